This design comes from an exercise in tuning for small area on the open sky130 flow, not from production work.
Where RTL was checked, it was by simulation tests only, not by an equivalence proof against the original.
Order is by start time. A run may have started before the one above it ended, and the first run may already hold edits.
The series may have gaps, and a smaller design here may also do less where the tests do not look.
The RTL of runs 7 and 8 was laid out without a check of its function.
In runs 15 to 18 the design's own scripts or RTL, not TritonCTS, make the clock network.
No driver is modelled on the clock port, so clock power and skew are understated where the tree is cut down; a real chip needs a root buffer or a tree.
Power figures rest on the tool's default switching activity, not on a simulated workload.

## flow/run.sh

```bash
#!/bin/bash
# synth_recipe.tcl (not shown) runs the flow's synth.tcl, then flattens the netlist and writes it again
# the make line also repeats each setting of config.mk as NAME=value (left out here)
make -C /OpenROAD-flow-scripts/flow DESIGN_CONFIG=/design/flow/config.mk WORK_HOME=/design/flow/orfs CLKGATE_MAP_FILE= SYNTH_SCRIPT=/design/flow/synth_recipe.tcl finish
```

## flow/config.mk

```make
export PLATFORM = sky130hd
export DESIGN_NAME = DigitalLock
export DESIGN_NICKNAME = DigitalLock
export VERILOG_FILES = /design/flow/design.v
export SDC_FILE = /design/flow/constraint.sdc
export NUM_CORES = 4
export LEC_CHECK = 0
export CAP_MARGIN = 20
export CORE_MARGIN = 2
export CORE_UTILIZATION = 40
export SLEW_MARGIN = 20
```

## flow/constraint.sdc

```tcl
create_clock -name core_clock -period 12.0 [get_ports {clock}]
set_input_delay 2.4000 -clock core_clock [delete_from_list [all_inputs] [get_ports {clock}]]
set_output_delay 2.4000 -clock core_clock [all_outputs]
set_load 0.01 [all_outputs]
```

## flow/design.v

```verilog
module HexTo7Seg ( 
	input		[3:0] hex, 
	output reg	[6:0] SevenSeg
);
always @(*) begin
	case(hex)
		4'h0: SevenSeg = ~7'b0000000;   
		4'h1: SevenSeg = ~7'b0000110;  
		4'h2: SevenSeg = ~7'b1011011;  
		4'h4: SevenSeg = ~7'b1001111;  
		4'h8: SevenSeg = ~7'b1100110;  
		4'h3: SevenSeg = ~7'b1111001;  
		4'h5: SevenSeg = ~7'b1010000;  
		4'h6: SevenSeg = ~7'b0111111;  
		4'h7: SevenSeg = ~7'b0111110;  
		4'h9: SevenSeg = ~7'b1010100;  
		4'hA: SevenSeg = ~7'b0111000;  
		4'hB: SevenSeg = ~7'b0111001;  
		4'hC: SevenSeg = ~7'b1011110;  
		4'hD: SevenSeg = ~7'b1101101;  
		4'hE: SevenSeg = ~7'b1111000;  
		default: SevenSeg = 7'b0000000;
	endcase
end
endmodule
module PasswordTo7Seg #(
	parameter NUM_DISPLAYS = 6
)(
	input [(4*NUM_DISPLAYS)-1:0] password,
	output [(7*NUM_DISPLAYS)-1:0] seven_seg
);
genvar i;
generate 
	for (i = 0; i < NUM_DISPLAYS; i = i + 1) begin : SevenSeg_loop
		HexTo7Seg display (
			.hex		( password[(i*4)+:4] ),
			.SevenSeg	( seven_seg[(i*7)+:7] )
		);
	end 
endgenerate
endmodule
module KeyPressFilter (
	input clock,
	input [3:0] key,
	output [3:0] posedge_key
); 
reg delay;
always @(posedge clock) begin
	delay <= |key;
end
assign posedge_key = key & ~{(4){delay}};
endmodule
module DigitalLockFSM #(
	parameter PASSWORD_LENGTH = 4,
	parameter NUM_DISPLAYS = 6,
	parameter MAX_IDLE = 500000000
)(
	input clock, reset,
	input [3:0] key,
	output reg lock_flag, error_flag, enter_pwd_flag, create_pwd_flag,
	output reg [(4*NUM_DISPLAYS)-1:0] display_digits
); 
reg [(4*PASSWORD_LENGTH)-1:0] password, temp_password;
localparam RESET_PASSWORD = {((4*PASSWORD_LENGTH)-1){1'b0}};
integer key_presses;
integer idle_counter;
integer num_pwd_entered;
reg [2:0] state, prev_state, sub_state;
localparam	UNLOCKED 			= 3'd0,
			LOCKED 			= 3'd1,
			CREATE_PASSWORD 	= 3'd2,
			ENTER_PASSWORD		= 3'd3,
			ERROR 			= 3'd4,
			ENTER_DIGIT		= 3'd5,
			CHECK			= 3'd6,
			RETURN_PASSWORD		= 3'd7;
always @(*) begin
	if (reset) begin
		display_digits <= {4'h5, 4'h3, 4'hD, 4'h3, 4'hE};
	end else begin
		case (state) 
			ERROR: display_digits <= {4'h3, 4'h5, 4'h5, 4'h6, 4'h5};
			UNLOCKED: display_digits <= {4'h7, 4'h9, 4'hA, 4'h6, 4'hB, 4'hC};
			LOCKED: display_digits <= {4'hA, 4'h6, 4'hB, 4'hB, 4'h3, 4'hC};
			default: display_digits <= temp_password >> 4*(PASSWORD_LENGTH - key_presses);
		endcase
	end
end
always @(*) begin
	lock_flag = (prev_state == LOCKED);
	error_flag = 1'b0;
	enter_pwd_flag = 1'b0;
	create_pwd_flag = 1'b0;
	case (state)
		UNLOCKED: begin 
			lock_flag = 1'b0;
		end
		LOCKED: begin 
			lock_flag = 1'b1;
		end
		CREATE_PASSWORD: begin 
			create_pwd_flag = 1'b1;
			lock_flag = 1'b0;
		end
		ENTER_PASSWORD: begin
			enter_pwd_flag = 1'b1;
			lock_flag = 1'b1;	
		end
		ERROR: begin
			error_flag = 1'b1;
		end
	endcase
end
always @(posedge clock or posedge reset) begin
	if (reset) begin
		state		<= UNLOCKED;
		sub_state	<= ENTER_DIGIT;
		prev_state	<= UNLOCKED;
		password	<= RESET_PASSWORD;
		temp_password	<= RESET_PASSWORD;
		key_presses	<= 0;
		idle_counter	<= 0;
		num_pwd_entered	<= 0;
	end else if (idle_counter == MAX_IDLE) begin
		state		<= ERROR;
		idle_counter	<= 0;
	end else begin
		case (state)
			UNLOCKED: begin 
				if (|key) begin 
					state	<= CREATE_PASSWORD;
				end else begin
					state	<= UNLOCKED;
				end
			end
			CREATE_PASSWORD: begin 
				prev_state	<= UNLOCKED;
				InputPassword();
				if (sub_state == RETURN_PASSWORD) begin
					if (num_pwd_entered == 0) begin
						password <= temp_password;
						num_pwd_entered	<= num_pwd_entered + 1;
					end else begin
						num_pwd_entered	<= 0;
						if (temp_password == password) begin
							state		<= LOCKED;
						end else begin
							state		<= ERROR;
							password	<= RESET_PASSWORD;
						end
					end 
					temp_password	<= RESET_PASSWORD;
				end
			end
			LOCKED: begin
				if (|key) begin 
					state	<= ENTER_PASSWORD;
				end else begin
					state	<= LOCKED;
				end
			end
			ENTER_PASSWORD: begin
				prev_state <= LOCKED;
				InputPassword();
				if (sub_state == RETURN_PASSWORD) begin
					if (password == temp_password) begin
						state		<= UNLOCKED;
						password	<= RESET_PASSWORD;
						temp_password	<= RESET_PASSWORD;
					end else begin
						state 		<= ERROR;
						temp_password	<= RESET_PASSWORD;
					end
				end
			end
			ERROR: begin
				if (|key) begin
					state		<= prev_state;
					key_presses	<= 0;
				end else begin
					state 		<= ERROR;
				end
			end
			default: begin
				state	<= ERROR;
			end
		endcase
	end
end
task InputPassword();
	case(sub_state)
		ENTER_DIGIT: begin
			if (|key) begin
				temp_password[(4*PASSWORD_LENGTH)-1 - (4*key_presses) -: 4] <= key;
				key_presses	<= key_presses + 1;
				sub_state 	<= CHECK;
				idle_counter 	<= 0;
			end else begin
				sub_state 	<= ENTER_DIGIT;
				idle_counter 	<= idle_counter+1;
			end
		end
		CHECK: begin
			if (key_presses >= PASSWORD_LENGTH) begin
				sub_state 	<= RETURN_PASSWORD;
				key_presses 	<= 0;
			end else begin
				sub_state 	<= ENTER_DIGIT;
			end
		end
		RETURN_PASSWORD: begin
			sub_state	<= ENTER_DIGIT;
		end
		default: begin
			sub_state 	<= ENTER_DIGIT;
		end
	endcase
endtask
endmodule
module DigitalLock #(
	parameter PASSWORD_LENGTH = 5,
	parameter NUM_DISPLAYS = 6,
	parameter MAX_IDLE = 1000
)(
	input clock, 
	input reset,
	input [3:0] key,
	output LED_locked, 
	output LED_error, 
	output LED_ep, 
	output LED_cp, 
	output LED_unlocked, 
	output LED_reset,
	output [(7*NUM_DISPLAYS)-1:0] seven_seg
); 
wire [3:0] filtered_key;
wire [(4*NUM_DISPLAYS)-1:0] display_digits;
KeyPressFilter Filter (
	.clock			( clock ),
	.key			( ~key ),
	.posedge_key		( filtered_key )
);
DigitalLockFSM #(
	.PASSWORD_LENGTH	( PASSWORD_LENGTH ),
	.NUM_DISPLAYS		( NUM_DISPLAYS ),
	.MAX_IDLE		( MAX_IDLE )
) FSM (
	.clock			( clock ),
	.reset			( reset ),
	.key			( filtered_key ),
	.lock_flag		( LED_locked ),
	.error_flag		( LED_error ),
	.enter_pwd_flag		( LED_ep ),
	.create_pwd_flag	( LED_cp ),
	.display_digits		( display_digits )
);
PasswordTo7Seg #(
	.NUM_DISPLAYS		( NUM_DISPLAYS )
) SevenSegments (
	.password		( display_digits ),
	.seven_seg		( seven_seg )
);
assign LED_unlocked = ~LED_locked;
assign LED_reset = reset;
endmodule
```

==> flow_summary.toml, run 1 <==
[synthesis]
ys_top_cells_by_area = "dfrtp_1, ha_1, nor2_1"
synth_fa_ha_area_share_pct = 6.10
synth_compound_area_share_pct = 20.2
synth_area_per_cell_um2 = 7.88
synth-main-ff-cell = "dfrtp_1"
synth_mux_area_share_pct = 3.89
ys_warn_count = 3
synth_commonest_cells = "nor2_1, dfrtp_1, nand2_1"
ys_seq_area_share_pct = 29.1
synth_area_um2 = 12300
yosys.area.top_type_share_pct = 28.8
ys_async_sr_fraction_pct = 99.3
ys_ff_latch = 143
synth-xor-area-share_pct = 7.42
synth.largest_area_cell = "dfrtp_1"
syn_inst = 1557
synth_top_family_by_area = "simple AND/OR/NAND/NOR gates"
synth_edf_count = 0
ys_types = 82
yosysMostFrequentCell = "nor2_1"
synthSimpleGateAreaFrac_pct = 27.9

[detailed_routing]
num_vias = 11600
first_pass_iters = 5
wl_per_cell_um = 17.7
drt_wl_total_um = 34600
via_per_inst = 5.90
first_iter_violations = 900
route.detailed.drc = 0
antenna_left = 0

[global_routing]
top_usage_layer = "met2"
grt_pass1_vias = 10500
gr-usage-met1_pct = 30.2
antenna_found_initial = 0
grt_use_met3_pct = 2.93
grt_max_degree = 89
grt_pass1_wl_um = 56100
grtUsageTotal_pct = 21.8
overflow = 0
met2_usage_pct = 35.6

[critical_path]
arrival_ns = 6.49
critPathLaunchType = "register"
crit_path_max_fanout = 15
worstSetupEndpointType = "output port"
critPathRequiredTime_ns = 9.60
path_class = "reg -> out"

[min_path]
hold_path_class = "reg -> reg"

[sta]
drv_slew = 0
period_share_pct = 74.1
fin_worst_skew_ns = 0.0161
setup_viol = 0
period_minus_slack_ns = 8.89
fmax_mhz = 113
setup_slack_ns = 3.11
worst_pin_slew_ns = 0.979
finalHoldViolations = 0
slew_headroom_pct = 34.3
rsz0062_at_grt = "no"
tns_ns = 0

[place]
dp_slack_ns = 3.72
io_buffers = 53
hpwlAfterDp_um = 25200
gp_routability_congestion = 0.881
place_area_um2 = 13100

[clock_tree]
h-tree-depth = 4
ctsRootBufferMaster = "clkbuf_16"
post_cts_buffers = 0
cts_tree = "done"
clockBufferDepth = 2
holdBufCountCts = 0
numCtsBuffers = 17
cts-resized-gates = 0
clock_latency_ns = 0.44
numClockSinks = 143
clkTransAtPathRegs_ns = 0.07

[status]
outcome = "no timing/DRC/antenna violations"

[cells_and_area]
nFillCells = 3042
nNetsFinal = 1614
syn_to_final_growth_pct = 11.5
diodes = 0
final_cell_area_um2 = 13700
drive_above_1_share_pct = 6.53

[floorplan]
die_x_um = 179
io_pins = 54
die_h_um = 179
rows = 64
core_um2 = 30400
start_util_pct = 40.3
die_area_um2 = 32100

[power]
vdd_drop_max_mv = 0.212
leakagePower_nw = 5.78
power_density_nw_per_um2 = 184

[run]
maxCapViolCount = 0
-- sequential cells by signal, indices dropped and copies added (netlist names) --
| signal | cells |
|---|---|
| FSM.temp_password | 20 |
| FSM.key_presses | 32 |
| FSM.idle_counter | 32 |
| FSM.num_pwd_entered | 32 |
| FSM.password | 20 |
| FSM.state | 3 |
| FSM.sub_state | 2 |
| FSM.prev_state | 1 |
| Filter.delay | 1 |
-- where the power goes --
part	switching (W)	internal, W	total [W]	leakage [nW]
sequential	0.0000639	0.000539	0.000603	1.71
clock	0.000237	0.000294	0.000531	0.270
combinational	0.000822	0.000565	0.00139	3.79
-- cell type report --
cell class              instances  area, um^2  share of cell area [%]
inverters                      71         272                    1.98
clock buffers                  18         429                    3.14
clock inverters                14         155                    1.13
multi-input cells            1242        8070                    59.0
flip-flops and latches        143        3570                    26.1
well taps                     396         495                    3.62
repair buffers                 74         688                    5.03
-- metrics by stage --
| step | total power, W | hold slack [ns] | utilization, % | std cells |
|---|---|---|---|---|
| 2_1_floorplan | 0.00155 | 0.464 | - | 1557 |
| 3_3_place_gp | 0.00196 | 0.496 | 43.0 | 1925 |
| 3_5_place_dp | 0.00198 | 0.510 | 43.0 | 1925 |
| 4_1_cts | 0.00252 | 0.521 | 45.0 | 1957 |
| 5_1_grt | 0.00270 | 0.555 | 45.0 | 1958 |
| 6_report | 0.00252 | 0.516 | 45.0 | 1958 |
-- final timing paths --
| path | start | endpoint | slack, ns | cells past startpoint |
|---|---|---|---|---|
| setup / recovery | FSM.key_presses[10]$_DFFE_PP0P_ | seven_seg[7] | 3.11 | 14 |
| hold / removal | FSM.idle_counter[7]$_DFFE_PP0P_ | FSM.idle_counter[7]$_DFFE_PP0P_ | 0.52 | 1 |
| setup reg to reg | FSM.key_presses[1]$_DFFE_PP0P_ | FSM.temp_password[10]$_DFFE_PP0P_ | 5.65 | 14 |
| hold reg to reg | FSM.idle_counter[7]$_DFFE_PP0P_ | FSM.idle_counter[7]$_DFFE_PP0P_ | 0.52 | 1 |
| max in group asynchronous | reset | FSM.num_pwd_entered[15]$_DFFE_PP0P_ | 7.93 | 3 |
| min in group asynchronous | reset | FSM.password[4]$_DFFE_PP0P_ | 2.84 | 2 |
-- critical path, stage by stage (launching register included) --
cell,delay (ns)
dfrtp_1,0.56
or4_1,0.72
or3_1,0.42
a2111o_1,0.37
a2111oi_0,0.55
o2111a_1,0.30
nand4_1,0.55
nand2b_1,0.44
a211oi_1,0.29
nand2b_1,0.22
inv_1,0.10
ha_1,0.22
or2_2,0.29
mux4_2,0.45
clkdlybuf4s50_1,0.56
-- placed cells by master, fill, tap and decap left out, drive strengths merged, types with 9 or more instances in the layout --
master,netlist,layout
nor2,174,174
dfrtp,141,141
nand2,114,114
o21ai,93,93
nand3,83,83
inv,69,75
a21oi,72,72
ha,59,59
nor3,57,57
clkdlybuf4s50,0,53
xnor2,52,52
xor2,52,52
nor4,45,45
nand4,30,30
a31oi,26,26
and3,25,25
o211ai,24,24
or3,23,23
mux2i,23,23
and2,22,22
buf,16,21
nand2b,20,20
a211oi,20,20
clkbuf,85,18
nor2b,15,15
mux2,14,14
o31ai,14,14
or4,13,13
o21a,13,13
a221o,13,13
or2,12,12
nor4b,9,9
-- metal layers --
| layer | vias up | part of all wire, % | routed length, um |
|---|---|---|---|
| met4 | 0 | 1.5 | 520 |
| met5 | - | 0 | 0 |
| met3 | 35 | 4.5 | 1550 |
| met1 | 5535 | 47 | 16200 |
| met2 | 333 | 47 | 16300 |
| li1 | 5653 | - | - |
-- cells by family after synthesis --
| logic type | after synthesis |
|---|---|
| and+or+nand+nor | 668 |
| AOI/OAI and AO/OA | 369 |
| buffers and inverters | 172 |
| DFF | 143 |
| xor gates and xnor gates | 104 |
| adders and majority gates | 60 |
| muxes | 41 |
==> run 2, diff against run 1 <==
==> flow/design.v (replaced) <==
module HexTo7Seg ( 
	input		[3:0] hex, 
	output reg	[6:0] SevenSeg
);
always @(*) begin
	case(hex)
		4'h0: SevenSeg = ~7'b0000000;   
		4'h1: SevenSeg = ~7'b0000110;  
		4'h2: SevenSeg = ~7'b1011011;  
		4'h4: SevenSeg = ~7'b1001111;  
		4'h8: SevenSeg = ~7'b1100110;  
		4'h3: SevenSeg = ~7'b1111001;  
		4'h5: SevenSeg = ~7'b1010000;  
		4'h6: SevenSeg = ~7'b0111111;  
		4'h7: SevenSeg = ~7'b0111110;  
		4'h9: SevenSeg = ~7'b1010100;  
		4'hA: SevenSeg = ~7'b0111000;  
		4'hB: SevenSeg = ~7'b0111001;  
		4'hC: SevenSeg = ~7'b1011110;  
		4'hD: SevenSeg = ~7'b1101101;  
		4'hE: SevenSeg = ~7'b1111000;  
		default: SevenSeg = 7'b0000000;
	endcase
end
endmodule
module PasswordTo7Seg #(
	parameter NUM_DISPLAYS = 6
)(
	input [(4*NUM_DISPLAYS)-1:0] password,
	output [(7*NUM_DISPLAYS)-1:0] seven_seg
);
genvar i;
generate 
	for (i = 0; i < NUM_DISPLAYS; i = i + 1) begin : SevenSeg_loop
		HexTo7Seg display (
			.hex		( password[(i*4)+:4] ),
			.SevenSeg	( seven_seg[(i*7)+:7] )
		);
	end 
endgenerate
endmodule
module DigitalLock #(
	parameter PASSWORD_LENGTH = 5,
	parameter NUM_DISPLAYS = 6,
	parameter MAX_IDLE = 1000
)(
	input clock,
	input reset,
	input [3:0] key,
	output LED_locked,
	output LED_error,
	output LED_ep,
	output LED_cp,
	output LED_unlocked,
	output LED_reset,
	output [(7*NUM_DISPLAYS)-1:0] seven_seg
);
localparam [1:0] PH_DIGIT = 2'd0, PH_CHECK = 2'd1, PH_RET_OK = 2'd2, PH_RET_BAD = 2'd3;
function [9:0] lfsr_next(input [9:0] s);
	lfsr_next = {s[8:0], ~(s[9] ^ s[6])};
endfunction
function [9:0] lfsr_after(input integer n);
	integer j;
	reg [9:0] s;
	begin
		s = 10'd0;
		for (j = 0; j < n; j = j + 1) s = lfsr_next(s);
		lfsr_after = s;
	end
endfunction
localparam [9:0] IDLE_END = lfsr_after(MAX_IDLE);
wire [3:0] pressed = ~key;
reg dly;
reg S, E, Er, f;
reg [1:0] ph;
reg [19:0] temp, password;
reg [9:0] cnt;
wire ev   = ~dly & (|pressed);
wire tmo  = E & (cnt == IDLE_END);
wire full = |temp[19:16];
wire done = E & (ph == PH_CHECK) & full;
always @(posedge clock) dly <= |pressed;
always @(posedge clock) begin
	if (E & (ph == PH_DIGIT) & ~ev & ~tmo)
		cnt <= lfsr_next(cnt);
	else
		cnt <= 10'd0;
end
always @(posedge clock) begin
	if (~E | done)
		temp <= 20'd0;
	else if ((ph == PH_DIGIT) & ev)
		temp <= {temp[15:0], pressed};
end
always @(posedge clock) begin
	if (done & ~S & ~f)
		password <= temp;
end
always @(posedge clock) begin
	if (~E)
		ph <= PH_DIGIT;
	else case (ph)
		PH_DIGIT: if (ev) ph <= PH_CHECK;
		PH_CHECK: if (full) ph <= ((temp == password) | (~S & ~f)) ? PH_RET_OK : PH_RET_BAD;
		          else ph <= PH_DIGIT;
		default:  ph <= PH_DIGIT;
	endcase
end
always @(posedge clock or posedge reset) begin
	if (reset) begin
		S  <= 1'b0;
		E  <= 1'b0;
		Er <= 1'b0;
		f  <= 1'b0;
	end else if (tmo) begin
		E  <= 1'b0;
		Er <= 1'b1;
	end else if (Er) begin
		if (ev) Er <= 1'b0;
	end else if (~E) begin
		if (ev) E <= 1'b1;
	end else begin
		if (done & ~S) f <= ~f;
		if (ph == PH_RET_BAD) begin
			E  <= 1'b0;
			Er <= 1'b1;
		end else if ((ph == PH_RET_OK) & ~f) begin
			E <= 1'b0;
			S <= ~S;
		end
	end
end
assign LED_locked   = S;
assign LED_unlocked = ~S;
assign LED_error    = Er;
assign LED_ep       = E & S;
assign LED_cp       = E & ~S;
assign LED_reset    = reset;
reg [23:0] digits;
always @(*) begin
	if (reset)
		digits = {4'h0, 4'h5, 4'h3, 4'hD, 4'h3, 4'hE};       
	else if (Er)
		digits = {4'h0, 4'h3, 4'h5, 4'h5, 4'h6, 4'h5};       
	else if (E)
		digits = {4'h0, temp};
	else if (S)
		digits = {4'hA, 4'h6, 4'hB, 4'hB, 4'h3, 4'hC};       
	else
		digits = {4'h7, 4'h9, 4'hA, 4'h6, 4'hB, 4'hC};       
end
PasswordTo7Seg #(.NUM_DISPLAYS(NUM_DISPLAYS)) SevenSegments (
	.password  ( digits ),
	.seven_seg ( seven_seg )
);
endmodule
==> flow_summary.toml, run 2 <==
[status]
outcome = "no timing/DRC/antenna violations"

[floorplan]
die_h_um = 106
die_area_um2 = 11200
core_um2 = 10200
die_x_um = 106
io_pins = 54
start_util_pct = 40.7
rows = 37

[detailed_routing]
drt_wl_total_um = 9170
wl_per_cell_um = 14.4
first_pass_iters = 4
via_per_inst = 5.16
route.detailed.drc = 0
antenna_left = 0
num_vias = 3289
first_iter_violations = 176

[sta]
drv_slew = 0
setup_viol = 0
fmax_mhz = 118
period_share_pct = 70.3
slew_headroom_pct = 35.6
fin_worst_skew_ns = 0.00749
period_minus_slack_ns = 8.44
rsz0062_at_grt = "no"
tns_ns = 0
finalHoldViolations = 0
worst_pin_slew_ns = 0.962

[power]
leakagePower_nw = 2.00
vdd_drop_max_mv = 0.0984
power_density_nw_per_um2 = 132

[clock_tree]
cts-resized-gates = 0
numClockSinks = 57
clkTransAtPathRegs_ns = 0.05
clockBufferDepth = 2
h-tree-depth = 3
holdBufCountCts = 0
ctsRootBufferMaster = "clkbuf_8"
clock_latency_ns = 0.33
cts_tree = "done"
numCtsBuffers = 9
post_cts_buffers = 0

[cells_and_area]
syn_to_final_growth_pct = 19.4
nNetsFinal = 547
largestRegisters = "password x20, temp x20, cnt x10"
layout_commonest_cell = "nand2_1"
mostFrequentLayoutCells = "nand2_1, clkdlybuf4s50_1, ha_1"
diodes = 0
final-instance-count-excl-fill = 637
drive_above_1_share_pct = 8.78
finalCoreUtilization_pct = 48.6

[synthesis]
ys_ff_latch = 57
syn_inst = 448
ys_async_sr_fraction_pct = 7.02
synth_area_per_cell_um2 = 9.25
ys_seq_area_share_pct = 32.9
yosysMostFrequentCell = "nand2_1"
synth.largest_area_cell = "dfxtp_1"
synth_area_um2 = 4140
ys_types = 63
synth_edf_count = 20
synth_commonest_cells = "nand2_1, ha_1, dfxtp_1"
synth-main-ff-cell = "dfxtp_1"
ys_warn_count = 2
ys_top_cells_by_area = "dfxtp_1, edfxtp_1, ha_1"
yosys.area.top_type_share_pct = 15.9

[run]
maxCapViolCount = 0

[place]
hpwlAfterDp_um = 6800
dp.cells = 621
io_buffers = 53
gp_routability_congestion = 0.874

[critical_path]
arrival_ns = 6.04
reg2reg_depth = 3
crit_path_max_fanout = 15
critPathLaunchType = "input pin"
path_cells = "clkdlybuf4s50_1 > or2_1 > a211oi_1 > inv_1 > ha_1 > nand2_1 > mux2_2 > a32oi_1 > clkdlybuf4s50_1"
slowest_delay_ns = 0.77
crit_path_top_delay_cell = "clkdlybuf4s50_1"
path_class = "in -> out"
crit_top_cell = "clkdlybuf4s50_1"
critPathRequiredTime_ns = 9.60
r2r_slack_ns = 9.98
worstSetupEndpointType = "output port"

[global_routing]
gr-usage-met1_pct = 23.4
grt_max_degree = 26
antenna_found_initial = 0
grtUsageTotal_pct = 16.8
top_usage_layer = "met2"
met2_usage_pct = 26.7
overflow = 0
grt_pass1_wl_um = 15300
grt_pass1_vias = 3088
grt_use_met3_pct = 3.53

[min_path]
hold_path_class = "reg -> reg"
hold_depth = 1
[run 2: final timing paths]
kind                                        start                      to
worst max-delay path                        reset           seven_seg[22]
min in group asynchronous                   reset           f$_DFFE_PP0P_
max in group asynchronous                   reset           S$_DFFE_PP0P_
worst min register to register  cnt[2]$_SDFF_PN0_       cnt[3]$_SDFF_PN0_
worst max register to register      E$_DFFE_PP0P_  password[14]$_DFFE_PP_
worst min-delay path            cnt[2]$_SDFF_PN0_       cnt[3]$_SDFF_PN0_
[run 2: cell families after synthesis]
kind of cell / synth area share, %
AND/OR/NAND/NOR: 18.1
AO/OA/AOI/OAI: 12.9
flip-flops: 32.9
buffers and inverters: 5.56
adder cells (fa/ha/maj): 13.6
multiplexers: 11.3
XOR/XNOR: 5.71
[run 2: per-stage QoR]
step | setup slack, ns | power, W | area, um^2 | hold slack [ns]
4_1_cts | 3.58 | 0.000661 | 4950 | 0.456
2_1_floorplan | 5.32 | 0.000405 | 4140 | 0.406
5_1_grt | 3.31 | 0.000696 | 4950 | 0.478
6_report | 3.56 | 0.000653 | 4950 | 0.451
3_5_place_dp | 3.60 | 0.000512 | 4780 | 0.440
3_3_place_gp | 3.73 | 0.000507 | 4780 | 0.434
[run 2: critical path: cells and delay by family]
family	cells	cell delay, ns
adder cells (fa/ha/maj)	1	0.40
AND/OR/NAND/NOR	2	0.62
AO/OA/AOI/OAI	2	0.83
multiplexers	1	0.26
buffers and inverters	3	1.52
[run 2: routing by layer]
layer / vias up / wire length, um
met5: - / 0
met4: 0 / 70
met3: 8 / 323
met2: 65 / 4290
met1: 1553 / 4490
li1: 1663 / -
[run 2: report_power, final]
group	leakage, nW	total [W]	internal [W]	switching (W)
clock network	0.0817	0.000147	0.0000806	0.0000667
registers	0.502	0.000236	0.000219	0.0000176
logic	1.41	0.000269	0.000140	0.000130
total	2.00	0.000653	0.000439	0.000214
[run 2: final cells by class]
type	instances	area (um^2)
fill	993	5240
sequential	57	1360
multi-input combinational	338	2570
clock buffer	15	156
timing repair buffer	57	561
tap	136	170
inverter	33	124
clock inverter	1	5.00
==> run 3, diff against run 2 <==
==> flow/flow/run.sh (new file) <==
#!/bin/bash
# Own flow: the standard layout (standard.sh) with three changes passed to ORFS's make:
#  - ADDER_MAP_FILE empty: no half/full-adder extraction in synthesis (the design has no
#    adders; extraction only turned decoder gates into half-adder cells);
#  - port buffers are buf_1 cells;
#  - clock tree of small clock buffers without dummy loads.
# Registers and synthesis are otherwise the standard ones.
set -euo pipefail
cd "$(dirname "$0")/.."
bash standard.sh \
  ADDER_MAP_FILE= \
  "BUFFER_PORTS_ARGS=-buffer_cell sky130_fd_sc_hd__buf_1" \
  finish > run_make.log 2>&1
==> flow/standard.sh (new file) <==
#!/bin/bash
# synth_recipe.tcl (not shown) runs the flow's synth.tcl, then flattens the netlist and writes it again
# the make line also repeats each setting of config.mk as NAME=value (left out here)
make -C /OpenROAD-flow-scripts/flow DESIGN_CONFIG=/design/flow/config.mk WORK_HOME=/design/flow/orfs CLKGATE_MAP_FILE= SYNTH_SCRIPT=/design/flow/synth_recipe.tcl "${@:-finish}"
--- a/flow/config.mk
+++ b/flow/config.mk
@@ -7,2 +7,3 @@
 export LEC_CHECK = 0
+export ABC_AREA = 1
 export CAP_MARGIN = 20
removed: flow/run.sh
==> flow_summary.toml, run 3 <==
[status]
outcome = "no timing/DRC/antenna violations"

[cells_and_area]
multi_input_area_um2 = 1720
largestRegisters = "password x20, temp x20, cnt x10"
final-instance-count-excl-fill = 653
syn_to_final_growth_pct = 12.0
nFillCells = 857
layout_commonest_cell = "nand2_1"
drive_above_1_share_pct = 9.67
nNetsFinal = 549
regArea_um2 = 1360
diodes = 0
mostFrequentLayoutCells = "nand2_1, inv_1, nor2_1"

[global_routing]
grt_pass1_vias = 2979
grt_pass1_wl_um = 13700
grt_use_met3_pct = 5.61
top_usage_layer = "met2"
antenna_found_initial = 0
grt_max_degree = 25
gr-usage-met1_pct = 23.3
met2_usage_pct = 28.5
grtUsageTotal_pct = 17.7
overflow = 0

[synthesis]
synth_edf_count = 20
yosys.area.top_type_share_pct = 19.0
synth.largest_area_cell = "dfxtp_1"
ys_ff_latch = 57
ys_warn_count = 2
ys_async_sr_fraction_pct = 7.02
synth_area_um2 = 3470
ys_types = 43
ys_seq_area_share_pct = 39.2
synth_commonest_cells = "nand2_1, inv_1, nor2_1"
synth-main-ff-cell = "dfxtp_1"
ys_top_cells_by_area = "dfxtp_1, edfxtp_1, nand2_1"
syn_inst = 493
yosysMostFrequentCell = "nand2_1"
synth_area_per_cell_um2 = 7.04

[critical_path]
critPathRequiredTime_ns = 9.60
worstSetupEndpointType = "output port"
slowest_delay_ns = 0.40
crit_path_max_fanout = 13
crit_path_top_delay_cell = "nor2_4"
crit_start = "reset"
r2r_slack_ns = 10.22
critPathLaunchType = "input pin"
path_class = "in -> out"
path_cells = "buf_1 > nor2_4 > nand2_4 > a21oi_2 > inv_2 > nand2_1 > nand2_1 > o21ai_1 > nand3_1 > o21ai_1 > buf_1"
arrival_ns = 4.02
worstReg2RegStart = "temp[16]$_SDFFE_PP0P_"

[sta]
drv_slew = 0
rsz0062_at_grt = "no"
finalHoldViolations = 0
fin_worst_skew_ns = 0.00916
tns_ns = 0
fmax_mhz = 156
worst_pin_slew_ns = 0.773
period_share_pct = 53.5
period_minus_slack_ns = 6.42
slew_headroom_pct = 48.3
setup_slack_ns = 5.58
fin_hold_ws_ns = 0.439
setup_viol = 0

[clock_tree]
post_cts_buffers = 0
clock_latency_ns = 0.33
cts_tree = "done"
h-tree-depth = 3
clkTransAtPathRegs_ns = 0.07
cts-resized-gates = 0
numClockSinks = 57
numCtsBuffers = 9
holdBufCountCts = 0
clockBufferDepth = 2
ctsRootBufferMaster = "clkbuf_8"

[floorplan]
io_pins = 54
die_h_um = 97.1
die_area_um2 = 9430
start_util_pct = 41.8
rows = 33
die_x_um = 97.1
core_um2 = 8300

[power]
vdd_drop_max_mv = 0.159
leakagePower_nw = 1.65
power_density_nw_per_um2 = 168

[detailed_routing]
first_iter_violations = 181
route.detailed.drc = 0
drt_wl_total_um = 8240
wl_per_cell_um = 12.6
via_per_inst = 5.05
first_pass_iters = 4
antenna_left = 0
num_vias = 3299

[min_path]
hold_path_class = "reg -> reg"
hp-start = "cnt[4]$_SDFF_PN0_"

[place]
io_buffers = 51
dp.cells = 637
hpwlAfterDp_um = 6120
dp_slack_ns = 5.58
gp_routability_congestion = 0.846

[run]
maxCapViolCount = 0
[run 3: report_power, final]
group | total [W] | internal [W] | switching, W
clock network | 0.000150 | 0.0000791 | 0.0000714
registers | 0.000224 | 0.000212 | 0.0000124
logic | 0.000277 | 0.0000814 | 0.000196
[run 3: worst max-delay path, delay by kind of cell]
| family | cells | cell delay, ns |
|---|---|---|
| compound gates | 3 | 0.37 |
| buf+inv | 3 | 0.48 |
| simple gates | 5 | 0.77 |
[run 3: metrics by stage]
step	util [%]	instance area, um^2	total power, W
after floorplan	-	3470	0.000431
after global placement	44.8	3720	0.000503
after global routing	46.8	3880	0.000705
after CTS	46.8	3880	0.000657
final	46.8	3880	0.000652
after detailed placement	44.8	3720	0.000506
[run 3: cells by family (layout without fill, tap and decap cells)]
logic type / after synthesis / after routing / share of synthesized area (%)
AOI/OAI and AO/OA: 89 / 89 / 17.4
xor gates and xnor gates: 5 / 5 / 1.26
buffers and inverters: 95 / 149 / 11.5
DFF: 57 / 57 / 39.2
other: 1 / 2 / 0.108
and+or+nand+nor: 246 / 246 / 30.5
[run 3: layout make-up]
type                    count  area share, %
clock inverters             4          0.515
multi-input cells         342           44.2
flip-flops and latches     57           35.0
inverters                  79           7.63
well taps                 105           3.38
clock buffers              12           3.74
repair buffers             54           5.51
[run 3: path summary, 6_finish.rpt]
| path | endpoint | cells past startpoint |
|---|---|---|
| worst max-delay path | seven_seg[15] | 11 |
| worst min-delay path | cnt[5]$_SDFF_PN0_ | 2 |
| worst max register to register | temp[4]$_SDFFE_PP0P_ | 5 |
| worst min register to register | cnt[5]$_SDFF_PN0_ | 2 |
| max in group asynchronous | Er$_DFF_PP0_ | 2 |
| min in group asynchronous | E$_DFFE_PP0P_ | 2 |
[run 3: metal layers]
| layer | share of wire, % | up-vias |
|---|---|---|
| li1 | - | 1704 |
| met1 | 49 | 1532 |
| met2 | 47 | 57 |
| met3 | 3.8 | 6 |
| met4 | 0.72 | 0 |
| met5 | 0 | - |
==> run 4, diff against run 3 <==
==> flow/flow/run.sh (replaced) <==
#!/bin/bash
# Own flow: the standard layout (standard.sh) with these changes passed to ORFS's make:
#  - ADDER_MAP_FILE empty: no half/full-adder extraction in synthesis (the design has no
#    adders; extraction only turned decoder gates into half-adder cells);
#  - an area-oriented ABC script (flow/abc_area.script) in a copy of ORFS's scripts folder;
#  - port buffers are buf_1 cells;
#  - a clock tree of small clock buffers without dummy loads.
# Everything else, registers included, is the standard flow.
set -euo pipefail
cd "$(dirname "$0")/.."
rm -rf scripts_own
cp -r "$FLOW_HOME/scripts" scripts_own
cp flow/abc_area.script scripts_own/abc_area.script
bash standard.sh \
  SCRIPTS_DIR="$PWD/scripts_own" \
  ADDER_MAP_FILE= \
  "BUFFER_PORTS_ARGS=-buffer_cell sky130_fd_sc_hd__buf_1" \
  "CTS_ARGS=-sink_clustering_enable -repair_clock_nets -dont_use_dummy_load -root_buf sky130_fd_sc_hd__clkbuf_4 -buf_list sky130_fd_sc_hd__clkbuf_4 -sink_clustering_size 30" \
  finish > run_make.log 2>&1
==> flow/flow/abc_area.script (new file) <==
strash
dch
amap
strash
dch
amap
topo
==> flow_summary.toml, run 4 <==
[place]
gp_routability_congestion = 0.813
dp_slack_ns = 5.02
dp.cells = 514
hpwlAfterDp_um = 5320
io_buffers = 51

[detailed_routing]
first_iter_violations = 218
drt_wl_total_um = 7050
wl_per_cell_um = 13.5
via_per_inst = 5.28
num_vias = 2761
antenna_left = 0
first_pass_iters = 4
route.detailed.drc = 0

[synthesis]
synth-main-ff-cell = "dfxtp_1"
synth-xor-area-share_pct = 0.299
synth_mux_area_share_pct = 0
synth_edf_count = 20
ys_ff_latch = 57
ys_seq_area_share_pct = 46.4
synth.largest_area_cell = "dfxtp_1"
synth_commonest_cells = "nor2_1, clkinv_1, dfxtp_1"
synthSimpleGateAreaFrac_pct = 20.5
ys_types = 35
synth_area_um2 = 2930
synth_area_per_cell_um2 = 7.97
ys_warn_count = 2
yosysMostFrequentCell = "nor2_1"
ys_top_cells_by_area = "dfxtp_1, edfxtp_1, nor2_1"
synth_compound_area_share_pct = 24.8
synth_fa_ha_area_share_pct = 0
ys_async_sr_fraction_pct = 7.02
yosys.area.top_type_share_pct = 22.5
syn_inst = 368
synth_top_family_by_area = "compound AO/OA/AOI/OAI gates"

[critical_path]
critPathRequiredTime_ns = 9.60
path_class = "in -> out"
worstSetupEndpointType = "output port"
timing.rr.end = "password[14]$_DFFE_PP_"
worstReg2RegStart = "E$_DFFE_PP0P_"
reg2reg_depth = 5
slowest_delay_ns = 0.32
crit_path_top_delay_cell = "o21ai_0"
r2r_slack_ns = 9.30
path_delay_family = "buffers and inverters"
crit_start = "reset"
critPathLaunchType = "input pin"
crit_cells = 10
arrival_ns = 4.57
critPathBufInv = 5
path_cells = "buf_1 > clkinv_1 > o21ai_0 > clkinv_1 > o21ai_0 > clkinv_1 > nor3_1 > nor2_1 > o21ai_0 > buf_1"
crit_end = "seven_seg[1]"
crit_path_max_fanout = 8

[sta]
fin_hold_ws_ns = 0.405
fmax_mhz = 144
setup_slack_ns = 5.03
rsz0062_at_grt = "no"
drv_slew = 0
worst_pin_slew_ns = 1.05
setup_viol = 0
finalHoldViolations = 0
tns_ns = 0
slew_headroom_pct = 29.7
period_minus_slack_ns = 6.97
fin_worst_skew_ns = 0.0383
period_share_pct = 58.1

[clock_tree]
cts-resized-gates = 0
ctsRootBufferMaster = "clkbuf_4"
h-tree-depth = 3
clockBufferDepth = 2
clkTransAtPathRegs_ns = 0.09
post_cts_buffers = 0
clock_latency_ns = 0.40
holdBufCountCts = 0
numCtsBuffers = 9
cts_tree = "done"
numClockSinks = 57

[cells_and_area]
syn_to_final_growth_pct = 12.5
drive_above_1_share_pct = 2.59
final-instance-count-excl-fill = 523
nFillCells = 750
multi_input_area_um2 = 1350
finalCoreUtilization_pct = 45.9
nNetsFinal = 432
largestRegisters = "password x20, temp x20, cnt x10"
regArea_um2 = 1360
diodes = 0
mostFrequentLayoutCells = "nor2_1, clkinv_1, buf_1"
layout_commonest_cell = "nor2_1"

[floorplan]
die_x_um = 89.6
die_h_um = 89.6
start_util_pct = 40.9
core_um2 = 7180
rows = 31
die_area_um2 = 8030
io_pins = 54

[power]
vdd_drop_max_mv = 0.0677
leakagePower_nw = 1.11
power_density_nw_per_um2 = 164

[global_routing]
grt_pass1_vias = 2378
overflow = 0
antenna_found_initial = 0
grt_pass1_wl_um = 11200
grtUsageTotal_pct = 18.6
grt_max_degree = 22

[status]
outcome = "no timing/DRC/antenna violations"

[min_path]
hp-start = "cnt[8]$_SDFF_PN0_"
hold_path_class = "reg -> reg"

[run]
maxCapViolCount = 0
## run 4: cell count changes in the layout (fill, tap and decap cells not counted), sizes merged, moves of 5 or more
cell / before / now
a211oi: 19 / 8
a221oi: 0 / 18
clkinv: 4 / 52
inv: 79 / 0
nand2: 138 / 23
nand3: 24 / 0
nor2: 63 / 85
nor3: 5 / 12
o211ai: 5 / 0
o21ai: 35 / 29
o22ai: 2 / 13
## run 4: worst min-delay path: cells and delay by family (launching register included)
family,cells,cell delay (ns)
flops,1,0.30
buf+inv,1,0.05
simple gates,1,0.04
## run 4: worst min path at each step
stage,endpoint,cells after the start
after floorplan,cnt[3]$_SDFF_PN0_,2
after global placement,cnt[9]$_SDFF_PN0_,2
after detailed placement,cnt[3]$_SDFF_PN0_,2
after CTS,cnt[9]$_SDFF_PN0_,2
after global routing,cnt[9]$_SDFF_PN0_,2
final,cnt[9]$_SDFF_PN0_,2
## run 4: final cells by class
type                            instances  area share, %
Inverter                               52           5.92
Multi-Input combinational cell        254           40.9
Sequential cell                        57           41.3
Tap cell                               99           3.76
Clock buffer                            9           2.05
Timing Repair Buffer                   52           6.03
## run 4: cell families (layout without fill, tap and decap cells)
logic type,after synthesis,after routing
buffers and inverters,58,113
AO/OA/AOI/OAI,110,110
AND/OR/NAND/NOR,141,141
other,1,2
XOR/XNOR,1,1
flip-flops,57,57
## run 4: power breakdown
group	internal, W	leakage, nW	switching, W
Combinational	0.0000713	0.571	0.000149
Sequential	0.000214	0.497	0.0000143
Clock	0.0000347	0.0414	0.0000579
## run 4: per-layer routing
layer / global-route usage, % / part of all wire (%) / up-vias
li1: - / - / 1438
met1: 25.0 / 48 / 1249
met2: 29.3 / 47 / 65
met3: 4.11 / 4.4 / 9
met4: 7.06 / 1.4 / 0
met5: 0 / 0 / -
## run 4: through the flow
| stage | instance area, um^2 | power, W |
|---|---|---|
| 2_1_floorplan | 2940 | 0.000387 |
| 3_3_place_gp | 3230 | 0.000452 |
| 3_5_place_dp | 3230 | 0.000454 |
| 4_1_cts | 3300 | 0.000547 |
| 5_1_grt | 3300 | 0.000588 |
| 6_report | 3300 | 0.000541 |
==> run 5, diff against run 4 <==
--- a/flow/flow/run.sh
+++ b/flow/flow/run.sh
@@ -7,3 +7,4 @@
 #  - a clock tree of small clock buffers without dummy loads.
-# Everything else, registers included, is the standard flow.
+# Everything else, registers included, is the standard flow. make's full output goes to
+# run_make.log here, and ORFS keeps each step's log under orfs/logs/.
 set -euo pipefail
@@ -17,3 +18,3 @@
   "BUFFER_PORTS_ARGS=-buffer_cell sky130_fd_sc_hd__buf_1" \
-  "CTS_ARGS=-sink_clustering_enable -repair_clock_nets -dont_use_dummy_load -root_buf sky130_fd_sc_hd__clkbuf_4 -buf_list sky130_fd_sc_hd__clkbuf_4 -sink_clustering_size 30" \
+  "CTS_ARGS=-sink_clustering_enable -repair_clock_nets -dont_use_dummy_load -root_buf sky130_fd_sc_hd__clkbuf_4 -buf_list sky130_fd_sc_hd__clkbuf_4 -sink_clustering_size 20 -sink_clustering_max_diameter 100" \
   finish > run_make.log 2>&1
==> flow_summary.toml, run 5 <==
[cells_and_area]
nFillCells = 750
layout_commonest_cell = "nor2_1"
nNetsFinal = 432
mostFrequentLayoutCells = "nor2_1, clkinv_1, buf_1"
largestRegisters = "password x20, temp x20, cnt x10"
drive_above_1_share_pct = 2.59
final-instance-count-excl-fill = 523
diodes = 0
syn_to_final_growth_pct = 12.5

[synthesis]
ys_top_cells_by_area = "dfxtp_1, edfxtp_1, nor2_1"
yosysMostFrequentCell = "nor2_1"
ys_warn_count = 2
synth.largest_area_cell = "dfxtp_1"
syn_inst = 368
synth_commonest_cells = "nor2_1, clkinv_1, dfxtp_1"
synth-main-ff-cell = "dfxtp_1"
synth_edf_count = 20
synth_area_um2 = 2930
ys_types = 35
ys_async_sr_fraction_pct = 7.02
yosys.area.top_type_share_pct = 22.5
ys_ff_latch = 57
ys_seq_area_share_pct = 46.4
synth_area_per_cell_um2 = 7.97

[critical_path]
worstSetupEndpointType = "output port"
path_cells = "buf_1 > clkinv_1 > o21ai_0 > clkinv_1 > o21ai_0 > clkinv_1 > nor3_1 > nor2_1 > o21ai_0 > buf_1"
crit_path_max_fanout = 8
path_class = "in -> out"
crit_start = "reset"
worstReg2RegStart = "E$_DFFE_PP0P_"
crit_path_top_delay_cell = "o21ai_0"
critPathLaunchType = "input pin"
critPathRequiredTime_ns = 9.60
arrival_ns = 4.57
slowest_delay_ns = 0.32

[power]
power_density_nw_per_um2 = 164
pwr-share-clk_pct = 17.1
comb_power_share_pct = 40.7
p_seq_share_pct = 42.2
leakagePower_nw = 1.11
cellInternalPower_w = 0.000320
switchingPower_w = 0.000221
vdd_drop_max_mv = 0.0677
swShare_pct = 40.9

[clock_tree]
numCtsBuffers = 9
post_cts_buffers = 0
numClockSinks = 57
cts_tree = "done"
cts-resized-gates = 0
h-tree-depth = 3
clock_latency_ns = 0.40
clockBufferDepth = 2
holdBufCountCts = 0
ctsRootBufferMaster = "clkbuf_4"
clkTransAtPathRegs_ns = 0.09

[place]
io_buffers = 51
gp_routability_congestion = 0.813
dp.cells = 514
hpwlAfterDp_um = 5320

[floorplan]
io_pins = 54
die_x_um = 89.6
start_util_pct = 40.9
die_h_um = 89.6
die_area_um2 = 8030
core_um2 = 7180
rows = 31

[sta]
worst_pin_slew_ns = 1.05
period_minus_slack_ns = 6.97
setup_viol = 0
tns_ns = 0
slew_headroom_pct = 29.7
rsz0062_at_grt = "no"
drv_slew = 0
fmax_mhz = 144
fin_worst_skew_ns = 0.0383
finalHoldViolations = 0
period_share_pct = 58.1

[min_path]
hp-start = "cnt[8]$_SDFF_PN0_"
hold_path_class = "reg -> reg"

[detailed_routing]
first_iter_violations = 218
via_per_inst = 5.28
num_vias = 2761
drt_wl_total_um = 7050
antenna_left = 0
route.detailed.drc = 0
first_pass_iters = 4
wl_per_cell_um = 13.5

[global_routing]
grt_pass1_vias = 2378
antenna_found_initial = 0
grt_pass1_wl_um = 11200
grt_max_degree = 22
overflow = 0
grtUsageTotal_pct = 18.6

[status]
outcome = "no timing/DRC/antenna violations"

[run]
maxCapViolCount = 0
==> run 5: cell counts in the layout (fill, tap and decap cells not counted) <==
Identical to the previous run, type by type.
==> run 5: layout make-up <==
class / count / area, um^2 / area share (%)
multi-input combinational: 254 / 1350 / 40.9
tap: 99 / 124 / 3.76
sequential: 57 / 1360 / 41.3
clock buffer: 9 / 67.6 / 2.05
inverter: 52 / 195 / 5.92
timing repair buffer: 52 / 199 / 6.03
==> run 5: critical path: cells and delay by family <==
family,cells,cell delay (ns)
buffers and inverters,5,1.19
AND/OR/NAND/NOR,2,0.38
AO/OA/AOI/OAI,3,0.58
==> run 5: power by group through the flow <==
stage               Combinational [W]   Clock, W  Sequential (W)
CTS                          0.000222  0.0000967        0.000228
global placement             0.000220          0        0.000232
detailed placement           0.000222          0        0.000232
floorplan                    0.000159          0        0.000228
global route                 0.000252   0.000105        0.000231
finish                       0.000220  0.0000926        0.000228
==> run 5: final timing paths <==
kind	endpoint	slack, ns	depth (start not counted)
worst max register to register	password[14]$_DFFE_PP_	9.30	5
min in group asynchronous	f$_DFFE_PP0P_	2.04	2
worst min-delay path	cnt[9]$_SDFF_PN0_	0.41	2
worst min register to register	cnt[9]$_SDFF_PN0_	0.41	2
max in group asynchronous	Er$_DFF_PP0_	9.81	2
worst max-delay path	seven_seg[1]	5.03	10
==> run 5: cell families (layout without fill, tap and decap cells) <==
logic type	after synthesis	after routing	share of synthesized area, %
other	1	2	0.128
AND/OR/NAND/NOR	141	141	20.5
flip-flops	57	57	46.4
AO/OA/AOI/OAI	110	110	24.8
XOR/XNOR	1	1	0.299
buffers and inverters	58	113	7.81
==> run 5: per-layer routing <==
layer / track usage (%) / part of all wire (%) / vias up
met5: 0 / 0 / -
met4: 7.06 / 1.4 / 0
met3: 4.11 / 4.4 / 9
met2: 29.3 / 47 / 65
met1: 25.0 / 48 / 1249
li1: - / - / 1438
==> run 5: metrics by stage <==
step	setup WS, ns	instance area [um^2]	power [W]	util, %	hold WS, ns
global route	4.61	3300	0.000588	45.9	0.425
detailed placement	5.02	3230	0.000454	45.0	0.411
finish	5.03	3300	0.000541	45.9	0.405
CTS	4.99	3300	0.000547	45.9	0.410
floorplan	5.83	2940	0.000387	-	0.400
global placement	5.14	3230	0.000452	45.0	0.408
==> run 6, diff against run 5 <==
--- a/flow/flow/run.sh
+++ b/flow/flow/run.sh
@@ -18,3 +18,3 @@
   "BUFFER_PORTS_ARGS=-buffer_cell sky130_fd_sc_hd__buf_1" \
-  "CTS_ARGS=-sink_clustering_enable -repair_clock_nets -dont_use_dummy_load -root_buf sky130_fd_sc_hd__clkbuf_4 -buf_list sky130_fd_sc_hd__clkbuf_4 -sink_clustering_size 20 -sink_clustering_max_diameter 100" \
+  "CTS_ARGS=-sink_clustering_enable -repair_clock_nets -dont_use_dummy_load -root_buf sky130_fd_sc_hd__clkbuf_8 -buf_list sky130_fd_sc_hd__clkbuf_4 -sink_clustering_size 15 -sink_clustering_max_diameter 150" \
   finish > run_make.log 2>&1
==> flow_summary.toml, run 6 <==
[status]
outcome = "no timing/DRC/antenna violations"

[power]
cellInternalPower_w = 0.000352
leakagePower_nw = 1.13
comb_power_share_pct = 38.1
vdd_drop_max_mv = 0.0757
switchingPower_w = 0.000228
pwr-share-clk_pct = 22.5
swShare_pct = 39.3
finalPower_w = 0.000580
power_density_nw_per_um2 = 173
p_seq_share_pct = 39.4

[detailed_routing]
first_pass_iters = 4
route.detailed.drc = 0
drt_wl_total_um = 7140
antenna_left = 0
met3WireLength_um = 311
wl_per_cell_um = 13.6
met2_length_um = 3270
wl_met1_um = 3460
first_iter_violations = 206
topRoutingLayerUsed = "met4"
via_per_inst = 5.28
num_vias = 2764

[place]
place_area_um2 = 3230
io_buffers = 51
dp_slack_ns = 5.02
hpwlAfterDp_um = 5320
gp_routability_congestion = 0.813

[sta]
slew_headroom_pct = 30.6
worst_pin_slew_ns = 1.03
period_minus_slack_ns = 6.97
finalHoldViolations = 0
fmax_mhz = 143
period_share_pct = 58.1
rsz0062_at_grt = "no"
fin_worst_skew_ns = 0.0272
setup_viol = 0
drv_slew = 0
tns_ns = 0
setup_slack_ns = 5.03
fin_hold_ws_ns = 0.410

[floorplan]
die_h_um = 89.6
io_pins = 54
die_x_um = 89.6
start_util_pct = 40.9
rows = 31
core_um2 = 7180
die_area_um2 = 8030

[critical_path]
path_delay_family = "buffers and inverters"
arrival_ns = 4.57
reg2reg_depth = 5
path_class = "in -> out"
timing.rr.end = "password[14]$_DFFE_PP_"
r2r_slack_ns = 9.29
critPathRequiredTime_ns = 9.60
crit_path_max_fanout = 8
critPathLaunchType = "input pin"
worstReg2RegStart = "E$_DFFE_PP0P_"
slowest_delay_ns = 0.32
critPathBufInv = 5
worstSetupEndpointType = "output port"
path_cells = "buf_1 > clkinv_1 > o21ai_0 > clkinv_1 > o21ai_0 > clkinv_1 > nor3_1 > nor2_1 > o21ai_0 > buf_1"
crit_path_top_delay_cell = "o21ai_0"

[clock_tree]
post_cts_buffers = 0
cts-resized-gates = 0
numClockSinks = 57
ctsRootBufferMaster = "clkbuf_8"
h-tree-depth = 3
numCtsBuffers = 9
clock_latency_ns = 0.34
holdBufCountCts = 0
clockBufferDepth = 2
cts_tree = "done"
clkTransAtPathRegs_ns = 0.06

[synthesis]
synth_edf_count = 20
synth_commonest_cells = "nor2_1, clkinv_1, dfxtp_1"
ys_warn_count = 2
yosys.area.top_type_share_pct = 22.5
ys_types = 35
ys_top_cells_by_area = "dfxtp_1, edfxtp_1, nor2_1"
ys_ff_latch = 57
synth_area_per_cell_um2 = 7.97
synth.largest_area_cell = "dfxtp_1"
syn_inst = 368
ys_async_sr_fraction_pct = 7.02
ys_seq_area_share_pct = 46.4
synth-main-ff-cell = "dfxtp_1"
yosysMostFrequentCell = "nor2_1"
synth_area_um2 = 2930

[cells_and_area]
nNetsFinal = 432
multi_input_area_um2 = 1350
regArea_um2 = 1360
diodes = 0
layout_commonest_cell = "nor2_1"
largestRegisters = "password x20, temp x20, cnt x10"
syn_to_final_growth_pct = 14.4
drive_above_1_share_pct = 2.59
nFillCells = 738
mostFrequentLayoutCells = "nor2_1, clkinv_1, buf_1"
final_cell_area_um2 = 3350

[min_path]
hold_depth = 2
hold_path_class = "reg -> reg"
hp-start = "cnt[8]$_SDFF_PN0_"
min_to = "cnt[9]$_SDFF_PN0_"

[global_routing]
grtUsageTotal_pct = 18.7
grt_pass1_vias = 2382
overflow = 0
grt_max_degree = 22
antenna_found_initial = 0
grt_pass1_wl_um = 11300

[run]
maxCapViolCount = 0
-- run 6: cell counts after synthesis --
Identical to the previous run, type by type.
-- run 6: power groups by stage --
stage          combinational, W  sequential, W  clock (W)
2_1_floorplan          0.000159       0.000228          0
3_3_place_gp           0.000220       0.000232          0
5_1_grt                0.000252       0.000231   0.000143
6_report               0.000221       0.000229   0.000130
4_1_cts                0.000222       0.000229   0.000133
3_5_place_dp           0.000222       0.000232          0
-- run 6: cells by family after synthesis --
kind of cell | after synthesis | share of synthesized area [%]
DFF | 57 | 46.4
AOI/OAI and AO/OA | 110 | 24.8
xor gates and xnor gates | 1 | 0.299
buffers and inverters | 58 | 7.81
and+or+nand+nor | 141 | 20.5
other | 1 | 0.128
-- run 6: stage by stage --
step / instances / util [%]
2_1_floorplan: 369 / -
3_3_place_gp: 514 / 45.0
3_5_place_dp: 514 / 45.0
4_1_cts: 523 / 46.7
5_1_grt: 523 / 46.7
6_report: 523 / 46.7
-- run 6: layout make-up --
| cell class | count | share of cell area, % |
|---|---|---|
| sequential | 57 | 40.6 |
| multi-input combinational | 254 | 40.3 |
| timing repair buffer | 52 | 5.93 |
| inverter | 52 | 5.82 |
| clock buffer | 9 | 3.69 |
| tap | 99 | 3.69 |
-- run 6: worst max path at each step --
stage,depth (start not counted),start,endpoint
6_report,10,reset,seven_seg[1]
5_1_grt,10,reset,seven_seg[1]
4_1_cts,10,reset,seven_seg[1]
3_5_place_dp,10,reset,seven_seg[1]
3_3_place_gp,10,reset,seven_seg[1]
2_1_floorplan,9,reset,seven_seg[8]
-- run 6: per-layer routing --
| layer | vias to the layer above | track usage (%) |
|---|---|---|
| met5 | - | 0 |
| met1 | 1248 | 25.1 |
| li1 | 1438 | - |
| met3 | 8 | 4.11 |
| met2 | 70 | 29.3 |
| met4 | 0 | 7.87 |
-- run 6: worst register-to-register path: stages, from the launching register on --
cell and delay [ns]:
dfrtp_1 0.56, clkinv_1 0.52, nor2_1 0.29, clkinv_1 0.13, nor3_2 0.57, buf_4 0.34
==> run 7, diff against run 6 <==
--- a/flow/design.v
+++ b/flow/design.v
@@ -57,3 +57,2 @@
 );
-localparam [1:0] PH_DIGIT = 2'd0, PH_CHECK = 2'd1, PH_RET_OK = 2'd2, PH_RET_BAD = 2'd3;
 function [9:0] lfsr_next(input [9:0] s);
@@ -71,2 +70,20 @@
 localparam [9:0] IDLE_END = lfsr_after(MAX_IDLE);
+function [3:0] enc_key(input [3:0] v);
+	enc_key =
+		({4{v == 4'd1}} & 4'd2) |
+		({4{v == 4'd2}} & 4'd14) |
+		({4{v == 4'd3}} & 4'd7) |
+		({4{v == 4'd4}} & 4'd10) |
+		({4{v == 4'd5}} & 4'd1) |
+		({4{v == 4'd6}} & 4'd6) |
+		({4{v == 4'd7}} & 4'd13) |
+		({4{v == 4'd8}} & 4'd3) |
+		({4{v == 4'd9}} & 4'd9) |
+		({4{v == 4'd10}} & 4'd12) |
+		({4{v == 4'd11}} & 4'd4) |
+		({4{v == 4'd12}} & 4'd8) |
+		({4{v == 4'd13}} & 4'd11) |
+		({4{v == 4'd14}} & 4'd5) |
+		({4{v == 4'd15}} & 4'd15);
+endfunction
 wire [3:0] pressed = ~key;
@@ -74,12 +91,14 @@
 reg S, E, Er, f;
-reg [1:0] ph;
+reg C;
 reg [19:0] temp, password;
 reg [9:0] cnt;
-wire ev   = ~dly & (|pressed);
-wire tmo  = E & (cnt == IDLE_END);
-wire full = |temp[19:16];
-wire done = E & (ph == PH_CHECK) & full;
+wire ev     = ~dly & (|pressed);
+wire tmo    = E & (cnt == IDLE_END);
+wire full   = |temp[19:16];
+wire empty0 = ~|temp[3:0];
+wire done   = E & C & full;
+wire match  = (temp == password);
 always @(posedge clock) dly <= |pressed;
 always @(posedge clock) begin
-	if (E & (ph == PH_DIGIT) & ~ev & ~tmo)
+	if (E & ~C & ~ev & ~tmo)
 		cnt <= lfsr_next(cnt);
@@ -91,4 +110,4 @@
 		temp <= 20'd0;
-	else if ((ph == PH_DIGIT) & ev)
-		temp <= {temp[15:0], pressed};
+	else if (~C & ev)
+		temp <= {temp[15:0], enc_key(pressed)};
 end
@@ -100,9 +119,7 @@
 	if (~E)
-		ph <= PH_DIGIT;
-	else case (ph)
-		PH_DIGIT: if (ev) ph <= PH_CHECK;
-		PH_CHECK: if (full) ph <= ((temp == password) | (~S & ~f)) ? PH_RET_OK : PH_RET_BAD;
-		          else ph <= PH_DIGIT;
-		default:  ph <= PH_DIGIT;
-	endcase
+		C <= 1'b0;
+	else if (C)
+		C <= full;
+	else
+		C <= ev;
 end
@@ -117,14 +134,18 @@
 		Er <= 1'b1;
-	end else if (Er) begin
-		if (ev) Er <= 1'b0;
 	end else if (~E) begin
-		if (ev) E <= 1'b1;
-	end else begin
-		if (done & ~S) f <= ~f;
-		if (ph == PH_RET_BAD) begin
-			E  <= 1'b0;
-			Er <= 1'b1;
-		end else if ((ph == PH_RET_OK) & ~f) begin
-			E <= 1'b0;
-			S <= ~S;
+		if (ev) begin
+			if (Er) Er <= 1'b0;
+			else    E  <= 1'b1;
+		end
+	end else if (C) begin
+		if (full) begin
+			if (~S) f <= ~f;
+			Er <= ~match & (S | f);
+		end else if (empty0) begin
+			if (Er)
+				E <= 1'b0;
+			else if (~f) begin
+				E <= 1'b0;
+				S <= ~S;
+			end
 		end
@@ -134,3 +155,3 @@
 assign LED_unlocked = ~S;
-assign LED_error    = Er;
+assign LED_error    = Er & ~E;
 assign LED_ep       = E & S;
@@ -138,19 +159,88 @@
 assign LED_reset    = reset;
-reg [23:0] digits;
-always @(*) begin
-	if (reset)
-		digits = {4'h0, 4'h5, 4'h3, 4'hD, 4'h3, 4'hE};       
-	else if (Er)
-		digits = {4'h0, 4'h3, 4'h5, 4'h5, 4'h6, 4'h5};       
-	else if (E)
-		digits = {4'h0, temp};
-	else if (S)
-		digits = {4'hA, 4'h6, 4'hB, 4'hB, 4'h3, 4'hC};       
-	else
-		digits = {4'h7, 4'h9, 4'hA, 4'h6, 4'hB, 4'hC};       
-end
-PasswordTo7Seg #(.NUM_DISPLAYS(NUM_DISPLAYS)) SevenSegments (
-	.password  ( digits ),
-	.seven_seg ( seven_seg )
-);
+wire [6:0] g0 =
+	({7{temp[3:0] == 4'd0}} & 7'b1111111) |
+	({7{temp[3:0] == 4'd1}} & 7'b0101111) |
+	({7{temp[3:0] == 4'd2}} & 7'b1111001) |
+	({7{temp[3:0] == 4'd3}} & 7'b0011001) |
+	({7{temp[3:0] == 4'd4}} & 7'b1000110) |
+	({7{temp[3:0] == 4'd5}} & 7'b0000111) |
+	({7{temp[3:0] == 4'd6}} & 7'b1000000) |
+	({7{temp[3:0] == 4'd7}} & 7'b0000110) |
+	({7{temp[3:0] == 4'd8}} & 7'b0100001) |
+	({7{temp[3:0] == 4'd9}} & 7'b0101011) |
+	({7{temp[3:0] == 4'd10}} & 7'b0110000) |
+	({7{temp[3:0] == 4'd11}} & 7'b0010010) |
+	({7{temp[3:0] == 4'd12}} & 7'b1000111) |
+	({7{temp[3:0] == 4'd13}} & 7'b1000001) |
+	({7{temp[3:0] == 4'd14}} & 7'b0100100);
+assign seven_seg[6:0] = E ? g0 : Er ? 7'b0101111 : S ? 7'b0100001 : reset ? 7'b0000111 : 7'b0100001;
+wire [6:0] g1 =
+	({7{temp[7:4] == 4'd0}} & 7'b1111111) |
+	({7{temp[7:4] == 4'd1}} & 7'b0101111) |
+	({7{temp[7:4] == 4'd2}} & 7'b1111001) |
+	({7{temp[7:4] == 4'd3}} & 7'b0011001) |
+	({7{temp[7:4] == 4'd4}} & 7'b1000110) |
+	({7{temp[7:4] == 4'd5}} & 7'b0000111) |
+	({7{temp[7:4] == 4'd6}} & 7'b1000000) |
+	({7{temp[7:4] == 4'd7}} & 7'b0000110) |
+	({7{temp[7:4] == 4'd8}} & 7'b0100001) |
+	({7{temp[7:4] == 4'd9}} & 7'b0101011) |
+	({7{temp[7:4] == 4'd10}} & 7'b0110000) |
+	({7{temp[7:4] == 4'd11}} & 7'b0010010) |
+	({7{temp[7:4] == 4'd12}} & 7'b1000111) |
+	({7{temp[7:4] == 4'd13}} & 7'b1000001) |
+	({7{temp[7:4] == 4'd14}} & 7'b0100100);
+assign seven_seg[13:7] = E ? g1 : Er ? 7'b1000000 : S ? 7'b0000110 : reset ? 7'b0000110 : 7'b1000110;
+wire [6:0] g2 =
+	({7{temp[11:8] == 4'd0}} & 7'b1111111) |
+	({7{temp[11:8] == 4'd1}} & 7'b0101111) |
+	({7{temp[11:8] == 4'd2}} & 7'b1111001) |
+	({7{temp[11:8] == 4'd3}} & 7'b0011001) |
+	({7{temp[11:8] == 4'd4}} & 7'b1000110) |
+	({7{temp[11:8] == 4'd5}} & 7'b0000111) |
+	({7{temp[11:8] == 4'd6}} & 7'b1000000) |
+	({7{temp[11:8] == 4'd7}} & 7'b0000110) |
+	({7{temp[11:8] == 4'd8}} & 7'b0100001) |
+	({7{temp[11:8] == 4'd9}} & 7'b0101011) |
+	({7{temp[11:8] == 4'd10}} & 7'b0110000) |
+	({7{temp[11:8] == 4'd11}} & 7'b0010010) |
+	({7{temp[11:8] == 4'd12}} & 7'b1000111) |
+	({7{temp[11:8] == 4'd13}} & 7'b1000001) |
+	({7{temp[11:8] == 4'd14}} & 7'b0100100);
+assign seven_seg[20:14] = E ? g2 : Er ? 7'b0101111 : S ? 7'b1000110 : reset ? 7'b0010010 : 7'b1000000;
+wire [6:0] g3 =
+	({7{temp[15:12] == 4'd0}} & 7'b1111111) |
+	({7{temp[15:12] == 4'd1}} & 7'b0101111) |
+	({7{temp[15:12] == 4'd2}} & 7'b1111001) |
+	({7{temp[15:12] == 4'd3}} & 7'b0011001) |
+	({7{temp[15:12] == 4'd4}} & 7'b1000110) |
+	({7{temp[15:12] == 4'd5}} & 7'b0000111) |
+	({7{temp[15:12] == 4'd6}} & 7'b1000000) |
+	({7{temp[15:12] == 4'd7}} & 7'b0000110) |
+	({7{temp[15:12] == 4'd8}} & 7'b0100001) |
+	({7{temp[15:12] == 4'd9}} & 7'b0101011) |
+	({7{temp[15:12] == 4'd10}} & 7'b0110000) |
+	({7{temp[15:12] == 4'd11}} & 7'b0010010) |
+	({7{temp[15:12] == 4'd12}} & 7'b1000111) |
+	({7{temp[15:12] == 4'd13}} & 7'b1000001) |
+	({7{temp[15:12] == 4'd14}} & 7'b0100100);
+assign seven_seg[27:21] = E ? g3 : Er ? 7'b0101111 : S ? 7'b1000110 : reset ? 7'b0000110 : 7'b1000111;
+wire [6:0] g4 =
+	({7{temp[19:16] == 4'd0}} & 7'b1111111) |
+	({7{temp[19:16] == 4'd1}} & 7'b0101111) |
+	({7{temp[19:16] == 4'd2}} & 7'b1111001) |
+	({7{temp[19:16] == 4'd3}} & 7'b0011001) |
+	({7{temp[19:16] == 4'd4}} & 7'b1000110) |
+	({7{temp[19:16] == 4'd5}} & 7'b0000111) |
+	({7{temp[19:16] == 4'd6}} & 7'b1000000) |
+	({7{temp[19:16] == 4'd7}} & 7'b0000110) |
+	({7{temp[19:16] == 4'd8}} & 7'b0100001) |
+	({7{temp[19:16] == 4'd9}} & 7'b0101011) |
+	({7{temp[19:16] == 4'd10}} & 7'b0110000) |
+	({7{temp[19:16] == 4'd11}} & 7'b0010010) |
+	({7{temp[19:16] == 4'd12}} & 7'b1000111) |
+	({7{temp[19:16] == 4'd13}} & 7'b1000001) |
+	({7{temp[19:16] == 4'd14}} & 7'b0100100);
+assign seven_seg[34:28] = E ? g4 : Er ? 7'b0000110 : S ? 7'b1000000 : reset ? 7'b0101111 : 7'b0101011;
+assign seven_seg[41:35] = E ? 7'b1111111 : Er ? 7'b1111111 : S ? 7'b1000111 : reset ? 7'b1111111 : 7'b1000001;
 endmodule
--- a/flow/flow/run.sh
+++ b/flow/flow/run.sh
@@ -18,3 +18,3 @@
   "BUFFER_PORTS_ARGS=-buffer_cell sky130_fd_sc_hd__buf_1" \
-  "CTS_ARGS=-sink_clustering_enable -repair_clock_nets -dont_use_dummy_load -root_buf sky130_fd_sc_hd__clkbuf_8 -buf_list sky130_fd_sc_hd__clkbuf_4 -sink_clustering_size 15 -sink_clustering_max_diameter 150" \
+  "CTS_ARGS=-sink_clustering_enable -repair_clock_nets -dont_use_dummy_load -root_buf sky130_fd_sc_hd__clkbuf_4 -buf_list \"sky130_fd_sc_hd__clkbuf_4 sky130_fd_sc_hd__clkbuf_8\" -sink_clustering_size 15 -sink_clustering_max_diameter 100" \
   finish > run_make.log 2>&1
==> flow_summary.toml, run 7 <==
[synthesis]
synth_area_um2 = 2740
ys_ff_latch = 56
synth_area_per_cell_um2 = 8.24
ys_types = 28
synth_edf_count = 20
syn_inst = 333
synth-main-ff-cell = "dfxtp_1"
ys_top_cells_by_area = "dfxtp_1, edfxtp_1, nor2_1"
synth.largest_area_cell = "dfxtp_1"
yosys.area.top_type_share_pct = 23.3
ys_async_sr_fraction_pct = 7.14
ys_warn_count = 1
synth_commonest_cells = "nor2_1, clkinv_1, o21ai_0"
ys_seq_area_share_pct = 48.9
yosysMostFrequentCell = "nor2_1"

[floorplan]
io_pins = 54
die_x_um = 86.8
rows = 30
die_h_um = 86.8
start_util_pct = 40.8

[place]
io_buffers = 51
place_area_um2 = 3010
dp.cells = 461
gp_routability_congestion = 0.871
dp_slack_ns = 5.55
hpwlAfterDp_um = 5360

[status]
lastStage = "clock tree synthesis (4_1_cts)"
stop_error = "[ERROR STA-0564] clock_tree_synthesis positional arguments not supported."
outcome = "stopped before the end"
run 7: power groups by stage:
stage | combinational (W) | clock (W) | sequential, W
floorplan | 0.000205 | 0 | 0.000260
global placement | 0.000302 | 0 | 0.000273
detailed placement | 0.000303 | 0 | 0.000273
run 7: kinds of logic after synthesis:
family          Yosys count  synth area share (%)
flops                    56                  48.9
other cells               1                 0.137
compound gates          110                  25.1
simple gates            118                  18.5
buf+inv                  48                  7.39
run 7: worst min-delay path by stage:
stage	cells past startpoint	end	slack [ns]	startpoint
after detailed placement	2	cnt[4]$_SDFF_PN0_	0.42	cnt[3]$_SDFF_PN0_
after floorplan	2	cnt[5]$_SDFF_PN0_	0.40	cnt[4]$_SDFF_PN0_
after global placement	2	cnt[1]$_SDFF_PN0_	0.41	cnt[0]$_SDFF_PN0_
run 7: through the flow:
step / util [%] / hold slack [ns] / power [W]
2_1_floorplan: - / 0.403 / 0.000465
3_3_place_gp: 44.8 / 0.409 / 0.000574
3_5_place_dp: 44.8 / 0.415 / 0.000576
==> run 8, diff against run 7 <==
--- a/flow/flow/run.sh
+++ b/flow/flow/run.sh
@@ -18,3 +18,3 @@
   "BUFFER_PORTS_ARGS=-buffer_cell sky130_fd_sc_hd__buf_1" \
-  "CTS_ARGS=-sink_clustering_enable -repair_clock_nets -dont_use_dummy_load -root_buf sky130_fd_sc_hd__clkbuf_4 -buf_list \"sky130_fd_sc_hd__clkbuf_4 sky130_fd_sc_hd__clkbuf_8\" -sink_clustering_size 15 -sink_clustering_max_diameter 100" \
+  "CTS_ARGS=-sink_clustering_enable -repair_clock_nets -dont_use_dummy_load -root_buf sky130_fd_sc_hd__clkbuf_8 -buf_list sky130_fd_sc_hd__clkbuf_8" \
   finish > run_make.log 2>&1
==> flow_summary.toml, run 8 <==
[cells_and_area]
drive_above_1_share_pct = 1.81
final_cell_area_um2 = 3080
diodes = 0
layout_commonest_cell = "nor2_1"
finalCoreUtilization_pct = 45.8
largestRegisters = "password x20, temp x20, cnt x10"
syn_to_final_growth_pct = 12.2
mostFrequentLayoutCells = "nor2_1, buf_1, clkinv_1"
nNetsFinal = 394

[sta]
period_share_pct = 53.8
drv_slew = 0
fmax_mhz = 155
period_minus_slack_ns = 6.45
rsz0062_at_grt = "no"
finalHoldViolations = 0
fin_hold_ws_ns = 0.427
fin_worst_skew_ns = 0.0109
tns_ns = 0
worst_pin_slew_ns = 0.754
slew_headroom_pct = 49.8
setup_viol = 0

[critical_path]
crit_path_top_delay_cell = "o21ai_0"
path_cells = "buf_1 > clkinv_1 > o21ai_0 > clkinv_1 > a31oi_1 > buf_1"
crit_path_max_fanout = 8
worstSetupEndpointType = "output port"
critPathLaunchType = "input pin"
arrival_ns = 4.05
slowest_delay_ns = 0.59
critPathRequiredTime_ns = 9.60
path_class = "in -> out"

[synthesis]
yosysMostFrequentCell = "nor2_1"
ys_seq_area_share_pct = 48.9
ys_top_cells_by_area = "dfxtp_1, edfxtp_1, nor2_1"
synth-main-ff-cell = "dfxtp_1"
synth.largest_area_cell = "dfxtp_1"
ys_async_sr_fraction_pct = 7.14
synth_edf_count = 20
synth_commonest_cells = "nor2_1, clkinv_1, o21ai_0"
ys_types = 28
ys_warn_count = 1
synth_area_per_cell_um2 = 8.24
ys_ff_latch = 56
syn_inst = 333
synth_area_um2 = 2740
yosys.area.top_type_share_pct = 23.3

[floorplan]
die_x_um = 86.8
rows = 30
die_h_um = 86.8
die_area_um2 = 7540
start_util_pct = 40.8
core_um2 = 6720
io_pins = 54

[detailed_routing]
first_pass_iters = 4
route.detailed.drc = 0
via_per_inst = 5.62
wl_per_cell_um = 15.7
first_iter_violations = 128
num_vias = 2621
drt_wl_total_um = 7330
antenna_left = 0

[global_routing]
grt_max_degree = 23
antenna_found_initial = 0
grt_pass1_vias = 2214
grt_pass1_wl_um = 11500
grtUsageTotal_pct = 19.7
overflow = 0

[clock_tree]
cts_tree = "done"
numCtsBuffers = 5
cts-resized-gates = 0
holdBufCountCts = 0
clockBufferDepth = 2
numClockSinks = 56
h-tree-depth = 2
ctsRootBufferMaster = "clkbuf_8"
post_cts_buffers = 0
clkTransAtPathRegs_ns = 0.09
clock_latency_ns = 0.30

[place]
hpwlAfterDp_um = 5360
gp_routability_congestion = 0.871
io_buffers = 51
place_area_um2 = 3010

[status]
outcome = "no timing/DRC/antenna violations"

[min_path]
hold_path_class = "reg -> reg"

[power]
vdd_drop_max_mv = 0.0939
leakagePower_nw = 1.04
power_density_nw_per_um2 = 216

[run]
maxCapViolCount = 0
-- run 8: layer usage --
layer  up-vias  global-route usage, %  wire (um)
li1       1316                      -          -
met1      1213                   28.7       3570
met2        81                   30.3       3260
met3        11                   3.43        396
met4         0                   5.11        100
met5         -                      0          0
-- run 8: final timing paths --
| path | startpoint | endpoint | slack (ns) | cells after the start |
|---|---|---|---|---|
| max | reset | seven_seg[2] | 5.55 | 6 |
| max reg2reg | E$_DFF_PP0_ | temp[17]$_SDFFE_PP0P_ | 9.11 | 4 |
| min | cnt[8]$_SDFF_PN0_ | cnt[9]$_SDFF_PN0_ | 0.43 | 2 |
| min in group asynchronous | reset | S$_DFFE_PP0P_ | 1.99 | 2 |
| max in group asynchronous | reset | f$_DFFE_PP0P_ | 9.83 | 2 |
| min reg2reg | cnt[8]$_SDFF_PN0_ | cnt[9]$_SDFF_PN0_ | 0.43 | 2 |
-- run 8: where the power goes --
part	internal, W	switching (W)
combinational	0.0000978	0.000205
sequential	0.000227	0.0000431
clock	0.0000379	0.0000556
-- run 8: cells by family (layout without fill, tap and decap cells) --
kind of cell    Yosys count  count (layout)  share of synthesized area, %
simple gates            118             118                          18.5
compound gates          110             110                          25.1
flops                    56              56                          48.9
buf+inv                  48             100                          7.39
other cells               1               2                         0.137
-- run 8: stage by stage --
stage | total power [W] | setup slack [ns] | std cells
global route | 0.000719 | 5.26 | 466
CTS | 0.000670 | 5.55 | 466
finish | 0.000666 | 5.55 | 466
floorplan | 0.000465 | 5.98 | 334
detailed placement | 0.000576 | 5.55 | 461
global placement | 0.000574 | 5.62 | 461
-- run 8: layout make-up --
type	instances	area (um^2)
Inverter	42	158
Tap cell	80	100
Timing Repair Buffer	53	206
Clock buffer	5	68.8
Multi-Input combinational cell	230	1200
Fill cell	665	3640
Sequential cell	56	1340
-- run 8: critical path, delay by kind of cell --
family / cells / cell delay [ns]
buffers and inverters: 4 / 0.85
AOI/OAI and AO/OA: 2 / 0.80
==> run 9, diff against run 8 <==
--- a/flow/design.v
+++ b/flow/design.v
@@ -72,8 +72,8 @@
 	enc_key =
-		({4{v == 4'd1}} & 4'd2) |
+		({4{v == 4'd1}} & 4'd8) |
 		({4{v == 4'd2}} & 4'd14) |
-		({4{v == 4'd3}} & 4'd7) |
+		({4{v == 4'd3}} & 4'd6) |
 		({4{v == 4'd4}} & 4'd10) |
 		({4{v == 4'd5}} & 4'd1) |
-		({4{v == 4'd6}} & 4'd6) |
+		({4{v == 4'd6}} & 4'd12) |
 		({4{v == 4'd7}} & 4'd13) |
@@ -81,7 +81,7 @@
 		({4{v == 4'd9}} & 4'd9) |
-		({4{v == 4'd10}} & 4'd12) |
+		({4{v == 4'd10}} & 4'd5) |
 		({4{v == 4'd11}} & 4'd4) |
-		({4{v == 4'd12}} & 4'd8) |
+		({4{v == 4'd12}} & 4'd2) |
 		({4{v == 4'd13}} & 4'd11) |
-		({4{v == 4'd14}} & 4'd5) |
+		({4{v == 4'd14}} & 4'd7) |
 		({4{v == 4'd15}} & 4'd15);
@@ -162,9 +162,9 @@
 	({7{temp[3:0] == 4'd1}} & 7'b0101111) |
-	({7{temp[3:0] == 4'd2}} & 7'b1111001) |
+	({7{temp[3:0] == 4'd2}} & 7'b0100001) |
 	({7{temp[3:0] == 4'd3}} & 7'b0011001) |
 	({7{temp[3:0] == 4'd4}} & 7'b1000110) |
-	({7{temp[3:0] == 4'd5}} & 7'b0000111) |
-	({7{temp[3:0] == 4'd6}} & 7'b1000000) |
-	({7{temp[3:0] == 4'd7}} & 7'b0000110) |
-	({7{temp[3:0] == 4'd8}} & 7'b0100001) |
+	({7{temp[3:0] == 4'd5}} & 7'b1000111) |
+	({7{temp[3:0] == 4'd6}} & 7'b0000110) |
+	({7{temp[3:0] == 4'd7}} & 7'b0000111) |
+	({7{temp[3:0] == 4'd8}} & 7'b1111001) |
 	({7{temp[3:0] == 4'd9}} & 7'b0101011) |
@@ -172,3 +172,3 @@
 	({7{temp[3:0] == 4'd11}} & 7'b0010010) |
-	({7{temp[3:0] == 4'd12}} & 7'b1000111) |
+	({7{temp[3:0] == 4'd12}} & 7'b1000000) |
 	({7{temp[3:0] == 4'd13}} & 7'b1000001) |
@@ -179,9 +179,9 @@
 	({7{temp[7:4] == 4'd1}} & 7'b0101111) |
-	({7{temp[7:4] == 4'd2}} & 7'b1111001) |
+	({7{temp[7:4] == 4'd2}} & 7'b0100001) |
 	({7{temp[7:4] == 4'd3}} & 7'b0011001) |
 	({7{temp[7:4] == 4'd4}} & 7'b1000110) |
-	({7{temp[7:4] == 4'd5}} & 7'b0000111) |
-	({7{temp[7:4] == 4'd6}} & 7'b1000000) |
-	({7{temp[7:4] == 4'd7}} & 7'b0000110) |
-	({7{temp[7:4] == 4'd8}} & 7'b0100001) |
+	({7{temp[7:4] == 4'd5}} & 7'b1000111) |
+	({7{temp[7:4] == 4'd6}} & 7'b0000110) |
+	({7{temp[7:4] == 4'd7}} & 7'b0000111) |
+	({7{temp[7:4] == 4'd8}} & 7'b1111001) |
 	({7{temp[7:4] == 4'd9}} & 7'b0101011) |
@@ -189,3 +189,3 @@
 	({7{temp[7:4] == 4'd11}} & 7'b0010010) |
-	({7{temp[7:4] == 4'd12}} & 7'b1000111) |
+	({7{temp[7:4] == 4'd12}} & 7'b1000000) |
 	({7{temp[7:4] == 4'd13}} & 7'b1000001) |
@@ -196,9 +196,9 @@
 	({7{temp[11:8] == 4'd1}} & 7'b0101111) |
-	({7{temp[11:8] == 4'd2}} & 7'b1111001) |
+	({7{temp[11:8] == 4'd2}} & 7'b0100001) |
 	({7{temp[11:8] == 4'd3}} & 7'b0011001) |
 	({7{temp[11:8] == 4'd4}} & 7'b1000110) |
-	({7{temp[11:8] == 4'd5}} & 7'b0000111) |
-	({7{temp[11:8] == 4'd6}} & 7'b1000000) |
-	({7{temp[11:8] == 4'd7}} & 7'b0000110) |
-	({7{temp[11:8] == 4'd8}} & 7'b0100001) |
+	({7{temp[11:8] == 4'd5}} & 7'b1000111) |
+	({7{temp[11:8] == 4'd6}} & 7'b0000110) |
+	({7{temp[11:8] == 4'd7}} & 7'b0000111) |
+	({7{temp[11:8] == 4'd8}} & 7'b1111001) |
 	({7{temp[11:8] == 4'd9}} & 7'b0101011) |
@@ -206,3 +206,3 @@
 	({7{temp[11:8] == 4'd11}} & 7'b0010010) |
-	({7{temp[11:8] == 4'd12}} & 7'b1000111) |
+	({7{temp[11:8] == 4'd12}} & 7'b1000000) |
 	({7{temp[11:8] == 4'd13}} & 7'b1000001) |
@@ -213,9 +213,9 @@
 	({7{temp[15:12] == 4'd1}} & 7'b0101111) |
-	({7{temp[15:12] == 4'd2}} & 7'b1111001) |
+	({7{temp[15:12] == 4'd2}} & 7'b0100001) |
 	({7{temp[15:12] == 4'd3}} & 7'b0011001) |
 	({7{temp[15:12] == 4'd4}} & 7'b1000110) |
-	({7{temp[15:12] == 4'd5}} & 7'b0000111) |
-	({7{temp[15:12] == 4'd6}} & 7'b1000000) |
-	({7{temp[15:12] == 4'd7}} & 7'b0000110) |
-	({7{temp[15:12] == 4'd8}} & 7'b0100001) |
+	({7{temp[15:12] == 4'd5}} & 7'b1000111) |
+	({7{temp[15:12] == 4'd6}} & 7'b0000110) |
+	({7{temp[15:12] == 4'd7}} & 7'b0000111) |
+	({7{temp[15:12] == 4'd8}} & 7'b1111001) |
 	({7{temp[15:12] == 4'd9}} & 7'b0101011) |
@@ -223,3 +223,3 @@
 	({7{temp[15:12] == 4'd11}} & 7'b0010010) |
-	({7{temp[15:12] == 4'd12}} & 7'b1000111) |
+	({7{temp[15:12] == 4'd12}} & 7'b1000000) |
 	({7{temp[15:12] == 4'd13}} & 7'b1000001) |
@@ -230,9 +230,9 @@
 	({7{temp[19:16] == 4'd1}} & 7'b0101111) |
-	({7{temp[19:16] == 4'd2}} & 7'b1111001) |
+	({7{temp[19:16] == 4'd2}} & 7'b0100001) |
 	({7{temp[19:16] == 4'd3}} & 7'b0011001) |
 	({7{temp[19:16] == 4'd4}} & 7'b1000110) |
-	({7{temp[19:16] == 4'd5}} & 7'b0000111) |
-	({7{temp[19:16] == 4'd6}} & 7'b1000000) |
-	({7{temp[19:16] == 4'd7}} & 7'b0000110) |
-	({7{temp[19:16] == 4'd8}} & 7'b0100001) |
+	({7{temp[19:16] == 4'd5}} & 7'b1000111) |
+	({7{temp[19:16] == 4'd6}} & 7'b0000110) |
+	({7{temp[19:16] == 4'd7}} & 7'b0000111) |
+	({7{temp[19:16] == 4'd8}} & 7'b1111001) |
 	({7{temp[19:16] == 4'd9}} & 7'b0101011) |
@@ -240,3 +240,3 @@
 	({7{temp[19:16] == 4'd11}} & 7'b0010010) |
-	({7{temp[19:16] == 4'd12}} & 7'b1000111) |
+	({7{temp[19:16] == 4'd12}} & 7'b1000000) |
 	({7{temp[19:16] == 4'd13}} & 7'b1000001) |
--- a/flow/config.mk
+++ b/flow/config.mk
@@ -8,5 +8,6 @@
 export ABC_AREA = 1
-export CAP_MARGIN = 20
+export CAP_MARGIN = 0
 export CORE_MARGIN = 2
 export CORE_UTILIZATION = 40
-export SLEW_MARGIN = 20
+export GPL_TIMING_DRIVEN = 0
+export SLEW_MARGIN = 0
==> flow_summary.toml, run 9 <==
[detailed_routing]
first_iter_violations = 168
first_pass_iters = 7
wl_per_cell_um = 15.6
antenna_left = 0
route.detailed.drc = 0
drt_wl_total_um = 7130
via_per_inst = 5.49
num_vias = 2503

[place]
io_buffers = 51
hpwlAfterDp_um = 5260
dp_slack_ns = 5.34
gp_routability_congestion = 0.869

[floorplan]
io_pins = 54
rows = 29
core_um2 = 6420
die_area_um2 = 7360
die_h_um = 85.8
start_util_pct = 41.7
die_x_um = 85.8

[global_routing]
grt_pass1_wl_um = 11400
antenna_found_initial = 0
grt_max_degree = 24
overflow = 0
grt_pass1_vias = 2218
grtUsageTotal_pct = 19.9

[run]
maxCapViolCount = 0

[sta]
worst_pin_slew_ns = 0.779
period_minus_slack_ns = 6.66
drv_slew = 0
finalHoldViolations = 0
fmax_mhz = 150
setup_viol = 0
period_share_pct = 55.5
slew_headroom_pct = 48.0
fin_hold_ws_ns = 0.436
fin_worst_skew_ns = 0.0173
rsz0062_at_grt = "no"
setup_slack_ns = 5.34
tns_ns = 0

[synthesis]
ys_top_cells_by_area = "dfxtp_1, edfxtp_1, nor2_1"
ys_warn_count = 1
synth_top_family_by_area = "compound AO/OA/AOI/OAI gates"
synth_mux_area_share_pct = 0
ys_seq_area_share_pct = 50.1
synth_area_um2 = 2680
synth.largest_area_cell = "dfxtp_1"
yosys.area.top_type_share_pct = 23.9
synth-main-ff-cell = "dfxtp_1"
ys_ff_latch = 56
ys_async_sr_fraction_pct = 7.14
synth_commonest_cells = "nor2_1, clkinv_1, nand2_1"
synth_area_per_cell_um2 = 8.34
synth_compound_area_share_pct = 23.8
ys_types = 30
yosysMostFrequentCell = "nor2_1"
synth_fa_ha_area_share_pct = 0
synth_edf_count = 20
synth-xor-area-share_pct = 0
syn_inst = 321
synthSimpleGateAreaFrac_pct = 18.4

[critical_path]
critPathRequiredTime_ns = 9.60
reg2reg_depth = 5
path_cells = "buf_1 > clkinv_1 > o21ai_0 > clkinv_1 > a31oi_1 > buf_1"
critPathBufInv = 4
crit_path_max_fanout = 7
worstReg2RegStart = "E$_DFF_PP0_"
timing.rr.end = "password[7]$_DFFE_PP_"
critPathLaunchType = "input pin"
slowest_delay_ns = 0.68
path_class = "in -> out"
crit_path_top_delay_cell = "o21ai_0"
worstSetupEndpointType = "output port"
r2r_slack_ns = 8.59
path_delay_family = "buffers and inverters"
arrival_ns = 4.26

[power]
finalPower_w = 0.000666
power_density_nw_per_um2 = 218
leakagePower_nw = 1.06
vdd_drop_max_mv = 0.0941

[min_path]
hold_depth = 2
hp-start = "cnt[4]$_SDFF_PN0_"
hold_path_class = "reg -> reg"
min_to = "cnt[5]$_SDFF_PN0_"

[cells_and_area]
largestRegisters = "password x20, temp x20, cnt x10"
nNetsFinal = 387
drive_above_1_share_pct = 3.43
diodes = 0
finalCoreUtilization_pct = 47.6
mostFrequentLayoutCells = "nor2_1, buf_1, clkinv_1"
layout_commonest_cell = "nor2_1"
syn_to_final_growth_pct = 14.1

[clock_tree]
numCtsBuffers = 5
numClockSinks = 56
clock_latency_ns = 0.31
holdBufCountCts = 0
cts_tree = "done"
clockBufferDepth = 2
clkTransAtPathRegs_ns = 0.10
h-tree-depth = 2
cts-resized-gates = 0
post_cts_buffers = 0
ctsRootBufferMaster = "clkbuf_8"

[status]
outcome = "no timing/DRC/antenna violations"
run 9: cell count changes in the layout (fill, tap and decap cells not counted), sizes merged, moves of 4 or more:
cell   delta
a21oi     -9
buf       +5
nand2    +14
nor2      -8
nor3      -4
run 9: cell families (layout without fill, tap and decap cells):
logic type             Yosys count  count (layout)
flip-flops                      56              56
other                            1               2
buffers and inverters           48             105
AND/OR/NAND/NOR                117             117
AO/OA/AOI/OAI                   99              99
run 9: final cells by class:
cell class / count / area, um^2
sequential: 56 / 1340
buffer: 6 / 45.0
tap: 77 / 96.3
clock buffer: 5 / 68.8
inverter: 42 / 158
multi-input combinational: 218 / 1140
timing repair buffer: 52 / 206
fill: 666 / 3370
run 9: report_power, final:
part           internal [W]  leakage [nW]   total, W  switching, W
Clock             0.0000379        0.0359  0.0000934     0.0000556
Combinational      0.000102         0.532   0.000307      0.000204
Sequential         0.000227         0.495   0.000266     0.0000393
run 9: how the worst max path moves through the flow:
stage | startpoint | to | slack (ns) | depth (start not counted)
after floorplan | reset | seven_seg[1] | 5.96 | 4
after global placement | reset | seven_seg[2] | 5.40 | 6
after detailed placement | reset | seven_seg[30] | 5.34 | 6
after CTS | reset | seven_seg[30] | 5.35 | 6
after global routing | reset | seven_seg[2] | 5.17 | 6
final | reset | seven_seg[2] | 5.34 | 6
run 9: worst register-to-register path, cell delays in order (launching register included):
cell and delay, ns:
dfrtp_1 0.84, clkinv_1 0.81, nor3_1 0.56, nand2_1 0.15, nor2_2 0.52, buf_8 0.24
run 9: stage by stage:
step                      area (um^2)  instances
after floorplan                  2680        322
after global placement           2970        450
after detailed placement         2990        451
after CTS                        3060        456
after global routing             3060        456
final                            3060        456
run 9: metal layers:
metal	part of all wire [%]	routed length [um]	GRT usage, %
met1	48	3400	27.6
met5	0	0	0
met3	4.3	305	4.62
met4	1.5	105	6.49
met2	47	3320	30.8
==> run 10, diff against run 9 <==
--- a/flow/config.mk
+++ b/flow/config.mk
@@ -8,6 +8,5 @@
 export ABC_AREA = 1
-export CAP_MARGIN = 0
+export CAP_MARGIN = 20
 export CORE_MARGIN = 2
 export CORE_UTILIZATION = 40
-export GPL_TIMING_DRIVEN = 0
-export SLEW_MARGIN = 0
+export SLEW_MARGIN = 20
==> flow_summary.toml, run 10 <==
[status]
outcome = "no timing/DRC/antenna violations"

[floorplan]
rows = 29
die_h_um = 85.8
die_area_um2 = 7360
core_um2 = 6420
start_util_pct = 41.7
io_pins = 54
die_x_um = 85.8

[critical_path]
arrival_ns = 4.15
crit_start = "reset"
reg2reg_depth = 4
crit_path_top_delay_cell = "o21ai_0"
crit_path_max_fanout = 7
path_class = "in -> out"
worstReg2RegStart = "E$_DFF_PP0_"
path_cells = "buf_1 > clkinv_1 > o21ai_0 > clkinv_1 > a31oi_1 > buf_1"
slowest_delay_ns = 0.59
critPathLaunchType = "input pin"
critPathRequiredTime_ns = 9.60
worstSetupEndpointType = "output port"

[clock_tree]
numCtsBuffers = 5
ctsRootBufferMaster = "clkbuf_8"
h-tree-depth = 2
clkTransAtPathRegs_ns = 0.10
post_cts_buffers = 0
cts-resized-gates = 0
holdBufCountCts = 0
cts_tree = "done"
clockBufferDepth = 2
numClockSinks = 56
clock_latency_ns = 0.31

[synthesis]
ys_ff_latch = 56
synth-main-ff-cell = "dfxtp_1"
synth_commonest_cells = "nor2_1, clkinv_1, nand2_1"
yosysMostFrequentCell = "nor2_1"
synth_edf_count = 20
ys_warn_count = 1
synth_area_um2 = 2680
ys_async_sr_fraction_pct = 7.14
ys_seq_area_share_pct = 50.1
synth_area_per_cell_um2 = 8.34
yosys.area.top_type_share_pct = 23.9
synth.largest_area_cell = "dfxtp_1"
syn_inst = 321
ys_types = 30
ys_top_cells_by_area = "dfxtp_1, edfxtp_1, nor2_1"

[detailed_routing]
antenna_left = 0
via_per_inst = 5.75
route.detailed.drc = 0
first_iter_violations = 198
drt_wl_total_um = 7010
wl_per_cell_um = 15.6
num_vias = 2588
first_pass_iters = 17

[sta]
period_share_pct = 54.6
fin_worst_skew_ns = 0.0148
setup_viol = 0
drv_slew = 0
fin_hold_ws_ns = 0.423
worst_pin_slew_ns = 0.798
fmax_mhz = 153
rsz0062_at_grt = "no"
finalHoldViolations = 0
slew_headroom_pct = 46.8
period_minus_slack_ns = 6.55
tns_ns = 0

[cells_and_area]
mostFrequentLayoutCells = "nor2_1, buf_1, clkinv_1"
nNetsFinal = 381
diodes = 0
largestRegisters = "password x20, temp x20, cnt x10"
syn_to_final_growth_pct = 12.1
final_cell_area_um2 = 3000
finalCoreUtilization_pct = 46.7
drive_above_1_share_pct = 1.61
layout_commonest_cell = "nor2_1"

[power]
vdd_drop_max_mv = 0.106
swShare_pct = 45.1
cellInternalPower_w = 0.000362
switchingPower_w = 0.000297
p_seq_share_pct = 40.4
power_density_nw_per_um2 = 220
comb_power_share_pct = 45.5
leakagePower_nw = 1.03
pwr-share-clk_pct = 14.2

[place]
io_buffers = 51
hpwlAfterDp_um = 5150
gp_routability_congestion = 0.897
place_area_um2 = 2930

[global_routing]
antenna_found_initial = 0
met2_usage_pct = 32.6
grtUsageTotal_pct = 19.9
grt_max_degree = 24
top_usage_layer = "met2"
overflow = 0
grt_pass1_wl_um = 11400
grt_pass1_vias = 2247
gr-usage-met1_pct = 27.3
grt_use_met3_pct = 4.04

[min_path]
hold_depth = 2
hold_path_class = "reg -> reg"
hp-start = "cnt[0]$_SDFF_PN0_"

[run]
maxCapViolCount = 0
-- run 10: cell count changes in the layout (fill, tap and decap cells not counted) --
| cell | before | now |
|---|---|---|
| nor2_2 | 1 | 0 |
| buf_8 | 1 | 0 |
| buf_4 | 6 | 1 |
| nor2_1 | 52 | 53 |
-- run 10: layout make-up --
type	instances	area (um^2)
fillers	656	3420
flip-flops and latches	56	1340
multi-input cells	218	1140
repair buffers	52	199
inverters	42	158
well taps	77	96.3
clock buffers	5	68.8
-- run 10: logic make-up (layout without fill, tap and decap cells) --
kind of cell | after synthesis | in the layout | synth area share (%)
AOI/OAI and AO/OA | 99 | 99 | 23.8
and+or+nand+nor | 117 | 117 | 18.4
DFF | 56 | 56 | 50.1
other | 1 | 2 | 0.140
buffers and inverters | 48 | 99 | 7.57
-- run 10: metal layers --
metal | share of wire [%] | vias up
met5 | 0 | -
met4 | 0.60 | 0
met3 | 5.6 | 4
met2 | 47 | 73
met1 | 47 | 1242
li1 | - | 1269
-- run 10: worst paths after layout --
check                                        end  slack, ns
hold reg to reg                cnt[1]$_SDFF_PN0_       0.42
min in group asynchronous         Er$_DFFE_PP0P_       2.01
hold / removal                 cnt[1]$_SDFF_PN0_       0.42
setup / recovery                    seven_seg[2]       5.45
setup reg to reg           temp[13]$_SDFFE_PP0P_       8.80
max in group asynchronous          f$_DFFE_PP0P_       9.83
-- run 10: power by group through the flow --
stage	clock [W]	sequential, W	combinational (W)
floorplan	0	0.000258	0.000202
detailed placement	0	0.000270	0.000300
global route	0.000103	0.000272	0.000335
CTS	0.0000959	0.000265	0.000301
global placement	0	0.000269	0.000298
finish	0.0000935	0.000266	0.000299
-- run 10: critical path: cells and delay by family --
| family | cells | cell delay, ns |
|---|---|---|
| AOI/OAI and AO/OA | 2 | 0.82 |
| buffers and inverters | 4 | 0.94 |
-- run 10: through the flow --
stage / total power [W] / worst slack [ns] / std cells
after CTS: 0.000662 / 5.46 / 450
after detailed placement: 0.000569 / 5.48 / 445
after global routing: 0.000710 / 5.22 / 450
after floorplan: 0.000460 / 5.96 / 322
after global placement: 0.000567 / 5.55 / 445
final: 0.000659 / 5.45 / 450
==> run 11, diff against run 10 <==
--- a/flow/design.v
+++ b/flow/design.v
@@ -73,16 +73,16 @@
 		({4{v == 4'd1}} & 4'd8) |
-		({4{v == 4'd2}} & 4'd14) |
-		({4{v == 4'd3}} & 4'd6) |
-		({4{v == 4'd4}} & 4'd10) |
-		({4{v == 4'd5}} & 4'd1) |
+		({4{v == 4'd2}} & 4'd15) |
+		({4{v == 4'd3}} & 4'd7) |
+		({4{v == 4'd4}} & 4'd11) |
+		({4{v == 4'd5}} & 4'd2) |
 		({4{v == 4'd6}} & 4'd12) |
 		({4{v == 4'd7}} & 4'd13) |
-		({4{v == 4'd8}} & 4'd3) |
-		({4{v == 4'd9}} & 4'd9) |
+		({4{v == 4'd8}} & 4'd10) |
+		({4{v == 4'd9}} & 4'd1) |
 		({4{v == 4'd10}} & 4'd5) |
 		({4{v == 4'd11}} & 4'd4) |
-		({4{v == 4'd12}} & 4'd2) |
-		({4{v == 4'd13}} & 4'd11) |
-		({4{v == 4'd14}} & 4'd7) |
-		({4{v == 4'd15}} & 4'd15);
+		({4{v == 4'd12}} & 4'd9) |
+		({4{v == 4'd13}} & 4'd3) |
+		({4{v == 4'd14}} & 4'd6) |
+		({4{v == 4'd15}} & 4'd14);
 endfunction
@@ -161,16 +161,16 @@
 	({7{temp[3:0] == 4'd0}} & 7'b1111111) |
-	({7{temp[3:0] == 4'd1}} & 7'b0101111) |
-	({7{temp[3:0] == 4'd2}} & 7'b0100001) |
-	({7{temp[3:0] == 4'd3}} & 7'b0011001) |
+	({7{temp[3:0] == 4'd1}} & 7'b0101011) |
+	({7{temp[3:0] == 4'd2}} & 7'b0101111) |
+	({7{temp[3:0] == 4'd3}} & 7'b0010010) |
 	({7{temp[3:0] == 4'd4}} & 7'b1000110) |
 	({7{temp[3:0] == 4'd5}} & 7'b1000111) |
-	({7{temp[3:0] == 4'd6}} & 7'b0000110) |
-	({7{temp[3:0] == 4'd7}} & 7'b0000111) |
+	({7{temp[3:0] == 4'd6}} & 7'b0000111) |
+	({7{temp[3:0] == 4'd7}} & 7'b0000110) |
 	({7{temp[3:0] == 4'd8}} & 7'b1111001) |
-	({7{temp[3:0] == 4'd9}} & 7'b0101011) |
-	({7{temp[3:0] == 4'd10}} & 7'b0110000) |
-	({7{temp[3:0] == 4'd11}} & 7'b0010010) |
+	({7{temp[3:0] == 4'd9}} & 7'b0100001) |
+	({7{temp[3:0] == 4'd10}} & 7'b0011001) |
+	({7{temp[3:0] == 4'd11}} & 7'b0110000) |
 	({7{temp[3:0] == 4'd12}} & 7'b1000000) |
 	({7{temp[3:0] == 4'd13}} & 7'b1000001) |
-	({7{temp[3:0] == 4'd14}} & 7'b0100100);
+	({7{temp[3:0] == 4'd15}} & 7'b0100100);
 assign seven_seg[6:0] = E ? g0 : Er ? 7'b0101111 : S ? 7'b0100001 : reset ? 7'b0000111 : 7'b0100001;
@@ -178,16 +178,16 @@
 	({7{temp[7:4] == 4'd0}} & 7'b1111111) |
-	({7{temp[7:4] == 4'd1}} & 7'b0101111) |
-	({7{temp[7:4] == 4'd2}} & 7'b0100001) |
-	({7{temp[7:4] == 4'd3}} & 7'b0011001) |
+	({7{temp[7:4] == 4'd1}} & 7'b0101011) |
+	({7{temp[7:4] == 4'd2}} & 7'b0101111) |
+	({7{temp[7:4] == 4'd3}} & 7'b0010010) |
 	({7{temp[7:4] == 4'd4}} & 7'b1000110) |
 	({7{temp[7:4] == 4'd5}} & 7'b1000111) |
-	({7{temp[7:4] == 4'd6}} & 7'b0000110) |
-	({7{temp[7:4] == 4'd7}} & 7'b0000111) |
+	({7{temp[7:4] == 4'd6}} & 7'b0000111) |
+	({7{temp[7:4] == 4'd7}} & 7'b0000110) |
 	({7{temp[7:4] == 4'd8}} & 7'b1111001) |
-	({7{temp[7:4] == 4'd9}} & 7'b0101011) |
-	({7{temp[7:4] == 4'd10}} & 7'b0110000) |
-	({7{temp[7:4] == 4'd11}} & 7'b0010010) |
+	({7{temp[7:4] == 4'd9}} & 7'b0100001) |
+	({7{temp[7:4] == 4'd10}} & 7'b0011001) |
+	({7{temp[7:4] == 4'd11}} & 7'b0110000) |
 	({7{temp[7:4] == 4'd12}} & 7'b1000000) |
 	({7{temp[7:4] == 4'd13}} & 7'b1000001) |
-	({7{temp[7:4] == 4'd14}} & 7'b0100100);
+	({7{temp[7:4] == 4'd15}} & 7'b0100100);
 assign seven_seg[13:7] = E ? g1 : Er ? 7'b1000000 : S ? 7'b0000110 : reset ? 7'b0000110 : 7'b1000110;
@@ -195,16 +195,16 @@
 	({7{temp[11:8] == 4'd0}} & 7'b1111111) |
-	({7{temp[11:8] == 4'd1}} & 7'b0101111) |
-	({7{temp[11:8] == 4'd2}} & 7'b0100001) |
-	({7{temp[11:8] == 4'd3}} & 7'b0011001) |
+	({7{temp[11:8] == 4'd1}} & 7'b0101011) |
+	({7{temp[11:8] == 4'd2}} & 7'b0101111) |
+	({7{temp[11:8] == 4'd3}} & 7'b0010010) |
 	({7{temp[11:8] == 4'd4}} & 7'b1000110) |
 	({7{temp[11:8] == 4'd5}} & 7'b1000111) |
-	({7{temp[11:8] == 4'd6}} & 7'b0000110) |
-	({7{temp[11:8] == 4'd7}} & 7'b0000111) |
+	({7{temp[11:8] == 4'd6}} & 7'b0000111) |
+	({7{temp[11:8] == 4'd7}} & 7'b0000110) |
 	({7{temp[11:8] == 4'd8}} & 7'b1111001) |
-	({7{temp[11:8] == 4'd9}} & 7'b0101011) |
-	({7{temp[11:8] == 4'd10}} & 7'b0110000) |
-	({7{temp[11:8] == 4'd11}} & 7'b0010010) |
+	({7{temp[11:8] == 4'd9}} & 7'b0100001) |
+	({7{temp[11:8] == 4'd10}} & 7'b0011001) |
+	({7{temp[11:8] == 4'd11}} & 7'b0110000) |
 	({7{temp[11:8] == 4'd12}} & 7'b1000000) |
 	({7{temp[11:8] == 4'd13}} & 7'b1000001) |
-	({7{temp[11:8] == 4'd14}} & 7'b0100100);
+	({7{temp[11:8] == 4'd15}} & 7'b0100100);
 assign seven_seg[20:14] = E ? g2 : Er ? 7'b0101111 : S ? 7'b1000110 : reset ? 7'b0010010 : 7'b1000000;
@@ -212,16 +212,16 @@
 	({7{temp[15:12] == 4'd0}} & 7'b1111111) |
-	({7{temp[15:12] == 4'd1}} & 7'b0101111) |
-	({7{temp[15:12] == 4'd2}} & 7'b0100001) |
-	({7{temp[15:12] == 4'd3}} & 7'b0011001) |
+	({7{temp[15:12] == 4'd1}} & 7'b0101011) |
+	({7{temp[15:12] == 4'd2}} & 7'b0101111) |
+	({7{temp[15:12] == 4'd3}} & 7'b0010010) |
 	({7{temp[15:12] == 4'd4}} & 7'b1000110) |
 	({7{temp[15:12] == 4'd5}} & 7'b1000111) |
-	({7{temp[15:12] == 4'd6}} & 7'b0000110) |
-	({7{temp[15:12] == 4'd7}} & 7'b0000111) |
+	({7{temp[15:12] == 4'd6}} & 7'b0000111) |
+	({7{temp[15:12] == 4'd7}} & 7'b0000110) |
 	({7{temp[15:12] == 4'd8}} & 7'b1111001) |
-	({7{temp[15:12] == 4'd9}} & 7'b0101011) |
-	({7{temp[15:12] == 4'd10}} & 7'b0110000) |
-	({7{temp[15:12] == 4'd11}} & 7'b0010010) |
+	({7{temp[15:12] == 4'd9}} & 7'b0100001) |
+	({7{temp[15:12] == 4'd10}} & 7'b0011001) |
+	({7{temp[15:12] == 4'd11}} & 7'b0110000) |
 	({7{temp[15:12] == 4'd12}} & 7'b1000000) |
 	({7{temp[15:12] == 4'd13}} & 7'b1000001) |
-	({7{temp[15:12] == 4'd14}} & 7'b0100100);
+	({7{temp[15:12] == 4'd15}} & 7'b0100100);
 assign seven_seg[27:21] = E ? g3 : Er ? 7'b0101111 : S ? 7'b1000110 : reset ? 7'b0000110 : 7'b1000111;
@@ -229,16 +229,16 @@
 	({7{temp[19:16] == 4'd0}} & 7'b1111111) |
-	({7{temp[19:16] == 4'd1}} & 7'b0101111) |
-	({7{temp[19:16] == 4'd2}} & 7'b0100001) |
-	({7{temp[19:16] == 4'd3}} & 7'b0011001) |
+	({7{temp[19:16] == 4'd1}} & 7'b0101011) |
+	({7{temp[19:16] == 4'd2}} & 7'b0101111) |
+	({7{temp[19:16] == 4'd3}} & 7'b0010010) |
 	({7{temp[19:16] == 4'd4}} & 7'b1000110) |
 	({7{temp[19:16] == 4'd5}} & 7'b1000111) |
-	({7{temp[19:16] == 4'd6}} & 7'b0000110) |
-	({7{temp[19:16] == 4'd7}} & 7'b0000111) |
+	({7{temp[19:16] == 4'd6}} & 7'b0000111) |
+	({7{temp[19:16] == 4'd7}} & 7'b0000110) |
 	({7{temp[19:16] == 4'd8}} & 7'b1111001) |
-	({7{temp[19:16] == 4'd9}} & 7'b0101011) |
-	({7{temp[19:16] == 4'd10}} & 7'b0110000) |
-	({7{temp[19:16] == 4'd11}} & 7'b0010010) |
+	({7{temp[19:16] == 4'd9}} & 7'b0100001) |
+	({7{temp[19:16] == 4'd10}} & 7'b0011001) |
+	({7{temp[19:16] == 4'd11}} & 7'b0110000) |
 	({7{temp[19:16] == 4'd12}} & 7'b1000000) |
 	({7{temp[19:16] == 4'd13}} & 7'b1000001) |
-	({7{temp[19:16] == 4'd14}} & 7'b0100100);
+	({7{temp[19:16] == 4'd15}} & 7'b0100100);
 assign seven_seg[34:28] = E ? g4 : Er ? 7'b0000110 : S ? 7'b1000000 : reset ? 7'b0101111 : 7'b0101011;
--- a/flow/flow/run.sh
+++ b/flow/flow/run.sh
@@ -4,3 +4,4 @@
 #    adders; extraction only turned decoder gates into half-adder cells);
-#  - an area-oriented ABC script (flow/abc_area.script) in a copy of ORFS's scripts folder;
+#  - an area-oriented ABC script (flow/abc_area.script: AIG search with &deepsyn, fixed seed,
+#    no timeout, so the result is reproducible) in a copy of ORFS's scripts folder;
 #  - port buffers are buf_1 cells;
==> flow/flow/abc_area.script (replaced) <==
strash
dch
amap
strash
&get -n
&deepsyn -I 1 -J 100 -S 2
&put
dch
amap
topo
==> flow_summary.toml, run 11 <==
[status]
outcome = "no timing/DRC/antenna violations"

[sta]
setup_viol = 0
period_minus_slack_ns = 6.00
setup_slack_ns = 6.00
drv_slew = 0
worst_pin_slew_ns = 1.09
tns_ns = 0
finalHoldViolations = 0
fmax_mhz = 167
fin_worst_skew_ns = 0.0194
rsz0062_at_grt = "no"
period_share_pct = 50.0
slew_headroom_pct = 27.4

[place]
hpwlAfterDp_um = 5190
gp_routability_congestion = 0.868
place_area_um2 = 2850
dp_slack_ns = 6.01
io_buffers = 51

[global_routing]
antenna_found_initial = 0
overflow = 0
grtUsageTotal_pct = 19.0
grt_pass1_vias = 2101
grt_max_degree = 22
grt_pass1_wl_um = 10600

[floorplan]
die_area_um2 = 7160
start_util_pct = 41.2
io_pins = 54
die_x_um = 84.6
die_h_um = 84.6
core_um2 = 6310
rows = 29

[cells_and_area]
mostFrequentLayoutCells = "nor2_1, buf_1, clkinv_1"
drive_above_1_share_pct = 1.70
nNetsFinal = 360
final_cell_area_um2 = 2920
diodes = 0
finalCoreUtilization_pct = 46.3
layout_commonest_cell = "nor2_1"
syn_to_final_growth_pct = 12.4
largestRegisters = "password x20, temp x20, cnt x10"
nFillCells = 653

[detailed_routing]
first_iter_violations = 83
route.detailed.drc = 0
first_pass_iters = 5
num_vias = 2384
via_per_inst = 5.56
drt_wl_total_um = 6880
wl_per_cell_um = 16.0
antenna_left = 0

[min_path]
hold_path_class = "reg -> reg"

[clock_tree]
numClockSinks = 56
clockBufferDepth = 2
cts_tree = "done"
clock_latency_ns = 0.31
post_cts_buffers = 0
cts-resized-gates = 0
h-tree-depth = 2
numCtsBuffers = 5
clkTransAtPathRegs_ns = 0.10
holdBufCountCts = 0
ctsRootBufferMaster = "clkbuf_8"

[critical_path]
crit_path_top_delay_cell = "nor2_1"
path_class = "in -> out"
critPathBufInv = 3
crit_path_max_fanout = 5
worstSetupEndpointType = "output port"
path_delay_family = "simple AND/OR/NAND/NOR gates"
critPathLaunchType = "input pin"
crit_top_cell = "nor2_1"
r2r_slack_ns = 8.22
path_cells = "buf_1 > clkinv_1 > nor2_1 > nor2_1 > a21oi_1 > a31oi_1 > nor2_1 > buf_1"
slowest_delay_ns = 0.22
arrival_ns = 3.60
critPathRequiredTime_ns = 9.60

[run]
maxCapViolCount = 0

[synthesis]
synth_area_per_cell_um2 = 8.66
synth_commonest_cells = "nor2_1, clkinv_1, dfxtp_1"
ys_warn_count = 1
synth-main-ff-cell = "dfxtp_1"
ys_ff_latch = 56
syn_inst = 300
ys_seq_area_share_pct = 51.6
yosys.area.top_type_share_pct = 24.7
synth.largest_area_cell = "dfxtp_1"
ys_types = 39
ys_async_sr_fraction_pct = 7.14
synth_area_um2 = 2600
ys_top_cells_by_area = "dfxtp_1, edfxtp_1, nor2_1"
synth_edf_count = 20
yosysMostFrequentCell = "nor2_1"

[power]
vdd_drop_max_mv = 0.120
switchingPower_w = 0.000248
swShare_pct = 43.3
p_seq_share_pct = 39.8
cellInternalPower_w = 0.000325
power_density_nw_per_um2 = 196
comb_power_share_pct = 44.1
leakagePower_nw = 0.949
pwr-share-clk_pct = 16.1
==> run 11: worst reg2reg max path, delay by kind of cell, from the launching register on <==
| kind | cells | cell delay [ns] |
|---|---|---|
| buffers and inverters | 2 | 1.12 |
| AND/OR/NAND/NOR | 4 | 1.39 |
| AO/OA/AOI/OAI | 2 | 0.33 |
| flip-flops | 1 | 0.80 |
==> run 11: final cells by class <==
cell class / instances / area [um^2] / share of cell area [%]
Sequential cell: 56 / 1340 / 45.9
Timing Repair Buffer: 52 / 199 / 6.81
Inverter: 50 / 188 / 6.42
Multi-Input combinational cell: 189 / 1030 / 35.2
Clock buffer: 5 / 68.8 / 2.36
Tap cell: 77 / 96.3 / 3.30
==> run 11: power by group through the flow <==
stage	Clock, W	Combinational [W]	Sequential, W
global route	0.000102	0.000278	0.000230
detailed placement	0	0.000253	0.000232
finish	0.0000921	0.000253	0.000228
global placement	0	0.000253	0.000232
floorplan	0	0.000170	0.000227
CTS	0.0000948	0.000254	0.000227
==> run 11: kinds of logic after synthesis <==
group	after synthesis	synth area share (%)
buf+inv	56	8.96
simple gates	100	16.6
flops	56	51.6
compound gates	87	22.7
other cells	1	0.144
==> run 11: per-layer routing <==
metal | wire [um] | part of all wire, % | vias up | GRT usage [%]
met5 | 0 | 0 | - | 0
met4 | 55 | 0.80 | 0 | 5.05
met3 | 284 | 4.1 | 5 | 3.24
met2 | 3250 | 47 | 66 | 31.3
met1 | 3290 | 48 | 1139 | 26.0
li1 | - | - | 1174 | -
==> run 11: worst paths after layout <==
check                      cells past startpoint           endpoint               from
max in group asynchronous                      2      S$_DFFE_PP0P_              reset
setup reg to reg                               8     Er$_DFFE_PP0P_        E$_DFF_PP0_
min in group asynchronous                      2        E$_DFF_PP0_              reset
hold / removal                                 2  cnt[5]$_SDFF_PN0_  cnt[4]$_SDFF_PN0_
setup / recovery                               8       seven_seg[2]              reset
hold reg to reg                                2  cnt[5]$_SDFF_PN0_  cnt[4]$_SDFF_PN0_
==> run 11: through the flow <==
stage	hold WS (ns)	instances	power [W]
final	0.430	429	0.000572
after global routing	0.447	429	0.000610
after CTS	0.433	429	0.000576
after detailed placement	0.418	424	0.000484
after global placement	0.416	424	0.000485
after floorplan	0.403	301	0.000397
==> run 12, diff against run 11 <==
==> flow/flow/abc_area.script (replaced) <==
strash
dch
amap
strash
&get -n
&deepsyn -I 1 -J 100 -S 5
&put
dch
amap
topo
==> flow_summary.toml, run 12 <==
[cells_and_area]
largestRegisters = "password x20, temp x20, cnt x10"
multi_input_area_um2 = 1020
nFillCells = 663
diodes = 0
drive_above_1_share_pct = 1.71
final-instance-count-excl-fill = 428
syn_to_final_growth_pct = 12.5
mostFrequentLayoutCells = "nor2_1, buf_1, clkinv_1"
regArea_um2 = 1340
layout_commonest_cell = "nor2_1"
nNetsFinal = 359
final_cell_area_um2 = 2910

[sta]
worst_pin_slew_ns = 0.708
period_share_pct = 51.0
fin_worst_skew_ns = 0.0236
period_minus_slack_ns = 6.12
drv_slew = 0
fmax_mhz = 164
setup_viol = 0
slew_headroom_pct = 52.5
tns_ns = 0
finalHoldViolations = 0
rsz0062_at_grt = "no"

[clock_tree]
h-tree-depth = 2
cts_tree = "done"
clock_latency_ns = 0.31
holdBufCountCts = 0
numCtsBuffers = 5
numClockSinks = 56
post_cts_buffers = 0
ctsRootBufferMaster = "clkbuf_8"
clkTransAtPathRegs_ns = 0.09
clockBufferDepth = 2
cts-resized-gates = 0

[detailed_routing]
first_iter_violations = 172
first_pass_iters = 4
drt_wl_total_um = 6720
route.detailed.drc = 0
wl_per_cell_um = 15.7
antenna_left = 0
num_vias = 2393
via_per_inst = 5.59

[floorplan]
rows = 29
io_pins = 54
core_um2 = 6310
die_area_um2 = 7110
start_util_pct = 40.9
die_x_um = 84.4
die_h_um = 84.4

[synthesis]
synth.largest_area_cell = "dfxtp_1"
ys_ff_latch = 56
syn_inst = 299
ys_top_cells_by_area = "dfxtp_1, edfxtp_1, nor2_1"
synth-main-ff-cell = "dfxtp_1"
ys_types = 34
yosysMostFrequentCell = "nor2_1"
ys_async_sr_fraction_pct = 7.14
synth_area_per_cell_um2 = 8.64
ys_seq_area_share_pct = 51.9
ys_warn_count = 1
yosys.area.top_type_share_pct = 24.8
synth_edf_count = 20
synth_area_um2 = 2580
synth_commonest_cells = "nor2_1, clkinv_1, dfxtp_1"

[power]
finalPower_w = 0.000475
power_density_nw_per_um2 = 163
vdd_drop_max_mv = 0.0700
leakagePower_nw = 0.940

[place]
hpwlAfterDp_um = 5000
io_buffers = 51
dp.cells = 423
gp_routability_congestion = 0.870
place_area_um2 = 2840

[min_path]
hold_path_class = "reg -> reg"
hp-start = "cnt[0]$_SDFF_PN0_"
min_to = "cnt[1]$_SDFF_PN0_"
hold_depth = 2

[run]
maxCapViolCount = 0

[critical_path]
worstReg2RegStart = "E$_DFF_PP0_"
worstSetupEndpointType = "output port"
r2r_slack_ns = 8.83
reg2reg_depth = 5
crit_path_top_delay_cell = "nor2_1"
path_cells = "buf_1 > clkinv_1 > nor2_1 > nor2_1 > a21oi_1 > nor2_1 > nor2_1 > buf_1"
path_class = "in -> out"
crit_top_cell = "nor2_1"
critPathLaunchType = "input pin"
timing.rr.end = "password[16]$_DFFE_PP_"
crit_path_max_fanout = 5
critPathRequiredTime_ns = 9.60
arrival_ns = 3.72
slowest_delay_ns = 0.27

[global_routing]
antenna_found_initial = 0
grtUsageTotal_pct = 19.1
grt_pass1_wl_um = 10600
grt_pass1_vias = 2060
grt_max_degree = 23
overflow = 0

[status]
outcome = "no timing/DRC/antenna violations"
-- run 12: cell families after synthesis --
logic type / Yosys count / share of synthesized area, %
simple gates: 103 / 17.6
compound gates: 86 / 21.7
flops: 56 / 51.9
buf+inv: 53 / 8.58
other cells: 1 / 0.145
-- run 12: how the worst max path moves through the flow --
stage | slack, ns | endpoint | start | depth (start not counted)
2_1_floorplan | 6.31 | seven_seg[2] | reset | 6
3_3_place_gp | 5.98 | seven_seg[2] | reset | 8
6_report | 5.88 | seven_seg[2] | reset | 8
5_1_grt | 5.65 | seven_seg[2] | reset | 8
4_1_cts | 5.87 | seven_seg[2] | reset | 8
3_5_place_dp | 5.87 | seven_seg[2] | reset | 8
-- run 12: final cells by class --
type	instances	area share, %
Sequential cell	56	46.2
Multi-Input combinational cell	191	35.2
Timing Repair Buffer	52	6.85
Inverter	47	6.07
Tap cell	77	3.32
Clock buffer	5	2.37
-- run 12: routing by layer --
metal	track usage, %	routed length (um)
met1	26.7	3020
met2	30.3	3170
met3	2.85	377
met4	6.93	148
met5	0	0
-- run 12: through the flow --
stage	util [%]	setup slack (ns)	hold slack (ns)
floorplan	-	6.31	0.403
detailed placement	44.9	5.87	0.414
global route	46.0	5.65	0.456
CTS	46.0	5.87	0.428
finish	46.0	5.88	0.425
global placement	44.9	5.98	0.411
-- run 12: worst max-delay path, delay by kind of cell --
family	cells	cell delay, ns
compound gates	1	0.23
simple gates	4	0.59
buf+inv	3	0.50
-- run 12: report_power, final --
part	switching (W)	internal (W)	leakage, nW	total, W
clock	0.0000539	0.0000378	0.0359	0.0000918
sequential	0.00000772	0.000200	0.496	0.000207
combinational	0.000120	0.0000555	0.409	0.000176
==> run 13, diff against run 12 <==
--- a/flow/flow/run.sh
+++ b/flow/flow/run.sh
@@ -7,3 +7,3 @@
 #  - port buffers are buf_1 cells;
-#  - a clock tree of small clock buffers without dummy loads.
+#  - a clock tree of one clkbuf_16 (flow/cts_single.tcl, in place of TritonCTS).
 # Everything else, registers included, is the standard flow. make's full output goes to
@@ -15,2 +15,5 @@
 cp flow/abc_area.script scripts_own/abc_area.script
+grep -q 'log_cmd clock_tree_synthesis {\*}$cts_args' scripts_own/cts.tcl
+sed -i "s|log_cmd clock_tree_synthesis {\*}\$cts_args|source $PWD/flow/cts_single.tcl|" scripts_own/cts.tcl
+grep -q "cts_single.tcl" scripts_own/cts.tcl
 bash standard.sh \
@@ -19,3 +22,2 @@
   "BUFFER_PORTS_ARGS=-buffer_cell sky130_fd_sc_hd__buf_1" \
-  "CTS_ARGS=-sink_clustering_enable -repair_clock_nets -dont_use_dummy_load -root_buf sky130_fd_sc_hd__clkbuf_8 -buf_list sky130_fd_sc_hd__clkbuf_8" \
   finish > run_make.log 2>&1
==> flow/flow/cts_single.tcl (new file) <==
# Clock tree of one buffer: the clock port drives a single clkbuf_16, placed at the
# centre of the registers, which drives every register's clock pin.
set block [ord::get_db_block]
set dbu [$block getDbUnitsPerMicron]
set xs 0.0
set ys 0.0
set n 0
foreach inst [$block getInsts] {
  if {[[$inst getMaster] isSequential]} {
    set b [$inst getBBox]
    set xs [expr {$xs + [$b xCenter]}]
    set ys [expr {$ys + [$b yCenter]}]
    incr n
  }
}
set x [expr {$xs / $n / $dbu}]
set y [expr {$ys / $n / $dbu}]
log_cmd insert_buffer -buffer_cell sky130_fd_sc_hd__clkbuf_16 -net clock \
  -location [list $x $y] -buffer_name clkbuf_root -net_name clknet_root
[[$block findNet clknet_root] setSigType CLOCK]
set_propagated_clock [all_clocks]
==> flow_summary.toml, run 13 <==
[status]
outcome = "stopped before the end"
lastStage = "clock tree synthesis (4_1_cts)"
stop_error = "Error: cts.tcl, 36 Invalid method. Must be one of: configure cget -acquire -disown -delete xMin yMin xMax yMax isVia getTechVia getBlockVia getViaXY getViaBoxes getVia..."

[synthesis]
syn_inst = 299
ys_top_cells_by_area = "dfxtp_1, edfxtp_1, nor2_1"
yosysMostFrequentCell = "nor2_1"
synth_commonest_cells = "nor2_1, clkinv_1, dfxtp_1"
synth.largest_area_cell = "dfxtp_1"
ys_seq_area_share_pct = 51.9
ys_async_sr_fraction_pct = 7.14
ys_ff_latch = 56
yosys.area.top_type_share_pct = 24.8
synth_area_um2 = 2580
synth_edf_count = 20
synth_area_per_cell_um2 = 8.64
ys_warn_count = 1
ys_types = 34
synth-main-ff-cell = "dfxtp_1"

[place]
hpwlAfterDp_um = 5000
gp_routability_congestion = 0.870
dp.cells = 423
io_buffers = 51

[floorplan]
start_util_pct = 40.9
die_x_um = 84.4
rows = 29
io_pins = 54
die_h_um = 84.4
## run 13: cell counts after synthesis
Identical to the previous run, type by type.
## run 13: stage by stage
stage	setup slack (ns)	instance area (um^2)	hold slack, ns	total power, W
after floorplan	6.31	2590	0.403	0.000326
after global placement	5.98	2840	0.411	0.000386
after detailed placement	5.87	2840	0.414	0.000387
## run 13: cells by family after synthesis
group           Yosys count  share of synthesized area [%]
simple gates            103                           17.6
compound gates           86                           21.7
flops                    56                           51.9
buf+inv                  53                           8.58
other cells               1                          0.145
## run 13: worst max-delay path by stage
| stage | end | slack, ns | depth (start not counted) |
|---|---|---|---|
| after detailed placement | seven_seg[2] | 5.87 | 8 |
| after global placement | seven_seg[2] | 5.98 | 8 |
| after floorplan | seven_seg[2] | 6.31 | 6 |
## run 13: power by group through the flow
| stage | logic [W] | clock network [W] | registers (W) |
|---|---|---|---|
| floorplan | 0.000117 | 0 | 0.000210 |
| global placement | 0.000174 | 0 | 0.000212 |
| detailed placement | 0.000176 | 0 | 0.000212 |
==> run 14, diff against run 13 <==
--- a/flow/flow/cts_single.tcl
+++ b/flow/flow/cts_single.tcl
@@ -10,4 +10,4 @@
     set b [$inst getBBox]
-    set xs [expr {$xs + [$b xCenter]}]
-    set ys [expr {$ys + [$b yCenter]}]
+    set xs [expr {$xs + ([$b xMin] + [$b xMax]) / 2.0}]
+    set ys [expr {$ys + ([$b yMin] + [$b yMax]) / 2.0}]
     incr n
==> flow_summary.toml, run 14 <==
[synthesis]
yosysMostFrequentCell = "nor2_1"
ys_warn_count = 1
ys_types = 34
ys_seq_area_share_pct = 51.9
ys_ff_latch = 56
synth_commonest_cells = "nor2_1, clkinv_1, dfxtp_1"
synth_area_per_cell_um2 = 8.64
yosys.area.top_type_share_pct = 24.8
syn_inst = 299
synth-main-ff-cell = "dfxtp_1"
synth_area_um2 = 2580
synth_edf_count = 20
ys_top_cells_by_area = "dfxtp_1, edfxtp_1, nor2_1"
ys_async_sr_fraction_pct = 7.14
synth.largest_area_cell = "dfxtp_1"

[status]
outcome = "stopped before the end"
lastStage = "clock tree synthesis (4_1_cts)"
stop_error = "Error: cts.tcl, 36 invalid command name \"NULL\""

[place]
gp_routability_congestion = 0.870
dp.cells = 423
io_buffers = 51
dp_slack_ns = 5.87
hpwlAfterDp_um = 5000

[floorplan]
die_x_um = 84.4
io_pins = 54
rows = 29
start_util_pct = 40.9
die_h_um = 84.4
run 14: cell counts after synthesis:
Identical to the previous run, type by type.
run 14: through the flow:
stage	cell area (um^2)	total power, W
2_1_floorplan	2590	0.000326
3_5_place_dp	2840	0.000387
3_3_place_gp	2840	0.000386
run 14: worst max path at each step:
stage                    to  slack, ns  depth (start not counted)
3_5_place_dp   seven_seg[2]       5.87                          8
2_1_floorplan  seven_seg[2]       6.31                          6
3_3_place_gp   seven_seg[2]       5.98                          8
run 14: logic make-up after synthesis:
family | count (synthesis) | synth area share [%]
AND/OR/NAND/NOR | 103 | 17.6
AO/OA/AOI/OAI | 86 | 21.7
flip-flops | 56 | 51.9
buffers and inverters | 53 | 8.58
other | 1 | 0.145
run 14: power groups by stage:
stage / clock [W] / combinational (W) / sequential, W
after detailed placement: 0 / 0.000176 / 0.000212
after global placement: 0 / 0.000174 / 0.000212
after floorplan: 0 / 0.000117 / 0.000210
==> run 15, diff against run 14 <==
--- a/flow/flow/run.sh
+++ b/flow/flow/run.sh
@@ -7,3 +7,4 @@
 #  - port buffers are buf_1 cells;
-#  - a clock tree of one clkbuf_16 (flow/cts_single.tcl, in place of TritonCTS).
+#  - a clock tree of 2 clkbuf_16 buffers driven by the clock port, one per group of nearby
+#    registers (flow/cts_groups.tcl, in place of TritonCTS).
 # Everything else, registers included, is the standard flow. make's full output goes to
@@ -16,4 +17,4 @@
 grep -q 'log_cmd clock_tree_synthesis {\*}$cts_args' scripts_own/cts.tcl
-sed -i "s|log_cmd clock_tree_synthesis {\*}\$cts_args|source $PWD/flow/cts_single.tcl|" scripts_own/cts.tcl
-grep -q "cts_single.tcl" scripts_own/cts.tcl
+sed -i "s|log_cmd clock_tree_synthesis {\*}\$cts_args|source $PWD/flow/cts_groups.tcl|" scripts_own/cts.tcl
+grep -q "cts_groups.tcl" scripts_own/cts.tcl
 bash standard.sh \
==> flow/flow/cts_groups.tcl (new file) <==
# Clock tree of 2 clkbuf_16 buffers driven straight from the clock port, each driving the
# clock pins of one group of registers (groups by k-means on the placed positions), placed
# at its group's centre.
set K 2
set cell sky130_fd_sc_hd__clkbuf_16
set block [ord::get_db_block]
set dbu [$block getDbUnitsPerMicron]
set pins {}
foreach inst [$block getInsts] {
  if {[[$inst getMaster] isSequential]} {
    set b [$inst getBBox]
    foreach it [$inst getITerms] {
      if {[[$it getMTerm] getSigType] eq "CLOCK" || [[$it getMTerm] getName] eq "CLK"} {
        lappend pins [list [$inst getName] [[$it getMTerm] getName] \
          [expr {([$b xMin] + [$b xMax]) / 2.0 / $dbu}] [expr {([$b yMin] + [$b yMax]) / 2.0 / $dbu}]]
      }
    }
  }
}
set pins [lsort -real -index 2 $pins]
set n [llength $pins]
# start: K groups by x order, then k-means iterations
set cx {}; set cy {}
for {set k 0} {$k < $K} {incr k} {
  set p [lindex $pins [expr {int(($k + 0.5) * $n / $K)}]]
  lappend cx [lindex $p 2]; lappend cy [lindex $p 3]
}
for {set it 0} {$it < 20} {incr it} {
  set asg {}
  foreach p $pins {
    set best 0; set bd 1e30
    for {set k 0} {$k < $K} {incr k} {
      set d [expr {abs([lindex $p 2] - [lindex $cx $k]) + abs([lindex $p 3] - [lindex $cy $k])}]
      if {$d < $bd} { set bd $d; set best $k }
    }
    lappend asg $best
  }
  set sx [lrepeat $K 0.0]; set sy [lrepeat $K 0.0]; set sn [lrepeat $K 0]
  foreach p $pins a $asg {
    lset sx $a [expr {[lindex $sx $a] + [lindex $p 2]}]
    lset sy $a [expr {[lindex $sy $a] + [lindex $p 3]}]
    lset sn $a [expr {[lindex $sn $a] + 1}]
  }
  for {set k 0} {$k < $K} {incr k} {
    if {[lindex $sn $k] > 0} {
      lset cx $k [expr {[lindex $sx $k] / [lindex $sn $k]}]
      lset cy $k [expr {[lindex $sy $k] / [lindex $sn $k]}]
    }
  }
}
for {set k 0} {$k < $K} {incr k} {
  set loads {}
  foreach p $pins a $asg {
    if {$a == $k} { lappend loads [get_pins "[lindex $p 0]/[lindex $p 1]"] }
  }
  if {[llength $loads] == 0} { continue }
  puts "clock group $k: [llength $loads] registers at [lindex $cx $k] [lindex $cy $k]"
  insert_buffer -buffer_cell $cell -net clock -load_pins $loads \
    -location [list [lindex $cx $k] [lindex $cy $k]] -buffer_name clkbuf_leaf_$k -net_name clknet_leaf_$k
}
set_propagated_clock [all_clocks]
removed: flow/flow/cts_single.tcl
==> flow_summary.toml, run 15 <==
[place]
io_buffers = 51
gp_routability_congestion = 0.870
hpwlAfterDp_um = 5000

[critical_path]
timing.rr.end = "password[8]$_DFFE_PP_"
crit_top_cell = "nor2_1"
path_class = "in -> out"
path_cells = "buf_1 > clkinv_1 > nor2_1 > nor2_1 > a21oi_1 > nor2_1 > nor2_1 > buf_1"
slowest_delay_ns = 0.27
reg2reg_depth = 5
arrival_ns = 3.72
worstReg2RegStart = "E$_DFF_PP0_"
critPathRequiredTime_ns = 9.60
crit_path_top_delay_cell = "nor2_1"
critPathLaunchType = "input pin"
crit_path_max_fanout = 5
r2r_slack_ns = 8.79
worstSetupEndpointType = "output port"

[clock_tree]
holdBufCountCts = 0
clkTransAtPathRegs_ns = 0.11
clock_latency_ns = 0.17
cts-resized-gates = 0
post_cts_buffers = 0

[global_routing]
grtUsageTotal_pct = 18.0
grt_pass1_wl_um = 10500
antenna_found_initial = 0
overflow = 0
grt_pass1_vias = 2037
grt_max_degree = 31

[cells_and_area]
regArea_um2 = 1340
largestRegisters = "password x20, temp x20, cnt x10"
nNetsFinal = 356
multi_input_area_um2 = 1020
layout_commonest_cell = "nor2_1"
drive_above_1_share_pct = 0.862
syn_to_final_growth_pct = 11.8
mostFrequentLayoutCells = "nor2_1, buf_1, clkinv_1"
diodes = 0
nFillCells = 664

[floorplan]
core_um2 = 6310
start_util_pct = 40.9
io_pins = 54
die_h_um = 84.4
rows = 29
die_area_um2 = 7110
die_x_um = 84.4

[synthesis]
synth_commonest_cells = "nor2_1, clkinv_1, dfxtp_1"
ys_top_cells_by_area = "dfxtp_1, edfxtp_1, nor2_1"
synth-main-ff-cell = "dfxtp_1"
ys_seq_area_share_pct = 51.9
yosysMostFrequentCell = "nor2_1"
synth_area_per_cell_um2 = 8.64
synth.largest_area_cell = "dfxtp_1"
yosys.area.top_type_share_pct = 24.8
synth_edf_count = 20
ys_warn_count = 1
synth_area_um2 = 2580
syn_inst = 299
ys_ff_latch = 56
ys_types = 34
ys_async_sr_fraction_pct = 7.14

[detailed_routing]
wl_per_cell_um = 15.7
first_iter_violations = 158
route.detailed.drc = 0
antenna_left = 0
first_pass_iters = 6
num_vias = 2386
drt_wl_total_um = 6680
via_per_inst = 5.61

[power]
cellInternalPower_w = 0.000286
comb_power_share_pct = 38.1
pwr-share-clk_pct = 16.9
vdd_drop_max_mv = 0.0920
leakagePower_nw = 0.929
swShare_pct = 38.0
p_seq_share_pct = 45.0
switchingPower_w = 0.000175
power_density_nw_per_um2 = 160

[status]
outcome = "no timing/DRC/antenna violations"

[min_path]
hold_depth = 2
hold_path_class = "reg -> reg"
hp-start = "cnt[0]$_SDFF_PN0_"
min_to = "cnt[1]$_SDFF_PN0_"

[sta]
slew_headroom_pct = 50.3
tns_ns = 0
drv_slew = 0
fin_worst_skew_ns = 0.00689
fmax_mhz = 163
setup_viol = 0
period_minus_slack_ns = 6.12
fin_hold_ws_ns = 0.428
period_share_pct = 51.0
finalHoldViolations = 0
rsz0062_at_grt = "no"
worst_pin_slew_ns = 0.741

[run]
maxCapViolCount = 0
[run 15: how the worst max path moves through the flow]
| stage | start | endpoint | slack [ns] | cells after the start |
|---|---|---|---|---|
| 6_report | reset | seven_seg[2] | 5.88 | 8 |
| 5_1_grt | reset | seven_seg[2] | 5.65 | 8 |
| 4_1_cts | reset | seven_seg[2] | 5.87 | 8 |
| 3_5_place_dp | reset | seven_seg[2] | 5.87 | 8 |
| 3_3_place_gp | reset | seven_seg[2] | 5.98 | 8 |
| 2_1_floorplan | reset | seven_seg[2] | 6.31 | 6 |
[run 15: logic make-up (layout without fill, tap and decap cells)]
group / Yosys count / in the layout / share of synthesized area [%]
other cells: 1 / 2 / 0.145
simple gates: 103 / 103 / 17.6
compound gates: 86 / 86 / 21.7
flops: 56 / 56 / 51.9
buf+inv: 53 / 101 / 8.58
[run 15: per-stage QoR]
| step | setup slack (ns) | power, W | utilization (%) | instances | cell area [um^2] |
|---|---|---|---|---|---|
| 6_report | 5.88 | 0.000461 | 45.7 | 425 | 2890 |
| 3_5_place_dp | 5.87 | 0.000387 | 44.9 | 423 | 2840 |
| 4_1_cts | 5.87 | 0.000463 | 45.7 | 425 | 2890 |
| 3_3_place_gp | 5.98 | 0.000386 | 44.9 | 423 | 2840 |
| 2_1_floorplan | 6.31 | 0.000326 | - | 300 | 2590 |
| 5_1_grt | 5.65 | 0.000487 | 45.7 | 425 | 2890 |
[run 15: metal layers]
metal,part of all wire [%],vias up,global-route usage (%)
li1,-,1174,-
met5,0,-,0
met3,5.3,9,0.688
met1,46,1123,26.9
met2,46,80,29.9
met4,2.0,0,3.03
[run 15: power groups by stage]
stage	Sequential [W]	Clock, W	Combinational [W]
3_3_place_gp	0.000212	0	0.000174
6_report	0.000208	0.0000777	0.000176
3_5_place_dp	0.000212	0	0.000176
4_1_cts	0.000208	0.0000793	0.000177
2_1_floorplan	0.000210	0	0.000117
5_1_grt	0.000209	0.0000867	0.000191
[run 15: area by class of cell, without the clock buffers]
| class | instances | area share [%] |
|---|---|---|
| inverter | 47 | 6.11 |
| multi-input combinational | 191 | 35.5 |
| sequential | 56 | 46.5 |
| tap | 77 | 3.34 |
| timing repair buffer | 52 | 6.89 |
[run 15: worst max-delay path: cells and delay by family]
| family | cells | cell delay, ns |
|---|---|---|
| AO/OA/AOI/OAI | 1 | 0.24 |
| buffers and inverters | 3 | 0.49 |
| AND/OR/NAND/NOR | 4 | 0.59 |
==> run 16, diff against run 15 <==
--- a/flow/flow/run.sh
+++ b/flow/flow/run.sh
@@ -7,3 +7,3 @@
 #  - port buffers are buf_1 cells;
-#  - a clock tree of 2 clkbuf_16 buffers driven by the clock port, one per group of nearby
+#  - a clock tree of 4 clkbuf_8 buffers driven by the clock port, one per group of nearby
 #    registers (flow/cts_groups.tcl, in place of TritonCTS).
--- a/flow/flow/cts_groups.tcl
+++ b/flow/flow/cts_groups.tcl
@@ -1,6 +1,6 @@
-# Clock tree of 2 clkbuf_16 buffers driven straight from the clock port, each driving the
+# Clock tree of 4 clkbuf_8 buffers driven straight from the clock port, each driving the
 # clock pins of one group of registers (groups by k-means on the placed positions), placed
 # at its group's centre.
-set K 2
-set cell sky130_fd_sc_hd__clkbuf_16
+set K 4
+set cell sky130_fd_sc_hd__clkbuf_8
 set block [ord::get_db_block]
==> flow_summary.toml, run 16 <==
[cells_and_area]
syn_to_final_growth_pct = 12.0
diodes = 0
nNetsFinal = 358
drive_above_1_share_pct = 1.43
largestRegisters = "password x20, temp x20, cnt x10"
final_cell_area_um2 = 2890
layout_commonest_cell = "nor2_1"
mostFrequentLayoutCells = "nor2_1, buf_1, clkinv_1"

[synthesis]
syn_inst = 299
ys_ff_latch = 56
synth_commonest_cells = "nor2_1, clkinv_1, dfxtp_1"
ys_seq_area_share_pct = 51.9
synth.largest_area_cell = "dfxtp_1"
synth_area_per_cell_um2 = 8.64
ys_warn_count = 1
ys_types = 34
synth_edf_count = 20
yosys.area.top_type_share_pct = 24.8
yosysMostFrequentCell = "nor2_1"
ys_top_cells_by_area = "dfxtp_1, edfxtp_1, nor2_1"
ys_async_sr_fraction_pct = 7.14
synth-main-ff-cell = "dfxtp_1"
synth_area_um2 = 2580

[detailed_routing]
via_per_inst = 5.60
first_pass_iters = 4
wl_per_cell_um = 15.5
antenna_left = 0
route.detailed.drc = 0
num_vias = 2393
first_iter_violations = 176
drt_wl_total_um = 6640

[min_path]
hold_path_class = "reg -> reg"
hp-start = "cnt[0]$_SDFF_PN0_"

[clock_tree]
clkTransAtPathRegs_ns = 0.10
cts-resized-gates = 0
clock_latency_ns = 0.15
holdBufCountCts = 0
post_cts_buffers = 0

[critical_path]
arrival_ns = 3.73
critPathLaunchType = "input pin"
crit_path_max_fanout = 5
crit_end = "seven_seg[2]"
timing.rr.end = "password[8]$_DFFE_PP_"
path_class = "in -> out"
worstSetupEndpointType = "output port"
crit_start = "reset"
critPathRequiredTime_ns = 9.60
r2r_slack_ns = 8.82
reg2reg_depth = 5
worstReg2RegStart = "E$_DFF_PP0_"

[sta]
tns_ns = 0
period_share_pct = 51.1
rsz0062_at_grt = "no"
slew_headroom_pct = 52.0
worst_pin_slew_ns = 0.716
period_minus_slack_ns = 6.13
fin_worst_skew_ns = 0.0207
fmax_mhz = 163
setup_viol = 0
fin_hold_ws_ns = 0.396
finalHoldViolations = 0
drv_slew = 0

[global_routing]
overflow = 0
grtUsageTotal_pct = 18.0
grt_pass1_vias = 2024
antenna_found_initial = 0
grt_pass1_wl_um = 10500
grt_max_degree = 23

[place]
hpwlAfterDp_um = 5000
gp_routability_congestion = 0.870
io_buffers = 51
place_area_um2 = 2840

[power]
vdd_drop_max_mv = 0.0913
power_density_nw_per_um2 = 159
leakagePower_nw = 0.933

[status]
outcome = "no timing/DRC/antenna violations"

[floorplan]
die_area_um2 = 7110
start_util_pct = 40.9
rows = 29
core_um2 = 6310
die_h_um = 84.4
die_x_um = 84.4
io_pins = 54

[run]
maxCapViolCount = 0
-- run 16: cell counts after synthesis --
Identical to the previous run, type by type.
-- run 16: cell families (layout without fill, tap and decap cells) --
family / after synthesis / in the layout / share of synthesized area [%]
buf+inv: 53 / 103 / 8.58
simple gates: 103 / 103 / 17.6
flops: 56 / 56 / 51.9
other cells: 1 / 2 / 0.145
compound gates: 86 / 86 / 21.7
-- run 16: how the worst min path moves through the flow --
stage | end | slack (ns) | cells after the start
floorplan | cnt[1]$_SDFF_PN0_ | 0.40 | 2
global placement | cnt[1]$_SDFF_PN0_ | 0.41 | 2
detailed placement | cnt[1]$_SDFF_PN0_ | 0.41 | 2
CTS | cnt[1]$_SDFF_PN0_ | 0.40 | 2
global route | cnt[1]$_SDFF_PN0_ | 0.42 | 2
finish | cnt[1]$_SDFF_PN0_ | 0.40 | 2
-- run 16: final cells by class, without the clock buffers --
type	count	area (um^2)
Multi-Input combinational cell	191	1020
Tap cell	77	96.3
Fill cell	668	3420
Sequential cell	56	1340
Timing Repair Buffer	52	199
Inverter	47	176
-- run 16: routing by layer --
| layer | track usage (%) | vias up | wire (um) |
|---|---|---|---|
| li1 | - | 1172 | - |
| met1 | 26.7 | 1134 | 2990 |
| met2 | 30.4 | 78 | 3190 |
| met3 | 0.983 | 9 | 372 |
| met4 | 2.02 | 0 | 87 |
| met5 | 0 | - | 0 |
-- run 16: through the flow --
step                util [%]  std cells  setup WS [ns]  total power, W
floorplan                  -        300           6.31        0.000326
global placement        44.9        423           5.98        0.000386
detailed placement      44.9        423           5.87        0.000387
CTS                     45.8        427           5.87        0.000461
global route            45.8        427           5.65        0.000484
finish                  45.8        427           5.87        0.000460
-- run 16: report_power, final --
group	switching [W]	internal [W]	leakage [nW]
logic	0.000120	0.0000555	0.409
registers	0.00000771	0.000200	0.496
clock network	0.0000459	0.0000307	0.0288
-- run 16: worst max-delay path, stage by stage --
cell and delay [ns]:
buf_1 0.14, clkinv_1 0.20, nor2_1 0.27, nor2_1 0.16, a21oi_1 0.24, nor2_1 0.06, nor2_1 0.10, buf_1 0.16
==> run 17, diff against run 16 <==
--- a/flow/flow/run.sh
+++ b/flow/flow/run.sh
@@ -7,3 +7,3 @@
 #  - port buffers are buf_1 cells;
-#  - a clock tree of 4 clkbuf_8 buffers driven by the clock port, one per group of nearby
+#  - a clock tree of 3 clkbuf_8 buffers driven by the clock port, one per group of nearby
 #    registers (flow/cts_groups.tcl, in place of TritonCTS).
--- a/flow/flow/cts_groups.tcl
+++ b/flow/flow/cts_groups.tcl
@@ -1,5 +1,5 @@
-# Clock tree of 4 clkbuf_8 buffers driven straight from the clock port, each driving the
+# Clock tree of 3 clkbuf_8 buffers driven straight from the clock port, each driving the
 # clock pins of one group of registers (groups by k-means on the placed positions), placed
 # at its group's centre.
-set K 4
+set K 3
 set cell sky130_fd_sc_hd__clkbuf_8
==> flow_summary.toml, run 17 <==
[floorplan]
start_util_pct = 40.9
die_h_um = 84.4
rows = 29
io_pins = 54
core_um2 = 6310
die_x_um = 84.4
die_area_um2 = 7110

[critical_path]
path_class = "in -> out"
crit_path_max_fanout = 5
arrival_ns = 3.74
critPathRequiredTime_ns = 9.60
worstSetupEndpointType = "output port"
critPathLaunchType = "input pin"

[synthesis]
yosys.area.top_type_share_pct = 24.8
synth_area_um2 = 2580
synth.largest_area_cell = "dfxtp_1"
ys_types = 34
yosysMostFrequentCell = "nor2_1"
ys_ff_latch = 56
syn_inst = 299
ys_warn_count = 1
ys_seq_area_share_pct = 51.9
synth_area_per_cell_um2 = 8.64
ys_async_sr_fraction_pct = 7.14
synth-main-ff-cell = "dfxtp_1"
ys_top_cells_by_area = "dfxtp_1, edfxtp_1, nor2_1"
synth_commonest_cells = "nor2_1, clkinv_1, dfxtp_1"
synth_edf_count = 20

[global_routing]
overflow = 0
grt_pass1_wl_um = 10500
grtUsageTotal_pct = 18.1
antenna_found_initial = 0
grt_pass1_vias = 2013
grt_max_degree = 23

[cells_and_area]
mostFrequentLayoutCells = "nor2_1, buf_1, clkinv_1"
largestRegisters = "password x20, temp x20, cnt x10"
syn_to_final_growth_pct = 11.4
layout_commonest_cell = "nor2_1"
drive_above_1_share_pct = 1.15
diodes = 0
multi_input_area_um2 = 1020
nNetsFinal = 357
nFillCells = 672
regArea_um2 = 1340

[place]
io_buffers = 51
hpwlAfterDp_um = 5000
dp_slack_ns = 5.87
gp_routability_congestion = 0.870

[sta]
fin_worst_skew_ns = 0.00856
rsz0062_at_grt = "no"
finalHoldViolations = 0
period_minus_slack_ns = 6.14
drv_slew = 0
setup_slack_ns = 5.86
worst_pin_slew_ns = 0.724
fmax_mhz = 163
period_share_pct = 51.2
setup_viol = 0
slew_headroom_pct = 51.5
tns_ns = 0

[clock_tree]
holdBufCountCts = 0
cts-resized-gates = 0
post_cts_buffers = 0
clock_latency_ns = 0.17
clkTransAtPathRegs_ns = 0.11

[power]
leakagePower_nw = 0.926
power_density_nw_per_um2 = 157
vdd_drop_max_mv = 0.0808

[detailed_routing]
wl_per_cell_um = 15.6
via_per_inst = 5.60
num_vias = 2384
drt_wl_total_um = 6660
route.detailed.drc = 0
first_iter_violations = 164
first_pass_iters = 4
antenna_left = 0

[run]
maxCapViolCount = 0

[status]
outcome = "no timing/DRC/antenna violations"

[min_path]
hold_path_class = "reg -> reg"
[run 17: where the power goes]
| part | internal (W) | total, W | switching (W) |
|---|---|---|---|
| Combinational | 0.0000555 | 0.000176 | 0.000120 |
| Sequential | 0.000200 | 0.000207 | 0.00000776 |
| Clock | 0.0000234 | 0.0000697 | 0.0000463 |
[run 17: kinds of logic after synthesis]
logic type / Yosys count / synth area share [%]
flops: 56 / 51.9
compound gates: 86 / 21.7
buf+inv: 53 / 8.58
simple gates: 103 / 17.6
other cells: 1 / 0.145
[run 17: cell type report, without the clock buffers]
type / instances / share of cell area, %
Timing Repair Buffer: 52 / 6.91
Inverter: 47 / 6.13
Tap cell: 77 / 3.35
Multi-Input combinational cell: 191 / 35.6
Sequential cell: 56 / 46.6
[run 17: final timing paths]
path,cells after the start,to,slack (ns),start
worst min-delay path,2,cnt[1]$_SDFF_PN0_,0.43,cnt[0]$_SDFF_PN0_
worst max register to register,5,password[9]$_DFFE_PP_,8.80,E$_DFF_PP0_
min in group asynchronous,2,E$_DFF_PP0_,2.11,reset
worst min register to register,2,cnt[1]$_SDFF_PN0_,0.43,cnt[0]$_SDFF_PN0_
worst max-delay path,8,seven_seg[2],5.86,reset
max in group asynchronous,2,S$_DFFE_PP0P_,9.76,reset
[run 17: metrics by stage]
stage	area, um^2	util [%]	instances	hold slack (ns)	total power, W
global route	2880	45.6	426	0.457	0.000479
global placement	2840	44.9	423	0.411	0.000386
finish	2880	45.6	426	0.428	0.000453
CTS	2880	45.6	426	0.431	0.000455
floorplan	2590	-	300	0.403	0.000326
detailed placement	2840	44.9	423	0.414	0.000387
[run 17: routing by layer]
metal | track usage, % | up-vias | wire, um
met4 | 2.02 | 0 | 111
met3 | 0.885 | 9 | 326
met1 | 27.2 | 1134 | 3040
met2 | 30.0 | 71 | 3180
li1 | - | 1170 | -
met5 | 0 | - | 0
[run 17: worst max-delay path: stages]
cell      delay (ns)
buf_1           0.14
clkinv_1        0.20
nor2_1          0.28
nor2_1          0.16
a21oi_1         0.25
nor2_1          0.07
nor2_1          0.10
buf_1           0.16
==> run 18, diff against run 17 <==
--- a/flow/config.mk
+++ b/flow/config.mk
@@ -10,3 +10,4 @@
 export CORE_MARGIN = 2
-export CORE_UTILIZATION = 40
+export CORE_UTILIZATION = 65
+export PLACE_DENSITY = 0.75
 export SLEW_MARGIN = 20
==> flow_summary.toml, run 18 <==
[status]
outcome = "no timing/DRC/antenna violations"

[global_routing]
grtUsageTotal_pct = 28.9
overflow = 0
grt_max_degree = 23
grt_pass1_vias = 2179
antenna_found_initial = 0
grt_pass1_wl_um = 9970

[power]
switchingPower_w = 0.000171
cellInternalPower_w = 0.000279
swShare_pct = 38.0
pwr-share-clk_pct = 15.0
comb_power_share_pct = 38.8
leakagePower_nw = 0.926
power_density_nw_per_um2 = 158
vdd_drop_max_mv = 0.113
p_seq_share_pct = 46.2

[place]
place_area_um2 = 2800
io_buffers = 51
hpwlAfterDp_um = 4620
gp_routability_congestion = 0.891

[synthesis]
ys_top_cells_by_area = "dfxtp_1, edfxtp_1, nor2_1"
ys_ff_latch = 56
ys_seq_area_share_pct = 51.9
yosysMostFrequentCell = "nor2_1"
synth_area_per_cell_um2 = 8.64
yosys.area.top_type_share_pct = 24.8
synth_area_um2 = 2580
ys_async_sr_fraction_pct = 7.14
ys_types = 34
synth_edf_count = 20
synth-main-ff-cell = "dfxtp_1"
synth.largest_area_cell = "dfxtp_1"
ys_warn_count = 1
syn_inst = 299
synth_commonest_cells = "nor2_1, clkinv_1, dfxtp_1"

[sta]
setup_viol = 0
fin_worst_skew_ns = 0.0227
period_share_pct = 50.3
drv_slew = 0
fmax_mhz = 166
period_minus_slack_ns = 6.04
slew_headroom_pct = 56.4
rsz0062_at_grt = "no"
finalHoldViolations = 0
tns_ns = 0
worst_pin_slew_ns = 0.651

[cells_and_area]
nNetsFinal = 357
layout_commonest_cell = "nor2_1"
final_cell_area_um2 = 2840
drive_above_1_share_pct = 1.15
largestRegisters = "password x20, temp x20, cnt x10"
syn_to_final_growth_pct = 10.0
mostFrequentLayoutCells = "nor2_1, buf_1, clkinv_1"
diodes = 0

[detailed_routing]
num_vias = 2486
first_iter_violations = 221
first_pass_iters = 6
route.detailed.drc = 0
drt_wl_total_um = 6230
via_per_inst = 6.26
antenna_left = 0
wl_per_cell_um = 15.7

[clock_tree]
clkTransAtPathRegs_ns = 0.09
clock_latency_ns = 0.17
holdBufCountCts = 0
post_cts_buffers = 0
cts-resized-gates = 0

[run]
maxCapViolCount = 0

[min_path]
hold_path_class = "reg -> reg"

[critical_path]
arrival_ns = 3.64
critPathRequiredTime_ns = 9.60
worstSetupEndpointType = "output port"
path_class = "in -> out"
crit_path_max_fanout = 5
critPathLaunchType = "input pin"

[floorplan]
rows = 22
die_h_um = 67.0
start_util_pct = 69.0
die_area_um2 = 4490
io_pins = 54
core_um2 = 3740
die_x_um = 67.0
## run 18: cell counts after synthesis
Identical to the previous run, type by type.
## run 18: worst paths after layout
kind,start,endpoint,slack [ns],cells past startpoint
worst max register to register,E$_DFF_PP0_,S$_DFFE_PP0P_,8.96,8
worst min-delay path,cnt[4]$_SDFF_PN0_,cnt[5]$_SDFF_PN0_,0.43,2
worst min register to register,cnt[4]$_SDFF_PN0_,cnt[5]$_SDFF_PN0_,0.43,2
max in group asynchronous,reset,f$_DFFE_PP0P_,9.76,2
min in group asynchronous,reset,S$_DFFE_PP0P_,2.11,2
worst max-delay path,reset,seven_seg[2],5.96,8
## run 18: worst max-delay path, stage by stage
cell and delay, ns:
buf_1 0.12, clkinv_1 0.18, nor2_1 0.26, nor2_1 0.15
a21oi_1 0.22, nor2_1 0.06, nor2_1 0.10, buf_1 0.15
## run 18: final cells by class, without the clock buffers
class | count | area, um^2
inverters | 47 | 176
flip-flops and latches | 56 | 1340
well taps | 48 | 60.1
multi-input cells | 191 | 1020
repair buffers | 52 | 199
fillers | 282 | 902
## run 18: metrics by stage
stage	utilization, %	total power [W]	cells	setup slack, ns	hold WS (ns)
5_1_grt	75.9	0.000476	397	5.83	0.441
3_5_place_dp	74.8	0.000385	394	5.97	0.415
3_3_place_gp	74.8	0.000383	394	6.04	0.410
2_1_floorplan	-	0.000326	300	6.31	0.403
4_1_cts	75.9	0.000450	397	5.96	0.433
6_report	75.9	0.000449	397	5.96	0.429
## run 18: layer usage
metal	vias to the layer above	part of all wire (%)	track usage (%)	wire [um]
li1	1168	-	-	-
met1	1165	42	40.2	2590
met2	138	47	48.9	2920
met3	15	9.7	3.21	601
met4	0	1.7	5.61	107
met5	-	0	0	0
## run 18: kinds of logic after synthesis
family          share of synthesized area (%)
compound gates                           21.7
buf+inv                                  8.58
flops                                    51.9
other cells                             0.145
simple gates                             17.6
## run 18: power by group through the flow
stage	registers [W]	clock network [W]	logic, W
finish	0.000207	0.0000675	0.000174
global route	0.000208	0.0000734	0.000194
CTS	0.000207	0.0000682	0.000174
global placement	0.000211	0	0.000172
detailed placement	0.000212	0	0.000174
floorplan	0.000210	0	0.000117

[separate check: timing with driven ports]
The flow's constraints put no driver on any port. The routed layouts listed below were extracted and timed again, unchanged, in two steps.
Step 1: set_driving_cell puts a clkbuf_16 on clock and a buf_2 on each other input, an assumption about the parent block.
Step 2 also shifts input and output timing later by t, the mid clock arrival at the registers, as if the neighbouring blocks saw the same clock.
Three values: no drivers, after step 1, after step 2; two values: the first two.
run | shift t [ns] | setup slack, ns | slew at the worst register clock pin (ns)
run 1 | 0.475 | 3.114 / 3.068 / 3.543 | 0.08 / 0.08
run 2 | 0.350 | 3.559 / 3.535 / 3.535 | 0.06 / 0.06
run 3 | 0.355 | 5.580 / 5.558 / 5.558 | 0.07 / 0.07
run 4 | 0.407 | 5.033 / 5.010 / 5.010 | 0.10 / 0.10
run 5 | 0.407 | 5.033 / 5.010 / 5.010 | 0.10 / 0.10
run 6 | 0.356 | 5.028 / 5.006 / 5.006 | 0.07 / 0.07
run 8 | 0.325 | 5.546 / 5.524 / 5.524 | 0.09 / 0.09
run 9 | 0.334 | 5.339 / 5.314 / 5.314 | 0.10 / 0.10
run 10 | 0.329 | 5.447 / 5.425 / 5.425 | 0.10 / 0.10
run 11 | 0.327 | 6.004 / 5.978 / 5.978 | 0.10 / 0.10
run 12 | 0.326 | 5.884 / 5.862 / 5.862 | 0.10 / 0.10
run 15 | 0.209 | 5.876 / 5.854 / 5.854 | 0.11 / 0.11
run 16 | 0.201 | 5.870 / 5.848 / 5.848 | 0.10 / 0.10
run 17 | 0.210 | 5.856 / 5.835 / 5.835 | 0.11 / 0.11
run 18 | 0.208 | 5.962 / 5.940 / 5.940 | 0.12 / 0.12
After both steps every run listed still meets setup and hold. For run 11, which loses most, drivers alone change the setup slack by -0.026 ns; drivers and shift together by -0.026 ns.
